Background: an optimization exercise with open tools, aiming at small area and a short achievable clock period. Do not read the settings as production practice.
Where RTL was checked, it was by simulation tests only, not by an equivalence proof against the original.
Runs are listed by start time; runs that overlapped did not see each other's results, and the first one shown may already differ from the original design.
The series may have gaps, and a smaller design here may also do less where the tests do not look.
No functional check of the RTL was part of runs 2, 5 to 11, 13 and 19.
The clock port is modelled as an ideal driver; clocking choices that lean on that would not hold on a real chip.
Power figures rest on the tool's default switching activity, not on a simulated workload.

File: config.mk
export PLATFORM = sky130hd
export DESIGN_NAME = timing
export DESIGN_NICKNAME = timing
export VERILOG_FILES = /design/flow/design.v
export SDC_FILE = /design/flow/constraint.sdc
export NUM_CORES = 4
export LEC_CHECK = 0
export CAP_MARGIN = 20
export CORE_MARGIN = 2
export CORE_UTILIZATION = 40
export SLEW_MARGIN = 20
File: run.sh
#!/bin/bash
# synth_recipe.tcl (not shown) runs the flow's synth.tcl, then flattens the netlist and writes it again
# the make line also repeats each setting of config.mk as NAME=value (left out here)
make -C /OpenROAD-flow-scripts/flow DESIGN_CONFIG=/design/flow/config.mk WORK_HOME=/design/flow/orfs CLKGATE_MAP_FILE= SYNTH_SCRIPT=/design/flow/synth_recipe.tcl finish
File: design.v
module timing (
    input clk,
    input [7:0] a,
    input [7:0] b,
    output [31:0] c
  );
  reg [7:0] a_d, a_q, b_d, b_q;
  reg [31:0] c_d, c_q;
  reg [15:0] temp1_d, temp1_q;
  reg [15:0] temp2_d, temp2_q;
  assign c = c_q;
  always @(*) begin
    a_d = a;
    b_d = b;
    temp1_d = (a_q * a_q) * (a_q * a_q);
    temp2_d = (b_q * b_q) * (b_q * b_q);
    c_d =  temp1_q * temp2_q;
  end
  always @(posedge clk) begin
    a_q <= a_d;
    b_q <= b_d;
    c_q <= c_d;
    temp1_q <= temp1_d;
    temp2_q <= temp2_d;
  end
endmodule
File: constraint.sdc
create_clock -name core_clock -period 8.5 [get_ports {clk}]
set_input_delay 1.7000 -clock core_clock [delete_from_list [all_inputs] [get_ports {clk}]]
set_output_delay 1.7000 -clock core_clock [all_outputs]
set_load 0.01 [all_outputs]
==> reports/metrics.csv, run 1 <==
metric,value,unit
status,"complete, no violations",
num-fill-cells,4083,
netlist.area_leader.share,36.4,%
min_path_type,reg2reg,
worst-path-buf-inv,4,
grt_max_degree,18,
routed_wl,32700,microns
die_area,43700,sq um
drive_gt1_share,3.91,%
path_delay_family,adder cells,
drc,0,
cpPeakStageDelay,600,ps
first_pass_iters,5,
synth_area_leaders,"fa_1, ha_1, inv_1",
overflow,0,
path_max_fanout,10,
synthArstFlopShare,0,%
drt-initial-drc-count,391,
synth_cell_types,55,
chipHeight,209,microns
cts_setup_buffers,0,
seq_area_frac_synth,8.80,%
multiInputGateArea,13800,sq um
cp.arrival,8380,ps
drv_slew,0,
fin_area,18400,sq um
synth_area_per_cell,9.21,sq um
relSlewSlack,44.9,%
clock-sinks,74,
areaGrowthSynthToFinish,9.50,%
grt_usage,16.2,%
clk_pin_slew,70,ps
grt_pass1_vias,12408,
cts_buffers,9,
placedCellCount,2420,
fin_tns_setup,0,ps
via_per_inst,4.70,
antenna_found_initial,0,
ys_ff_latch,74,
stdcell_count,2434,
cp-end-kind,flop,
synth-edff-count,0,
hold_viol,0,
fin_nets,2476,
dpl_cell_area,18000,sq um
start_util,40.3,%
synth_warnings,1,
antenna_left,0,
critPathRequiredTime,8740,ps
port_buffers,46,
hold_ws,577,ps
seqCellArea,1510,sq um
insertion_delay,380,ps
grt_pass1_wl,57800,microns
ioPinCount,49,
core_area,41800,sq um
die_width,209,microns
drv_cap,0,
via_count,11442,
tritoncts,done,
wl_per_cell,13.4,microns
period_needed,8140,ps
hpwl,27800,microns
synthFlopType,dfxtp_1,
synth_area,16800,sq um
cp-start-kind,flop,
cts-root-buf,clkbuf_16,
cts_buffer_depth,2,
period_share,95.8,%
cts.hold.buffers_added,0,
finalSetupViolCount,0,
path_class,reg2reg,
row_count,75,
antenna_cells,0,
rrSetupSlack,360,ps
crit_top_cell,fa_1,
tightest_slew,820,ps
yosysTopAreaCell,fa_1,
gp_congestion,0.803,
max_freq,0.123,GHz
finClkSkew,18.5,ps
cts_max_level,3,
synth_cells,1826,
slowest_stage,or4b_2,
path summary, 6_finish.rpt:
path,startpoint,endpoint,cells after the start
setup / recovery,b_q[1]$_DFF_P_,temp2_q[14]$_DFF_P_,26
hold / removal,a_q[0]$_DFF_P_,temp1_q[0]$_DFF_P_,1
setup reg to reg,b_q[1]$_DFF_P_,temp2_q[14]$_DFF_P_,26
hold reg to reg,a_q[0]$_DFF_P_,temp1_q[0]$_DFF_P_,1
per-stage QoR:
stage / setup WS, ps / utilization (%)
3_5_place_dp: 44.2 / 43.1
3_3_place_gp: 162 / 43.1
6_report: 357 / 44.1
4_1_cts: 22.4 / 43.9
5_1_grt: -14.8 / 44.1
2_1_floorplan: 311 / -
synth_stat cells (4+ instances only):
master	n
o21ai_0	23
fa_1	306
nand2b_1	9
ha_1	261
dfxtp_1	74
a21o_1	19
clkbuf_1	38
a21oi_1	50
and3_1	6
and2_1	146
nor2_1	57
nand3_1	5
a31o_2	5
o21bai_1	7
nor2b_1	8
o21a_1	12
xor2_1	26
a31oi_1	4
inv_1	436
nand2_1	187
xnor2_1	75
nor3_1	9
a211oi_1	9
placed cells by master (no fill, tap or decap), types with 3 or more instances in the layout:
master           Yosys  layout
and2_1             146     144
a211oi_1             9       9
dfxtp_4              0       4
inv_1              436     436
ha_1               261     260
a31o_2               5       5
nor4_1               3       3
or3_1                3       3
nor2_2               0       3
xnor2_2              0       3
o21ai_1              0       6
xor2_2               0       3
conb_1               2      43
and3_1               6       6
a31oi_1              4       4
o21bai_1             7       7
o21ai_0             23      17
nand2_1            187     187
mux2i_1              3       3
o21a_1              12      12
fa_1               306     306
o211ai_1             3       3
mux2_2               3       3
a21oi_2              2       6
xnor2_1             75      72
clkbuf_16            0       9
buf_4                2       8
clkdlybuf4s50_1      0      46
dfxtp_1             74      62
nand3_1              5       5
nor2_1              57      54
a21o_1              19      19
dfxtp_2              0       8
nor3_1               9       9
nor2b_1              8       8
a21oi_1             50      46
xor2_1              26      23
nand2b_1             9       9
layer usage:
layer	track usage (%)	share of wire, %	vias up
met4	3.87	1.2	0
met1	21.3	47	5679
met2	28.3	49	135
met3	2.04	2.5	22
met5	0	0	-
li1	-	-	5606
registers in the layout (all words and copies together) (netlist names):
signal / cells
c_q: 30
temp1_q: 14
temp2_q: 14
a_q: 8
b_q: 8
area by class of cell:
class                   count  share of cell area, %
clock inverters             4                  0.292
inverters                 437                   8.90
clock buffers              10                   1.30
well taps                 539                   3.66
repair buffers             54                   2.83
flip-flops and latches     74                   8.18
multi-input cells        1316                   74.8
what timing repair did:
item                                   in CTS  in global routing
endpoints found under the hold margin       0                  0
gates resized for setup                     1                 40
setup endpoints to repair                   1                  7
pin swaps                                   0                  4
cell families after synthesis:
logic type                 synth area share [%]
xor gates and xnor gates                   5.26
and+or+nand+nor                            12.9
muxes                                     0.379
DFF                                        8.80
AOI/OAI and AO/OA                          6.13
buffers and inverters                      10.7
other                                    0.0446
adders and majority gates                  55.8
Power of run 1 is not shown: default switching activity piles up to over one toggle a cycle in this logic, so the estimate is an artifact.
==> inputs of run 2 (changes only) <==
==> design.v (replaced) <==
module timing (
    input clk,
    input [7:0] a,
    input [7:0] b,
    output [31:0] c
  );
  function [11:0] p4hi(input [7:0] v);
    case (v)
      8'd0: p4hi = 12'd0;
      8'd1: p4hi = 12'd0;
      8'd2: p4hi = 12'd1;
      8'd3: p4hi = 12'd5;
      8'd4: p4hi = 12'd16;
      8'd5: p4hi = 12'd39;
      8'd6: p4hi = 12'd81;
      8'd7: p4hi = 12'd150;
      8'd8: p4hi = 12'd256;
      8'd9: p4hi = 12'd410;
      8'd10: p4hi = 12'd625;
      8'd11: p4hi = 12'd915;
      8'd12: p4hi = 12'd1296;
      8'd13: p4hi = 12'd1785;
      8'd14: p4hi = 12'd2401;
      8'd15: p4hi = 12'd3164;
      8'd16: p4hi = 12'd0;
      8'd17: p4hi = 12'd1124;
      8'd18: p4hi = 12'd2465;
      8'd19: p4hi = 12'd4049;
      8'd20: p4hi = 12'd1808;
      8'd21: p4hi = 12'd3963;
      8'd22: p4hi = 12'd2353;
      8'd23: p4hi = 12'd1106;
      8'd24: p4hi = 12'd256;
      8'd25: p4hi = 12'd3934;
      8'd26: p4hi = 12'd3985;
      8'd27: p4hi = 12'd447;
      8'd28: p4hi = 12'd1552;
      8'd29: p4hi = 12'd3245;
      8'd30: p4hi = 12'd1473;
      8'd31: p4hi = 12'd376;
      8'd32: p4hi = 12'd0;
      8'd33: p4hi = 12'd392;
      8'd34: p4hi = 12'd1601;
      8'd35: p4hi = 12'd3677;
      8'd36: p4hi = 12'd2576;
      8'd37: p4hi = 12'd2447;
      8'd38: p4hi = 12'd3345;
      8'd39: p4hi = 12'd1230;
      8'd40: p4hi = 12'd256;
      8'd41: p4hi = 12'd482;
      8'd42: p4hi = 12'd1969;
      8'd43: p4hi = 12'd683;
      8'd44: p4hi = 12'd784;
      8'd45: p4hi = 12'd2337;
      8'd46: p4hi = 12'd1313;
      8'd47: p4hi = 12'd1876;
      8'd48: p4hi = 12'd0;
      8'd49: p4hi = 12'd3948;
      8'd50: p4hi = 12'd1505;
      8'd51: p4hi = 12'd937;
      8'd52: p4hi = 12'd2320;
      8'd53: p4hi = 12'd1635;
      8'd54: p4hi = 12'd3057;
      8'd55: p4hi = 12'd2570;
      8'd56: p4hi = 12'd256;
      8'd57: p4hi = 12'd294;
      8'd58: p4hi = 12'd2769;
      8'd59: p4hi = 12'd3671;
      8'd60: p4hi = 12'd3088;
      8'd61: p4hi = 12'd1109;
      8'd62: p4hi = 12'd1921;
      8'd63: p4hi = 12'd1520;
      8'd64: p4hi = 12'd0;
      8'd65: p4hi = 12'd1552;
      8'd66: p4hi = 12'd2177;
      8'd67: p4hi = 12'd1973;
      8'd68: p4hi = 12'd1040;
      8'd69: p4hi = 12'd3575;
      8'd70: p4hi = 12'd1489;
      8'd71: p4hi = 12'd3078;
      8'd72: p4hi = 12'd256;
      8'd73: p4hi = 12'd1322;
      8'd74: p4hi = 12'd2289;
      8'd75: p4hi = 12'd3267;
      8'd76: p4hi = 12'd272;
      8'd77: p4hi = 12'd1609;
      8'd78: p4hi = 12'd3297;
      8'd79: p4hi = 12'd1356;
      8'd80: p4hi = 12'd0;
      8'd81: p4hi = 12'd3444;
      8'd82: p4hi = 12'd3617;
      8'd83: p4hi = 12'd641;
      8'd84: p4hi = 12'd2832;
      8'd85: p4hi = 12'd2123;
      8'd86: p4hi = 12'd2737;
      8'd87: p4hi = 12'd706;
      8'd88: p4hi = 12'd256;
      8'd89: p4hi = 12'd1518;
      8'd90: p4hi = 12'd529;
      8'd91: p4hi = 12'd1519;
      8'd92: p4hi = 12'd528;
      8'd93: p4hi = 12'd1789;
      8'd94: p4hi = 12'd1345;
      8'd95: p4hi = 12'd3432;
      8'd96: p4hi = 12'd0;
      8'd97: p4hi = 12'd3480;
      8'd98: p4hi = 12'd1729;
      8'd99: p4hi = 12'd3085;
      8'd100: p4hi = 12'd3600;
      8'd101: p4hi = 12'd3423;
      8'd102: p4hi = 12'd2705;
      8'd103: p4hi = 12'd1598;
      8'd104: p4hi = 12'd256;
      8'd105: p4hi = 12'd2930;
      8'd106: p4hi = 12'd1585;
      8'd107: p4hi = 12'd475;
      8'd108: p4hi = 12'd3856;
      8'd109: p4hi = 12'd3697;
      8'd110: p4hi = 12'd161;
      8'd111: p4hi = 12'd1604;
      8'd112: p4hi = 12'd0;
      8'd113: p4hi = 12'd3708;
      8'd114: p4hi = 12'd609;
      8'd115: p4hi = 12'd3161;
      8'd116: p4hi = 12'd3344;
      8'd117: p4hi = 12'd1331;
      8'd118: p4hi = 12'd1393;
      8'd119: p4hi = 12'd3706;
      8'd120: p4hi = 12'd256;
      8'd121: p4hi = 12'd3510;
      8'd122: p4hi = 12'd1361;
      8'd123: p4hi = 12'd2183;
      8'd124: p4hi = 12'd2064;
      8'd125: p4hi = 12'd1189;
      8'd126: p4hi = 12'd3841;
      8'd127: p4hi = 12'd2016;
      8'd128: p4hi = 12'd0;
      8'd129: p4hi = 12'd2080;
      8'd130: p4hi = 12'd257;
      8'd131: p4hi = 12'd2917;
      8'd132: p4hi = 12'd2064;
      8'd133: p4hi = 12'd1991;
      8'd134: p4hi = 12'd2897;
      8'd135: p4hi = 12'd886;
      8'd136: p4hi = 12'd256;
      8'd137: p4hi = 12'd1210;
      8'd138: p4hi = 12'd3953;
      8'd139: p4hi = 12'd499;
      8'd140: p4hi = 12'd3344;
      8'd141: p4hi = 12'd409;
      8'd142: p4hi = 12'd97;
      8'd143: p4hi = 12'd2620;
      8'd144: p4hi = 12'd0;
      8'd145: p4hi = 12'd644;
      8'd146: p4hi = 12'd673;
      8'd147: p4hi = 12'd305;
      8'd148: p4hi = 12'd3856;
      8'd149: p4hi = 12'd3355;
      8'd150: p4hi = 12'd3121;
      8'd151: p4hi = 12'd3378;
      8'd152: p4hi = 12'd256;
      8'd153: p4hi = 12'd2174;
      8'd154: p4hi = 12'd1169;
      8'd155: p4hi = 12'd1567;
      8'd156: p4hi = 12'd3600;
      8'd157: p4hi = 12'd3405;
      8'd158: p4hi = 12'd1217;
      8'd159: p4hi = 12'd1368;
      8'd160: p4hi = 12'd0;
      8'd161: p4hi = 12'd1448;
      8'd162: p4hi = 12'd1857;
      8'd163: p4hi = 12'd1469;
      8'd164: p4hi = 12'd528;
      8'd165: p4hi = 12'd3375;
      8'd166: p4hi = 12'd2065;
      8'd167: p4hi = 12'd942;
      8'd168: p4hi = 12'd256;
      8'd169: p4hi = 12'd258;
      8'd170: p4hi = 12'd1201;
      8'd171: p4hi = 12'd3339;
      8'd172: p4hi = 12'd2832;
      8'd173: p4hi = 12'd4033;
      8'd174: p4hi = 12'd3105;
      8'd175: p4hi = 12'd308;
      8'd176: p4hi = 12'd0;
      8'd177: p4hi = 12'd2444;
      8'd178: p4hi = 12'd3809;
      8'd179: p4hi = 12'd265;
      8'd180: p4hi = 12'd272;
      8'd181: p4hi = 12'd3;
      8'd182: p4hi = 12'd3825;
      8'd183: p4hi = 12'd3818;
      8'd184: p4hi = 12'd256;
      8'd185: p4hi = 12'd1606;
      8'd186: p4hi = 12'd4049;
      8'd187: p4hi = 12'd3767;
      8'd188: p4hi = 12'd1040;
      8'd189: p4hi = 12'd245;
      8'd190: p4hi = 12'd1665;
      8'd191: p4hi = 12'd1488;
      8'd192: p4hi = 12'd0;
      8'd193: p4hi = 12'd1584;
      8'd194: p4hi = 12'd2433;
      8'd195: p4hi = 12'd2837;
      8'd196: p4hi = 12'd3088;
      8'd197: p4hi = 12'd3479;
      8'd198: p4hi = 12'd209;
      8'd199: p4hi = 12'd1766;
      8'd200: p4hi = 12'd256;
      8'd201: p4hi = 12'd74;
      8'd202: p4hi = 12'd1521;
      8'd203: p4hi = 12'd803;
      8'd204: p4hi = 12'd2320;
      8'd205: p4hi = 12'd2281;
      8'd206: p4hi = 12'd993;
      8'd207: p4hi = 12'd2860;
      8'd208: p4hi = 12'd0;
      8'd209: p4hi = 12'd916;
      8'd210: p4hi = 12'd1825;
      8'd211: p4hi = 12'd3041;
      8'd212: p4hi = 12'd784;
      8'd213: p4hi = 12'd3563;
      8'd214: p4hi = 12'd3505;
      8'd215: p4hi = 12'd930;
      8'd216: p4hi = 12'd256;
      8'd217: p4hi = 12'd1806;
      8'd218: p4hi = 12'd1809;
      8'd219: p4hi = 12'd591;
      8'd220: p4hi = 12'd2576;
      8'd221: p4hi = 12'd3997;
      8'd222: p4hi = 12'd1089;
      8'd223: p4hi = 12'd2376;
      8'd224: p4hi = 12'd0;
      8'd225: p4hi = 12'd2488;
      8'd226: p4hi = 12'd1985;
      8'd227: p4hi = 12'd2925;
      8'd228: p4hi = 12'd1552;
      8'd229: p4hi = 12'd2303;
      8'd230: p4hi = 12'd1425;
      8'd231: p4hi = 12'd3358;
      8'd232: p4hi = 12'd256;
      8'd233: p4hi = 12'd658;
      8'd234: p4hi = 12'd817;
      8'd235: p4hi = 12'd1083;
      8'd236: p4hi = 12'd1808;
      8'd237: p4hi = 12'd3345;
      8'd238: p4hi = 12'd1953;
      8'd239: p4hi = 12'd2084;
      8'd240: p4hi = 12'd0;
      8'd241: p4hi = 12'd156;
      8'd242: p4hi = 12'd2913;
      8'd243: p4hi = 12'd441;
      8'd244: p4hi = 12'd1296;
      8'd245: p4hi = 12'd1747;
      8'd246: p4hi = 12'd2161;
      8'd247: p4hi = 12'd2906;
      8'd248: p4hi = 12'd256;
      8'd249: p4hi = 12'd2774;
      8'd250: p4hi = 12'd2641;
      8'd251: p4hi = 12'd231;
      8'd252: p4hi = 12'd16;
      8'd253: p4hi = 12'd2373;
      8'd254: p4hi = 12'd3585;
      8'd255: p4hi = 12'd4032;
      default: p4hi = 12'd0;
    endcase
  endfunction
  reg [7:0] a_q, b_q;
  reg [11:0] x_q, y_q;
  reg a0_q, b0_q;
  reg [11:0] lo_q;
  reg cy_q;
  reg [19:0] hs_q, hc_q;
  wire s1, k2, s3, k4, s5, k6, s7, k8, s9, k10, s11, k12, s13, k14, s15, k16, s17, k18, s19, k20, s21, k22, s23, k24, s25, k26, s27, k28, s29, k30, s31, k32, s33, k34, s35, k36, s37, k38, s39, k40, s41, k42, s43, k44, s45, k46, s47, k48, s49, k50, s51, k52, s53, k54, s55, k56, s57, k58, s59, k60, s61, k62, s63, k64, s65, k66, s67, k68, s69, k70, s71, k72, s73, k74, s75, k76, s77, k78, s79, k80, s81, k82, s83, k84, s85, k86, s87, k88, s89, k90, s91, k92, s93, k94, s95, k96, s97, k98, s99, k100, s101, k102, s103, k104, s105, k106, s107, k108, s109, k110, s111, k112, s113, k114, s115, k116, s117, k118, s119, k120, s121, k122, s123, k124, s125, k126, s127, k128, s129, k130, s131, k132, s133, k134, s135, k136, s137, k138, s139, k140, s141, k142, s143, k144, s145, k146, s147, k148, s149, k150, s151, k152, s153, k154, s155, k156, s157, k158, s159, k160, s161, k162, s163, k164, s165, k166, s167, k168, s169, k170, s171, k172, s173, k174, s175, k176, s177, k178, s179, k180, s181, k182, s183, k184, s185, k186, s187, k188, s189, k190, s191, k192, s193, k194, s195, k196, s197, k198, s199, k200, s201, k202, s203, k204, s205, k206, s207, k208, s209, k210, s211, k212, s213, k214, s215, k216, s217, k218, s219, k220, s221, k222, s223, k224, s225, k226, s227, k228, s229, k230, s231, k232, s233, k234, s235, k236, s237, k238, s239, k240, s241, k242, s243, k244, s245, k246, s247, k248, s249, k250, s251, k252, p253, p254, p255, p256, p257, p258, p259, p260, p261, p262, p263;
  ha_cell us1 (.a(x_q[0] & y_q[7]), .b(x_q[1] & y_q[6]), .s(s1), .co(k2));
  ha_cell us3 (.a(x_q[0] & y_q[8]), .b(x_q[1] & y_q[7]), .s(s3), .co(k4));
  fa_cell us5 (.a(x_q[0] & y_q[9]), .b(x_q[1] & y_q[8]), .c(x_q[2] & y_q[7]), .s(s5), .co(k6));
  fa_cell us7 (.a(x_q[0] & y_q[10]), .b(x_q[1] & y_q[9]), .c(x_q[2] & y_q[8]), .s(s7), .co(k8));
  ha_cell us9 (.a(x_q[3] & y_q[7]), .b(x_q[4] & y_q[6]), .s(s9), .co(k10));
  fa_cell us11 (.a(x_q[0] & y_q[11]), .b(x_q[1] & y_q[10]), .c(x_q[2] & y_q[9]), .s(s11), .co(k12));
  fa_cell us13 (.a(x_q[3] & y_q[8]), .b(x_q[4] & y_q[7]), .c(x_q[5] & y_q[6]), .s(s13), .co(k14));
  ha_cell us15 (.a(x_q[6] & y_q[5]), .b(x_q[7] & y_q[4]), .s(s15), .co(k16));
  fa_cell us17 (.a(x_q[1] & y_q[11]), .b(x_q[2] & y_q[10]), .c(x_q[3] & y_q[9]), .s(s17), .co(k18));
  fa_cell us19 (.a(x_q[4] & y_q[8]), .b(x_q[5] & y_q[7]), .c(x_q[6] & y_q[6]), .s(s19), .co(k20));
  ha_cell us21 (.a(x_q[7] & y_q[5]), .b(x_q[8] & y_q[4]), .s(s21), .co(k22));
  fa_cell us23 (.a(x_q[2] & y_q[11]), .b(x_q[3] & y_q[10]), .c(x_q[4] & y_q[9]), .s(s23), .co(k24));
  fa_cell us25 (.a(x_q[5] & y_q[8]), .b(x_q[6] & y_q[7]), .c(x_q[7] & y_q[6]), .s(s25), .co(k26));
  fa_cell us27 (.a(x_q[3] & y_q[11]), .b(x_q[4] & y_q[10]), .c(x_q[5] & y_q[9]), .s(s27), .co(k28));
  ha_cell us29 (.a(x_q[0] & y_q[4]), .b(x_q[1] & y_q[3]), .s(s29), .co(k30));
  fa_cell us31 (.a(x_q[0] & y_q[5]), .b(x_q[1] & y_q[4]), .c(x_q[2] & y_q[3]), .s(s31), .co(k32));
  ha_cell us33 (.a(x_q[3] & y_q[2]), .b(x_q[4] & y_q[1]), .s(s33), .co(k34));
  fa_cell us35 (.a(x_q[0] & y_q[6]), .b(x_q[1] & y_q[5]), .c(x_q[2] & y_q[4]), .s(s35), .co(k36));
  fa_cell us37 (.a(x_q[3] & y_q[3]), .b(x_q[4] & y_q[2]), .c(x_q[5] & y_q[1]), .s(s37), .co(k38));
  ha_cell us39 (.a(x_q[6] & y_q[0]), .b(a0_q & y_q[10]), .s(s39), .co(k40));
  fa_cell us41 (.a(x_q[2] & y_q[5]), .b(x_q[3] & y_q[4]), .c(x_q[4] & y_q[3]), .s(s41), .co(k42));
  fa_cell us43 (.a(x_q[5] & y_q[2]), .b(x_q[6] & y_q[1]), .c(x_q[7] & y_q[0]), .s(s43), .co(k44));
  fa_cell us45 (.a(a0_q & y_q[11]), .b(b0_q & x_q[11]), .c(s1), .s(s45), .co(k46));
  fa_cell us47 (.a(x_q[2] & y_q[6]), .b(x_q[3] & y_q[5]), .c(x_q[4] & y_q[4]), .s(s47), .co(k48));
  fa_cell us49 (.a(x_q[5] & y_q[3]), .b(x_q[6] & y_q[2]), .c(x_q[7] & y_q[1]), .s(s49), .co(k50));
  fa_cell us51 (.a(x_q[8] & y_q[0]), .b(k2), .c(s3), .s(s51), .co(k52));
  fa_cell us53 (.a(x_q[3] & y_q[6]), .b(x_q[4] & y_q[5]), .c(x_q[5] & y_q[4]), .s(s53), .co(k54));
  fa_cell us55 (.a(x_q[6] & y_q[3]), .b(x_q[7] & y_q[2]), .c(x_q[8] & y_q[1]), .s(s55), .co(k56));
  fa_cell us57 (.a(x_q[9] & y_q[0]), .b(k4), .c(s5), .s(s57), .co(k58));
  fa_cell us59 (.a(x_q[5] & y_q[5]), .b(x_q[6] & y_q[4]), .c(x_q[7] & y_q[3]), .s(s59), .co(k60));
  fa_cell us61 (.a(x_q[8] & y_q[2]), .b(x_q[9] & y_q[1]), .c(x_q[10] & y_q[0]), .s(s61), .co(k62));
  fa_cell us63 (.a(s9), .b(k6), .c(s7), .s(s63), .co(k64));
  fa_cell us65 (.a(x_q[8] & y_q[3]), .b(x_q[9] & y_q[2]), .c(x_q[10] & y_q[1]), .s(s65), .co(k66));
  fa_cell us67 (.a(x_q[11] & y_q[0]), .b(k10), .c(s15), .s(s67), .co(k68));
  fa_cell us69 (.a(k8), .b(s11), .c(s13), .s(s69), .co(k70));
  fa_cell us71 (.a(x_q[9] & y_q[3]), .b(x_q[10] & y_q[2]), .c(x_q[11] & y_q[1]), .s(s71), .co(k72));
  fa_cell us73 (.a(k16), .b(s21), .c(k12), .s(s73), .co(k74));
  fa_cell us75 (.a(k14), .b(s17), .c(s19), .s(s75), .co(k76));
  fa_cell us77 (.a(x_q[8] & y_q[5]), .b(x_q[9] & y_q[4]), .c(x_q[10] & y_q[3]), .s(s77), .co(k78));
  fa_cell us79 (.a(x_q[11] & y_q[2]), .b(k22), .c(k18), .s(s79), .co(k80));
  fa_cell us81 (.a(k20), .b(s23), .c(s25), .s(s81), .co(k82));
  fa_cell us83 (.a(x_q[6] & y_q[8]), .b(x_q[7] & y_q[7]), .c(x_q[8] & y_q[6]), .s(s83), .co(k84));
  fa_cell us85 (.a(x_q[9] & y_q[5]), .b(x_q[10] & y_q[4]), .c(x_q[11] & y_q[3]), .s(s85), .co(k86));
  fa_cell us87 (.a(k24), .b(k26), .c(s27), .s(s87), .co(k88));
  fa_cell us89 (.a(x_q[4] & y_q[11]), .b(x_q[5] & y_q[10]), .c(x_q[6] & y_q[9]), .s(s89), .co(k90));
  fa_cell us91 (.a(x_q[7] & y_q[8]), .b(x_q[8] & y_q[7]), .c(x_q[9] & y_q[6]), .s(s91), .co(k92));
  fa_cell us93 (.a(x_q[10] & y_q[5]), .b(x_q[11] & y_q[4]), .c(k28), .s(s93), .co(k94));
  fa_cell us95 (.a(x_q[5] & y_q[11]), .b(x_q[6] & y_q[10]), .c(x_q[7] & y_q[9]), .s(s95), .co(k96));
  fa_cell us97 (.a(x_q[8] & y_q[8]), .b(x_q[9] & y_q[7]), .c(x_q[10] & y_q[6]), .s(s97), .co(k98));
  fa_cell us99 (.a(x_q[6] & y_q[11]), .b(x_q[7] & y_q[10]), .c(x_q[8] & y_q[9]), .s(s99), .co(k100));
  ha_cell us101 (.a(x_q[0] & y_q[2]), .b(x_q[1] & y_q[1]), .s(s101), .co(k102));
  fa_cell us103 (.a(x_q[0] & y_q[3]), .b(x_q[1] & y_q[2]), .c(x_q[2] & y_q[1]), .s(s103), .co(k104));
  ha_cell us105 (.a(x_q[3] & y_q[0]), .b(a0_q & y_q[7]), .s(s105), .co(k106));
  fa_cell us107 (.a(x_q[2] & y_q[2]), .b(x_q[3] & y_q[1]), .c(x_q[4] & y_q[0]), .s(s107), .co(k108));
  fa_cell us109 (.a(a0_q & y_q[8]), .b(b0_q & x_q[8]), .c(s29), .s(s109), .co(k110));
  fa_cell us111 (.a(x_q[5] & y_q[0]), .b(a0_q & y_q[9]), .c(b0_q & x_q[9]), .s(s111), .co(k112));
  fa_cell us113 (.a(k30), .b(s33), .c(s31), .s(s113), .co(k114));
  fa_cell us115 (.a(b0_q & x_q[10]), .b(k34), .c(s39), .s(s115), .co(k116));
  fa_cell us117 (.a(k32), .b(s35), .c(s37), .s(s117), .co(k118));
  fa_cell us119 (.a(k40), .b(k36), .c(k38), .s(s119), .co(k120));
  fa_cell us121 (.a(s41), .b(s43), .c(s45), .s(s121), .co(k122));
  fa_cell us123 (.a(k42), .b(k44), .c(s47), .s(s123), .co(k124));
  fa_cell us125 (.a(s49), .b(k46), .c(s51), .s(s125), .co(k126));
  fa_cell us127 (.a(k48), .b(k50), .c(s53), .s(s127), .co(k128));
  fa_cell us129 (.a(s55), .b(k52), .c(s57), .s(s129), .co(k130));
  fa_cell us131 (.a(k54), .b(k56), .c(s59), .s(s131), .co(k132));
  fa_cell us133 (.a(s61), .b(k58), .c(s63), .s(s133), .co(k134));
  fa_cell us135 (.a(k60), .b(k62), .c(s65), .s(s135), .co(k136));
  fa_cell us137 (.a(s67), .b(k64), .c(s69), .s(s137), .co(k138));
  fa_cell us139 (.a(k66), .b(s71), .c(k68), .s(s139), .co(k140));
  fa_cell us141 (.a(s73), .b(k70), .c(s75), .s(s141), .co(k142));
  fa_cell us143 (.a(k72), .b(s77), .c(k74), .s(s143), .co(k144));
  fa_cell us145 (.a(s79), .b(k76), .c(s81), .s(s145), .co(k146));
  fa_cell us147 (.a(k78), .b(s83), .c(s85), .s(s147), .co(k148));
  fa_cell us149 (.a(k80), .b(k82), .c(s87), .s(s149), .co(k150));
  fa_cell us151 (.a(k84), .b(k86), .c(s89), .s(s151), .co(k152));
  fa_cell us153 (.a(s91), .b(s93), .c(k88), .s(s153), .co(k154));
  fa_cell us155 (.a(x_q[11] & y_q[5]), .b(k90), .c(k92), .s(s155), .co(k156));
  fa_cell us157 (.a(s95), .b(s97), .c(k94), .s(s157), .co(k158));
  fa_cell us159 (.a(x_q[9] & y_q[8]), .b(x_q[10] & y_q[7]), .c(x_q[11] & y_q[6]), .s(s159), .co(k160));
  fa_cell us161 (.a(k96), .b(k98), .c(s99), .s(s161), .co(k162));
  fa_cell us163 (.a(x_q[7] & y_q[11]), .b(x_q[8] & y_q[10]), .c(x_q[9] & y_q[9]), .s(s163), .co(k164));
  fa_cell us165 (.a(x_q[10] & y_q[8]), .b(x_q[11] & y_q[7]), .c(k100), .s(s165), .co(k166));
  fa_cell us167 (.a(x_q[8] & y_q[11]), .b(x_q[9] & y_q[10]), .c(x_q[10] & y_q[9]), .s(s167), .co(k168));
  ha_cell us169 (.a(x_q[0] & y_q[1]), .b(x_q[1] & y_q[0]), .s(s169), .co(k170));
  fa_cell us171 (.a(x_q[2] & y_q[0]), .b(a0_q & y_q[6]), .c(b0_q & x_q[6]), .s(s171), .co(k172));
  fa_cell us173 (.a(b0_q & x_q[7]), .b(k102), .c(s105), .s(s173), .co(k174));
  fa_cell us175 (.a(k106), .b(k104), .c(s107), .s(s175), .co(k176));
  fa_cell us177 (.a(k108), .b(s111), .c(k110), .s(s177), .co(k178));
  fa_cell us179 (.a(k112), .b(s115), .c(k114), .s(s179), .co(k180));
  fa_cell us181 (.a(k116), .b(s119), .c(k118), .s(s181), .co(k182));
  fa_cell us183 (.a(k120), .b(s123), .c(k122), .s(s183), .co(k184));
  fa_cell us185 (.a(k124), .b(s127), .c(k126), .s(s185), .co(k186));
  fa_cell us187 (.a(k128), .b(s131), .c(k130), .s(s187), .co(k188));
  fa_cell us189 (.a(k132), .b(s135), .c(k134), .s(s189), .co(k190));
  fa_cell us191 (.a(k136), .b(s139), .c(k138), .s(s191), .co(k192));
  fa_cell us193 (.a(k140), .b(s143), .c(k142), .s(s193), .co(k194));
  fa_cell us195 (.a(s147), .b(k144), .c(k146), .s(s195), .co(k196));
  fa_cell us197 (.a(k148), .b(s151), .c(s153), .s(s197), .co(k198));
  fa_cell us199 (.a(s155), .b(k152), .c(s157), .s(s199), .co(k200));
  fa_cell us201 (.a(s159), .b(k156), .c(s161), .s(s201), .co(k202));
  fa_cell us203 (.a(k160), .b(s163), .c(s165), .s(s203), .co(k204));
  fa_cell us205 (.a(x_q[11] & y_q[8]), .b(k164), .c(s167), .s(s205), .co(k206));
  fa_cell us207 (.a(x_q[9] & y_q[11]), .b(x_q[10] & y_q[10]), .c(x_q[11] & y_q[9]), .s(s207), .co(k208));
  ha_cell us209 (.a(x_q[0] & y_q[0]), .b(a0_q & y_q[4]), .s(s209), .co(k210));
  fa_cell us211 (.a(a0_q & y_q[5]), .b(b0_q & x_q[5]), .c(s169), .s(s211), .co(k212));
  fa_cell us213 (.a(k170), .b(s101), .c(s171), .s(s213), .co(k214));
  fa_cell us215 (.a(k172), .b(s103), .c(s173), .s(s215), .co(k216));
  fa_cell us217 (.a(k174), .b(s109), .c(s175), .s(s217), .co(k218));
  fa_cell us219 (.a(k176), .b(s113), .c(s177), .s(s219), .co(k220));
  fa_cell us221 (.a(s117), .b(k178), .c(s179), .s(s221), .co(k222));
  fa_cell us223 (.a(s121), .b(k180), .c(s181), .s(s223), .co(k224));
  fa_cell us225 (.a(s125), .b(k182), .c(s183), .s(s225), .co(k226));
  fa_cell us227 (.a(s129), .b(k184), .c(s185), .s(s227), .co(k228));
  fa_cell us229 (.a(s133), .b(k186), .c(s187), .s(s229), .co(k230));
  fa_cell us231 (.a(s137), .b(k188), .c(s189), .s(s231), .co(k232));
  fa_cell us233 (.a(s141), .b(k190), .c(s191), .s(s233), .co(k234));
  fa_cell us235 (.a(s145), .b(k192), .c(s193), .s(s235), .co(k236));
  fa_cell us237 (.a(s149), .b(k194), .c(s195), .s(s237), .co(k238));
  fa_cell us239 (.a(k150), .b(k196), .c(s197), .s(s239), .co(k240));
  fa_cell us241 (.a(k154), .b(s199), .c(k198), .s(s241), .co(k242));
  fa_cell us243 (.a(k158), .b(s201), .c(k200), .s(s243), .co(k244));
  fa_cell us245 (.a(k162), .b(s203), .c(k202), .s(s245), .co(k246));
  fa_cell us247 (.a(k166), .b(s205), .c(k204), .s(s247), .co(k248));
  fa_cell us249 (.a(k168), .b(s207), .c(k206), .s(s249), .co(k250));
  fa_cell us251 (.a(x_q[10] & y_q[11]), .b(x_q[11] & y_q[10]), .c(k208), .s(s251), .co(k252));
  assign p253 = a0_q & b0_q;
  assign p254 = a0_q & y_q[0];
  assign p255 = b0_q & x_q[0];
  assign p256 = a0_q & y_q[1];
  assign p257 = b0_q & x_q[1];
  assign p258 = a0_q & y_q[2];
  assign p259 = b0_q & x_q[2];
  assign p260 = a0_q & y_q[3];
  assign p261 = b0_q & x_q[3];
  assign p262 = b0_q & x_q[4];
  assign p263 = x_q[11] & y_q[11];
  wire [11:0] s_lo = {s215, s213, s211, p262, p260, p258, p256, p254, 1'b0, 1'b0, 1'b0, p253};
  wire [11:0] c_lo = {k214, k212, k210, s209, p261, p259, p257, p255, 1'b0, 1'b0, 1'b0, 1'b0};
  wire [19:0] s_hi = {1'b0, p263, s251, s249, s247, s245, s243, s241, s239, s237, s235, s233, s231, s229, s227, s225, s223, s221, s219, s217};
  wire [19:0] c_hi = {1'b0, k252, k250, k248, k246, k244, k242, k240, k238, k236, k234, k232, k230, k228, k226, k224, k222, k220, k218, k216};
  wire [12:0] lo_sum = s_lo + c_lo;
  always @(posedge clk) begin
    a_q <= a;
    b_q <= b;
    x_q <= p4hi(a_q);
    y_q <= p4hi(b_q);
    a0_q <= a_q[0];
    b0_q <= b_q[0];
    lo_q <= lo_sum[11:0];
    cy_q <= lo_sum[12];
    hs_q <= s_hi;
    hc_q <= c_hi;
  end
  wire [19:0] hi_sum = hs_q + hc_q + cy_q;
  assign c = {hi_sum, lo_q};
endmodule
module fa_cell (input a, input b, input c, output s, output co);
  assign {co, s} = a + b + c;
endmodule
module ha_cell (input a, input b, output s, output co);
  assign {co, s} = a + b;
endmodule
--- a/config.mk
+++ b/config.mk
@@ -5,7 +5,9 @@
 export SDC_FILE = /design/flow/constraint.sdc
 export NUM_CORES = 4
 export LEC_CHECK = 0
+export ABC_AREA = 1
 export CAP_MARGIN = 20
 export CORE_MARGIN = 2
 export CORE_UTILIZATION = 40
 export SLEW_MARGIN = 20
+export SYNTH_HIERARCHICAL = 1
==> run 2 against run 1 <==
  * Via count grew 17%
  * Critical path type is now reg2out
  * Maximum frequency up 78%
  * Critical path depth shrank 16
  * Sequential share of layout area increased by 5.4 points
  * Synthesized area is 25% lower
  * Worst setup slack improved by 3600 ps
  * Synthesized cell count increased by 9.2%
  * Routed wire length grew 40%
  * Cell area decreased by 28%
  * First-iteration DRC count grew to 3.8 times the previous value
==> reports/metrics.csv, run 2 <==
metric,value,unit
relSlewSlack,28.7,%
ff2ff_path_depth,7,
cts_setup_buffers,0,
ir_worst_vdd,158,uV
antenna_left,0,
routed_wl,45800,microns
via_per_inst,5.69,
seq_area_frac_synth,14.3,%
areaGrowthSynthToFinish,6.08,%
critPathRequiredTime,6800,ps
fin_util,43.3,%
reg.largest.list,"hc_q: 19 flops, hs_q: 19 flops",
ys_top_cells_by_count,"nand2_1, nand3_1, inv_1",
grt_pass1_vias,13109,
antenna_found_initial,0,
timing.rr.start,x_q[5]$_DFF_P_,
synth-edff-count,0,
cp-start-kind,flop,
gp_congestion,0.990,
wl_per_cell,19.4,microns
hpwl,32400,microns
reg2reg_to,hs_q[11]$_DFF_P_,
period_share,53.7,%
antenna_cells,0,
min_path_type,reg2reg,
period_needed,4570,ps
layout_setup_ws,3930,ps
die_width,181,microns
placedCellCount,2342,
cp-end-kind,output pin,
grt_max_degree,60,
tritoncts,done,
synth_area_per_cell,6.30,sq um
cts_buffers,9,
place_ws,4290,ps
multiInputGateArea,9240,sq um
fin_nets,2161,
path_class,reg2out,
p_per_area,213,nW/um^2
dpl_cell_area,13000,sq um
drv_cap,0,
grt_pass1_wl,72600,microns
drt-initial-drc-count,1477,
rsz0062_at_grt,no,
netlist.area_leader.share,21.6,%
tightest_slew,1060,ps
p_leak,7.93,nW
seqCellArea,1800,sq um
yosysTopAreaCell,nand2_1,
final_common_cell,nand2_1,
cts.hold.buffers_added,0,
cts-root-buf,clkbuf_16,
drc,0,
grt_usage,28.2,%
post_cts_resized,0,
finalSetupViolCount,0,
synth_area,12600,sq um
synth_warnings,7,
finClkSkew,17.9,ps
chipHeight,181,microns
synthFlopType,dfxtp_1,
core_area,30700,sq um
cp.arrival,2870,ps
cts_buffer_depth,2,
first_pass_iters,5,
insertion_delay,370,ps
max_freq,0.219,GHz
path_max_fanout,3,
num-fill-cells,3266,
drv_slew,0,
overflow,0,
power,2.85,mW
port_buffers,45,
row_count,64,
die_area,32800,sq um
ys_ff_latch,90,
most-common-layout-cells,"nand2_1, nand3_1, inv_1",
clk_pin_slew,80,ps
critPathLaunch,cy_q$_DFF_P_,
rrSetupSlack,5130,ps
via_count,13407,
status,"complete, no violations",
start_util,40.9,%
hold_path_startpoint,a_q[7]$_DFF_P_,
ioPinCount,49,
fin_tns_setup,0,ps
endpoint,c[28],
hold_viol,0,
cts_max_level,3,
synth_cell_types,45,
drive_gt1_share,3.47,%
clock-sinks,90,
stdcell_count,2358,
synth_area_leaders,"nand2_1, fa_1, dfxtp_1",
synth_cells,1994,
hold_ws,607,ps
fin_area,13300,sq um
yosysMostFrequentCell,nand2_1,
synthArstFlopShare,0,%
==> run 2: kinds of logic (layout without fill, tap and decap cells) <==
| logic type | count (synthesis) | count (layout) | synth area share, % |
|---|---|---|---|
| adder cells (fa/ha/maj) | 187 | 187 | 25.6 |
| AO/OA/AOI/OAI | 143 | 143 | 6.21 |
| flip-flops | 90 | 90 | 14.3 |
| other | 1 | 3 | 0.0298 |
| XOR/XNOR | 21 | 21 | 1.46 |
| buffers and inverters | 364 | 330 | 12.1 |
| AND/OR/NAND/NOR | 1188 | 1188 | 40.2 |
==> run 2: per-layer routing <==
layer | vias to the layer above | track usage, % | wire length (microns)
met5 | - | 0 | 0
met4 | 0 | 13.5 | 2020
met3 | 159 | 4.98 | 4390
met2 | 816 | 44.0 | 20300
met1 | 6269 | 37.7 | 19200
li1 | 6163 | - | -
==> run 2: where the power goes <==
| group | internal (mW) | leakage [nW] | switching, mW |
|---|---|---|---|
| Clock | 0.208 | 0.136 | 0.193 |
| Combinational | 0.782 | 7.04 | 1.01 |
| Sequential | 0.545 | 0.755 | 0.111 |
| Total | 1.54 | 7.93 | 1.31 |
==> run 2: Yosys stat by module, one instance, submodules excluded <==
module / cells inside / area, sq um / times used / flops+latches
ha_cell: 1 / 12.5 / 12 / 0
timing: 1868 / 10100 / 1 / 90
fa_cell: 1 / 20.0 / 114 / 0
==> run 2: worst min-delay path by stage <==
stage	endpoint	slack (ps)	cells after the start
floorplan	a0_q$_DFF_P_	400	0
global placement	x_q[6]$_DFF_P_	570	2
detailed placement	x_q[5]$_DFF_P_	590	2
CTS	x_q[5]$_DFF_P_	600	2
global route	x_q[5]$_DFF_P_	640	2
finish	x_q[6]$_DFF_P_	610	2
==> run 2: critical path: stages, from the launching register on <==
cell	delay, ps
dfxtp_1	320
fa_1	490
fa_1	460
nand3_1	110
nand2_1	100
nand3_1	100
nand2_1	110
nand3_1	100
nand2_1	70
xor2_1	120
clkdlybuf4s50_1	540
==> run 2: final cells by class <==
type	count	area share (%)
Multi-Input combinational cell	1542	69.4
Sequential cell	90	13.5
Inverter	258	7.28
Timing Repair Buffer	56	4.00
Tap cell	396	3.72
Clock buffer	11	1.82
Clock inverter	5	0.291
==> inputs of run 3 (changes only) <==
==> design.v (replaced) <==
module timing (
    input clk,
    input [7:0] a,
    input [7:0] b,
    output [31:0] c
  );
  wire [11:0] x, y;
  p4tab ta (.v(a), .p(x));
  p4tab tb (.v(b), .p(y));
  reg [11:0] x_q, y_q;
  reg a0_q, b0_q;
  reg [11:0] lo_q, lo2_q;
  reg cy_q;
  reg [19:0] hs_q, hc_q, hi_q;
  wire p1, p2, p3, p4, p5, p6, p7, p8, p9, p10, p11, p12, p13, p14, p15, p16, p17, p18, p19, p20, p21, p22, p23, p24, p25, p26, p27, p28, p29, p30, p31, p32, p33, p34, p35, p36, p37, p38, p39, p40, p41, p42, p43, p44, p45, p46, p47, p48, p49, p50, p51, p52, p53, p54, p55, p56, p57, p58, p59, p60, p61, p62, p63, p64, p65, p66, p67, p68, p69, p70, p71, p72, p73, p74, p75, p76, p77, p78, p79, p80, p81, p82, p83, p84, p85, p86, p87, p88, p89, p90, p91, p92, p93, p94, p95, p96, p97, p98, p99, p100, p101, p102, p103, p104, p105, p106, p107, p108, p109, p110, p111, p112, p113, p114, p115, p116, p117, p118, p119, p120, p121, p122, p123, p124, p125, p126, p127, p128, p129, p130, p131, p132, p133, p134, p135, p136, p137, p138, p139, p140, p141, p142, p143, p144, p145, p146, p147, p148, p149, p150, p151, p152, p153, p154, p155, p156, p157, p158, p159, p160, p161, p162, p163, p164, p165, p166, p167, p168, p169, s170, k171, s172, k173, s174, k175, s176, k177, s178, k179, s180, k181, s182, k183, s184, k185, s186, k187, s188, k189, s190, k191, s192, k193, s194, k195, s196, k197, s198, k199, s200, k201, s202, k203, s204, k205, s206, k207, s208, k209, s210, k211, s212, k213, s214, k215, s216, k217, s218, k219, s220, k221, s222, k223, s224, k225, s226, k227, s228, k229, s230, k231, s232, k233, s234, k235, s236, k237, s238, k239, s240, k241, s242, k243, s244, k245, s246, k247, s248, k249, s250, k251, s252, k253, s254, k255, s256, k257, s258, k259, s260, k261, s262, k263, s264, k265, s266, k267, s268, k269, s270, k271, s272, k273, s274, k275, s276, k277, s278, k279, s280, k281, s282, k283, s284, k285, s286, k287, s288, k289, s290, k291, s292, k293, s294, k295, s296, k297, s298, k299, s300, k301, s302, k303, s304, k305, s306, k307, s308, k309, s310, k311, s312, k313, s314, k315, s316, k317, s318, k319, s320, k321, s322, k323, s324, k325, s326, k327, s328, k329, s330, k331, s332, k333, s334, k335, s336, k337, s338, k339, s340, k341, s342, k343, s344, k345, s346, k347, s348, k349, s350, k351, s352, k353, s354, k355, s356, k357, s358, k359, s360, k361, s362, k363, s364, k365, s366, k367, s368, k369, s370, k371, s372, k373, s374, k375, s376, k377, s378, k379, s380, k381, s382, k383, s384, k385, s386, k387, s388, k389, s390, k391, s392, k393, s394, k395, s396, k397, s398, k399, s400, k401, s402, k403, s404, k405, s406, k407, s408, k409, s410, k411, s412, k413, s414, k415, s416, k417, s418, k419, s420, k421;
  assign p1 = ~(x_q[0] & y_q[0]);
  assign p2 = ~(x_q[0] & y_q[1]);
  assign p3 = ~(x_q[0] & y_q[2]);
  assign p4 = ~(x_q[0] & y_q[3]);
  assign p5 = ~(x_q[0] & y_q[4]);
  assign p6 = ~(x_q[0] & y_q[5]);
  assign p7 = ~(x_q[0] & y_q[6]);
  assign p8 = ~(x_q[0] & y_q[7]);
  assign p9 = ~(x_q[0] & y_q[8]);
  assign p10 = ~(x_q[0] & y_q[9]);
  assign p11 = ~(x_q[0] & y_q[10]);
  assign p12 = ~(x_q[0] & y_q[11]);
  assign p13 = ~(x_q[1] & y_q[0]);
  assign p14 = ~(x_q[1] & y_q[1]);
  assign p15 = ~(x_q[1] & y_q[2]);
  assign p16 = ~(x_q[1] & y_q[3]);
  assign p17 = ~(x_q[1] & y_q[4]);
  assign p18 = ~(x_q[1] & y_q[5]);
  assign p19 = ~(x_q[1] & y_q[6]);
  assign p20 = ~(x_q[1] & y_q[7]);
  assign p21 = ~(x_q[1] & y_q[8]);
  assign p22 = ~(x_q[1] & y_q[9]);
  assign p23 = ~(x_q[1] & y_q[10]);
  assign p24 = ~(x_q[1] & y_q[11]);
  assign p25 = ~(x_q[2] & y_q[0]);
  assign p26 = ~(x_q[2] & y_q[1]);
  assign p27 = ~(x_q[2] & y_q[2]);
  assign p28 = ~(x_q[2] & y_q[3]);
  assign p29 = ~(x_q[2] & y_q[4]);
  assign p30 = ~(x_q[2] & y_q[5]);
  assign p31 = ~(x_q[2] & y_q[6]);
  assign p32 = ~(x_q[2] & y_q[7]);
  assign p33 = ~(x_q[2] & y_q[8]);
  assign p34 = ~(x_q[2] & y_q[9]);
  assign p35 = ~(x_q[2] & y_q[10]);
  assign p36 = ~(x_q[2] & y_q[11]);
  assign p37 = ~(x_q[3] & y_q[0]);
  assign p38 = ~(x_q[3] & y_q[1]);
  assign p39 = ~(x_q[3] & y_q[2]);
  assign p40 = ~(x_q[3] & y_q[3]);
  assign p41 = ~(x_q[3] & y_q[4]);
  assign p42 = ~(x_q[3] & y_q[5]);
  assign p43 = ~(x_q[3] & y_q[6]);
  assign p44 = ~(x_q[3] & y_q[7]);
  assign p45 = ~(x_q[3] & y_q[8]);
  assign p46 = ~(x_q[3] & y_q[9]);
  assign p47 = ~(x_q[3] & y_q[10]);
  assign p48 = ~(x_q[3] & y_q[11]);
  assign p49 = ~(x_q[4] & y_q[0]);
  assign p50 = ~(x_q[4] & y_q[1]);
  assign p51 = ~(x_q[4] & y_q[2]);
  assign p52 = ~(x_q[4] & y_q[3]);
  assign p53 = ~(x_q[4] & y_q[4]);
  assign p54 = ~(x_q[4] & y_q[5]);
  assign p55 = ~(x_q[4] & y_q[6]);
  assign p56 = ~(x_q[4] & y_q[7]);
  assign p57 = ~(x_q[4] & y_q[8]);
  assign p58 = ~(x_q[4] & y_q[9]);
  assign p59 = ~(x_q[4] & y_q[10]);
  assign p60 = ~(x_q[4] & y_q[11]);
  assign p61 = ~(x_q[5] & y_q[0]);
  assign p62 = ~(x_q[5] & y_q[1]);
  assign p63 = ~(x_q[5] & y_q[2]);
  assign p64 = ~(x_q[5] & y_q[3]);
  assign p65 = ~(x_q[5] & y_q[4]);
  assign p66 = ~(x_q[5] & y_q[5]);
  assign p67 = ~(x_q[5] & y_q[6]);
  assign p68 = ~(x_q[5] & y_q[7]);
  assign p69 = ~(x_q[5] & y_q[8]);
  assign p70 = ~(x_q[5] & y_q[9]);
  assign p71 = ~(x_q[5] & y_q[10]);
  assign p72 = ~(x_q[5] & y_q[11]);
  assign p73 = ~(x_q[6] & y_q[0]);
  assign p74 = ~(x_q[6] & y_q[1]);
  assign p75 = ~(x_q[6] & y_q[2]);
  assign p76 = ~(x_q[6] & y_q[3]);
  assign p77 = ~(x_q[6] & y_q[4]);
  assign p78 = ~(x_q[6] & y_q[5]);
  assign p79 = ~(x_q[6] & y_q[6]);
  assign p80 = ~(x_q[6] & y_q[7]);
  assign p81 = ~(x_q[6] & y_q[8]);
  assign p82 = ~(x_q[6] & y_q[9]);
  assign p83 = ~(x_q[6] & y_q[10]);
  assign p84 = ~(x_q[6] & y_q[11]);
  assign p85 = ~(x_q[7] & y_q[0]);
  assign p86 = ~(x_q[7] & y_q[1]);
  assign p87 = ~(x_q[7] & y_q[2]);
  assign p88 = ~(x_q[7] & y_q[3]);
  assign p89 = ~(x_q[7] & y_q[4]);
  assign p90 = ~(x_q[7] & y_q[5]);
  assign p91 = ~(x_q[7] & y_q[6]);
  assign p92 = ~(x_q[7] & y_q[7]);
  assign p93 = ~(x_q[7] & y_q[8]);
  assign p94 = ~(x_q[7] & y_q[9]);
  assign p95 = ~(x_q[7] & y_q[10]);
  assign p96 = ~(x_q[7] & y_q[11]);
  assign p97 = ~(x_q[8] & y_q[0]);
  assign p98 = ~(x_q[8] & y_q[1]);
  assign p99 = ~(x_q[8] & y_q[2]);
  assign p100 = ~(x_q[8] & y_q[3]);
  assign p101 = ~(x_q[8] & y_q[4]);
  assign p102 = ~(x_q[8] & y_q[5]);
  assign p103 = ~(x_q[8] & y_q[6]);
  assign p104 = ~(x_q[8] & y_q[7]);
  assign p105 = ~(x_q[8] & y_q[8]);
  assign p106 = ~(x_q[8] & y_q[9]);
  assign p107 = ~(x_q[8] & y_q[10]);
  assign p108 = ~(x_q[8] & y_q[11]);
  assign p109 = ~(x_q[9] & y_q[0]);
  assign p110 = ~(x_q[9] & y_q[1]);
  assign p111 = ~(x_q[9] & y_q[2]);
  assign p112 = ~(x_q[9] & y_q[3]);
  assign p113 = ~(x_q[9] & y_q[4]);
  assign p114 = ~(x_q[9] & y_q[5]);
  assign p115 = ~(x_q[9] & y_q[6]);
  assign p116 = ~(x_q[9] & y_q[7]);
  assign p117 = ~(x_q[9] & y_q[8]);
  assign p118 = ~(x_q[9] & y_q[9]);
  assign p119 = ~(x_q[9] & y_q[10]);
  assign p120 = ~(x_q[9] & y_q[11]);
  assign p121 = ~(x_q[10] & y_q[0]);
  assign p122 = ~(x_q[10] & y_q[1]);
  assign p123 = ~(x_q[10] & y_q[2]);
  assign p124 = ~(x_q[10] & y_q[3]);
  assign p125 = ~(x_q[10] & y_q[4]);
  assign p126 = ~(x_q[10] & y_q[5]);
  assign p127 = ~(x_q[10] & y_q[6]);
  assign p128 = ~(x_q[10] & y_q[7]);
  assign p129 = ~(x_q[10] & y_q[8]);
  assign p130 = ~(x_q[10] & y_q[9]);
  assign p131 = ~(x_q[10] & y_q[10]);
  assign p132 = ~(x_q[10] & y_q[11]);
  assign p133 = ~(x_q[11] & y_q[0]);
  assign p134 = ~(x_q[11] & y_q[1]);
  assign p135 = ~(x_q[11] & y_q[2]);
  assign p136 = ~(x_q[11] & y_q[3]);
  assign p137 = ~(x_q[11] & y_q[4]);
  assign p138 = ~(x_q[11] & y_q[5]);
  assign p139 = ~(x_q[11] & y_q[6]);
  assign p140 = ~(x_q[11] & y_q[7]);
  assign p141 = ~(x_q[11] & y_q[8]);
  assign p142 = ~(x_q[11] & y_q[9]);
  assign p143 = ~(x_q[11] & y_q[10]);
  assign p144 = ~(x_q[11] & y_q[11]);
  assign p145 = ~(a0_q & y_q[0]);
  assign p146 = ~(b0_q & x_q[0]);
  assign p147 = ~(a0_q & y_q[1]);
  assign p148 = ~(b0_q & x_q[1]);
  assign p149 = ~(a0_q & y_q[2]);
  assign p150 = ~(b0_q & x_q[2]);
  assign p151 = ~(a0_q & y_q[3]);
  assign p152 = ~(b0_q & x_q[3]);
  assign p153 = ~(a0_q & y_q[4]);
  assign p154 = ~(b0_q & x_q[4]);
  assign p155 = ~(a0_q & y_q[5]);
  assign p156 = ~(b0_q & x_q[5]);
  assign p157 = ~(a0_q & y_q[6]);
  assign p158 = ~(b0_q & x_q[6]);
  assign p159 = ~(a0_q & y_q[7]);
  assign p160 = ~(b0_q & x_q[7]);
  assign p161 = ~(a0_q & y_q[8]);
  assign p162 = ~(b0_q & x_q[8]);
  assign p163 = ~(a0_q & y_q[9]);
  assign p164 = ~(b0_q & x_q[9]);
  assign p165 = ~(a0_q & y_q[10]);
  assign p166 = ~(b0_q & x_q[10]);
  assign p167 = ~(a0_q & y_q[11]);
  assign p168 = ~(b0_q & x_q[11]);
  assign p169 = ~(a0_q & b0_q);
  han_cell us170 (.a(p8), .b(p19), .s(s170), .co(k171));
  han_cell us172 (.a(p9), .b(p20), .s(s172), .co(k173));
  fa_cell us174 (.a(p10), .b(p21), .c(p32), .s(s174), .co(k175));
  fa_cell us176 (.a(p11), .b(p22), .c(p33), .s(s176), .co(k177));
  han_cell us178 (.a(p44), .b(p55), .s(s178), .co(k179));
  fa_cell us180 (.a(p12), .b(p23), .c(p34), .s(s180), .co(k181));
  fa_cell us182 (.a(p45), .b(p56), .c(p67), .s(s182), .co(k183));
  han_cell us184 (.a(p78), .b(p89), .s(s184), .co(k185));
  fa_cell us186 (.a(p24), .b(p35), .c(p46), .s(s186), .co(k187));
  fa_cell us188 (.a(p57), .b(p68), .c(p79), .s(s188), .co(k189));
  han_cell us190 (.a(p90), .b(p101), .s(s190), .co(k191));
  fa_cell us192 (.a(p36), .b(p47), .c(p58), .s(s192), .co(k193));
  fa_cell us194 (.a(p69), .b(p80), .c(p91), .s(s194), .co(k195));
  fa_cell us196 (.a(p48), .b(p59), .c(p70), .s(s196), .co(k197));
  han_cell us198 (.a(p5), .b(p16), .s(s198), .co(k199));
  fa_cell us200 (.a(p6), .b(p17), .c(p28), .s(s200), .co(k201));
  han_cell us202 (.a(p39), .b(p50), .s(s202), .co(k203));
  fa_cell us204 (.a(p7), .b(p18), .c(p29), .s(s204), .co(k205));
  fa_cell us206 (.a(p40), .b(p51), .c(p62), .s(s206), .co(k207));
  han_cell us208 (.a(p73), .b(p165), .s(s208), .co(k209));
  fa_cell us210 (.a(p30), .b(p41), .c(p52), .s(s210), .co(k211));
  fa_cell us212 (.a(p63), .b(p74), .c(p85), .s(s212), .co(k213));
  fa_cell us214 (.a(p167), .b(p168), .c(s170), .s(s214), .co(k215));
  fa_cell us216 (.a(p31), .b(p42), .c(p53), .s(s216), .co(k217));
  fa_cell us218 (.a(p64), .b(p75), .c(p86), .s(s218), .co(k219));
  fa_cell us220 (.a(p97), .b(k171), .c(s172), .s(s220), .co(k221));
  fa_cell us222 (.a(p43), .b(p54), .c(p65), .s(s222), .co(k223));
  fa_cell us224 (.a(p76), .b(p87), .c(p98), .s(s224), .co(k225));
  fa_cell us226 (.a(p109), .b(k173), .c(s174), .s(s226), .co(k227));
  fa_cell us228 (.a(p66), .b(p77), .c(p88), .s(s228), .co(k229));
  fa_cell us230 (.a(p99), .b(p110), .c(p121), .s(s230), .co(k231));
  fa_cell us232 (.a(s178), .b(k175), .c(s176), .s(s232), .co(k233));
  fa_cell us234 (.a(p100), .b(p111), .c(p122), .s(s234), .co(k235));
  fa_cell us236 (.a(p133), .b(k179), .c(s184), .s(s236), .co(k237));
  fa_cell us238 (.a(k177), .b(s180), .c(s182), .s(s238), .co(k239));
  fa_cell us240 (.a(p112), .b(p123), .c(p134), .s(s240), .co(k241));
  fa_cell us242 (.a(k185), .b(s190), .c(k181), .s(s242), .co(k243));
  fa_cell us244 (.a(k183), .b(s186), .c(s188), .s(s244), .co(k245));
  fa_cell us246 (.a(p102), .b(p113), .c(p124), .s(s246), .co(k247));
  fa_cell us248 (.a(p135), .b(k191), .c(k187), .s(s248), .co(k249));
  fa_cell us250 (.a(k189), .b(s192), .c(s194), .s(s250), .co(k251));
  fa_cell us252 (.a(p81), .b(p92), .c(p103), .s(s252), .co(k253));
  fa_cell us254 (.a(p114), .b(p125), .c(p136), .s(s254), .co(k255));
  fa_cell us256 (.a(k193), .b(k195), .c(s196), .s(s256), .co(k257));
  fa_cell us258 (.a(p60), .b(p71), .c(p82), .s(s258), .co(k259));
  fa_cell us260 (.a(p93), .b(p104), .c(p115), .s(s260), .co(k261));
  fa_cell us262 (.a(p126), .b(p137), .c(k197), .s(s262), .co(k263));
  fa_cell us264 (.a(p72), .b(p83), .c(p94), .s(s264), .co(k265));
  fa_cell us266 (.a(p105), .b(p116), .c(p127), .s(s266), .co(k267));
  fa_cell us268 (.a(p84), .b(p95), .c(p106), .s(s268), .co(k269));
  han_cell us270 (.a(p3), .b(p14), .s(s270), .co(k271));
  fa_cell us272 (.a(p4), .b(p15), .c(p26), .s(s272), .co(k273));
  han_cell us274 (.a(p37), .b(p159), .s(s274), .co(k275));
  fa_cell us276 (.a(p27), .b(p38), .c(p49), .s(s276), .co(k277));
  fa_cell us278 (.a(p161), .b(p162), .c(s198), .s(s278), .co(k279));
  fa_cell us280 (.a(p61), .b(p163), .c(p164), .s(s280), .co(k281));
  fa_cell us282 (.a(k199), .b(s202), .c(s200), .s(s282), .co(k283));
  fa_cell us284 (.a(p166), .b(k203), .c(s208), .s(s284), .co(k285));
  fa_cell us286 (.a(k201), .b(s204), .c(s206), .s(s286), .co(k287));
  fa_cell us288 (.a(k209), .b(k205), .c(k207), .s(s288), .co(k289));
  fa_cell us290 (.a(s210), .b(s212), .c(s214), .s(s290), .co(k291));
  fa_cell us292 (.a(k211), .b(k213), .c(s216), .s(s292), .co(k293));
  fa_cell us294 (.a(s218), .b(k215), .c(s220), .s(s294), .co(k295));
  fa_cell us296 (.a(k217), .b(k219), .c(s222), .s(s296), .co(k297));
  fa_cell us298 (.a(s224), .b(k221), .c(s226), .s(s298), .co(k299));
  fa_cell us300 (.a(k223), .b(k225), .c(s228), .s(s300), .co(k301));
  fa_cell us302 (.a(s230), .b(k227), .c(s232), .s(s302), .co(k303));
  fa_cell us304 (.a(k229), .b(k231), .c(s234), .s(s304), .co(k305));
  fa_cell us306 (.a(s236), .b(k233), .c(s238), .s(s306), .co(k307));
  fa_cell us308 (.a(k235), .b(s240), .c(k237), .s(s308), .co(k309));
  fa_cell us310 (.a(s242), .b(k239), .c(s244), .s(s310), .co(k311));
  fa_cell us312 (.a(k241), .b(s246), .c(k243), .s(s312), .co(k313));
  fa_cell us314 (.a(s248), .b(k245), .c(s250), .s(s314), .co(k315));
  fa_cell us316 (.a(k247), .b(s252), .c(s254), .s(s316), .co(k317));
  fa_cell us318 (.a(k249), .b(k251), .c(s256), .s(s318), .co(k319));
  fa_cell us320 (.a(k253), .b(k255), .c(s258), .s(s320), .co(k321));
  fa_cell us322 (.a(s260), .b(s262), .c(k257), .s(s322), .co(k323));
  fa_cell us324 (.a(p138), .b(k259), .c(k261), .s(s324), .co(k325));
  fa_cell us326 (.a(s264), .b(s266), .c(k263), .s(s326), .co(k327));
  fa_cell us328 (.a(p117), .b(p128), .c(p139), .s(s328), .co(k329));
  fa_cell us330 (.a(k265), .b(k267), .c(s268), .s(s330), .co(k331));
  fa_cell us332 (.a(p96), .b(p107), .c(p118), .s(s332), .co(k333));
  fa_cell us334 (.a(p129), .b(p140), .c(k269), .s(s334), .co(k335));
  fa_cell us336 (.a(p108), .b(p119), .c(p130), .s(s336), .co(k337));
  han_cell us338 (.a(p2), .b(p13), .s(s338), .co(k339));
  fa_cell us340 (.a(p25), .b(p157), .c(p158), .s(s340), .co(k341));
  fa_cell us342 (.a(p160), .b(k271), .c(s274), .s(s342), .co(k343));
  fa_cell us344 (.a(k275), .b(k273), .c(s276), .s(s344), .co(k345));
  fa_cell us346 (.a(k277), .b(s280), .c(k279), .s(s346), .co(k347));
  fa_cell us348 (.a(k281), .b(s284), .c(k283), .s(s348), .co(k349));
  fa_cell us350 (.a(k285), .b(s288), .c(k287), .s(s350), .co(k351));
  fa_cell us352 (.a(k289), .b(s292), .c(k291), .s(s352), .co(k353));
  fa_cell us354 (.a(k293), .b(s296), .c(k295), .s(s354), .co(k355));
  fa_cell us356 (.a(k297), .b(s300), .c(k299), .s(s356), .co(k357));
  fa_cell us358 (.a(k301), .b(s304), .c(k303), .s(s358), .co(k359));
  fa_cell us360 (.a(k305), .b(s308), .c(k307), .s(s360), .co(k361));
  fa_cell us362 (.a(k309), .b(s312), .c(k311), .s(s362), .co(k363));
  fa_cell us364 (.a(s316), .b(k313), .c(k315), .s(s364), .co(k365));
  fa_cell us366 (.a(k317), .b(s320), .c(s322), .s(s366), .co(k367));
  fa_cell us368 (.a(s324), .b(k321), .c(s326), .s(s368), .co(k369));
  fa_cell us370 (.a(s328), .b(k325), .c(s330), .s(s370), .co(k371));
  fa_cell us372 (.a(k329), .b(s332), .c(s334), .s(s372), .co(k373));
  fa_cell us374 (.a(p141), .b(k333), .c(s336), .s(s374), .co(k375));
  fa_cell us376 (.a(p120), .b(p131), .c(p142), .s(s376), .co(k377));
  han_cell us378 (.a(p1), .b(p153), .s(s378), .co(k379));
  fa_cell us380 (.a(p155), .b(p156), .c(s338), .s(s380), .co(k381));
  fa_cell us382 (.a(k339), .b(s270), .c(s340), .s(s382), .co(k383));
  fa_cell us384 (.a(k341), .b(s272), .c(s342), .s(s384), .co(k385));
  fa_cell us386 (.a(k343), .b(s278), .c(s344), .s(s386), .co(k387));
  fa_cell us388 (.a(k345), .b(s282), .c(s346), .s(s388), .co(k389));
  fa_cell us390 (.a(s286), .b(k347), .c(s348), .s(s390), .co(k391));
  fa_cell us392 (.a(s290), .b(k349), .c(s350), .s(s392), .co(k393));
  fa_cell us394 (.a(s294), .b(k351), .c(s352), .s(s394), .co(k395));
  fa_cell us396 (.a(s298), .b(k353), .c(s354), .s(s396), .co(k397));
  fa_cell us398 (.a(s302), .b(k355), .c(s356), .s(s398), .co(k399));
  fa_cell us400 (.a(s306), .b(k357), .c(s358), .s(s400), .co(k401));
  fa_cell us402 (.a(s310), .b(k359), .c(s360), .s(s402), .co(k403));
  fa_cell us404 (.a(s314), .b(k361), .c(s362), .s(s404), .co(k405));
  fa_cell us406 (.a(s318), .b(k363), .c(s364), .s(s406), .co(k407));
  fa_cell us408 (.a(k319), .b(k365), .c(s366), .s(s408), .co(k409));
  fa_cell us410 (.a(k323), .b(s368), .c(k367), .s(s410), .co(k411));
  fa_cell us412 (.a(k327), .b(s370), .c(k369), .s(s412), .co(k413));
  fa_cell us414 (.a(k331), .b(s372), .c(k371), .s(s414), .co(k415));
  fa_cell us416 (.a(k335), .b(s374), .c(k373), .s(s416), .co(k417));
  fa_cell us418 (.a(k337), .b(s376), .c(k375), .s(s418), .co(k419));
  fa_cell us420 (.a(p132), .b(p143), .c(k377), .s(s420), .co(k421));
  wire [11:0] s_lo = {s384, s382, s380, p154, p151, p149, p147, p145, 1'b0, 1'b0, 1'b0, p169};
  wire [11:0] c_lo = {k383, k381, k379, s378, p152, p150, p148, p146, 1'b0, 1'b0, 1'b0, 1'b0};
  wire [19:0] s_hi = {1'b0, p144, s420, s418, s416, s414, s412, s410, s408, s406, s404, s402, s400, s398, s396, s394, s392, s390, s388, s386};
  wire [19:0] c_hi = {1'b0, k421, k419, k417, k415, k413, k411, k409, k407, k405, k403, k401, k399, k397, k395, k393, k391, k389, k387, k385};
  wire [12:0] lo_sum = (s_lo ^ 12'hff1) + (c_lo ^ 12'hff0);
  wire [19:0] hi_sum = (hs_q ^ 20'h7ffff) + (hc_q ^ 20'h7ffff) + cy_q;
  assign c = {hi_q, lo2_q};
  always @(posedge clk) begin
    x_q <= x;
    y_q <= y;
    a0_q <= a[0];
    b0_q <= b[0];
    lo_q <= lo_sum[11:0];
    cy_q <= lo_sum[12];
    hs_q <= s_hi;
    hc_q <= c_hi;
    lo2_q <= lo_q;
    hi_q <= hi_sum;
  end
endmodule
module fa_cell (input a, input b, input c, output s, output co);
  assign {co, s} = a + b + c;
endmodule
module ha_cell (input a, input b, output s, output co);
  assign {co, s} = a + b;
endmodule
module han_cell (input a, input b, output s, output co);
  assign s = ~(a ^ b);
  assign co = a | b;
endmodule
module p4tab (input [7:0] v, output reg [11:0] p);
  always @* case (v)
    8'd0: p = 12'd0;
    8'd1: p = 12'd0;
    8'd2: p = 12'd1;
    8'd3: p = 12'd5;
    8'd4: p = 12'd16;
    8'd5: p = 12'd39;
    8'd6: p = 12'd81;
    8'd7: p = 12'd150;
    8'd8: p = 12'd256;
    8'd9: p = 12'd410;
    8'd10: p = 12'd625;
    8'd11: p = 12'd915;
    8'd12: p = 12'd1296;
    8'd13: p = 12'd1785;
    8'd14: p = 12'd2401;
    8'd15: p = 12'd3164;
    8'd16: p = 12'd0;
    8'd17: p = 12'd1124;
    8'd18: p = 12'd2465;
    8'd19: p = 12'd4049;
    8'd20: p = 12'd1808;
    8'd21: p = 12'd3963;
    8'd22: p = 12'd2353;
    8'd23: p = 12'd1106;
    8'd24: p = 12'd256;
    8'd25: p = 12'd3934;
    8'd26: p = 12'd3985;
    8'd27: p = 12'd447;
    8'd28: p = 12'd1552;
    8'd29: p = 12'd3245;
    8'd30: p = 12'd1473;
    8'd31: p = 12'd376;
    8'd32: p = 12'd0;
    8'd33: p = 12'd392;
    8'd34: p = 12'd1601;
    8'd35: p = 12'd3677;
    8'd36: p = 12'd2576;
    8'd37: p = 12'd2447;
    8'd38: p = 12'd3345;
    8'd39: p = 12'd1230;
    8'd40: p = 12'd256;
    8'd41: p = 12'd482;
    8'd42: p = 12'd1969;
    8'd43: p = 12'd683;
    8'd44: p = 12'd784;
    8'd45: p = 12'd2337;
    8'd46: p = 12'd1313;
    8'd47: p = 12'd1876;
    8'd48: p = 12'd0;
    8'd49: p = 12'd3948;
    8'd50: p = 12'd1505;
    8'd51: p = 12'd937;
    8'd52: p = 12'd2320;
    8'd53: p = 12'd1635;
    8'd54: p = 12'd3057;
    8'd55: p = 12'd2570;
    8'd56: p = 12'd256;
    8'd57: p = 12'd294;
    8'd58: p = 12'd2769;
    8'd59: p = 12'd3671;
    8'd60: p = 12'd3088;
    8'd61: p = 12'd1109;
    8'd62: p = 12'd1921;
    8'd63: p = 12'd1520;
    8'd64: p = 12'd0;
    8'd65: p = 12'd1552;
    8'd66: p = 12'd2177;
    8'd67: p = 12'd1973;
    8'd68: p = 12'd1040;
    8'd69: p = 12'd3575;
    8'd70: p = 12'd1489;
    8'd71: p = 12'd3078;
    8'd72: p = 12'd256;
    8'd73: p = 12'd1322;
    8'd74: p = 12'd2289;
    8'd75: p = 12'd3267;
    8'd76: p = 12'd272;
    8'd77: p = 12'd1609;
    8'd78: p = 12'd3297;
    8'd79: p = 12'd1356;
    8'd80: p = 12'd0;
    8'd81: p = 12'd3444;
    8'd82: p = 12'd3617;
    8'd83: p = 12'd641;
    8'd84: p = 12'd2832;
    8'd85: p = 12'd2123;
    8'd86: p = 12'd2737;
    8'd87: p = 12'd706;
    8'd88: p = 12'd256;
    8'd89: p = 12'd1518;
    8'd90: p = 12'd529;
    8'd91: p = 12'd1519;
    8'd92: p = 12'd528;
    8'd93: p = 12'd1789;
    8'd94: p = 12'd1345;
    8'd95: p = 12'd3432;
    8'd96: p = 12'd0;
    8'd97: p = 12'd3480;
    8'd98: p = 12'd1729;
    8'd99: p = 12'd3085;
    8'd100: p = 12'd3600;
    8'd101: p = 12'd3423;
    8'd102: p = 12'd2705;
    8'd103: p = 12'd1598;
    8'd104: p = 12'd256;
    8'd105: p = 12'd2930;
    8'd106: p = 12'd1585;
    8'd107: p = 12'd475;
    8'd108: p = 12'd3856;
    8'd109: p = 12'd3697;
    8'd110: p = 12'd161;
    8'd111: p = 12'd1604;
    8'd112: p = 12'd0;
    8'd113: p = 12'd3708;
    8'd114: p = 12'd609;
    8'd115: p = 12'd3161;
    8'd116: p = 12'd3344;
    8'd117: p = 12'd1331;
    8'd118: p = 12'd1393;
    8'd119: p = 12'd3706;
    8'd120: p = 12'd256;
    8'd121: p = 12'd3510;
    8'd122: p = 12'd1361;
    8'd123: p = 12'd2183;
    8'd124: p = 12'd2064;
    8'd125: p = 12'd1189;
    8'd126: p = 12'd3841;
    8'd127: p = 12'd2016;
    8'd128: p = 12'd0;
    8'd129: p = 12'd2080;
    8'd130: p = 12'd257;
    8'd131: p = 12'd2917;
    8'd132: p = 12'd2064;
    8'd133: p = 12'd1991;
    8'd134: p = 12'd2897;
    8'd135: p = 12'd886;
    8'd136: p = 12'd256;
    8'd137: p = 12'd1210;
    8'd138: p = 12'd3953;
    8'd139: p = 12'd499;
    8'd140: p = 12'd3344;
    8'd141: p = 12'd409;
    8'd142: p = 12'd97;
    8'd143: p = 12'd2620;
    8'd144: p = 12'd0;
    8'd145: p = 12'd644;
    8'd146: p = 12'd673;
    8'd147: p = 12'd305;
    8'd148: p = 12'd3856;
    8'd149: p = 12'd3355;
    8'd150: p = 12'd3121;
    8'd151: p = 12'd3378;
    8'd152: p = 12'd256;
    8'd153: p = 12'd2174;
    8'd154: p = 12'd1169;
    8'd155: p = 12'd1567;
    8'd156: p = 12'd3600;
    8'd157: p = 12'd3405;
    8'd158: p = 12'd1217;
    8'd159: p = 12'd1368;
    8'd160: p = 12'd0;
    8'd161: p = 12'd1448;
    8'd162: p = 12'd1857;
    8'd163: p = 12'd1469;
    8'd164: p = 12'd528;
    8'd165: p = 12'd3375;
    8'd166: p = 12'd2065;
    8'd167: p = 12'd942;
    8'd168: p = 12'd256;
    8'd169: p = 12'd258;
    8'd170: p = 12'd1201;
    8'd171: p = 12'd3339;
    8'd172: p = 12'd2832;
    8'd173: p = 12'd4033;
    8'd174: p = 12'd3105;
    8'd175: p = 12'd308;
    8'd176: p = 12'd0;
    8'd177: p = 12'd2444;
    8'd178: p = 12'd3809;
    8'd179: p = 12'd265;
    8'd180: p = 12'd272;
    8'd181: p = 12'd3;
    8'd182: p = 12'd3825;
    8'd183: p = 12'd3818;
    8'd184: p = 12'd256;
    8'd185: p = 12'd1606;
    8'd186: p = 12'd4049;
    8'd187: p = 12'd3767;
    8'd188: p = 12'd1040;
    8'd189: p = 12'd245;
    8'd190: p = 12'd1665;
    8'd191: p = 12'd1488;
    8'd192: p = 12'd0;
    8'd193: p = 12'd1584;
    8'd194: p = 12'd2433;
    8'd195: p = 12'd2837;
    8'd196: p = 12'd3088;
    8'd197: p = 12'd3479;
    8'd198: p = 12'd209;
    8'd199: p = 12'd1766;
    8'd200: p = 12'd256;
    8'd201: p = 12'd74;
    8'd202: p = 12'd1521;
    8'd203: p = 12'd803;
    8'd204: p = 12'd2320;
    8'd205: p = 12'd2281;
    8'd206: p = 12'd993;
    8'd207: p = 12'd2860;
    8'd208: p = 12'd0;
    8'd209: p = 12'd916;
    8'd210: p = 12'd1825;
    8'd211: p = 12'd3041;
    8'd212: p = 12'd784;
    8'd213: p = 12'd3563;
    8'd214: p = 12'd3505;
    8'd215: p = 12'd930;
    8'd216: p = 12'd256;
    8'd217: p = 12'd1806;
    8'd218: p = 12'd1809;
    8'd219: p = 12'd591;
    8'd220: p = 12'd2576;
    8'd221: p = 12'd3997;
    8'd222: p = 12'd1089;
    8'd223: p = 12'd2376;
    8'd224: p = 12'd0;
    8'd225: p = 12'd2488;
    8'd226: p = 12'd1985;
    8'd227: p = 12'd2925;
    8'd228: p = 12'd1552;
    8'd229: p = 12'd2303;
    8'd230: p = 12'd1425;
    8'd231: p = 12'd3358;
    8'd232: p = 12'd256;
    8'd233: p = 12'd658;
    8'd234: p = 12'd817;
    8'd235: p = 12'd1083;
    8'd236: p = 12'd1808;
    8'd237: p = 12'd3345;
    8'd238: p = 12'd1953;
    8'd239: p = 12'd2084;
    8'd240: p = 12'd0;
    8'd241: p = 12'd156;
    8'd242: p = 12'd2913;
    8'd243: p = 12'd441;
    8'd244: p = 12'd1296;
    8'd245: p = 12'd1747;
    8'd246: p = 12'd2161;
    8'd247: p = 12'd2906;
    8'd248: p = 12'd256;
    8'd249: p = 12'd2774;
    8'd250: p = 12'd2641;
    8'd251: p = 12'd231;
    8'd252: p = 12'd16;
    8'd253: p = 12'd2373;
    8'd254: p = 12'd3585;
    8'd255: p = 12'd4032;
    default: p = 12'd0;
  endcase
endmodule
==> run 3 against run 2 <==
  * Still clean on timing, DRC and antenna
  * Utilization decreased by 0.41 points
  * Clock skew fell by 3.4 ps
  * Synthesized cell count fell by 0.25%
  * Register-to-register slack got worse by 130 ps
  * Synthesized area up 0.56%
  * Global-route usage down 0.39 points
  * Sequential share of layout area is 1.8 points higher
  * Combinational power decreased by 8%
  * Count of clock-buffer cells in the layout is 1 lower
  * Critical endpoint is now y_q[11]$_DFF_P_
  * Largest power group unchanged
  * Highest routed layer unchanged
==> reports/metrics.csv, run 3 <==
metric,value,unit
cts_setup_buffers,0,
most-common-layout-cells,"nand2_1, nand3_1, inv_1",
p_leak,6.82,nW
synth_compound_area_share,6.33,%
first_pass_iters,6,
finClkSkew,14.5,ps
wl_met1,18700,microns
cp-start-kind,input port,
intPower,1.57,mW
cts_buffers,9,
cts_buffer_depth,2,
ioPinCount,49,
final_common_cell,nand2_1,
relSlewSlack,37.7,%
min_path_type,reg2reg,
power_switching_share,45.1,%
synth_xor_area_share,1.04,%
via_per_inst,5.66,
clock-sinks,103,
cpPeakStageDelay,850,ps
grt_pass1_vias,13162,
synth_cell_types,35,
status,"complete, no violations",
yosysMostFrequentCell,nand2_1,
drc,0,
met3_length,4640,microns
die_area,33000,sq um
period_share,52.0,%
grt_usage,27.8,%
synth_area,12600,sq um
hpwl,32900,microns
row_count,65,
synthMuxAreaShare,0,%
synth_cells,1989,
wl_per_cell,19.3,microns
rsz0062_at_grt,no,
finalSetupViolCount,0,
cts-root-buf,clkbuf_16,
wl_met2,19900,microns
top_register,hi_q,
num-fill-cells,3400,
cp_cell_sequence,clkdlybuf4s50_1 > buf_4 > nand2_1 > inv_1 > nand3_1 > nand2_1 > inv_1 > nand2_1 > nand3_1 > nand2_1 > nand2_1 > nand2_1,
place_ws,3910,ps
drive_gt1_share,3.57,%
slowest_stage,clkdlybuf4s50_1,
period_needed,4420,ps
critPathLaunch,b[3],
largest_register_ffs,20,
power.switching,1.29,mW
timing.rr.start,y_q[8]$_DFF_P_,
hold_viol,0,
power,2.87,mW
tritoncts,done,
port_buffers,45,
p_per_area,213,nW/um^2
routed_wl,45700,microns
core_area,31300,sq um
overflow,0,
synth-edff-count,0,
clk_pin_slew,80,ps
comb_power_share,57.1,%
ys_top_cells_by_count,"nand2_1, nand3_1, inv_1",
antenna_found_initial,0,
layout_setup_ws,4080,ps
grt_max_degree,50,
netlist.area_leader.share,23.2,%
crit_top_cell,nand2_1,
tightest_slew,935,ps
fin_nets,2160,
areaGrowthSynthToFinish,6.41,%
synth_fa_ha_area_share,25.5,%
cts.hold.buffers_added,0,
seq_area_frac_synth,16.3,%
antenna_cells,0,
ys_ff_latch,103,
reg.largest.list,"hi_q: 20 flops, hc_q: 19 flops, hs_q: 19 flops",
fin_util,42.9,%
synth_warnings,8,
synth_area_per_cell,6.35,sq um
ir_worst_vdd,106,uV
path_class,in2reg,
critPathRequiredTime,8800,ps
gp_congestion,1.08,
grt_pass1_wl,72300,microns
cts_max_level,3,
synth-simple-area-share,40.3,%
antenna_left,0,
yosysTopAreaCell,nand2_1,
path_max_fanout,39,
drt-initial-drc-count,1465,
insertion_delay,360,ps
synthFlopType,dfxtp_1,
chipHeight,182,microns
drv_cap,0,
top_layer_used,met4,
synth_top_family_by_area,simple AND/OR/NAND/NOR gates,
drv_slew,0,
synthArstFlopShare,0,%
hold_path_startpoint,lo_q[11]$_DFF_P_,
p_seq_share,27.3,%
cp.arrival,4720,ps
post_cts_resized,0,
fin_tns_setup,0,ps
die_width,182,microns
clock_power_share,15.6,%
via_count,13385,
start_util,40.4,%
max_freq,0.226,GHz
synth_area_leaders,"nand2_1, fa_1, dfxtp_1",
cp-end-kind,flop,
==> run 3: path summary, 6_finish.rpt <==
check,end,slack [ps],cells after the start
max,y_q[11]$_DFF_P_,4080,12
min,lo2_q[11]$_DFF_P_,330,0
max reg2reg,hs_q[8]$_DFF_P_,5000,6
min reg2reg,lo2_q[11]$_DFF_P_,330,0
==> run 3: layer usage <==
metal  up-vias  GRT usage (%)
met4         0           15.4
met1      6212           36.5
li1       6170              -
met2       831           43.6
met3       172           4.57
met5         -              0
==> run 3: logic make-up after synthesis <==
family	after synthesis
adders and majority gates	187
AOI/OAI and AO/OA	153
xor gates and xnor gates	15
other	1
and+or+nand+nor	1222
buffers and inverters	308
DFF	103
==> run 3: final cells by class <==
type                            instances  area, sq um  share of cell area [%]
Multi-Input combinational cell       1580         9250                    68.8
Sequential cell                       103         2060                    15.3
Inverter                              203          762                    5.67
Timing Repair Buffer                   59          556                    4.13
Tap cell                              402          503                    3.74
Clock buffer                           10          239                    1.78
Clock inverter                          6         75.1                   0.558
==> run 3: through the flow <==
step / area (sq um) / hold slack [ps] / std cells
finish: 13400 / 329 / 2363
global route: 13400 / 341 / 2363
CTS: 13400 / 332 / 2363
detailed placement: 13100 / 313 / 2347
global placement: 13100 / 314 / 2347
floorplan: 12600 / 310 / 1991
==> run 3: modules after synthesis, one instance, submodules excluded <==
| module | cell area, sq um | flip-flops and latches | times used |
|---|---|---|---|
| timing | 4390 | 103 | 1 |
| p4tab | 2810 | 0 | 2 |
| han_cell | 27.5 | 0 | 12 |
| fa_cell | 20.0 | 0 | 114 |
==> run 3: power groups by stage <==
stage	combinational (mW)	sequential, mW	clock [mW]
after floorplan	1.17	0.759	0
after global placement	1.61	0.794	0
after CTS	1.64	0.784	0.459
after global routing	1.88	0.802	0.477
after detailed placement	1.63	0.795	0
final	1.64	0.783	0.448
==> run 3: worst max-delay path, delay by kind of cell <==
kind,cells,cell delay (ps)
and+or+nand+nor,8,1040
buffers and inverters,4,1960
==> inputs of run 4 (changes only) <==
--- a/config.mk
+++ b/config.mk
@@ -9,5 +9,6 @@
 export CAP_MARGIN = 20
 export CORE_MARGIN = 2
 export CORE_UTILIZATION = 40
+export SETUP_SLACK_MARGIN = 5
 export SLEW_MARGIN = 20
 export SYNTH_HIERARCHICAL = 1
==> run 4 against run 3 <==
  * Sequential share of layout area shrank 0.54 points
  * Clock power is essentially flat
  * Die area is the same
  * First-iteration DRC count shrank 1.6%
  * Hold slack is essentially flat
  * Register-to-register slack gained 120 ps
  * Global-route usage grew 0.53 points
  * Sequential cell count is the same
  * Critical endpoint is now y_q[9]$_DFF_P_
==> reports/metrics.csv, run 4 <==
metric,value,unit
status,"complete, no violations",
grt_max_degree,50,
critPathRequiredTime,8800,ps
synth-edff-count,0,
yosysTopAreaCell,nand2_1,
routed_wl,47200,microns
hold_viol,0,
die_width,182,microns
min_path_type,reg2reg,
netlist.area_leader.share,23.2,%
seqCellArea,2070,sq um
worst-path-buf-inv,4,
grt_pass1_wl,73600,microns
cp_cell_sequence,clkdlybuf4s15_2 > inv_2 > buf_6 > nand2_1 > inv_2 > nand2_2 > nand3_1 > nor2_1 > nor2_1 > nand2_1 > nand2_1 > nand2_1 > nand2_1,
antenna_cells,0,
grt_pass1_vias,13433,
ir_worst_vdd,106,uV
tightest_slew,703,ps
path_delay_family,buffers and inverters,
cts_max_level,3,
antenna_found_initial,0,
cp.depth,13,
power,2.90,mW
hpwl,32900,microns
slowest_stage,buf_6,
finClkSkew,13.7,ps
dpl_cell_area,13100,sq um
seq_area_frac_synth,16.3,%
fin_tns_setup,0,ps
cts_buffers,9,
tritoncts,done,
synth_area,12600,sq um
largest_register_ffs,20,
chipHeight,182,microns
period_share,41.0,%
cts-root-buf,clkbuf_16,
drive_gt1_share,6.44,%
clk_pin_slew,80,ps
cpPeakStageDelay,360,ps
cp-end-kind,flop,
fin_nets,2187,
final_common_cell,nand2_1,
port_buffers,45,
most-common-layout-cells,"nand2_1, nand3_1, inv_1",
crit_top_cell,nand2_1,
num-fill-cells,3355,
synth_cells,1989,
gp_congestion,1.08,
insertion_delay,360,ps
ff2ff_path_depth,6,
via_per_inst,5.69,
cp.arrival,3780,ps
p_leak,7.04,nW
reg.largest.list,"hi_q: 20 flops, hc_q: 19 flops, hs_q: 19 flops",
first_pass_iters,7,
cts_buffer_depth,2,
endpoint,y_q[9]$_DFF_P_,
synth_cell_types,35,
drv_slew,0,
yosysMostFrequentCell,nand2_1,
synthFlopType,dfxtp_1,
areaGrowthSynthToFinish,10.5,%
max_freq,0.287,GHz
multiInputGateArea,9290,sq um
wl_per_cell,19.7,microns
overflow,0,
synth_area_per_cell,6.35,sq um
row_count,65,
p_per_area,208,nW/um^2
rsz0062_at_grt,yes,
drc,0,
grt_usage,28.3,%
via_count,13605,
start_util,40.4,%
die_area,33000,sq um
ioPinCount,49,
drv_cap,0,
ys_ff_latch,103,
ys_top_cells_by_count,"nand2_1, nand3_1, inv_1",
timing.rr.start,y_q[11]$_DFF_P_,
core_area,31300,sq um
clock-sinks,103,
path_max_fanout,48,
drt-initial-drc-count,1441,
reg2reg_to,hs_q[8]$_DFF_P_,
hold_path_startpoint,lo_q[11]$_DFF_P_,
top_register,hi_q,
synthArstFlopShare,0,%
period_needed,3480,ps
synth_area_leaders,"nand2_1, fa_1, dfxtp_1",
fin_area,14000,sq um
cp-start-kind,input port,
cts.hold.buffers_added,0,
path_class,in2reg,
relSlewSlack,53.0,%
antenna_left,0,
critPathLaunch,b[3],
synth_warnings,8,
rrSetupSlack,5120,ps
finalSetupViolCount,0,
[run 4: per-layer routing]
layer / share of wire, % / track usage, % / vias to the layer above / wire length [microns]
met5: 0 / 0 / - / 0
met4: 5.3 / 16.2 / 0 / 2500
met3: 11 / 4.73 / 193 / 4980
met2: 43 / 44.2 / 872 / 20500
met1: 41 / 37.1 / 6301 / 19200
li1: - / - / 6239 / -
[run 4: per-stage QoR]
stage / setup slack [ps] / hold slack (ps) / utilization (%) / std cells
finish: 5020 / 329 / 44.6 / 2390
global route: 4980 / 341 / 44.6 / 2390
CTS: 4990 / 332 / 44.3 / 2387
detailed placement: 3910 / 313 / 41.9 / 2347
global placement: 3790 / 314 / 41.9 / 2347
floorplan: 5240 / 310 / - / 1991
[run 4: worst min-delay path by stage]
stage	cells past startpoint	slack, ps	to
floorplan	0	310	lo2_q[0]$_DFF_P_
detailed placement	0	310	lo2_q[11]$_DFF_P_
CTS	0	330	lo2_q[11]$_DFF_P_
global placement	0	310	lo2_q[7]$_DFF_P_
finish	0	330	lo2_q[11]$_DFF_P_
global route	0	340	lo2_q[7]$_DFF_P_
[run 4: cells by family (layout without fill, tap and decap cells)]
kind of cell,after synthesis,after routing,share of synthesized area (%)
and+or+nand+nor,1222,1222,40.3
buffers and inverters,308,305,10.5
adders and majority gates,187,187,25.5
AOI/OAI and AO/OA,153,153,6.33
DFF,103,103,16.3
xor gates and xnor gates,15,15,1.04
other,1,3,0.0297
[run 4: final cells by class]
type	count	share of cell area, %
clock inverter	6	0.538
tap	402	3.60
inverter	203	5.85
clock buffer	10	1.71
timing repair buffer	84	6.85
multi-input combinational	1580	66.5
timing repair inverter	2	0.108
sequential	103	14.8
[run 4: timing repair]
action                                  CTS  global route
endpoints found under the setup margin   23            24
endpoints found under the hold margin     0             0
cloned                                    5             2
gates resized for setup                  64            26
setup buffers                            19             1
[run 4: power breakdown]
part | switching (mW) | internal [mW] | leakage (nW)
Combinational | 0.989 | 0.682 | 6.02
Sequential | 0.112 | 0.672 | 0.864
Clock | 0.207 | 0.242 | 0.152
Total | 1.31 | 1.60 | 7.04
[run 4: Yosys stat by module, one instance, submodules excluded]
| module | cell area, sq um | flops+latches | copies in the design |
|---|---|---|---|
| p4tab | 2810 | 0 | 2 |
| timing | 4390 | 103 | 1 |
| han_cell | 27.5 | 0 | 12 |
| fa_cell | 20.0 | 0 | 114 |
--- run 5: outline of the changes from run 4 ---
design.v: 601 -> 1722 lines; modules unchanged: 3
  timing: edited, 330 -> 1640 lines, shown in part
  g_a211o: new, 3 lines
  g_a21o: new, 3 lines
  g_a22o: new, 3 lines
  g_a311o: new, 3 lines
  g_a311oi: new, 3 lines
  g_a31oi: new, 3 lines
  g_a32oi: new, 3 lines
  g_and2: new, 3 lines
  g_clkinv: new, 3 lines
  g_nand2: new, 3 lines
  g_nand2b: new, 3 lines
  g_nand3: new, 3 lines
  g_nand4: new, 3 lines
  g_nor2: new, 3 lines
  g_o21a: new, 3 lines
  g_o21ai: new, 3 lines
  g_o21bai: new, 3 lines
  g_o221a: new, 3 lines
  g_o22ai: new, 3 lines
  g_o311a: new, 3 lines
  g_o311ai: new, 3 lines
  g_o41a: new, 3 lines
  g_or3: new, 3 lines
  g_xor2: new, 3 lines
  removed: p4tab
==> module timing, changes in run 5, first 104 of 1386 lines <==
@@ -5,8 +5,1318 @@
     output [31:0] c
   );
   wire [11:0] x, y;
-  p4tab ta (.v(a), .p(x));
-  p4tab tb (.v(b), .p(y));
+  wire ta_000_;
+  wire ta_001_;
+  wire ta_002_;
+  wire ta_003_;
+  wire ta_004_;
+  wire ta_005_;
+  wire ta_006_;
+  wire ta_007_;
+  wire ta_008_;
+  wire ta_009_;
+  wire ta_010_;
+  wire ta_011_;
+  wire ta_012_;
+  wire ta_013_;
+  wire ta_014_;
+  wire ta_015_;
+  wire ta_016_;
+  wire ta_017_;
+  wire ta_018_;
+  wire ta_019_;
+  wire ta_020_;
+  wire ta_021_;
+  wire ta_022_;
+  wire ta_023_;
+  wire ta_024_;
+  wire ta_025_;
+  wire ta_026_;
+  wire ta_027_;
+  wire ta_028_;
+  wire ta_029_;
+  wire ta_030_;
+  wire ta_031_;
+  wire ta_032_;
+  wire ta_033_;
+  wire ta_034_;
+  wire ta_035_;
+  wire ta_036_;
+  wire ta_037_;
+  wire ta_038_;
+  wire ta_039_;
+  wire ta_040_;
+  wire ta_041_;
+  wire ta_042_;
+  wire ta_043_;
+  wire ta_044_;
+  wire ta_045_;
+  wire ta_046_;
+  wire ta_047_;
+  wire ta_048_;
+  wire ta_049_;
+  wire ta_050_;
+  wire ta_051_;
+  wire ta_052_;
+  wire ta_053_;
+  wire ta_054_;
+  wire ta_055_;
+  wire ta_056_;
+  wire ta_057_;
+  wire ta_058_;
+  wire ta_059_;
+  wire ta_060_;
+  wire ta_061_;
+  wire ta_062_;
+  wire ta_063_;
+  wire ta_064_;
+  wire ta_065_;
+  wire ta_066_;
+  wire ta_067_;
+  wire ta_068_;
+  wire ta_069_;
+  wire ta_070_;
+  wire ta_071_;
+  wire ta_072_;
+  wire ta_073_;
+  wire ta_074_;
+  wire ta_075_;
+  wire ta_076_;
+  wire ta_077_;
+  wire ta_078_;
+  wire ta_079_;
+  wire ta_080_;
+  wire ta_081_;
+  wire ta_082_;
+  wire ta_083_;
+  wire ta_084_;
+  wire ta_085_;
+  wire ta_086_;
+  wire ta_087_;
+  wire ta_088_;
+  wire ta_089_;
+  wire ta_090_;
+  wire ta_091_;
+  wire ta_092_;
+  wire ta_093_;
+  wire ta_094_;
+  wire ta_095_;
+  wire ta_096_;
+  wire ta_097_;
==> module g_a211o as of run 5 <==
module g_a211o (input A1, input A2, input B1, input C1, output X);
  assign X = (A1&A2) | (B1) | (C1);
endmodule
==> module g_a21o as of run 5 <==
module g_a21o (input A1, input A2, input B1, output X);
  assign X = (A1&A2) | (B1);
endmodule
==> module g_a22o as of run 5 <==
module g_a22o (input A1, input A2, input B1, input B2, output X);
  assign X = (B1&B2) | (A1&A2);
endmodule
==> module g_a311o as of run 5 <==
module g_a311o (input A1, input A2, input A3, input B1, input C1, output X);
  assign X = (A1&A2&A3) | (B1) | (C1);
endmodule
==> module g_a311oi as of run 5 <==
module g_a311oi (input A1, input A2, input A3, input B1, input C1, output Y);
  assign Y = (~A1&~B1&~C1) | (~A2&~B1&~C1) | (~A3&~B1&~C1);
endmodule
==> module g_a31oi as of run 5 <==
module g_a31oi (input A1, input A2, input A3, input B1, output Y);
  assign Y = (~A1&~B1) | (~A2&~B1) | (~A3&~B1);
endmodule
==> module g_a32oi as of run 5 <==
module g_a32oi (input A1, input A2, input A3, input B1, input B2, output Y);
  assign Y = (~A1&~B1) | (~A1&~B2) | (~A2&~B1) | (~A3&~B1) | (~A2&~B2) | (~A3&~B2);
endmodule
==> module g_and2 as of run 5 <==
module g_and2 (input A, input B, output X);
  assign X = (A&B);
endmodule
==> module g_clkinv as of run 5 <==
module g_clkinv (input A, output Y);
  assign Y = (~A);
endmodule
==> module g_nand2 as of run 5 <==
module g_nand2 (input A, input B, output Y);
  assign Y = (~A) | (~B);
endmodule
==> module g_nand2b as of run 5 <==
module g_nand2b (input A_N, input B, output Y);
  assign Y = (A_N) | (~B);
endmodule
==> module g_nand3 as of run 5 <==
module g_nand3 (input A, input B, input C, output Y);
  assign Y = (~A) | (~B) | (~C);
endmodule
==> module g_nand4 as of run 5 <==
module g_nand4 (input A, input B, input C, input D, output Y);
  assign Y = (~A) | (~B) | (~C) | (~D);
endmodule
==> module g_nor2 as of run 5 <==
module g_nor2 (input A, input B, output Y);
  assign Y = (~A&~B);
endmodule
==> module g_o21a as of run 5 <==
module g_o21a (input A1, input A2, input B1, output X);
  assign X = (A1&B1) | (A2&B1);
endmodule
==> module g_o21ai as of run 5 <==
module g_o21ai (input A1, input A2, input B1, output Y);
  assign Y = (~A1&~A2) | (~B1);
endmodule
==> module g_o21bai as of run 5 <==
module g_o21bai (input A1, input A2, input B1_N, output Y);
  assign Y = (~A1&~A2) | (B1_N);
endmodule
==> module g_o221a as of run 5 <==
module g_o221a (input A1, input A2, input B1, input B2, input C1, output X);
  assign X = (A1&B1&C1) | (A2&B1&C1) | (A1&B2&C1) | (A2&B2&C1);
endmodule
==> module g_o22ai as of run 5 <==
module g_o22ai (input A1, input A2, input B1, input B2, output Y);
  assign Y = (~B1&~B2) | (~A1&~A2);
endmodule
==> module g_o311a as of run 5 <==
module g_o311a (input A1, input A2, input A3, input B1, input C1, output X);
  assign X = (A1&B1&C1) | (A2&B1&C1) | (A3&B1&C1);
endmodule
==> module g_o311ai as of run 5 <==
module g_o311ai (input A1, input A2, input A3, input B1, input C1, output Y);
  assign Y = (~A1&~A2&~A3) | (~B1) | (~C1);
endmodule
==> module g_o41a as of run 5 <==
module g_o41a (input A1, input A2, input A3, input A4, input B1, output X);
  assign X = (A1&B1) | (A2&B1) | (A3&B1) | (A4&B1);
endmodule
==> module g_or3 as of run 5 <==
module g_or3 (input A, input B, input C, output X);
  assign X = (A) | (B) | (C);
endmodule
==> module g_xor2 as of run 5 <==
module g_xor2 (input A, input B, output X);
  assign X = (A&~B) | (~A&B);
endmodule
--- a/config.mk
+++ b/config.mk
@@ -5,7 +5,6 @@
 export SDC_FILE = /design/flow/constraint.sdc
 export NUM_CORES = 4
 export LEC_CHECK = 0
-export ABC_AREA = 1
 export CAP_MARGIN = 20
 export CORE_MARGIN = 2
 export CORE_UTILIZATION = 40
==> run 5 against run 4 <==
  * Clock skew decreased by 5.1 ps
  * Register-to-register slack lost 60 ps
  * Synthesized area is 21% lower
  * Utilization rose by 11 points
  * Cell area fell by 2.7%
  * Synthesized cell count shrank 35%
  * Power grew 2.9%
  * Count of clock-buffer cells in the layout is the same
  * Global-route usage grew 2.9 points
  * Die area down 21%
  * Worst setup slack worse by 140 ps
  * Final cell count down 22%
  * Highest routed layer unchanged
==> reports/metrics.csv, run 5 <==
metric,value,unit
endpoint,x_q[7]$_DFF_P_,
synth_warnings,7,
seq_area_frac_synth,20.8,%
overflow,0,
cp-end-kind,flop,
slowest_stage,a311oi_1,
ff2ff_path_depth,6,
cts-root-buf,clkbuf_16,
die_width,162,microns
core_area,24300,sq um
via_count,11335,
synth-edff-count,0,
wl_per_cell,22.4,microns
ir_worst_vdd,175,uV
yosysTopAreaCell,fa_1,
fin_nets,1696,
multiInputGateArea,7970,sq um
fin_area,13600,sq um
ys_top_cells_by_count,"nand2_1, nor2_1, inv_1",
power.switching,1.30,mW
insertion_delay,350,ps
reg2reg_to,hs_q[8]$_DFF_P_,
hold_ws,327,ps
synth_area,9940,sq um
tritoncts,done,
drv_cap,0,
path_class,in2reg,
yosysMostFrequentCell,nand2_1,
grt_usage,31.2,%
antenna_left,0,
period_needed,3630,ps
max_freq,0.276,GHz
grt_max_degree,19,
hpwl,28100,microns
fin_util,55.9,%
clock-sinks,103,
p_leak,5.50,nW
min_path_type,reg2reg,
finalSetupViolCount,0,
crit_top_cell,buf_4,
finClkSkew,8.58,ps
ioPinCount,49,
drt-initial-drc-count,1555,
cts_buffers,9,
clock_power_share,13.3,%
gp_congestion,1.05,
power_switching_share,43.5,%
reg.largest.list,"hi_q: 20 flops, hc_q: 19 flops, hs_q: 19 flops",
grt_pass1_vias,11177,
clk_pin_slew,70,ps
power,2.99,mW
cp_cell_sequence,buf_2 > buf_12 > clkinvlp_4 > buf_6 > nor2_4 > inv_2 > nor2_2 > inv_1 > buf_4 > buf_4 > buf_4 > buf_4 > buf_4 > buf_4 > nand2_1 > a311oi_1 > a31oi_1,
cts_max_level,3,
synth_area_per_cell,7.70,sq um
num-fill-cells,2212,
critPathLaunch,a[5],
port_buffers,45,
fin_tns_setup,0,ps
rrSetupSlack,5060,ps
rsz0062_at_grt,yes,
areaGrowthSynthToFinish,36.7,%
ys_ff_latch,103,
antenna_cells,0,
synthArstFlopShare,0,%
synthFlopType,dfxtp_1,
largest_register_ffs,20,
antenna_found_initial,0,
drive_gt1_share,26.4,%
synth_area_leaders,"fa_1, dfxtp_1, nand2_1",
critPathRequiredTime,8700,ps
netlist.area_leader.share,26.0,%
timing.rr.start,y_q[4]$_DFF_P_,
chipHeight,162,microns
intPower,1.69,mW
drv_slew,0,
grt_pass1_wl,62900,microns
first_pass_iters,7,
cp-start-kind,input port,
cp.arrival,3830,ps
start_util,40.9,%
cpPeakStageDelay,570,ps
die_area,26100,sq um
via_per_inst,6.12,
p_seq_share,26.7,%
seqCellArea,2070,sq um
top_register,hi_q,
drc,0,
final_common_cell,nand2_1,
relSlewSlack,49.0,%
cts_buffer_depth,2,
most-common-layout-cells,"nand2_1, buf_4, fa_1",
dpl_cell_area,10800,sq um
status,"complete, no violations",
synth_cell_types,51,
cts.hold.buffers_added,0,
tightest_slew,765,ps
path_max_fanout,8,
comb_power_share,60.0,%
row_count,57,
period_share,42.7,%
hold_depth,0,
hold_viol,0,
p_per_area,220,nW/um^2
routed_wl,41500,microns
synth_cells,1290,
-- run 5: power by group through the flow --
stage	sequential, mW	combinational [mW]	clock [mW]
floorplan	0.769	1.15	0
global placement	0.807	1.60	0
detailed placement	0.810	1.64	0
CTS	0.798	1.75	0.407
global route	0.817	2.02	0.429
finish	0.799	1.79	0.397
-- run 5: logic make-up (layout without fill, tap and decap cells) --
logic type,count (synthesis),after routing,synth area share [%]
compound gates,251,251,16.6
xor+xnor,22,22,1.94
fa+ha+maj,155,155,29.3
buf+inv,172,398,6.62
flops,103,103,20.8
mux,1,1,0.101
other cells,2,15,0.0756
simple gates,584,584,24.6
-- run 5: worst min path at each step --
stage | startpoint | to
finish | lo_q[5]$_DFF_P_ | lo2_q[5]$_DFF_P_
detailed placement | lo_q[9]$_DFF_P_ | lo2_q[9]$_DFF_P_
global route | lo_q[6]$_DFF_P_ | lo2_q[6]$_DFF_P_
CTS | lo_q[9]$_DFF_P_ | lo2_q[9]$_DFF_P_
floorplan | lo_q[0]$_DFF_P_ | lo2_q[0]$_DFF_P_
global placement | lo_q[8]$_DFF_P_ | lo2_q[8]$_DFF_P_
-- run 5: final cells by class --
cell class	count	share of cell area [%]
flip-flops and latches	103	15.2
multi-input cells	1028	58.7
well taps	324	2.98
clock inverters	6	0.396
clock buffers	10	1.69
inverters	141	4.46
repair buffers	241	16.6
-- run 5: modules after synthesis (local to each module, per instance), a selection --
module / area, sq um / flip-flops and latches / cells
g_nand3: 5.00 / 0 / 1
g_a22o: 8.76 / 0 / 1
g_clkinv: 3.75 / 0 / 1
g_and2: 6.26 / 0 / 1
g_a21o: 7.51 / 0 / 1
g_nand4: 6.26 / 0 / 1
g_o21bai: 7.51 / 0 / 1
g_a31oi: 6.26 / 0 / 1
-- run 5: critical path: cells and delay by family --
family	cells	cell delay, ps
buffers and inverters	12	1250
AND/OR/NAND/NOR	3	130
AO/OA/AOI/OAI	2	750
-- run 5: metal layers --
metal  GRT usage, %  vias up  routed length [microns]
li1               -     4780                        -
met1           38.8     5381                    15900
met2           49.9      876                    17900
met3           8.35      298                     4690
met4           16.0        0                     3050
met5              0        -                        0
-- run 5: per-stage QoR --
stage | std cells | setup slack, ps
2_1_floorplan | 1303 | 4980
3_3_place_gp | 1651 | 2640
3_5_place_dp | 1651 | 2890
4_1_cts | 1821 | 4910
5_1_grt | 1853 | 4890
6_report | 1853 | 4870
-- run 5: timing repair --
action                                  4_1_cts  5_1_grt
endpoints found under the setup margin       21       18
pin swaps                                    51       44
setup buffers                               154       32
gates resized for setup                     274       79
==> inputs of run 6 (changes only) <==
--- a/config.mk
+++ b/config.mk
@@ -8,6 +8,7 @@
 export CAP_MARGIN = 20
 export CORE_MARGIN = 2
 export CORE_UTILIZATION = 40
+export CTS_BUF_LIST = sky130_fd_sc_hd__clkbuf_4 sky130_fd_sc_hd__clkbuf_8
 export SETUP_SLACK_MARGIN = 5
 export SLEW_MARGIN = 20
 export SYNTH_HIERARCHICAL = 1
==> run 6 against run 5 <==
  * Synthesized area did not move
  * Register-to-register slack improved by 60 ps
  * Die area unchanged
  * Global-route usage decreased by 0.38 points
  * Combinational power barely moved
  * Power decreased by 3.7%
  * Sequential share of layout area rose by 0.17 points
  * Critical path type unchanged
  * Largest cell class unchanged
==> reports/metrics.csv, run 6 <==
metric,value,unit
clock-sinks,103,
hold_viol,0,
drc,0,
grt_max_degree,19,
ff2ff_path_depth,6,
top_register,hi_q,
synth-edff-count,0,
relSlewSlack,52.3,%
cts.hold.buffers_added,0,
fin_tns_setup,0,ps
seq_area_frac_synth,20.8,%
finClkSkew,13.3,ps
rsz0062_at_grt,yes,
multiInputGateArea,7980,sq um
cts-root-buf,clkbuf_8,
cp-end-kind,flop,
insertion_delay,380,ps
drv_slew,0,
hold_ws,330,ps
synth_cells,1290,
wl_per_cell,22.2,microns
most-common-layout-cells,"nand2_1, buf_4, fa_1",
tightest_slew,716,ps
fin_area,13500,sq um
yosysMostFrequentCell,nand2_1,
cp.depth,12,
p_leak,5.46,nW
clk_pin_slew,110,ps
yosysTopAreaCell,fa_1,
dpl_cell_area,10800,sq um
cp.arrival,3880,ps
p_per_area,214,nW/um^2
areaGrowthSynthToFinish,35.5,%
final_common_cell,nand2_1,
first_pass_iters,8,
grt_pass1_wl,62100,microns
netlist.area_leader.share,26.0,%
grt_usage,30.8,%
synthArstFlopShare,0,%
drive_gt1_share,26.4,%
hold_depth,0,
cts_max_level,3,
ioPinCount,49,
start_util,40.9,%
via_count,11260,
synthFlopType,dfxtp_1,
core_area,24300,sq um
status,"complete, no violations",
period_needed,3610,ps
seqCellArea,2070,sq um
antenna_cells,0,
synth_area_per_cell,7.70,sq um
hpwl,28100,microns
place_ws,2890,ps
cts_buffer_depth,2,
synth_area,9940,sq um
die_area,26100,sq um
min_path_type,reg2reg,
ir_worst_vdd,160,uV
ys_ff_latch,103,
slowest_stage,clkdlybuf4s50_1,
finalSetupViolCount,0,
path_delay_family,buffers and inverters,
cp-start-kind,input port,
antenna_found_initial,0,
hold_path_startpoint,lo_q[6]$_DFF_P_,
cts_buffers,9,
path_class,in2reg,
period_share,42.5,%
fin_nets,1691,
grt_pass1_vias,10966,
cp_cell_sequence,clkdlybuf4s50_1 > buf_12 > clkinvlp_4 > buf_12 > nor2_4 > o21ai_4 > inv_1 > o311ai_1 > o22ai_1 > o311ai_1 > nand3_2 > o21ai_2,
antenna_left,0,
synth_area_leaders,"fa_1, dfxtp_1, nand2_1",
synth_cell_types,51,
worst-path-buf-inv,5,
port_buffers,45,
drt-initial-drc-count,1509,
ys_top_cells_by_count,"nand2_1, nor2_1, inv_1",
largest_register_ffs,20,
path_max_fanout,5,
timing.rr.start,x_q[4]$_DFF_P_,
drv_cap,0,
gp_congestion,1.05,
critPathLaunch,b[6],
row_count,57,
synth_warnings,7,
reg.largest.list,"hi_q: 20 flops, hc_q: 19 flops, hs_q: 19 flops",
routed_wl,41100,microns
chipHeight,162,microns
layout_setup_ws,4890,ps
max_freq,0.277,GHz
num-fill-cells,2259,
die_width,162,microns
critPathRequiredTime,8760,ps
via_per_inst,6.09,
cpPeakStageDelay,510,ps
tritoncts,done,
overflow,0,
run 6: final timing paths:
check	slack, ps	end
max	4890	y_q[9]$_DFF_P_
min	330	lo2_q[6]$_DFF_P_
max reg2reg	5120	hs_q[8]$_DFF_P_
min reg2reg	330	lo2_q[6]$_DFF_P_
run 6: repair_timing:
action                                  4_1_cts  5_1_grt
pin swaps                                    44       48
setup buffers                               134       45
resized for setup                           267       84
endpoints found under the setup margin       21       17
cloned                                        1        1
run 6: final cells by class:
cell class                 count  share of cell area, %
multi-input combinational   1028                   59.2
tap                          324                   3.01
inverter                     141                   4.44
sequential                   103                   15.4
clock buffer                  10                  0.975
clock inverter                 6                  0.399
timing repair buffer         236                   16.6
run 6: cells by family (layout without fill, tap and decap cells):
| family | Yosys count | in the layout | synth area share (%) |
|---|---|---|---|
| mux | 1 | 1 | 0.101 |
| buf+inv | 172 | 393 | 6.62 |
| simple gates | 584 | 584 | 24.6 |
| xor+xnor | 22 | 22 | 1.94 |
| flops | 103 | 103 | 20.8 |
| fa+ha+maj | 155 | 155 | 29.3 |
| other cells | 2 | 15 | 0.0756 |
| compound gates | 251 | 251 | 16.6 |
run 6: stage by stage:
step	util [%]	total power, mW	cells
3_3_place_gp	44.5	2.41	1651
5_1_grt	55.4	3.16	1848
4_1_cts	52.5	2.84	1802
6_report	55.4	2.88	1848
3_5_place_dp	44.5	2.45	1651
2_1_floorplan	-	1.92	1303
run 6: Yosys stat by module (local to each module, per instance), a selection:
module	cells	copies in the design	area, sq um
fa_cell	1	126	20.0
g_o21ai	1	82	5.00
g_a22o	1	2	8.76
g_o311ai	1	16	8.76
g_a211o	1	2	8.76
g_nand2	1	116	3.75
g_a311o	1	4	10.0
g_a21o	1	4	7.51
g_o221a	1	2	11.3
g_nand2b	1	4	6.26
g_nand3	1	52	5.00
g_o22ai	1	18	6.26
run 6: power by group:
part	internal, mW	switching, mW
combinational	0.800	0.986
sequential	0.683	0.116
clock	0.114	0.179
total	1.60	1.28
run 6: per-layer routing:
metal | part of all wire, % | track usage [%] | routed length (microns)
met1 | 38 | 39.1 | 15700
met2 | 44 | 49.7 | 18100
met3 | 11 | 6.99 | 4450
met4 | 7.1 | 14.9 | 2900
met5 | 0 | 0 | 0
==> inputs of run 7 (changes only) <==
--- a/config.mk
+++ b/config.mk
@@ -8,7 +8,7 @@
 export CAP_MARGIN = 20
 export CORE_MARGIN = 2
 export CORE_UTILIZATION = 40
-export CTS_BUF_LIST = sky130_fd_sc_hd__clkbuf_4 sky130_fd_sc_hd__clkbuf_8
-export SETUP_SLACK_MARGIN = 5
+export SETUP_SLACK_MARGIN = 4.5
 export SLEW_MARGIN = 20
 export SYNTH_HIERARCHICAL = 1
+export TNS_END_PERCENT = 0
==> run 7 against run 6 <==
  * Power fell by 0.35%
  * Cell area fell by 11%
  * Critical path type unchanged
  * Synthesized area did not move
==> reports/metrics.csv, run 7 <==
metric,value,unit
p_per_area,240,nW/um^2
period_needed,4080,ps
synth_warnings,7,
seq_area_frac_synth,20.8,%
min_path_type,reg2reg,
start_util,40.9,%
dpl_cell_area,10800,sq um
slowest_stage,clkdlybuf4s50_1,
antenna_found_initial,0,
fin_tns_setup,0,ps
first_pass_iters,5,
path_max_fanout,16,
fin_nets,1575,
comb_power_share,58.2,%
ir_worst_vdd,142,uV
ioPinCount,49,
reg2reg_to,hs_q[8]$_DFF_P_,
max_freq,0.245,GHz
rrSetupSlack,4970,ps
clock-sinks,103,
insertion_delay,360,ps
path_delay_family,buffers and inverters,
path_class,in2reg,
overflow,0,
clk_pin_slew,70,ps
hold_viol,0,
drv_cap,0,
via_count,10543,
critPathRequiredTime,8770,ps
clock_power_share,13.9,%
relSlewSlack,50.7,%
fin_area,12000,sq um
status,"complete, no violations",
synthFlopType,dfxtp_1,
drt-initial-drc-count,1432,
grt_pass1_wl,59300,microns
worst-path-buf-inv,5,
ff2ff_path_depth,6,
reg.largest.list,"hi_q: 20 flops, hc_q: 19 flops, hs_q: 19 flops",
hold_path_startpoint,lo_q[5]$_DFF_P_,
p_seq_share,27.8,%
p_leak,4.78,nW
num-fill-cells,2388,
drive_gt1_share,12.7,%
largest_register_ffs,20,
antenna_left,0,
yosysTopAreaCell,fa_1,
grt_max_degree,19,
yosysMostFrequentCell,nand2_1,
synth_cell_types,51,
grt_usage,29.4,%
power_switching_share,43.6,%
synth_cells,1290,
tightest_slew,739,ps
wl_per_cell,22.1,microns
antenna_cells,0,
ys_ff_latch,103,
ys_top_cells_by_count,"nand2_1, nor2_1, inv_1",
synthArstFlopShare,0,%
period_share,48.0,%
cp-end-kind,flop,
intPower,1.62,mW
core_area,24300,sq um
synth_area_per_cell,7.70,sq um
hold_depth,0,
synth_area_leaders,"fa_1, dfxtp_1, nand2_1",
netlist.area_leader.share,26.0,%
drv_slew,0,
port_buffers,45,
final_common_cell,nand2_1,
rsz0062_at_grt,yes,
cp.arrival,4340,ps
finClkSkew,12.9,ps
power.switching,1.25,mW
drc,0,
cpPeakStageDelay,530,ps
timing.rr.start,y_q[5]$_DFF_P_,
die_width,162,microns
top_register,hi_q,
cts_max_level,3,
cts_buffer_depth,2,
areaGrowthSynthToFinish,20.3,%
chipHeight,162,microns
die_area,26100,sq um
finalSetupViolCount,0,
synth-edff-count,0,
hold_end,lo2_q[5]$_DFF_P_,
most-common-layout-cells,"nand2_1, nor2_1, fa_1",
tritoncts,done,
synth_area,9940,sq um
grt_pass1_vias,10611,
gp_congestion,1.04,
cts.hold.buffers_added,0,
cp-start-kind,input port,
cts-root-buf,clkbuf_16,
row_count,57,
cts_buffers,9,
hpwl,27700,microns
cp_cell_sequence,clkdlybuf4s50_1 > buf_12 > clkinvlp_4 > buf_4 > nor2_2 > inv_1 > nor2_1 > nor2_1 > o221a_1 > nand2_1 > a32oi_1 > o22ai_1 > nand2_1 > a31oi_1,
via_per_inst,6.09,
routed_wl,38300,microns
## run 7: cell counts after synthesis
Identical to the previous run, type by type.
## run 7: timing repair
action,CTS,global route
buffers inserted,56,11
pin swaps,8,11
endpoints found under the hold margin,0,0
gates cloned,0,1
resized for setup,105,52
endpoints found under the setup margin,16,13
## run 7: power groups by stage
stage / clock network, mW / registers [mW] / logic (mW)
2_1_floorplan: 0 / 0.769 / 1.15
3_3_place_gp: 0 / 0.807 / 1.60
3_5_place_dp: 0 / 0.811 / 1.61
4_1_cts: 0.413 / 0.799 / 1.66
5_1_grt: 0.434 / 0.817 / 1.89
6_report: 0.400 / 0.798 / 1.67
## run 7: cell families (layout without fill, tap and decap cells)
kind of cell,Yosys count,count (layout),share of synthesized area [%]
AND/OR/NAND/NOR,584,584,24.6
AO/OA/AOI/OAI,251,251,16.6
buffers and inverters,172,276,6.62
adder cells (fa/ha/maj),155,155,29.3
flip-flops,103,103,20.8
XOR/XNOR,22,22,1.94
other,2,15,0.0756
multiplexers,1,1,0.101
## run 7: per-stage QoR
stage	util (%)	power [mW]	hold slack, ps	setup WS [ps]	std cells
after floorplan	-	1.92	310	4700	1303
after global placement	44.3	2.41	310	2910	1648
after detailed placement	44.3	2.42	312	3070	1648
after CTS	48.3	2.87	330	4500	1719
after global routing	49.2	3.14	342	4400	1731
final	49.2	2.87	330	4420	1731
## run 7: worst max-delay path by stage
| stage | start | to | slack, ps | cells after the start |
|---|---|---|---|---|
| 3_5_place_dp | a[4] | x_q[7]$_DFF_P_ | 3070 | 14 |
| 5_1_grt | b[0] | y_q[7]$_DFF_P_ | 4400 | 14 |
| 4_1_cts | a[3] | x_q[9]$_DFF_P_ | 4500 | 17 |
| 6_report | b[0] | y_q[7]$_DFF_P_ | 4420 | 14 |
| 2_1_floorplan | a[4] | x_q[7]$_DFF_P_ | 4700 | 13 |
| 3_3_place_gp | a[4] | x_q[7]$_DFF_P_ | 2910 | 14 |
## run 7: layout make-up
type | instances | area (sq um) | share of cell area (%)
inverters | 141 | 577 | 4.82
multi-input cells | 1028 | 7510 | 62.8
well taps | 324 | 405 | 3.39
clock buffers | 9 | 225 | 1.88
flip-flops and latches | 103 | 2060 | 17.2
repair buffers | 120 | 1120 | 9.41
clock inverters | 6 | 53.8 | 0.450
## run 7: per-layer routing
metal  vias up  global-route usage, %  share of wire [%]
met1      5027                   37.0                 39
met4         0                   15.4                6.4
met3       210                   6.06                 10
met5         -                      0                  0
met2       769                   47.6                 45
li1       4537                      -                  -
## run 7: modules after synthesis, one instance, submodules excluded, a selection
module / flops+latches / times used
g_o221a: 0 / 2
g_nand3: 0 / 52
g_o21bai: 0 / 2
g_o41a: 0 / 2
g_o21a: 0 / 6
g_a32oi: 0 / 8
g_or3: 0 / 2
g_nor2: 0 / 154
g_clkinv: 0 / 88
timing: 103 / 1
==> inputs of run 8 (changes only) <==
--- a/config.mk
+++ b/config.mk
@@ -8,7 +8,7 @@
 export CAP_MARGIN = 20
 export CORE_MARGIN = 2
 export CORE_UTILIZATION = 40
-export SETUP_SLACK_MARGIN = 4.5
+export SETUP_SLACK_MARGIN = 5
 export SLEW_MARGIN = 20
 export SYNTH_HIERARCHICAL = 1
 export TNS_END_PERCENT = 0
==> run 8 against run 7 <==
  * First-iteration DRC count fell by 0.42%
  * Routed wire length rose by 5.6%
  * Highest routed layer unchanged
  * Sequential cell count did not move
  * Still clean
  * Sequential power barely moved
  * Maximum frequency rose by 15%
  * Sequential share of layout area fell by 1.8 points
==> reports/metrics.csv, run 8 <==
metric,value,unit
status,"complete, no violations",
power,2.96,mW
yosysMostFrequentCell,nand2_1,
row_count,57,
ir_worst_vdd,158,uV
min_path_type,reg2reg,
tritoncts,done,
drv_cap,0,
cp-start-kind,input port,
gp_congestion,1.02,
hold_depth,0,
final_common_cell,nand2_1,
max_freq,0.282,GHz
antenna_found_initial,0,
hpwl,27800,microns
p_leak,5.40,nW
cts_buffers,9,
synth-edff-count,0,
ys_ff_latch,103,
port_buffers,45,
grt_pass1_vias,11105,
period_needed,3540,ps
yosysTopAreaCell,fa_1,
synth_cell_types,51,
tightest_slew,772,ps
drive_gt1_share,25.0,%
fin_util,54.9,%
relSlewSlack,48.5,%
die_area,26100,sq um
core_area,24300,sq um
routed_wl,40500,microns
cp_cell_sequence,buf_2 > buf_12 > clkinvlp_4 > buf_6 > buf_4 > o21ai_1 > nand2_2 > nand2_1 > nand4_1 > a311oi_2 > o22ai_1 > nand4_1 > o21ai_1 > a31oi_1,
cts-root-buf,clkbuf_16,
finalSetupViolCount,0,
grt_max_degree,19,
areaGrowthSynthToFinish,34.2,%
ioPinCount,49,
netlist.area_leader.share,26.0,%
fin_nets,1676,
synth_area_per_cell,7.70,sq um
most-common-layout-cells,"nand2_1, buf_4, fa_1",
grt_pass1_wl,61600,microns
insertion_delay,360,ps
seq_area_frac_synth,20.8,%
p_per_area,222,nW/um^2
synthArstFlopShare,0,%
grt_usage,30.5,%
synth_area,9940,sq um
fin_tns_setup,0,ps
wl_per_cell,22.1,microns
synth_warnings,7,
cp-end-kind,flop,
top_register,hi_q,
largest_register_ffs,20,
path_max_fanout,4,
finClkSkew,12.3,ps
start_util,40.9,%
via_count,11082,
slowest_stage,a311oi_2,
overflow,0,
reg.largest.list,"hi_q: 20 flops, hc_q: 19 flops, hs_q: 19 flops",
via_per_inst,6.05,
synth_area_leaders,"fa_1, dfxtp_1, nand2_1",
layout_setup_ws,4960,ps
synth_cells,1290,
die_width,162,microns
antenna_cells,0,
hold_ws,325,ps
antenna_left,0,
cpPeakStageDelay,410,ps
ff2ff_path_depth,6,
clock-sinks,103,
num-fill-cells,2197,
ys_top_cells_by_count,"nand2_1, nor2_1, inv_1",
drc,0,
cts_buffer_depth,2,
period_share,41.7,%
cp.arrival,3820,ps
first_pass_iters,7,
path_class,in2reg,
synthFlopType,dfxtp_1,
clk_pin_slew,80,ps
chipHeight,162,microns
drv_slew,0,
drt-initial-drc-count,1426,
cts_max_level,3,
place_ws,3190,ps
critPathRequiredTime,8780,ps
rsz0062_at_grt,yes,
hold_viol,0,
## run 8: cell count changes in the layout (fill, tap and decap cells not counted), sizes merged
cell / change
buf: +110
clkbuf: -3
clkdlybuf4s50: -3
dlymetal6s2s: -3
dlygate4sd2: +2
clkdlybuf4s15: -1
clkinv: +1
inv: -1
## run 8: worst max-delay path, delay by kind of cell
kind                   cells  cell delay [ps]
AND/OR/NAND/NOR            4              450
buffers and inverters      5              660
AO/OA/AOI/OAI              5              990
## run 8: cells by family (layout without fill, tap and decap cells)
logic type / Yosys count / in the layout / synth area share, %
AOI/OAI and AO/OA: 251 / 251 / 16.6
xor gates and xnor gates: 22 / 22 / 1.94
adders and majority gates: 155 / 155 / 29.3
buffers and inverters: 172 / 378 / 6.62
DFF: 103 / 103 / 20.8
muxes: 1 / 1 / 0.101
other: 2 / 15 / 0.0756
and+or+nand+nor: 584 / 584 / 24.6
## run 8: path summary, 6_finish.rpt
check,from,slack (ps),endpoint
worst min-delay path,lo_q[5]$_DFF_P_,320,lo2_q[5]$_DFF_P_
worst max register to register,x_q[5]$_DFF_P_,5080,hs_q[10]$_DFF_P_
worst min register to register,lo_q[5]$_DFF_P_,320,lo2_q[5]$_DFF_P_
worst max-delay path,a[3],4960,x_q[6]$_DFF_P_
## run 8: repair_timing
action	in CTS	in global routing
setup endpoints to repair	21	21
pin swaps	44	49
resized for setup	255	95
buffers inserted	122	43
hold buffers	0	0
endpoints found under the hold margin	0	0
## run 8: per-module statistics from Yosys (local to each module, per instance), a selection
module,cells,flip-flops and latches,times used
g_o311ai,1,0,16
g_and2,1,0,6
g_o41a,1,0,2
g_clkinv,1,0,88
g_or3,1,0,2
g_a21o,1,0,4
timing,520,103,1
g_o21a,1,0,6
g_xor2,1,0,2
g_a311o,1,0,4
g_o21bai,1,0,2
g_o221a,1,0,2
g_a31oi,1,0,30
g_nand2b,1,0,4
## run 8: layout make-up
| cell class | instances | area, sq um | area share (%) |
|---|---|---|---|
| Multi-Input combinational cell | 1028 | 7970 | 59.8 |
| Sequential cell | 103 | 2070 | 15.5 |
| Timing Repair Buffer | 221 | 2020 | 15.1 |
| Inverter | 141 | 598 | 4.48 |
| Tap cell | 324 | 405 | 3.04 |
| Clock buffer | 10 | 229 | 1.72 |
| Clock inverter | 6 | 51.3 | 0.385 |
## run 8: through the flow
step | cells | instance area [sq um]
floorplan | 1303 | 10000
global placement | 1652 | 10800
detailed placement | 1652 | 10800
CTS | 1790 | 12700
global route | 1833 | 13300
finish | 1833 | 13300
## run 8: power by group
group	switching [mW]	internal, mW	leakage, nW
logic	0.973	0.789	4.40
registers	0.114	0.682	0.865
clock network	0.195	0.203	0.133
total	1.28	1.67	5.40
## run 8: layer usage
metal / track usage [%] / share of wire (%) / up-vias / wire length, microns
met5: 0 / 0 / - / 0
met1: 38.2 / 38 / 5244 / 15300
met2: 48.7 / 44 / 817 / 18000
met3: 7.52 / 11 / 275 / 4350
li1: - / - / 4746 / -
met4: 16.7 / 7.1 / 0 / 2860
==> inputs of run 9 (changes only) <==
--- a/design.v
+++ b/design.v
@@ -1319,9 +1319,9 @@
   assign tb_n_ys__n251 = y[7];
   reg [11:0] x_q, y_q;
   reg a0_q, b0_q;
-  reg [11:0] lo_q, lo2_q;
+  reg [15:0] lo_q, lo2_q;
   reg cy_q;
-  reg [19:0] hs_q, hc_q, hi_q;
+  reg [15:0] hs_q, hc_q, hi_q;
   wire p1, p2, p3, p4, p5, p6, p7, p8, p9, p10, p11, p12, p13, p14, p15, p16, p17, p18, p19, p20, p21, p22, p23, p24, p25, p26, p27, p28, p29, p30, p31, p32, p33, p34, p35, p36, p37, p38, p39, p40, p41, p42, p43, p44, p45, p46, p47, p48, p49, p50, p51, p52, p53, p54, p55, p56, p57, p58, p59, p60, p61, p62, p63, p64, p65, p66, p67, p68, p69, p70, p71, p72, p73, p74, p75, p76, p77, p78, p79, p80, p81, p82, p83, p84, p85, p86, p87, p88, p89, p90, p91, p92, p93, p94, p95, p96, p97, p98, p99, p100, p101, p102, p103, p104, p105, p106, p107, p108, p109, p110, p111, p112, p113, p114, p115, p116, p117, p118, p119, p120, p121, p122, p123, p124, p125, p126, p127, p128, p129, p130, p131, p132, p133, p134, p135, p136, p137, p138, p139, p140, p141, p142, p143, p144, p145, p146, p147, p148, p149, p150, p151, p152, p153, p154, p155, p156, p157, p158, p159, p160, p161, p162, p163, p164, p165, p166, p167, p168, p169, s170, k171, s172, k173, s174, k175, s176, k177, s178, k179, s180, k181, s182, k183, s184, k185, s186, k187, s188, k189, s190, k191, s192, k193, s194, k195, s196, k197, s198, k199, s200, k201, s202, k203, s204, k205, s206, k207, s208, k209, s210, k211, s212, k213, s214, k215, s216, k217, s218, k219, s220, k221, s222, k223, s224, k225, s226, k227, s228, k229, s230, k231, s232, k233, s234, k235, s236, k237, s238, k239, s240, k241, s242, k243, s244, k245, s246, k247, s248, k249, s250, k251, s252, k253, s254, k255, s256, k257, s258, k259, s260, k261, s262, k263, s264, k265, s266, k267, s268, k269, s270, k271, s272, k273, s274, k275, s276, k277, s278, k279, s280, k281, s282, k283, s284, k285, s286, k287, s288, k289, s290, k291, s292, k293, s294, k295, s296, k297, s298, k299, s300, k301, s302, k303, s304, k305, s306, k307, s308, k309, s310, k311, s312, k313, s314, k315, s316, k317, s318, k319, s320, k321, s322, k323, s324, k325, s326, k327, s328, k329, s330, k331, s332, k333, s334, k335, s336, k337, s338, k339, s340, k341, s342, k343, s344, k345, s346, k347, s348, k349, s350, k351, s352, k353, s354, k355, s356, k357, s358, k359, s360, k361, s362, k363, s364, k365, s366, k367, s368, k369, s370, k371, s372, k373, s374, k375, s376, k377, s378, k379, s380, k381, s382, k383, s384, k385, s386, k387, s388, k389, s390, k391, s392, k393, s394, k395, s396, k397, s398, k399, s400, k401, s402, k403, s404, k405, s406, k407, s408, k409, s410, k411, s412, k413, s414, k415, s416, k417, s418, k419, s420, k421;
   assign p1 = ~(x_q[0] & y_q[0]);
   assign p2 = ~(x_q[0] & y_q[1]);
@@ -1618,20 +1618,20 @@
   fa_cell us416 (.a(k335), .b(s374), .c(k373), .s(s416), .co(k417));
   fa_cell us418 (.a(k337), .b(s376), .c(k375), .s(s418), .co(k419));
   fa_cell us420 (.a(p132), .b(p143), .c(k377), .s(s420), .co(k421));
-  wire [11:0] s_lo = {s384, s382, s380, p154, p151, p149, p147, p145, 1'b0, 1'b0, 1'b0, p169};
-  wire [11:0] c_lo = {k383, k381, k379, s378, p152, p150, p148, p146, 1'b0, 1'b0, 1'b0, 1'b0};
-  wire [19:0] s_hi = {1'b0, p144, s420, s418, s416, s414, s412, s410, s408, s406, s404, s402, s400, s398, s396, s394, s392, s390, s388, s386};
-  wire [19:0] c_hi = {1'b0, k421, k419, k417, k415, k413, k411, k409, k407, k405, k403, k401, k399, k397, k395, k393, k391, k389, k387, k385};
-  wire [12:0] lo_sum = (s_lo ^ 12'hff1) + (c_lo ^ 12'hff0);
-  wire [19:0] hi_sum = (hs_q ^ 20'h7ffff) + (hc_q ^ 20'h7ffff) + cy_q;
+  wire [15:0] s_lo = {s392, s390, s388, s386, s384, s382, s380, p154, p151, p149, p147, p145, 1'b0, 1'b0, 1'b0, p169};
+  wire [15:0] c_lo = {k391, k389, k387, k385, k383, k381, k379, s378, p152, p150, p148, p146, 1'b0, 1'b0, 1'b0, 1'b0};
+  wire [15:0] s_hi = {1'b0, p144, s420, s418, s416, s414, s412, s410, s408, s406, s404, s402, s400, s398, s396, s394};
+  wire [15:0] c_hi = {1'b0, k421, k419, k417, k415, k413, k411, k409, k407, k405, k403, k401, k399, k397, k395, k393};
+  wire [16:0] lo_sum = (s_lo ^ 16'hfff1) + (c_lo ^ 16'hfff0);
+  wire [15:0] hi_sum = (hs_q ^ 16'h7fff) + (hc_q ^ 16'h7fff) + cy_q;
   assign c = {hi_q, lo2_q};
   always @(posedge clk) begin
     x_q <= x;
     y_q <= y;
     a0_q <= a[0];
     b0_q <= b[0];
-    lo_q <= lo_sum[11:0];
-    cy_q <= lo_sum[12];
+    lo_q <= lo_sum[15:0];
+    cy_q <= lo_sum[16];
     hs_q <= s_hi;
     hc_q <= c_hi;
     lo2_q <= lo_q;
==> run 9 against run 8 <==
  * Still clean on timing, DRC and antenna
  * Utilization decreased by 0.93 points
  * Critical path depth increased by 1
  * Count of clock-buffer cells in the layout unchanged
  * Register-to-register slack got worse by 100 ps
  * Worst setup slack got worse by 120 ps
  * Global-route usage increased by 0.36 points
  * Cell area decreased by 1.7%
  * Clock skew decreased by 1.7 ps
  * Combinational power increased by 9%
  * Sequential share of layout area increased by 0.075 points
  * Final cell count decreased by 0.65%
  * Critical path type unchanged
==> reports/metrics.csv, run 9 <==
metric,value,unit
critPathLaunch,b[3],
grt_usage,30.9,%
via_per_inst,6.10,
cp-end-kind,flop,
synth_warnings,7,
hpwl,27100,microns
clock_power_share,13.3,%
ys_ff_latch,99,
drt-initial-drc-count,1609,
largest_register_ffs,16,
areaGrowthSynthToFinish,32.1,%
cp_cell_sequence,buf_2 > buf_12 > clkinvlp_4 > buf_8 > nor2_4 > inv_2 > o311ai_1 > or3_4 > nand2_2 > o21a_1 > and2_1 > a21o_1 > nand3_2 > nand3_1 > o21ai_1,
rrSetupSlack,4980,ps
routed_wl,40200,microns
intPower,1.76,mW
synth-edff-count,0,
seq_area_frac_synth,20.0,%
timing.rr.start,x_q[7]$_DFF_P_,
row_count,57,
power.switching,1.32,mW
drive_gt1_share,24.0,%
grt_max_degree,19,
insertion_delay,360,ps
via_count,11109,
cpPeakStageDelay,280,ps
antenna_left,0,
relSlewSlack,46.2,%
synthFlopType,dfxtp_1,
clock-sinks,99,
final_common_cell,nand2_1,
ys_top_cells_by_count,"nand2_1, nor2_1, inv_1",
chipHeight,162,microns
port_buffers,45,
fin_nets,1664,
cts_max_level,3,
period_share,43.1,%
netlist.area_leader.share,26.0,%
power,3.08,mW
cts.hold.buffers_added,0,
first_pass_iters,8,
ioPinCount,49,
fin_tns_setup,0,ps
cp-start-kind,input port,
critPathRequiredTime,8770,ps
synthArstFlopShare,0,%
p_per_area,235,nW/um^2
path_max_fanout,6,
grt_pass1_vias,11052,
top_register,hi_q,
slowest_stage,o311ai_1,
max_freq,0.273,GHz
grt_pass1_wl,61900,microns
clk_pin_slew,60,ps
core_area,24300,sq um
yosysTopAreaCell,fa_1,
antenna_cells,0,
cts_buffer_depth,2,
min_path_type,reg2reg,
die_width,162,microns
most-common-layout-cells,"nand2_1, buf_4, fa_1",
period_needed,3660,ps
die_area,26100,sq um
endpoint,y_q[9]$_DFF_P_,
wl_per_cell,22.1,microns
reg2reg_to,hs_q[5]$_DFF_P_,
cts-root-buf,clkbuf_16,
num-fill-cells,2277,
finalSetupViolCount,0,
path_class,in2reg,
synth_area_per_cell,7.68,sq um
drv_slew,0,
hold_viol,0,
reg.largest.list,"hi_q: 16 flops, hc_q: 15 flops, hs_q: 15 flops",
drc,0,
cts_buffers,9,
status,"complete, no violations",
start_util,40.8,%
synth_area_leaders,"fa_1, dfxtp_1, nand2_1",
cp.arrival,3940,ps
yosysMostFrequentCell,nand2_1,
antenna_found_initial,0,
power_switching_share,42.8,%
synth_area,9930,sq um
overflow,0,
comb_power_share,62.3,%
rsz0062_at_grt,yes,
synth_cell_types,56,
drv_cap,0,
tritoncts,done,
finClkSkew,10.6,ps
tightest_slew,807,ps
ff2ff_path_depth,6,
p_leak,5.28,nW
ir_worst_vdd,181,uV
hold_path_startpoint,lo_q[14]$_DFF_P_,
p_seq_share,24.4,%
gp_congestion,1.11,
synth_cells,1292,
run 9: changes by cell type after synthesis, moves of 4 or more:
cell	delta
nor3_1	+4
nand2_1	-9
xor2_1	-5
dfxtp_1	-4
a21o_1	+4
run 9: worst min-delay path by stage:
stage,endpoint,slack [ps],cells after the start
final,lo2_q[14]$_DFF_P_,330,0
after global routing,lo2_q[6]$_DFF_P_,330,0
after CTS,lo2_q[6]$_DFF_P_,330,0
after detailed placement,lo2_q[6]$_DFF_P_,310,0
after global placement,lo2_q[7]$_DFF_P_,310,0
after floorplan,lo2_q[0]$_DFF_P_,310,0
run 9: cells by family after synthesis:
| family | count (synthesis) | share of synthesized area [%] |
|---|---|---|
| xor gates and xnor gates | 20 | 1.76 |
| buffers and inverters | 172 | 6.62 |
| AOI/OAI and AO/OA | 256 | 17.1 |
| DFF | 99 | 20.0 |
| and+or+nand+nor | 588 | 25.2 |
| other | 2 | 0.0757 |
| adders and majority gates | 155 | 29.3 |
run 9: critical path, delay by kind of cell:
kind                   cells  cell delay (ps)
AND/OR/NAND/NOR            6              760
buffers and inverters      5              670
AO/OA/AOI/OAI              4              790
run 9: cell type report:
cell class	count	area [sq um]	share of cell area, %
Multi-Input combinational cell	1034	7890	60.2
Clock inverter	6	65.1	0.496
Inverter	140	587	4.47
Tap cell	324	405	3.09
Sequential cell	99	2040	15.6
Clock buffer	10	229	1.75
Timing Repair Buffer	208	1900	14.5
run 9: layer usage:
metal  GRT usage (%)  routed length, microns  vias to the layer above  part of all wire (%)
li1                -                       -                     4743                     -
met1            38.5                   15400                     5252                    38
met2            48.5                   17700                      845                    44
met3            7.86                    4270                      269                    11
met4            18.0                    2880                        0                   7.1
met5               0                       0                        -                     0
run 9: power by group through the flow:
stage,Sequential [mW],Clock [mW],Combinational [mW]
after global placement,0.774,0,1.74
final,0.751,0.410,1.92
after global routing,0.769,0.446,2.16
after floorplan,0.740,0,1.25
after detailed placement,0.780,0,1.75
after CTS,0.753,0.423,1.89
run 9: repair_timing:
item	in CTS	in global routing
cloned	2	0
buffers inserted	136	15
pin swaps	43	17
endpoints found under the hold margin	0	0
resized for setup	263	60
endpoints found under the setup margin	27	23
run 9: Yosys stat by module, one instance, submodules excluded, excerpt:
module / flip-flops and latches / cell area, sq um
g_nand2: 0 / 3.75
g_and2: 0 / 6.26
g_a311o: 0 / 10.0
g_nand2b: 0 / 6.26
g_nand4: 0 / 6.26
g_o311ai: 0 / 8.76
g_o21ai: 0 / 5.00
timing: 99 / 4290
g_or3: 0 / 6.26
run 9: stage by stage:
stage	instance area, sq um	setup WS, ps	utilization (%)	hold slack [ps]	instances
floorplan	10000	4980	-	310	1305
global placement	10800	2870	44.4	311	1652
detailed placement	10800	3060	44.4	312	1652
CTS	12800	4990	52.5	326	1806
global route	13100	4790	53.9	325	1821
finish	13100	4840	53.9	326	1821
==> inputs of run 10 (changes only) <==
==> design.v: back to that of run 5 <==
==> flow/run.sh (new file) <==
#!/bin/bash
# The standard layout (standard.sh, unchanged), with the port buffers that
# ORFS's buffer_ports inserts made plain buf_2 cells instead of its default pick.
export BUFFER_PORTS_ARGS="-buffer_cell sky130_fd_sc_hd__buf_2"
cp standard.sh standard_copy.sh.txt
bash standard.sh > standard.log 2>&1
==> standard.sh (new file) <==
#!/bin/bash
# synth_recipe.tcl (not shown) runs the flow's synth.tcl, then flattens the netlist and writes it again
# the make line also repeats each setting of config.mk as NAME=value (left out here)
make -C /OpenROAD-flow-scripts/flow DESIGN_CONFIG=/design/flow/config.mk WORK_HOME=/design/flow/orfs CLKGATE_MAP_FILE= SYNTH_SCRIPT=/design/flow/synth_recipe.tcl "${@:-finish}"
removed: run.sh
==> run 10 against run 9 <==
  * Critical endpoint is now x_q[7]$_DFF_P_
  * Cell area decreased by 4.8%
  * Die area rose by 0.11%
  * Maximum frequency increased by 1.3%
  * Sequential share of layout area rose by 0.99 points
  * Critical path type unchanged
  * Hold slack improved by 4.2 ps
  * Register-to-register slack improved by 30 ps
  * Global-route usage fell by 1.5 points
  * Largest cell class unchanged
  * Routed wire length shrank 2.6%
  * Combinational power shrank 12%
  * Utilization is 2.6 points lower
==> reports/metrics.csv, run 10 <==
metric,value,unit
drv_slew,0,
routed_wl,39200,microns
overflow,0,
hold_path_startpoint,lo_q[11]$_DFF_P_,
cts_buffer_depth,2,
synthFlopType,dfxtp_1,
start_util,40.9,%
synth_top_family_by_area,adder cells,
synth_area,9940,sq um
critPathRequiredTime,8770,ps
antenna_cells,0,
final_common_cell,nand2_1,
relSlewSlack,44.4,%
tightest_slew,830,ps
fin_nets,1611,
tritoncts,done,
drc,0,
p_per_area,230,nW/um^2
ys_top_cells_by_count,"nand2_1, nor2_1, inv_1",
synth_xor_area_share,1.94,%
min_path_type,reg2reg,
via_count,10773,
core_area,24300,sq um
synth_compound_area_share,16.6,%
fin_area,12500,sq um
drive_gt1_share,21.7,%
synth_fa_ha_area_share,29.3,%
synthArstFlopShare,0,%
cp-end-kind,flop,
synth_cells,1290,
synth-edff-count,0,
yosysMostFrequentCell,nand2_1,
gp_congestion,1.06,
yosysTopAreaCell,fa_1,
fin_tns_setup,0,ps
synth-simple-area-share,24.6,%
layout_setup_ws,4880,ps
ys_ff_latch,103,
netlist.area_leader.share,26.0,%
insertion_delay,350,ps
synthMuxAreaShare,0.101,%
most-common-layout-cells,"nand2_1, fa_1, nor2_1",
areaGrowthSynthToFinish,25.6,%
largest_register_ffs,20,
p_leak,5.03,nW
synth_cell_types,51,
num-fill-cells,2319,
synth_area_per_cell,7.70,sq um
synth_warnings,7,
cts_max_level,3,
dpl_cell_area,10500,sq um
first_pass_iters,6,
chipHeight,162,microns
cts.hold.buffers_added,0,
rsz0062_at_grt,yes,
antenna_left,0,
cts-root-buf,clkbuf_16,
die_area,26100,sq um
status,"complete, no violations",
reg.largest.list,"hi_q: 20 flops, hc_q: 19 flops, hs_q: 19 flops",
via_per_inst,6.09,
drt-initial-drc-count,1343,
grt_usage,29.4,%
port_buffers,45,
stdcell_count,1768,
grt_pass1_wl,59600,microns
drv_cap,0,
cp.arrival,3890,ps
hpwl,28300,microns
top_register,hi_q,
clk_pin_slew,70,ps
period_needed,3620,ps
die_width,162,microns
power,2.87,mW
hold_viol,0,
max_freq,0.276,GHz
timing.rr.start,x_q[6]$_DFF_P_,
ir_worst_vdd,157,uV
critPathLaunch,a[1],
wl_per_cell,22.1,microns
row_count,57,
synth_area_leaders,"fa_1, dfxtp_1, nand2_1",
path_class,in2reg,
grt_pass1_vias,10792,
antenna_found_initial,0,
path_max_fanout,15,
finalSetupViolCount,0,
clock-sinks,103,
ioPinCount,49,
grt_max_degree,19,
placedCellCount,1642,
cts_buffers,9,
finClkSkew,8.41,ps
period_share,42.6,%
cp-start-kind,input port,
place_ws,3840,ps
seq_area_frac_synth,20.8,%
==> run 10: cell count changes after synthesis, moves of 4 or more <==
cell | before | now
xor2_1 | 6 | 11
nand2_1 | 282 | 291
dfxtp_1 | 99 | 103
nor3_1 | 7 | 3
a21o_1 | 15 | 11
==> run 10: metrics by stage <==
step	util (%)	hold slack (ps)
2_1_floorplan	-	310
3_3_place_gp	43.3	311
3_5_place_dp	43.3	315
4_1_cts	48.5	333
5_1_grt	51.3	339
6_report	51.3	330
==> run 10: cell families after synthesis <==
group	Yosys count
simple gates	584
flops	103
compound gates	251
other cells	2
xor+xnor	22
buf+inv	172
fa+ha+maj	155
mux	1
==> run 10: report_power, final <==
part | internal, mW | switching (mW)
registers | 0.682 | 0.111
clock network | 0.211 | 0.192
logic | 0.711 | 0.965
==> run 10: worst paths after layout <==
check | to | slack (ps) | depth (start not counted)
max reg2reg | hs_q[8]$_DFF_P_ | 5010 | 6
min | lo2_q[11]$_DFF_P_ | 330 | 0
min reg2reg | lo2_q[11]$_DFF_P_ | 330 | 0
max | x_q[7]$_DFF_P_ | 4880 | 12
==> run 10: routing by layer <==
layer | vias to the layer above | track usage (%) | share of wire [%]
met5 | - | 0 | 0
li1 | 4612 | - | -
met2 | 804 | 46.9 | 44
met4 | 0 | 17.2 | 7.0
met1 | 5121 | 37.7 | 39
met3 | 236 | 5.01 | 9.9
==> run 10: area by class of cell <==
cell class                      count  area (sq um)  share of cell area [%]
Clock buffer                       10           239                    1.91
Clock inverter                      6          52.6                   0.421
Inverter                          141           591                    4.73
Multi-Input combinational cell   1028          7760                    62.2
Sequential cell                   103          2070                    16.6
Tap cell                          324           405                    3.25
Timing Repair Buffer              156          1360                    10.9
==> run 10: worst max-delay path, cell delays in order <==
cell      delay, ps
buf_12          130
nor2_2          210
inv_1           220
nand3_2         120
o21ai_2          70
a211o_1         340
a311oi_2        350
o311a_1         240
a32oi_1          80
o22ai_2         210
nand2_1          70
a31oi_1         160
==> run 10: repair_timing <==
item / CTS / global route
setup buffers: 69 / 40
pin swaps: 21 / 39
resized for setup: 132 / 95
endpoints found under the setup margin: 14 / 18
cloned: 0 / 1
==> run 10: modules after synthesis, one instance, submodules excluded, excerpt <==
module / times used / area (sq um) / flip-flops and latches / cells
g_nand4: 32 / 6.26 / 0 / 1
fa_cell: 126 / 20.0 / 0 / 1
g_o21ai: 82 / 5.00 / 0 / 1
g_a311oi: 8 / 8.76 / 0 / 1
g_a21o: 4 / 7.51 / 0 / 1
g_o21a: 6 / 7.51 / 0 / 1
g_nor2: 154 / 3.75 / 0 / 1
g_o311a: 2 / 10.0 / 0 / 1
g_nand2b: 4 / 6.26 / 0 / 1
g_a22o: 2 / 8.76 / 0 / 1
g_a211o: 2 / 8.76 / 0 / 1
g_and2: 6 / 6.26 / 0 / 1
==> run 11: too many edits to list; what changed since run 10 <==
design.v: 1722 -> 1767 lines; modules unchanged: 25
  timing: edited, 1640 -> 1676 lines, shown in part
  g_a221o: new, 3 lines
  g_a32o: new, 3 lines
  g_and3: new, 3 lines
  g_nand3b: new, 3 lines
  g_o22a: new, 3 lines
  removed: g_o221a, g_xor2
==> module timing, changes in run 11, first 44 of 1376 lines <==
@@ -315,6 +315,15 @@
   wire ta_307_;
   wire ta_308_;
   wire ta_309_;
+  wire ta_310_;
+  wire ta_311_;
+  wire ta_312_;
+  wire ta_313_;
+  wire ta_314_;
+  wire ta_315_;
+  wire ta_316_;
+  wire ta_317_;
+  wire ta_318_;
   wire ta_n_ys__n145;
   wire ta_n_ys__n208;
   wire ta_n_ys__n251;
@@ -327,332 +336,342 @@
   wire ta_n_ys__n411;
   wire ta_n_ys__n448;
   wire ta_n_ys__n82;
-  g_clkinv ta_i_310_ (.A(a[1]), .Y(ta_107_));
-  g_nor2 ta_i_311_ (.A(a[2]), .B(ta_107_), .Y(ta_118_));
-  g_clkinv ta_i_312_ (.A(ta_118_), .Y(ta_129_));
-  g_clkinv ta_i_313_ (.A(a[0]), .Y(ta_140_));
-  g_clkinv ta_i_314_ (.A(a[3]), .Y(ta_151_));
-  g_nor2 ta_i_315_ (.A(ta_140_), .B(ta_151_), .Y(ta_159_));
-  g_nand2 ta_i_316_ (.A(ta_159_), .B(a[4]), .Y(ta_170_));
-  g_clkinv ta_i_317_ (.A(a[4]), .Y(ta_180_));
-  g_nor2 ta_i_318_ (.A(ta_140_), .B(ta_180_), .Y(ta_190_));
-  g_nand3 ta_i_319_ (.A(ta_190_), .B(a[5]), .C(ta_107_), .Y(ta_201_));
-  g_nor2 ta_i_320_ (.A(a[2]), .B(a[3]), .Y(ta_211_));
-  g_nor2 ta_i_321_ (.A(a[6]), .B(ta_211_), .Y(ta_221_));
-  g_clkinv ta_i_322_ (.A(ta_221_), .Y(ta_231_));
-  g_clkinv ta_i_323_ (.A(a[2]), .Y(ta_242_));
-  g_nor2 ta_i_324_ (.A(a[4]), .B(ta_242_), .Y(ta_245_));
-  g_nand2 ta_i_325_ (.A(ta_245_), .B(a[5]), .Y(ta_246_));
-  g_o21ai ta_i_326_ (.A1(ta_140_), .A2(ta_246_), .B1(ta_201_), .Y(ta_247_));
-  g_nor2 ta_i_327_ (.A(a[5]), .B(ta_107_), .Y(ta_248_));
-  g_clkinv ta_i_328_ (.A(ta_159_), .Y(ta_249_));
-  g_nor2 ta_i_329_ (.A(a[3]), .B(ta_242_), .Y(ta_250_));
-  g_nand2 ta_i_330_ (.A(ta_250_), .B(a[1]), .Y(ta_251_));
-  g_o311ai ta_i_331_ (.A1(a[4]), .A2(ta_248_), .A3(ta_249_), .B1(a[6]), .C1(ta_251_), .Y(ta_252_));
-  g_nor2 ta_i_332_ (.A(a[3]), .B(ta_107_), .Y(ta_253_));
-  g_clkinv ta_i_333_ (.A(ta_253_), .Y(ta_254_));
==> module g_a221o as of run 11 <==
module g_a221o (input A1, input A2, input B1, input B2, input C1, output X);
  assign X = (B1&B2) | (A1&A2) | (C1);
endmodule
==> module g_a32o as of run 11 <==
module g_a32o (input A1, input A2, input A3, input B1, input B2, output X);
  assign X = (A1&A2&A3) | (B1&B2);
endmodule
==> module g_and3 as of run 11 <==
module g_and3 (input A, input B, input C, output X);
  assign X = (A&B&C);
endmodule
==> module g_nand3b as of run 11 <==
module g_nand3b (input A_N, input B, input C, output Y);
  assign Y = (A_N) | (~B) | (~C);
endmodule
==> module g_o22a as of run 11 <==
module g_o22a (input A1, input A2, input B1, input B2, output X);
  assign X = (A1&B1) | (A2&B1) | (A1&B2) | (A2&B2);
endmodule
==> flow/run.sh (replaced) <==
#!/bin/bash
# The standard layout (standard.sh, unchanged), with the port buffers that
# ORFS's buffer_ports inserts made plain buf_2 cells instead of its default pick.
export BUFFER_PORTS_ARGS="-buffer_cell sky130_fd_sc_hd__buf_2"

bash standard.sh > standard.log 2>&1
==> run 11 against run 10 <==
  * Synthesized area rose by 0.48%
  * Register-to-register slack improved by 60 ps
  * Sequential power barely moved
  * Critical endpoint is now y_q[9]$_DFF_P_
  * Hold slack barely moved
  * Clock skew barely moved
  * Worst setup slack improved by 74 ps
  * Via count fell by 2.4%
  * Non-clock buffer count fell by 47
  * Synthesized cell count rose by 1.0%
==> reports/metrics.csv, run 11 <==
metric,value,unit
status,"complete, no violations",
gp_congestion,1.03,
yosysMostFrequentCell,nand2_1,
top_register,hi_q,
synth_xor_area_share,1.58,%
via_count,10512,
ys_ff_latch,103,
p_leak,4.92,nW
drv_cap,0,
cp-start-kind,input port,
synth_area_leaders,"fa_1, dfxtp_1, nand2_1",
synth_cells,1303,
drive_gt1_share,16.1,%
areaGrowthSynthToFinish,19.5,%
ff2ff_path_depth,6,
rrSetupSlack,5070,ps
finalSetupViolCount,0,
start_util,40.9,%
hpwl,28000,microns
via_per_inst,6.05,
reg2reg_to,hs_q[7]$_DFF_P_,
drv_slew,0,
synth-simple-area-share,26.2,%
path_class,in2reg,
synth_cell_types,54,
synth_compound_area_share,16.3,%
netlist.area_leader.share,25.9,%
grt_usage,28.9,%
p_per_area,234,nW/um^2
clock_power_share,14.9,%
power.switching,1.23,mW
dpl_cell_area,10600,sq um
antenna_left,0,
rsz0062_at_grt,yes,
grt_pass1_vias,10232,
clock-sinks,103,
synth_area_per_cell,7.66,sq um
wl_per_cell,22.0,microns
cts.hold.buffers_added,0,
row_count,57,
relSlewSlack,57.4,%
period_share,41.7,%
synthMuxAreaShare,0.113,%
stdcell_count,1737,
cp-end-kind,flop,
period_needed,3540,ps
seq_area_frac_synth,20.7,%
finClkSkew,8.27,ps
multiInputGateArea,7790,sq um
ir_worst_vdd,176,uV
critPathRequiredTime,8740,ps
port_buffers,45,
ioPinCount,49,
synth_area,9980,sq um
hold_end,lo2_q[8]$_DFF_P_,
placedCellCount,1657,
core_area,24400,sq um
min_path_type,reg2reg,
synthFlopType,dfxtp_1,
cts_buffer_depth,2,
ys_top_cells_by_count,"nand2_1, nor2_1, fa_1",
most-common-layout-cells,"nand2_1, fa_1, nor2_1",
power_switching_share,43.9,%
hold_viol,0,
cts-root-buf,clkbuf_16,
grt_pass1_wl,58300,microns
antenna_found_initial,2,
path_max_fanout,18,
synth_warnings,7,
comb_power_share,56.7,%
antenna_cells,0,
cts_buffers,9,
clk_pin_slew,80,ps
timing.rr.start,y_q[7]$_DFF_P_,
fin_nets,1580,
synth_fa_ha_area_share,29.1,%
p_seq_share,28.3,%
fin_tns_setup,0,ps
seqCellArea,2070,sq um
drt-initial-drc-count,1371,
final_common_cell,nand2_1,
routed_wl,38100,microns
synth_top_family_by_area,adder cells,
overflow,0,
cp.arrival,3780,ps
largest_register_ffs,20,
yosysTopAreaCell,fa_1,
grt_max_degree,21,
hold_depth,0,
fin_util,48.9,%
die_width,162,microns
chipHeight,162,microns
reg.largest.list,"hi_q: 20 flops, hc_q: 19 flops, hs_q: 19 flops",
max_freq,0.282,GHz
tritoncts,done,
num-fill-cells,2445,
drc,0,
first_pass_iters,8,
insertion_delay,360,ps
cts_max_level,3,
synthArstFlopShare,0,%
intPower,1.57,mW
die_area,26200,sq um
fin_area,11900,sq um
synth-edff-count,0,
hold_path_startpoint,lo_q[8]$_DFF_P_,
tightest_slew,637,ps
[run 11: cell count changes after synthesis, moves of 4 or more]
cell and change:
nand3_1 -5, o311ai_1 -8, a21o_1 -6, nor2_1 -14
o21ai_1 -34, o22ai_1 +7, nand3b_1 +6, nand2_1 +50
a31oi_1 +19, and3_1 +8, and2_1 -4, o21ai_0 +11
inv_1 -15
[run 11: layer usage]
layer / global-route usage [%] / part of all wire, %
met5: 0 / 0.018
met4: 14.9 / 5.7
met3: 6.66 / 10
met2: 45.2 / 44
met1: 37.6 / 40
[run 11: worst max path at each step]
stage	cells after the start	to	slack (ps)	from
finish	12	y_q[9]$_DFF_P_	4960	b[4]
CTS	12	x_q[9]$_DFF_P_	4880	a[1]
global placement	11	x_q[9]$_DFF_P_	3510	a[1]
detailed placement	11	x_q[9]$_DFF_P_	3610	a[1]
global route	12	x_q[9]$_DFF_P_	4940	a[2]
floorplan	10	x_q[9]$_DFF_P_	5010	a[4]
[run 11: power groups by stage]
stage	Sequential, mW	Combinational [mW]	Clock, mW
after floorplan	0.768	1.13	0
after detailed placement	0.803	1.52	0
after global placement	0.801	1.49	0
after global routing	0.814	1.81	0.451
after CTS	0.793	1.55	0.429
final	0.793	1.59	0.417
[run 11: per-stage QoR]
step,setup slack (ps),total power [mW],hold slack [ps]
5_1_grt,4940,3.07,337
4_1_cts,4880,2.78,334
6_report,4960,2.80,330
2_1_floorplan,5010,1.90,310
3_3_place_gp,3510,2.30,311
3_5_place_dp,3610,2.32,315
[run 11: layout make-up]
class / instances / share of cell area, %
multi-input cells: 1057 / 65.3
flip-flops and latches: 103 / 17.3
repair buffers: 109 / 6.99
inverters: 126 / 4.37
well taps: 324 / 3.40
clock buffers: 10 / 2.00
clock inverters: 6 / 0.482
repair inverters: 2 / 0.105
[run 11: logic make-up (layout without fill, tap and decap cells)]
family / count (synthesis) / after routing
multiplexers: 1 / 1
AND/OR/NAND/NOR: 623 / 623
buffers and inverters: 156 / 253
adder cells (fa/ha/maj): 155 / 155
AO/OA/AOI/OAI: 245 / 245
other: 2 / 15
flip-flops: 103 / 103
XOR/XNOR: 18 / 18
[run 11: per-module statistics from Yosys, one instance, submodules excluded, excerpt]
| module | flops+latches | times used | cell area [sq um] |
|---|---|---|---|
| fa_cell | 0 | 126 | 20.0 |
| g_a21o | 0 | 2 | 7.51 |
| g_a221o | 0 | 2 | 10.0 |
| g_a31oi | 0 | 48 | 6.26 |
| g_a32oi | 0 | 8 | 8.76 |
| g_nand2 | 0 | 164 | 3.75 |
| g_nand3 | 0 | 48 | 5.00 |
| g_o311a | 0 | 2 | 10.0 |
| g_o41a | 0 | 2 | 11.3 |
| g_or3 | 0 | 2 | 6.26 |
| timing | 103 | 1 | 4250 |
[run 11: worst max-delay path, cell delays in order]
cell and delay, ps:
buf_6 180, clkinvlp_4 210, buf_4 250, nand2_1 160, inv_1 140, a22o_1 220
nand2_1 70, nand4_1 240, o21a_1 280, nand2_1 80, and3_1 150, o22ai_1 80
[run 11: repair_timing]
item / in CTS / in global routing
gates cloned: 1 / 1
buffers inserted: 35 / 27
gates resized for setup: 63 / 84
endpoints found under the setup margin: 16 / 20
pin swaps: 4 / 13
hold endpoints to repair: 0 / 0
--- run 12: outline of the changes from run 11 ---
design.v: 1767 -> 1990 lines; modules unchanged: 29
  timing: edited, 1676 -> 1896 lines, shown in part
  g_buf: new, 3 lines
  g_inv: new, 3 lines
  removed: g_clkinv
==> module timing, changes in run 12, first 77 of 1602 lines <==
@@ -324,6 +324,61 @@
   wire ta_316_;
   wire ta_317_;
   wire ta_318_;
+  wire ta_319_;
+  wire ta_320_;
+  wire ta_321_;
+  wire ta_322_;
+  wire ta_323_;
+  wire ta_324_;
+  wire ta_325_;
+  wire ta_326_;
+  wire ta_327_;
+  wire ta_328_;
+  wire ta_329_;
+  wire ta_330_;
+  wire ta_331_;
+  wire ta_332_;
+  wire ta_333_;
+  wire ta_334_;
+  wire ta_335_;
+  wire ta_336_;
+  wire ta_337_;
+  wire ta_338_;
+  wire ta_339_;
+  wire ta_340_;
+  wire ta_341_;
+  wire ta_342_;
+  wire ta_343_;
+  wire ta_344_;
+  wire ta_345_;
+  wire ta_346_;
+  wire ta_347_;
+  wire ta_348_;
+  wire ta_349_;
+  wire ta_350_;
+  wire ta_351_;
+  wire ta_352_;
+  wire ta_353_;
+  wire ta_354_;
+  wire ta_355_;
+  wire ta_356_;
+  wire ta_357_;
+  wire ta_358_;
+  wire ta_359_;
+  wire ta_360_;
+  wire ta_361_;
+  wire ta_362_;
+  wire ta_363_;
+  wire ta_364_;
+  wire ta_365_;
+  wire ta_366_;
+  wire ta_367_;
+  wire ta_368_;
+  wire ta_369_;
+  wire ta_370_;
+  wire ta_371_;
+  wire ta_372_;
+  wire ta_373_;
   wire ta_n_ys__n145;
   wire ta_n_ys__n208;
   wire ta_n_ys__n251;
@@ -336,349 +391,404 @@
   wire ta_n_ys__n411;
   wire ta_n_ys__n448;
   wire ta_n_ys__n82;
-  g_nor2 ta_i_319_ (.A(a[2]), .B(a[0]), .Y(ta_107_));
-  g_nand2 ta_i_320_ (.A(ta_107_), .B(a[4]), .Y(ta_118_));
-  g_clkinv ta_i_321_ (.A(a[1]), .Y(ta_129_));
-  g_nor2 ta_i_322_ (.A(a[3]), .B(ta_129_), .Y(ta_140_));
-  g_clkinv ta_i_323_ (.A(ta_140_), .Y(ta_151_));
-  g_clkinv ta_i_324_ (.A(a[5]), .Y(ta_160_));
-  g_clkinv ta_i_325_ (.A(a[4]), .Y(ta_170_));
-  g_nor2 ta_i_326_ (.A(ta_160_), .B(ta_170_), .Y(ta_181_));
-  g_nor2 ta_i_327_ (.A(a[0]), .B(ta_129_), .Y(ta_191_));
-  g_nand2 ta_i_328_ (.A(ta_181_), .B(ta_191_), .Y(ta_201_));
-  g_o21ai ta_i_329_ (.A1(ta_118_), .A2(ta_151_), .B1(ta_201_), .Y(ta_212_));
==> module g_buf as of run 12 <==
module g_buf (input A, output X);
  assign X = (A);
endmodule
==> module g_inv as of run 12 <==
module g_inv (input A, output Y);
  assign Y = (~A);
endmodule
==> run 12 against run 11 <==
  * Sequential cell count is the same
  * Clock skew up 1.7 ps
  * Critical path depth down 1
  * Utilization down 4.1 points
  * Global-route usage down 3.9 points
==> reports/metrics.csv, run 12 <==
metric,value,unit
status,"complete, no violations",
antenna_found_initial,1,
cp-end-kind,flop,
stdcell_count,1761,
tightest_slew,653,ps
cts_max_level,3,
drive_gt1_share,16.0,%
path_class,in2reg,
hold_end,lo2_q[7]$_DFF_P_,
areaGrowthSynthToFinish,10.8,%
p_per_area,234,nW/um^2
die_area,28400,sq um
seq_area_frac_synth,19.1,%
die_width,168,microns
reg.largest.list,"hi_q: 20 flops, hc_q: 19 flops, hs_q: 19 flops",
via_per_inst,5.90,
hold_path_startpoint,lo_q[7]$_DFF_P_,
hpwl,26100,microns
relSlewSlack,56.4,%
ys_ff_latch,103,
routed_wl,35900,microns
gp_congestion,1.04,
overflow,0,
dpl_cell_area,10600,sq um
max_freq,0.282,GHz
synth_cells,1413,
ff2ff_path_depth,6,
rrSetupSlack,5080,ps
p_leak,4.94,nW
cts_buffer_depth,2,
cp-start-kind,input port,
synth_area_per_cell,7.65,sq um
period_share,41.8,%
wl_per_cell,20.4,microns
ioPinCount,49,
cts_buffers,9,
synthFlopType,dfxtp_1,
clock-sinks,103,
rsz0062_at_grt,yes,
min_path_type,reg2reg,
most-common-layout-cells,"nand2_1, fa_1, nor2_1",
ys_top_cells_by_count,"nand2_1, nor2_1, fa_1",
critPathRequiredTime,8770,ps
clk_pin_slew,70,ps
period_needed,3550,ps
port_buffers,45,
hold_viol,0,
grt_max_degree,21,
yosysMostFrequentCell,nand2_1,
synth_area,10800,sq um
ir_worst_vdd,91.5,uV
chipHeight,168,microns
synth_area_leaders,"fa_1, dfxtp_1, nand2_1",
grt_usage,25.0,%
hold_ws,329,ps
synth-edff-count,0,
fin_nets,1586,
row_count,60,
drv_slew,0,
first_pass_iters,8,
start_util,40.4,%
largest_register_ffs,20,
hold_depth,0,
fin_util,44.8,%
drc,0,
netlist.area_leader.share,23.9,%
drt-initial-drc-count,1428,
synth_cell_types,54,
timing.rr.start,y_q[7]$_DFF_P_,
cp.arrival,3820,ps
finClkSkew,9.95,ps
synth_warnings,7,
grt_pass1_wl,55600,microns
reg2reg_to,hs_q[8]$_DFF_P_,
drv_cap,0,
yosysTopAreaCell,fa_1,
tritoncts,done,
antenna_left,0,
synthArstFlopShare,0,%
grt_pass1_vias,10095,
finalSetupViolCount,0,
fin_area,12000,sq um
cts-root-buf,clkbuf_16,
via_count,10393,
core_area,26700,sq um
placedCellCount,1674,
top_register,hi_q,
final_common_cell,nand2_1,
insertion_delay,350,ps
fin_tns_setup,0,ps
path_max_fanout,16,
==> run 12: changes by cell type in the layout (fill, tap and decap cells not counted), sizes merged <==
| cell | previous run | this run |
|---|---|---|
| diode | 0 | 1 |
| inv | 117 | 115 |
| clkinv | 2 | 3 |
| bufinv | 0 | 1 |
| clkbuf | 12 | 11 |
| buf | 107 | 114 |
==> run 12: Yosys stat by module, one instance, submodules excluded, a selection <==
module,cells inside,flops+latches,cell area [sq um]
g_inv,1,0,3.75
g_nor2,1,0,3.75
g_a31oi,1,0,6.26
g_nand4,1,0,6.26
g_o311ai,1,0,8.76
g_o41a,1,0,11.3
g_o22ai,1,0,6.26
g_or3,1,0,6.26
g_a22o,1,0,8.76
g_o311a,1,0,10.0
fa_cell,1,0,20.0
g_nand2,1,0,3.75
g_o21a,1,0,7.51
g_a311oi,1,0,8.76
==> run 12: critical path, stage by stage <==
cell and delay [ps]:
buf_6 180, clkinvlp_4 190, nand2_2 250, nand4_1 260, a31oi_4 310, o22ai_4 130
o21ai_2 250, nand3b_1 140, nand2_1 70, and3_1 160, o22ai_1 160
==> run 12: final cells by class <==
type	count	area, sq um
Fill cell	2672	14800
Multi-Input combinational cell	1057	7770
Sequential cell	103	2070
Timing Repair Buffer	115	855
Inverter	126	522
Tap cell	341	427
Clock buffer	10	239
Clock inverter	6	76.3
Timing Repair inverter	2	10.0
Antenna cell	1	2.50
==> run 12: worst max path at each step <==
stage	start	to	slack, ps	cells past startpoint
floorplan	a[1]	x_q[9]$_DFF_P_	5270	11
global placement	a[4]	x_q[9]$_DFF_P_	3710	11
detailed placement	a[4]	x_q[9]$_DFF_P_	3840	11
CTS	a[4]	x_q[6]$_DFF_P_	4930	12
global route	a[6]	x_q[7]$_DFF_P_	4910	12
finish	a[5]	x_q[9]$_DFF_P_	4950	11
==> run 12: repair_timing <==
item,in CTS,in global routing
hold buffers,0,0
endpoints found under the hold margin,0,0
pin swaps,0,14
setup endpoints to repair,18,19
gates cloned,1,1
buffers inserted,32,36
resized for setup,65,78
==> run 12: through the flow <==
stage               setup slack, ps  total power [mW]
floorplan                      5270              1.94
global placement               3710              2.29
detailed placement             3840              2.31
CTS                            4930              2.78
global route                   4910              3.08
finish                         4950              2.80
==> run 12: layer usage <==
| metal | share of wire (%) | routed length (microns) | GRT usage (%) |
|---|---|---|---|
| met2 | 43 | 15500 | 39.3 |
| met3 | 10 | 3650 | 4.89 |
| met4 | 7.4 | 2670 | 14.9 |
| met1 | 39 | 14100 | 32.0 |
| met5 | 0 | 0 | 0 |
==> run 12: logic make-up (layout without fill, tap and decap cells) <==
logic type	count (synthesis)	count (layout)	synth area share, %
buffers and inverters	266	259	13.2
flip-flops	103	103	19.1
multiplexers	1	1	0.104
other	2	16	0.0695
AND/OR/NAND/NOR	623	623	24.2
adder cells (fa/ha/maj)	155	155	26.9
AO/OA/AOI/OAI	245	245	15.0
XOR/XNOR	18	18	1.46
==> run 12: where the power goes <==
part	internal, mW	switching (mW)
Clock	0.241	0.191
Combinational	0.677	0.899
Sequential	0.681	0.108
## Run 13: large edit since run 12, in outline
design.v: 1990 -> 2179 lines; modules unchanged: 31
  timing: edited, 1896 -> 2085 lines, shown in part
==> module timing, changes in run 13, first 72 of 1878 lines <==
@@ -379,6 +379,54 @@
   wire ta_371_;
   wire ta_372_;
   wire ta_373_;
+  wire ta_374_;
+  wire ta_375_;
+  wire ta_376_;
+  wire ta_377_;
+  wire ta_378_;
+  wire ta_379_;
+  wire ta_380_;
+  wire ta_381_;
+  wire ta_382_;
+  wire ta_383_;
+  wire ta_384_;
+  wire ta_385_;
+  wire ta_386_;
+  wire ta_387_;
+  wire ta_388_;
+  wire ta_389_;
+  wire ta_390_;
+  wire ta_391_;
+  wire ta_392_;
+  wire ta_393_;
+  wire ta_394_;
+  wire ta_395_;
+  wire ta_396_;
+  wire ta_397_;
+  wire ta_398_;
+  wire ta_399_;
+  wire ta_400_;
+  wire ta_401_;
+  wire ta_402_;
+  wire ta_403_;
+  wire ta_404_;
+  wire ta_405_;
+  wire ta_406_;
+  wire ta_407_;
+  wire ta_408_;
+  wire ta_409_;
+  wire ta_410_;
+  wire ta_411_;
+  wire ta_412_;
+  wire ta_413_;
+  wire ta_414_;
+  wire ta_415_;
+  wire ta_416_;
+  wire ta_417_;
+  wire ta_418_;
+  wire ta_419_;
+  wire ta_420_;
+  wire ta_421_;
   wire ta_n_ys__n145;
   wire ta_n_ys__n208;
   wire ta_n_ys__n251;
@@ -391,404 +439,452 @@
   wire ta_n_ys__n411;
   wire ta_n_ys__n448;
   wire ta_n_ys__n82;
-  g_nor2 ta_i_374_ (.A(a[2]), .B(a[0]), .Y(ta_109_));
-  g_nand2 ta_i_375_ (.A(ta_109_), .B(a[4]), .Y(ta_120_));
-  g_inv ta_i_376_ (.A(a[1]), .Y(ta_131_));
-  g_nor2 ta_i_377_ (.A(a[3]), .B(ta_131_), .Y(ta_142_));
-  g_inv ta_i_378_ (.A(ta_142_), .Y(ta_151_));
-  g_inv ta_i_379_ (.A(a[5]), .Y(ta_162_));
-  g_inv ta_i_380_ (.A(a[4]), .Y(ta_173_));
-  g_nor2 ta_i_381_ (.A(ta_162_), .B(ta_173_), .Y(ta_184_));
-  g_buf ta_i_382_ (.A(ta_131_), .X(ta_195_));
-  g_nor2 ta_i_383_ (.A(a[0]), .B(ta_195_), .Y(ta_206_));
-  g_nand2 ta_i_384_ (.A(ta_184_), .B(ta_206_), .Y(ta_217_));
-  g_o21ai ta_i_385_ (.A1(ta_120_), .A2(ta_151_), .B1(ta_217_), .Y(ta_225_));
-  g_buf ta_i_386_ (.A(ta_131_), .X(ta_236_));
--- a/config.mk
+++ b/config.mk
@@ -8,6 +8,7 @@
 export CAP_MARGIN = 20
 export CORE_MARGIN = 2
 export CORE_UTILIZATION = 40
+export CTS_BUF_LIST = sky130_fd_sc_hd__clkbuf_4 sky130_fd_sc_hd__clkbuf_8
 export SETUP_SLACK_MARGIN = 5
 export SLEW_MARGIN = 20
 export SYNTH_HIERARCHICAL = 1
==> run 13 against run 12 <==
  * Still clean on timing, DRC and antenna
  * Via count up 1.7%
  * Worst setup slack better by 34 ps
  * Non-clock buffer count decreased by 12
  * Sequential cell count up 25
  * Count of clock-buffer cells in the layout rose by 9
  * Power up 27%
  * Clock skew grew 2.1 ps
  * Routed wire length grew 9.1%
  * Clock power grew 18%
  * First-iteration DRC count fell by 39%
  * Combinational power rose by 31%
  * Largest power group unchanged
==> reports/metrics.csv, run 13 <==
metric,value,unit
p_leak,5.16,nW
drv_cap,0,
yosysTopAreaCell,dfxtp_1,
status,"complete, no violations",
routed_wl,39100,microns
die_area,31600,sq um
reg.largest.list,"hb_q: 67 flops, hi_q: 24 flops",
synth_area_per_cell,7.83,sq um
min_path_type,reg2reg,
critPathLaunch,b[2],
grt_usage,25.2,%
rsz0062_at_grt,yes,
drc,0,
hold_ws,324,ps
via_per_inst,5.74,
die_width,178,microns
insertion_delay,430,ps
synth_cells,1544,
synth_area,12100,sq um
tritoncts,done,
synthFlopType,dfxtp_1,
period_needed,3520,ps
first_pass_iters,6,
largest_register_ffs,67,
clock-sinks,128,
drv_slew,0,
ir_worst_vdd,148,uV
critPathRequiredTime,8800,ps
hpwl,29200,microns
synth_cell_types,52,
max_freq,0.284,GHz
antenna_found_initial,0,
relSlewSlack,55.1,%
wl_per_cell,21.2,microns
hold_viol,0,
fin_tns_setup,0,ps
cp-start-kind,input port,
tightest_slew,673,ps
gp_congestion,1.02,
cts.hold.buffers_added,0,
endpoint,y_q[9]$_DFF_P_,
finClkSkew,12.1,ps
synth_area_leaders,"dfxtp_1, fa_1, buf_4",
cts_buffers,17,
netlist.area_leader.share,21.2,%
ioPinCount,49,
top_register,hb_q,
most-common-layout-cells,"nand2_1, nor2_1, fa_1, dfxtp_1, inv_1",
ys_ff_latch,128,
cp-end-kind,flop,
reg2reg_to,hi_q[22]$_DFF_P_,
path_max_fanout,19,
port_buffers,45,
p_per_area,284,nW/um^2
via_count,10572,
drt-initial-drc-count,868,
path_class,in2reg,
row_count,63,
start_util,40.7,%
cts-root-buf,clkbuf_8,
synthArstFlopShare,0,%
ys_top_cells_by_count,"nand2_1, buf_4, nor2_1",
grt_pass1_vias,10530,
synth-edff-count,0,
cts_buffer_depth,2,
yosysMostFrequentCell,nand2_1,
drive_gt1_share,15.3,%
antenna_cells,0,
finalSetupViolCount,0,
grt_pass1_wl,61000,microns
final_common_cell,nand2_1,
timing.rr.start,hb_q[0]$_DFF_P_,
core_area,29700,sq um
grt_max_degree,21,
seq_area_frac_synth,21.2,%
cts_max_level,4,
antenna_left,0,
overflow,0,
fin_nets,1611,
clk_pin_slew,80,ps
ff2ff_path_depth,10,
rrSetupSlack,5430,ps
num-fill-cells,3051,
cp.arrival,3820,ps
areaGrowthSynthToFinish,3.39,%
chipHeight,178,microns
synth_warnings,7,
period_share,41.4,%
## run 13: cell types whose count changed in the layout (fill, tap and decap cells not counted), sizes merged, moves of 4 or more
cell | previous run | this run
dfxtp | 103 | 128
xnor2 | 10 | 15
a21o | 5 | 11
nand4 | 33 | 37
buf | 114 | 103
o21ai | 73 | 63
o21bai | 5 | 9
clkbuf | 11 | 19
and2 | 16 | 11
inv | 115 | 119
clkinvlp | 15 | 20
## run 13: metal layers
layer,track usage (%),share of wire (%)
met5,0,0
met1,33.5,42
met4,12.0,4.9
met2,40.1,45
met3,3.92,8.5
## run 13: stage by stage
step                      cell area [sq um]  power [mW]  util (%)  std cells  setup slack (ps)
final                                 12500        3.55      42.0       1842              4980
after global routing                  12500        3.91      42.0       1842              4980
after CTS                             12200        3.54      40.9       1827              4990
after detailed placement              11200        2.99      37.6       1752              3700
after global placement                11200        2.98      37.6       1752              3680
after floorplan                       12100        2.55         -       1556              5280
## run 13: area by class of cell
| type | count | area [sq um] | area share [%] |
|---|---|---|---|
| well taps | 390 | 488 | 3.91 |
| inverters | 129 | 537 | 4.30 |
| multi-input cells | 1058 | 7780 | 62.2 |
| flip-flops and latches | 128 | 2560 | 20.5 |
| clock inverters | 13 | 129 | 1.03 |
| repair inverters | 2 | 12.5 | 0.100 |
| clock buffers | 19 | 262 | 2.09 |
| repair buffers | 103 | 728 | 5.83 |
## run 13: kinds of logic after synthesis
family / share of synthesized area (%)
other cells: 0.0621
fa+ha+maj: 24.0
compound gates: 13.7
simple gates: 21.4
flops: 21.2
buf+inv: 18.0
xor+xnor: 1.67
## run 13: power by group
group          total, mW  leakage [nW]  switching [mW]  internal [mW]
sequential         0.964          1.07           0.144          0.821
combinational       2.07          3.90            1.21          0.858
clock              0.509         0.187           0.257          0.252
## run 13: worst min-delay path by stage
stage | start | end | slack [ps] | cells past startpoint
after global placement | lo_q[0]$_DFF_P_ | lo2_q[0]$_DFF_P_ | 310 | 0
after global routing | lo_q[7]$_DFF_P_ | lo2_q[7]$_DFF_P_ | 340 | 0
after CTS | lo_q[6]$_DFF_P_ | lo2_q[6]$_DFF_P_ | 330 | 0
after floorplan | lo_q[0]$_DFF_P_ | lo2_q[0]$_DFF_P_ | 310 | 0
after detailed placement | lo_q[0]$_DFF_P_ | lo2_q[0]$_DFF_P_ | 310 | 0
final | lo_q[6]$_DFF_P_ | lo2_q[6]$_DFF_P_ | 320 | 0
## run 13: worst max-delay path, stage by stage
cell and delay (ps):
buf_6 220, clkinvlp_4 200, buf_4 180, nor2_2 270
nor2_1 160, a31oi_1 180, nand4_1 280, o21a_1 290
nand2_1 80, and3_1 160, o22ai_1 90
## run 13: repair_timing
action | in CTS | in global routing
endpoints found under the setup margin | 16 | 10
gates resized for setup | 74 | 51
gates cloned | 2 | 0
pin swaps | 5 | 8
buffers inserted | 41 | 15
## run 13: Yosys stat by module (local to each module, per instance), a selection
module | area (sq um) | copies in the design
g_a311oi | 8.76 | 10
g_a22o | 8.76 | 4
g_nand3b | 7.51 | 6
g_o21a | 7.51 | 4
g_o22ai | 6.26 | 24
g_a31oi | 6.26 | 48
g_nand4 | 6.26 | 32
g_nand2b | 6.26 | 4
==> inputs of run 14 (changes only) <==
==> design.v: back to that of run 12 <==
--- a/config.mk
+++ b/config.mk
@@ -7,7 +7,7 @@
 export LEC_CHECK = 0
 export CAP_MARGIN = 20
 export CORE_MARGIN = 2
-export CORE_UTILIZATION = 40
+export CORE_UTILIZATION = 55
 export CTS_BUF_LIST = sky130_fd_sc_hd__clkbuf_4 sky130_fd_sc_hd__clkbuf_8
 export SETUP_SLACK_MARGIN = 5
 export SLEW_MARGIN = 20
==> run 14 against run 13 <==
  * Hold slack gained 16 ps
  * Die area shrank 34%
  * Register-to-register slack lost 370 ps
  * Sequential share of layout area shrank 2.7 points
  * Clock power shrank 39%
  * Largest power group unchanged
==> reports/metrics.csv, run 14 <==
metric,value,unit
yosysTopAreaCell,fa_1,
path_delay_family,compound AO/OA/AOI/OAI gates,
cts_max_level,3,
gp_congestion,1.06,
max_freq,0.281,GHz
synth-edff-count,0,
via_count,10727,
core_area,19400,sq um
status,"complete, no violations",
drv_slew,0,
die_area,20800,sq um
seq_area_frac_synth,19.1,%
synthArstFlopShare,0,%
tightest_slew,652,ps
ys_top_cells_by_count,"nand2_1, nor2_1, fa_1",
synth_warnings,7,
num-fill-cells,1674,
p_per_area,232,nW/um^2
crit_top_cell,buf_4,
cp.arrival,3850,ps
grt_pass1_vias,10321,
synth_area_leaders,"fa_1, dfxtp_1, nand2_1",
grt_max_degree,21,
row_count,51,
synthFlopType,dfxtp_1,
period_needed,3550,ps
most-common-layout-cells,"nand2_1, fa_1, nor2_1",
largest_register_ffs,20,
tritoncts,done,
slowest_stage,a311oi_2,
cts_buffers,9,
first_pass_iters,8,
synth_cell_types,54,
fin_tns_setup,0,ps
antenna_cells,0,
netlist.area_leader.share,23.9,%
ys_ff_latch,103,
antenna_found_initial,0,
fin_nets,1570,
critPathRequiredTime,8800,ps
port_buffers,45,
ioPinCount,49,
die_width,144,microns
synth_cells,1413,
synth_area_per_cell,7.65,sq um
top_register,hi_q,
hold_viol,0,
clock-sinks,103,
drt-initial-drc-count,2035,
min_path_type,reg2reg,
period_share,41.8,%
overflow,0,
cpPeakStageDelay,370,ps
grt_usage,35.1,%
areaGrowthSynthToFinish,7.33,%
yosysMostFrequentCell,nand2_1,
routed_wl,36600,microns
drv_cap,0,
fin_util,59.8,%
p_leak,4.80,nW
cp-start-kind,input port,
via_per_inst,6.43,
worst-path-buf-inv,4,
chipHeight,144,microns
place_ws,3870,ps
wl_per_cell,21.9,microns
reg.largest.list,"hi_q: 20 flops, hc_q: 19 flops, hs_q: 19 flops",
cts-root-buf,clkbuf_8,
drc,0,
hpwl,26400,microns
cp_cell_sequence,buf_4 > clkinvlp_4 > buf_4 > buf_4 > nor2_1 > nand2_1 > a32o_1 > a311oi_2 > o22ai_1 > nand3_1 > o22ai_1 > a31oi_1,
start_util,55.7,%
rsz0062_at_grt,yes,
ir_worst_vdd,135,uV
finalSetupViolCount,0,
cp-end-kind,flop,
antenna_left,0,
synth_area,10800,sq um
finClkSkew,11.3,ps
path_max_fanout,20,
final_common_cell,nand2_1,
grt_pass1_wl,55700,microns
rrSetupSlack,5060,ps
insertion_delay,370,ps
cts_buffer_depth,2,
path_class,in2reg,
clk_pin_slew,110,ps
layout_setup_ws,4950,ps
relSlewSlack,56.5,%
drive_gt1_share,14.7,%
## run 14: changes by cell type after synthesis, sizes merged, moves of 4 or more
cell | before | now
buf | 209 | 114
dfxtp | 128 | 103
o21ai | 63 | 73
a21o | 11 | 5
clkbuf | 32 | 26
and2 | 11 | 16
xnor2 | 15 | 10
nand4 | 37 | 33
o21bai | 9 | 5
## run 14: kinds of logic (layout without fill, tap and decap cells)
family          after synthesis  in the layout  synth area share [%]
compound gates              245            245                  15.0
xor+xnor                     18             18                  1.46
fa+ha+maj                   155            155                  26.9
buf+inv                     266            243                  13.2
flops                       103            103                  19.1
mux                           1              1                 0.104
other cells                   2             15                0.0695
simple gates                623            623                  24.2
## run 14: metal layers
layer	track usage, %	part of all wire [%]	vias up
li1	-	-	4558
met1	44.3	37	4955
met2	55.8	44	970
met3	9.64	13	244
met4	17.5	6.2	0
met5	0	0	-
## run 14: final timing paths
check                                      start                end  cells after the start
worst min-delay path            lo_q[11]$_DFF_P_  lo2_q[11]$_DFF_P_                      0
worst max-delay path                        b[0]     y_q[6]$_DFF_P_                     12
worst min register to register  lo_q[11]$_DFF_P_  lo2_q[11]$_DFF_P_                      0
worst max register to register    y_q[8]$_DFF_P_    hs_q[8]$_DFF_P_                      6
## run 14: per-module statistics from Yosys (local to each module, per instance), a selection
module	area, sq um	copies in the design	flops+latches
g_o311a	10.0	2	0
g_nand3b	7.51	6	0
g_a311oi	8.76	10	0
g_or3	6.26	2	0
g_o21a	7.51	4	0
g_o41a	11.3	2	0
g_a32o	10.0	2	0
## run 14: power breakdown
part | switching [mW] | total (mW) | internal [mW] | leakage (nW)
registers | 0.115 | 0.795 | 0.681 | 0.865
logic | 0.920 | 1.59 | 0.673 | 3.83
clock network | 0.185 | 0.308 | 0.123 | 0.103
## run 14: area by class of cell
| class | count | area [sq um] | area share (%) |
|---|---|---|---|
| repair buffers | 100 | 721 | 6.21 |
| well taps | 265 | 332 | 2.86 |
| multi-input cells | 1057 | 7760 | 66.9 |
| flip-flops and latches | 103 | 2070 | 17.8 |
| clock buffers | 10 | 138 | 1.19 |
| clock inverters | 6 | 60.1 | 0.518 |
| inverters | 126 | 522 | 4.50 |
| repair inverters | 1 | 5.00 | 0.0431 |
## run 14: through the flow
stage	std cells	instance area [sq um]	hold slack, ps	total power [mW]
CTS	1649	11200	341	2.66
global placement	1599	10500	310	2.24
finish	1668	11600	340	2.70
detailed placement	1599	10500	313	2.32
global route	1668	11600	344	2.94
floorplan	1426	10900	310	1.94
## run 14: timing repair
action | in CTS | in global routing
gates resized for setup | 66 | 68
setup buffers | 33 | 19
pin swaps | 2 | 14
endpoints found under the hold margin | 0 | 0
setup endpoints to repair | 16 | 17
hold buffers | 0 | 0
gates cloned | 1 | 0
==> inputs of run 15 (changes only) <==
--- a/config.mk
+++ b/config.mk
@@ -9,6 +9,7 @@
 export CORE_MARGIN = 2
 export CORE_UTILIZATION = 55
 export CTS_BUF_LIST = sky130_fd_sc_hd__clkbuf_4 sky130_fd_sc_hd__clkbuf_8
+export GPL_ROUTABILITY_DRIVEN = 0
 export SETUP_SLACK_MARGIN = 5
 export SLEW_MARGIN = 20
 export SYNTH_HIERARCHICAL = 1
==> run 15 against run 14 <==
  * Routed wire length decreased by 6.7%
  * Sequential cell count unchanged
  * Synthesized cell count unchanged
  * Final cell count increased by 0.12%
  * Largest power group unchanged
  * Clock skew about the same
  * Power decreased by 1.3%
==> reports/metrics.csv, run 15 <==
metric,value,unit
routed_wl,34100,microns
synthFlopType,dfxtp_1,
ys_top_cells_by_count,"nand2_1, nor2_1, fa_1",
relSlewSlack,54.0,%
synth_area,10800,sq um
largest_register_ffs,20,
tightest_slew,690,ps
drc,0,
power_switching_share,44.8,%
grt_usage,32.3,%
p_per_area,230,nW/um^2
insertion_delay,380,ps
synth_xor_area_share,1.46,%
ir_worst_vdd,112,uV
max_freq,0.273,GHz
dpl_cell_area,10500,sq um
period_needed,3660,ps
layout_setup_ws,4840,ps
synth_top_family_by_area,adder cells,
areaGrowthSynthToFinish,6.85,%
cts-root-buf,clkbuf_8,
cts_max_level,3,
via_count,10694,
min_path_type,reg2reg,
die_width,144,microns
clk_pin_slew,100,ps
slowest_stage,a31oi_2,
antenna_found_initial,0,
chipHeight,144,microns
synth_warnings,7,
cts_buffer_depth,2,
finalSetupViolCount,0,
synth_cell_types,54,
synth_cells,1413,
synth_area_per_cell,7.65,sq um
antenna_left,0,
fin_nets,1572,
power,2.66,mW
comb_power_share,59.2,%
synthArstFlopShare,0,%
cts.hold.buffers_added,0,
path_max_fanout,17,
grt_max_degree,21,
finClkSkew,10.9,ps
place_ws,4010,ps
ys_ff_latch,103,
start_util,55.7,%
fin_area,11600,sq um
rsz0062_at_grt,yes,
cp.arrival,3970,ps
port_buffers,45,
row_count,51,
cpPeakStageDelay,310,ps
synth_fa_ha_area_share,26.9,%
first_pass_iters,28,
p_leak,4.75,nW
synthMuxAreaShare,0.104,%
final_common_cell,nand2_1,
drv_slew,0,
die_area,20800,sq um
clock-sinks,103,
drv_cap,0,
crit_top_cell,nand2_1,
reg.largest.list,"hi_q: 20 flops, hc_q: 19 flops, hs_q: 19 flops",
cp_cell_sequence,buf_4 > nand2b_1 > nand2_1 > nand4_1 > a31oi_2 > o22ai_4 > o21ai_2 > nand3b_1 > nand2_1 > and3_1 > o22ai_1,
via_per_inst,6.40,
yosysTopAreaCell,fa_1,
stdcell_count,1670,
cts_buffers,9,
overflow,0,
intPower,1.47,mW
seq_area_frac_synth,19.1,%
power.switching,1.19,mW
period_share,43.0,%
drive_gt1_share,14.3,%
cp-end-kind,flop,
synth-simple-area-share,24.2,%
hpwl,23300,microns
path_class,in2reg,
hold_viol,0,
synth_compound_area_share,15.0,%
antenna_cells,0,
fin_util,59.5,%
p_seq_share,29.7,%
synth-edff-count,0,
grt_pass1_vias,9739,
ioPinCount,49,
status,"complete, no violations",
hold_ws,331,ps
yosysMostFrequentCell,nand2_1,
drt-initial-drc-count,1993,
cp-start-kind,input port,
clock_power_share,11.0,%
synth_area_leaders,"fa_1, dfxtp_1, nand2_1",
netlist.area_leader.share,23.9,%
tritoncts,done,
wl_per_cell,20.4,microns
grt_pass1_wl,52400,microns
critPathRequiredTime,8810,ps
placedCellCount,1596,
core_area,19400,sq um
most-common-layout-cells,"nand2_1, fa_1, nor2_1",
fin_tns_setup,0,ps
top_register,hi_q,
-- run 15: cell counts after synthesis --
No cell type changed its count.
-- run 15: worst max-delay path: cells and delay by family --
family / cells / cell delay (ps)
AOI/OAI and AO/OA: 4 / 830
buffers and inverters: 1 / 200
and+or+nand+nor: 6 / 1240
-- run 15: cells by family after synthesis --
| kind of cell | Yosys count |
|---|---|
| compound gates | 245 |
| xor+xnor | 18 |
| fa+ha+maj | 155 |
| buf+inv | 266 |
| flops | 103 |
| mux | 1 |
| other cells | 2 |
| simple gates | 623 |
-- run 15: path summary, 6_finish.rpt --
kind,start,to,slack [ps],cells after the start
setup reg to reg,y_q[11]$_DFF_P_,hs_q[8]$_DFF_P_,5060,6
hold / removal,lo_q[7]$_DFF_P_,lo2_q[7]$_DFF_P_,330,0
hold reg to reg,lo_q[7]$_DFF_P_,lo2_q[7]$_DFF_P_,330,0
setup / recovery,a[3],x_q[9]$_DFF_P_,4840,11
-- run 15: area by class of cell --
class / instances / area (sq um)
Timing Repair Buffer: 98 / 699
Sequential cell: 103 / 2070
Inverter: 126 / 526
Multi-Input combinational cell: 1057 / 7710
Clock inverter: 6 / 55.1
Clock buffer: 10 / 131
Tap cell: 265 / 332
Timing Repair inverter: 5 / 27.5
Fill cell: 1777 / 7850
-- run 15: power groups by stage --
stage	Combinational [mW]	Clock, mW	Sequential (mW)
after floorplan	1.17	0	0.768
after global placement	1.49	0	0.802
after detailed placement	1.51	0	0.803
after CTS	1.53	0.308	0.791
after global routing	1.78	0.327	0.815
final	1.58	0.293	0.791
-- run 15: timing repair --
item,4_1_cts,5_1_grt
endpoints found under the hold margin,0,0
setup buffers,27,26
endpoints found under the setup margin,14,19
cloned,2,3
resized for setup,47,69
pin swaps,0,11
-- run 15: per-layer routing --
metal / share of wire (%) / up-vias / global-route usage [%]
met4: 8.3 / 0 / 14.5
met1: 37 / 4813 / 43.2
met3: 12 / 347 / 7.62
met2: 42 / 973 / 50.1
li1: - / 4561 / -
met5: 0 / - / 0
-- run 15: modules after synthesis (local to each module, per instance), excerpt --
module,times used,cell area (sq um)
g_a211o,2,8.76
g_a21o,2,7.51
g_a221o,2,10.0
g_a311o,2,10.0
g_a32oi,8,8.76
g_inv,78,3.75
g_nand2,164,3.75
g_nand2b,4,6.26
g_nand3b,6,7.51
g_o21a,4,7.51
g_o21bai,4,7.51
g_o22a,2,8.76
g_o311ai,8,8.76
g_or3,2,6.26
timing,1,4250
==> inputs of run 16 (changes only) <==
--- a/config.mk
+++ b/config.mk
@@ -9,7 +9,7 @@
 export CORE_MARGIN = 2
 export CORE_UTILIZATION = 55
 export CTS_BUF_LIST = sky130_fd_sc_hd__clkbuf_4 sky130_fd_sc_hd__clkbuf_8
-export GPL_ROUTABILITY_DRIVEN = 0
+export PLACE_DENSITY = 0.7
 export SETUP_SLACK_MARGIN = 5
 export SLEW_MARGIN = 20
 export SYNTH_HIERARCHICAL = 1
==> run 16 against run 15 <==
  * Critical path type unchanged
  * Utilization grew 1.1 points
  * Clock power up 9.6%
  * Sequential share of layout area fell by 0.31 points
  * Sequential power about the same
  * Final cell count about the same
  * Register-to-register slack gained 20 ps
  * Critical path depth did not move
  * Synthesized cell count unchanged
  * Hold slack lost 8.8 ps
==> reports/metrics.csv, run 16 <==
metric,value,unit
status,"complete, no violations",
comb_power_share,59.2,%
tightest_slew,645,ps
wl_per_cell,21.6,microns
path_max_fanout,16,
ys_ff_latch,103,
drv_cap,0,
drive_gt1_share,15.9,%
areaGrowthSynthToFinish,8.80,%
slowest_stage,nor2_1,
clock-sinks,103,
p_seq_share,29.0,%
cp_cell_sequence,buf_4 > nor2_1 > nor2_1 > o21a_1 > a31oi_4 > o22ai_4 > o21ai_2 > nand3b_1 > nand2_1 > and3_1 > o22ai_1,
intPower,1.51,mW
power.switching,1.22,mW
critPathRequiredTime,8790,ps
relSlewSlack,57.0,%
grt_pass1_wl,55000,microns
grt_usage,34.5,%
crit_top_cell,nor2_1,
hold_end,lo2_q[8]$_DFF_P_,
chipHeight,144,microns
top_register,hi_q,
cts_max_level,3,
period_needed,3530,ps
hpwl,26300,microns
ioPinCount,49,
synth_area_leaders,"fa_1, dfxtp_1, nand2_1",
via_count,10714,
reg.largest.list,"hi_q: 20 flops, hc_q: 19 flops, hs_q: 19 flops",
fin_tns_setup,0,ps
synth_area,10800,sq um
clk_pin_slew,110,ps
path_class,in2reg,
drv_slew,0,
overflow,0,
synth_area_per_cell,7.65,sq um
gp_congestion,1.10,
drc,0,
hold_path_startpoint,lo_q[8]$_DFF_P_,
port_buffers,45,
timing.rr.start,x_q[6]$_DFF_P_,
hold_depth,0,
finClkSkew,20.3,ps
place_ws,3830,ps
ff2ff_path_depth,6,
ys_top_cells_by_count,"nand2_1, nor2_1, fa_1",
synth_cell_types,54,
synth_warnings,7,
grt_pass1_vias,10396,
tritoncts,done,
netlist.area_leader.share,23.9,%
routed_wl,36000,microns
synth_cells,1413,
rsz0062_at_grt,yes,
power,2.73,mW
most-common-layout-cells,"nand2_1, fa_1, nor2_1",
period_share,41.5,%
row_count,51,
antenna_cells,0,
power_switching_share,44.6,%
largest_register_ffs,20,
yosysTopAreaCell,fa_1,
ir_worst_vdd,111,uV
grt_max_degree,21,
die_area,20800,sq um
synthArstFlopShare,0,%
die_width,144,microns
drt-initial-drc-count,2014,
seq_area_frac_synth,19.1,%
via_per_inst,6.41,
hold_viol,0,
antenna_left,0,
max_freq,0.283,GHz
p_per_area,232,nW/um^2
finalSetupViolCount,0,
cts_buffer_depth,2,
min_path_type,reg2reg,
yosysMostFrequentCell,nand2_1,
fin_nets,1573,
antenna_found_initial,0,
cp-start-kind,input port,
p_leak,4.84,nW
clock_power_share,11.8,%
cpPeakStageDelay,450,ps
synth-edff-count,0,
cts_buffers,9,
rrSetupSlack,5080,ps
final_common_cell,nand2_1,
layout_setup_ws,4970,ps
core_area,19400,sq um
first_pass_iters,10,
insertion_delay,380,ps
num-fill-cells,1708,
cp.arrival,3820,ps
cp-end-kind,flop,
reg2reg_to,hs_q[8]$_DFF_P_,
synthFlopType,dfxtp_1,
cts-root-buf,clkbuf_8,
start_util,55.7,%
-- run 16: cell counts after synthesis --
No cell type changed its count.
-- run 16: power by group through the flow --
stage / sequential [mW] / combinational (mW) / clock [mW]
after floorplan: 0.768 / 1.17 / 0
after global placement: 0.795 / 1.45 / 0
after detailed placement: 0.801 / 1.54 / 0
after CTS: 0.790 / 1.57 / 0.329
after global routing: 0.812 / 1.81 / 0.343
final: 0.791 / 1.61 / 0.321
-- run 16: through the flow --
stage | hold slack [ps] | utilization, % | instance area (sq um) | cells
2_1_floorplan | 310 | - | 10900 | 1426
3_3_place_gp | 310 | 54.0 | 10500 | 1597
3_5_place_dp | 314 | 54.0 | 10500 | 1597
4_1_cts | 329 | 57.9 | 11200 | 1648
5_1_grt | 331 | 60.6 | 11800 | 1671
6_report | 322 | 60.6 | 11800 | 1671
-- run 16: layout make-up --
type                            count  area [sq um]  area share (%)
Clock buffer                       10           131            1.12
Clock inverter                      6          76.3           0.649
Inverter                          126           526            4.47
Multi-Input combinational cell   1058          7820            66.5
Sequential cell                   103          2070            17.6
Tap cell                          265           332            2.82
Timing Repair Buffer              102           803            6.83
Timing Repair inverter              1          5.00          0.0426
-- run 16: worst max-delay path by stage --
stage	startpoint	end	slack, ps	cells after the start
after global routing	a[6]	x_q[7]$_DFF_P_	4930	12
after detailed placement	b[1]	y_q[9]$_DFF_P_	3830	11
after CTS	a[1]	x_q[7]$_DFF_P_	4970	14
after floorplan	a[1]	x_q[9]$_DFF_P_	5270	11
after global placement	b[1]	y_q[9]$_DFF_P_	3690	11
final	b[5]	y_q[9]$_DFF_P_	4970	11
-- run 16: critical path, delay by kind of cell --
| kind | cells | cell delay (ps) |
|---|---|---|
| buffers and inverters | 1 | 190 |
| AND/OR/NAND/NOR | 5 | 990 |
| AO/OA/AOI/OAI | 5 | 930 |
-- run 16: metal layers --
metal  part of all wire [%]  GRT usage [%]  routed length [microns]  up-vias
li1                       -              -                        -     4571
met1                     38           43.8                    13800     5055
met2                     45           55.4                    16100      861
met3                     12           8.01                     4150      227
met4                    5.7           17.3                     2070        0
met5                      0              0                        0        -
-- run 16: kinds of logic (layout without fill, tap and decap cells) --
| logic type | after synthesis | count (layout) | synth area share (%) |
|---|---|---|---|
| AOI/OAI and AO/OA | 245 | 245 | 15.0 |
| xor gates and xnor gates | 18 | 18 | 1.46 |
| adders and majority gates | 155 | 155 | 26.9 |
| buffers and inverters | 266 | 245 | 13.2 |
| DFF | 103 | 103 | 19.1 |
| muxes | 1 | 1 | 0.104 |
| other | 2 | 15 | 0.0695 |
| and+or+nand+nor | 623 | 624 | 24.2 |
-- run 16: per-module statistics from Yosys, one instance, submodules excluded, excerpt --
module / cells inside / cell area, sq um / flops+latches
g_o21a: 1 / 7.51 / 0
timing: 515 / 4250 / 103
g_nand2b: 1 / 6.26 / 0
g_o311ai: 1 / 8.76 / 0
g_or3: 1 / 6.26 / 0
g_a22o: 1 / 8.76 / 0
g_o21bai: 1 / 7.51 / 0
g_a311o: 1 / 10.0 / 0
g_a32oi: 1 / 8.76 / 0
-- run 16: what timing repair did --
action,4_1_cts,5_1_grt
endpoints found under the setup margin,16,16
hold buffers,0,0
buffers inserted,34,22
gates cloned,1,1
gates resized for setup,74,88
pin swaps,4,24
==> inputs of run 17 (changes only) <==
==> flow/run.sh (replaced) <==
#!/bin/bash
# The standard layout (standard.sh, unchanged) with two additions:
#  - the port buffers that ORFS's buffer_ports inserts are plain buf_2 cells;
#  - after clock-tree synthesis, a second setup repair pass (flow/post_cts.tcl).
export BUFFER_PORTS_ARGS="-buffer_cell sky130_fd_sc_hd__buf_2"
export POST_CTS_TCL="$PWD/flow/post_cts.tcl"
bash standard.sh > standard.log 2>&1
==> flow/post_cts.tcl (new file) <==
# Second setup-repair pass after CTS (same margin as the first), then re-legalize.
estimate_parasitics -placement
repair_timing -setup -setup_margin $::env(SETUP_SLACK_MARGIN) -repair_tns 0 -max_passes 200 -verbose
detailed_placement
check_placement -verbose
--- a/config.mk
+++ b/config.mk
@@ -9,7 +9,6 @@
 export CORE_MARGIN = 2
 export CORE_UTILIZATION = 55
 export CTS_BUF_LIST = sky130_fd_sc_hd__clkbuf_4 sky130_fd_sc_hd__clkbuf_8
-export PLACE_DENSITY = 0.7
 export SETUP_SLACK_MARGIN = 5
 export SLEW_MARGIN = 20
 export SYNTH_HIERARCHICAL = 1
==> run 17 against run 16 <==
  * Final cell count grew 0.66%
  * Still clean on timing, DRC and antenna
  * Power down 1.1%
  * Utilization decreased by 0.27 points
==> reports/metrics.csv, run 17 <==
metric,value,unit
status,"complete, no violations",
synth_cells,1413,
path_class,in2reg,
relSlewSlack,57.5,%
rsz0062_at_grt,yes,
row_count,51,
areaGrowthSynthToFinish,8.31,%
drive_gt1_share,15.2,%
grt_max_degree,21,
tightest_slew,633,ps
synthFlopType,dfxtp_1,
ff2ff_path_depth,6,
p_per_area,230,nW/um^2
die_area,20800,sq um
chipHeight,144,microns
cp-start-kind,input port,
start_util,55.7,%
yosysMostFrequentCell,nand2_1,
fin_tns_setup,0,ps
grt_pass1_wl,55800,microns
synth_area,10800,sq um
path_max_fanout,8,
routed_wl,36700,microns
die_width,144,microns
hold_viol,0,
top_register,hi_q,
drc,0,
core_area,19400,sq um
cp-end-kind,flop,
via_per_inst,6.42,
ys_ff_latch,103,
clock-sinks,103,
antenna_left,0,
via_count,10803,
synth_area_leaders,"fa_1, dfxtp_1, nand2_1",
ioPinCount,49,
antenna_found_initial,0,
synth_warnings,7,
grt_usage,35.2,%
endpoint,x_q[7]$_DFF_P_,
synthArstFlopShare,0,%
antenna_cells,0,
seq_area_frac_synth,19.1,%
seqCellArea,2070,sq um
drt-initial-drc-count,1920,
yosysTopAreaCell,fa_1,
port_buffers,45,
tritoncts,done,
hpwl,26400,microns
reg2reg_to,hs_q[8]$_DFF_P_,
ys_top_cells_by_count,"nand2_1, nor2_1, fa_1",
reg.largest.list,"hi_q: 20 flops, hc_q: 19 flops, hs_q: 19 flops",
num-fill-cells,1664,
insertion_delay,370,ps
overflow,0,
final_common_cell,nand2_1,
drv_slew,0,
max_freq,0.283,GHz
clk_pin_slew,110,ps
most-common-layout-cells,"nand2_1, fa_1, nor2_1",
rrSetupSlack,5110,ps
critPathLaunch,a[1],
synth_area_per_cell,7.65,sq um
ir_worst_vdd,134,uV
gp_congestion,1.06,
cp.arrival,3770,ps
period_needed,3530,ps
synth_cell_types,54,
min_path_type,reg2reg,
period_share,41.6,%
synth-edff-count,0,
hold_ws,339,ps
finClkSkew,10.6,ps
timing.rr.start,y_q[7]$_DFF_P_,
wl_per_cell,21.8,microns
fin_nets,1584,
netlist.area_leader.share,23.9,%
grt_pass1_vias,10325,
p_leak,4.87,nW
first_pass_iters,9,
multiInputGateArea,7730,sq um
critPathRequiredTime,8730,ps
drv_cap,0,
finalSetupViolCount,0,
largest_register_ffs,20,
run 17: power breakdown:
part	internal (mW)	switching [mW]	leakage (nW)	total, mW
logic	0.677	0.918	3.91	1.59
clock network	0.123	0.185	0.103	0.308
registers	0.681	0.115	0.865	0.796
run 17: per-module statistics from Yosys, one instance, submodules excluded, excerpt:
module    cells inside  times used
g_or3                1           2
g_and2               1           4
g_o22a               1           2
g_o21ai              1          54
g_o311a              1           2
g_a22o               1           4
g_o21bai             1           4
timing             515           1
g_inv                1          78
g_a311o              1           2
run 17: layer usage:
| metal | part of all wire, % | global-route usage, % | up-vias |
|---|---|---|---|
| li1 | - | - | 4590 |
| met1 | 37 | 44.3 | 5006 |
| met2 | 44 | 55.9 | 945 |
| met3 | 13 | 9.74 | 262 |
| met4 | 6.4 | 17.2 | 0 |
| met5 | 0 | 0 | - |
run 17: layout make-up:
type	count	share of cell area [%]
clock buffer	10	1.18
clock inverter	6	0.513
inverter	126	4.49
multi-input combinational	1057	66.0
sequential	103	17.7
tap	265	2.83
timing repair buffer	114	7.29
timing repair inverter	1	0.0427
run 17: cells by family after synthesis:
group / after synthesis / synth area share, %
flops: 103 / 19.1
mux: 1 / 0.104
simple gates: 623 / 24.2
buf+inv: 266 / 13.2
fa+ha+maj: 155 / 26.9
compound gates: 245 / 15.0
other cells: 2 / 0.0695
xor+xnor: 18 / 1.46
run 17: worst max-delay path, cell delays in order:
cell	delay, ps
buf_12	80
clkinvlp_4	260
buf_6	240
nor2_4	180
clkinvlp_4	210
o311ai_4	410
a311oi_2	190
a32oi_1	220
o22ai_1	120
nand2_1	80
a31oi_1	80
run 17: metrics by stage:
| stage | setup WS, ps | instance area, sq um | power (mW) | util, % | std cells |
|---|---|---|---|---|---|
| after floorplan | 5270 | 10900 | 1.94 | - | 1426 |
| after global placement | 3830 | 10500 | 2.24 | 54.1 | 1599 |
| after detailed placement | 3870 | 10500 | 2.32 | 54.1 | 1599 |
| after global routing | 4930 | 11700 | 2.95 | 60.4 | 1682 |
| final | 4970 | 11700 | 2.70 | 60.4 | 1682 |
run 17: worst min path at each step:
stage	from	endpoint	slack, ps	cells after the start
floorplan	lo_q[0]$_DFF_P_	lo2_q[0]$_DFF_P_	310	0
global placement	lo_q[10]$_DFF_P_	lo2_q[10]$_DFF_P_	310	0
detailed placement	lo_q[8]$_DFF_P_	lo2_q[8]$_DFF_P_	310	0
global route	lo_q[7]$_DFF_P_	lo2_q[7]$_DFF_P_	340	0
finish	lo_q[9]$_DFF_P_	lo2_q[9]$_DFF_P_	340	0
==> inputs of run 18 (changes only) <==
==> flow/run.sh (replaced) <==
#!/bin/bash
# The standard layout (standard.sh, unchanged), with the port buffers that
# ORFS's buffer_ports inserts made plain buf_2 cells instead of its default pick.
export BUFFER_PORTS_ARGS="-buffer_cell sky130_fd_sc_hd__buf_2"

bash standard.sh > standard.log 2>&1
--- a/config.mk
+++ b/config.mk
@@ -9,6 +9,7 @@
 export CORE_MARGIN = 2
 export CORE_UTILIZATION = 55
 export CTS_BUF_LIST = sky130_fd_sc_hd__clkbuf_4 sky130_fd_sc_hd__clkbuf_8
+export GPL_TIMING_DRIVEN = 0
 export SETUP_SLACK_MARGIN = 5
 export SLEW_MARGIN = 20
 export SYNTH_HIERARCHICAL = 1
removed: flow/post_cts.tcl
==> run 18 against run 17 <==
  * Critical path type is now reg2reg
  * Non-clock buffer count rose by 76
  * Critical endpoint is now hs_q[5]$_DFF_P_
  * Clock power is 4% lower
  * Hold slack about the same
  * Sequential share of layout area is 0.40 points lower
  * Routed wire length is 12% higher
  * Final cell count is 4.5% higher
  * Largest power group unchanged
  * Via count rose by 4.3%
  * Still clean on timing, DRC and antenna
==> reports/metrics.csv, run 18 <==
metric,value,unit
synth_area_leaders,"fa_1, dfxtp_1, nand2_1",
tritoncts,done,
reg.largest.list,"hi_q: 20 flops, hc_q: 19 flops, hs_q: 19 flops",
grt_max_degree,21,
start_util,55.7,%
die_area,20800,sq um
cts_max_level,3,
max_freq,0.282,GHz
intPower,1.52,mW
drv_cap,0,
fin_area,11900,sq um
hpwl,31900,microns
synthArstFlopShare,0,%
yosysTopAreaCell,fa_1,
ir_worst_vdd,118,uV
synth_cell_types,54,
rsz0062_at_grt,yes,
period_share,41.7,%
antenna_found_initial,1,
most-common-layout-cells,"nand2_1, nor2_1, fa_1",
via_count,11265,
status,"complete, no violations",
power.switching,1.35,mW
num-fill-cells,1632,
synth_cells,1413,
port_buffers,45,
path_class,reg2reg,
row_count,51,
drv_slew,0,
fin_nets,1659,
synthFlopType,dfxtp_1,
top_register,hi_q,
clock-sinks,103,
synth-edff-count,0,
clock_power_share,10.3,%
seq_area_frac_synth,19.1,%
yosysMostFrequentCell,nand2_1,
p_leak,5.21,nW
cts_buffer_depth,2,
ioPinCount,49,
min_path_type,reg2reg,
path_max_fanout,10,
clk_pin_slew,110,ps
routed_wl,41100,microns
period_needed,3550,ps
comb_power_share,63.4,%
finalSetupViolCount,0,
dpl_cell_area,11400,sq um
cts.hold.buffers_added,0,
antenna_left,0,
chipHeight,144,microns
netlist.area_leader.share,23.9,%
gp_congestion,1.07,
drc,0,
insertion_delay,380,ps
fin_tns_setup,0,ps
drt-initial-drc-count,1734,
die_width,144,microns
p_seq_share,26.3,%
grt_usage,39.3,%
cp-start-kind,flop,
final_common_cell,nand2_1,
ys_top_cells_by_count,"nand2_1, nor2_1, fa_1",
synth_area_per_cell,7.65,sq um
areaGrowthSynthToFinish,10.4,%
synth_warnings,7,
synth_area,10800,sq um
largest_register_ffs,20,
core_area,19400,sq um
p_per_area,240,nW/um^2
power_switching_share,47.1,%
overflow,0,
relSlewSlack,50.6,%
drive_gt1_share,16.3,%
cts_buffers,9,
cts-root-buf,clkbuf_8,
grt_pass1_vias,11046,
hold_viol,0,
cp-end-kind,flop,
wl_per_cell,23.4,microns
via_per_inst,6.41,
ys_ff_latch,103,
first_pass_iters,6,
tightest_slew,733,ps
cp.arrival,3800,ps
critPathRequiredTime,8750,ps
grt_pass1_wl,61400,microns
finClkSkew,12.7,ps
==> run 18: cell counts after synthesis <==
Identical to the previous run, type by type.
==> run 18: worst paths after layout <==
| path | start | end | slack [ps] | depth (start not counted) |
|---|---|---|---|---|
| setup / recovery | x_q[1]$_DFF_P_ | hs_q[5]$_DFF_P_ | 4950 | 7 |
| hold / removal | lo_q[5]$_DFF_P_ | lo2_q[5]$_DFF_P_ | 340 | 0 |
| hold reg to reg | lo_q[5]$_DFF_P_ | lo2_q[5]$_DFF_P_ | 340 | 0 |
| setup reg to reg | x_q[1]$_DFF_P_ | hs_q[5]$_DFF_P_ | 4950 | 7 |
==> run 18: cells by family after synthesis <==
| family | after synthesis | share of synthesized area (%) |
|---|---|---|
| simple gates | 623 | 24.2 |
| mux | 1 | 0.104 |
| xor+xnor | 18 | 1.46 |
| flops | 103 | 19.1 |
| other cells | 2 | 0.0695 |
| fa+ha+maj | 155 | 26.9 |
| compound gates | 245 | 15.0 |
| buf+inv | 266 | 13.2 |
==> run 18: modules after synthesis (local to each module, per instance), excerpt <==
module    copies in the design  cells inside  cell area [sq um]
fa_cell                    126             1               20.0
g_a21o                       2             1               7.51
g_a221o                      2             1               10.0
g_a311o                      2             1               10.0
g_a311oi                    10             1               8.76
g_a31oi                     48             1               6.26
g_a32o                       2             1               10.0
g_nand2                    164             1               3.75
g_nand2b                     4             1               6.26
g_o21ai                     54             1               5.00
g_o22a                       2             1               8.76
g_or3                        2             1               6.26
==> run 18: timing repair <==
action / 4_1_cts / 5_1_grt
pin swaps: 4 / 12
endpoints found under the setup margin: 23 / 28
buffers inserted: 4 / 1
resized for setup: 25 / 68
==> run 18: power groups by stage <==
| stage | sequential (mW) | combinational [mW] | clock [mW] |
|---|---|---|---|
| 2_1_floorplan | 0.768 | 1.17 | 0 |
| 3_3_place_gp | 0.749 | 1.54 | 0 |
| 3_5_place_dp | 0.762 | 1.72 | 0 |
| 4_1_cts | 0.752 | 1.74 | 0.298 |
| 5_1_grt | 0.773 | 1.96 | 0.316 |
| 6_report | 0.756 | 1.82 | 0.295 |
==> run 18: per-layer routing <==
layer / GRT usage [%] / part of all wire (%) / up-vias
met1: 48.9 / 36 / 5156
met3: 10.3 / 13 / 295
met2: 62.0 / 43 / 1064
li1: - / - / 4750
met5: 0 / 0 / -
met4: 22.7 / 7.3 / 0
==> run 18: area by class of cell <==
class	instances	area, sq um	area share (%)
timing repair buffer	50	319	2.67
multi-input combinational	1057	7580	63.5
sequential	103	2060	17.3
buffer	140	975	8.17
clock buffer	9	124	1.04
clock inverter	7	66.3	0.556
tap	265	332	2.78
inverter	126	473	3.96
antenna	1	2.50	0.0210
==> run 18: critical path: stages, from the launching register on <==
cell,delay (ps)
dfxtp_1,510
buf_2,330
nand2_1,150
fa_1,540
fa_1,440
fa_1,430
fa_1,570
fa_1,450
==> run 18: through the flow <==
stage / util [%] / hold WS (ps) / worst slack, ps / instances / power (mW)
floorplan: - / 310 / 5270 / 1426 / 1.94
global placement: 58.8 / 310 / 3810 / 1736 / 2.29
detailed placement: 58.8 / 315 / 4030 / 1736 / 2.48
CTS: 60.4 / 340 / 4880 / 1756 / 2.79
global route: 61.5 / 344 / 4900 / 1757 / 3.05
finish: 61.5 / 339 / 4950 / 1758 / 2.87
## Run 19: large edit since run 18, in outline
design.v: 1990 -> 2195 lines; modules unchanged: 27
  timing: edited, 1896 -> 2101 lines, shown in part
  g_a31o: new, 3 lines
  g_and4: new, 3 lines
  g_o211a: new, 3 lines
  g_or2: new, 3 lines
  removed: g_a311o, g_a32o, g_nand3b, g_o41a
==> module timing, changes in run 19, first 33 of 1762 lines <==
@@ -391,392 +391,392 @@
   wire ta_n_ys__n411;
   wire ta_n_ys__n448;
   wire ta_n_ys__n82;
-  g_nor2 ta_i_374_ (.A(a[2]), .B(a[0]), .Y(ta_109_));
-  g_nand2 ta_i_375_ (.A(ta_109_), .B(a[4]), .Y(ta_120_));
-  g_inv ta_i_376_ (.A(a[1]), .Y(ta_131_));
-  g_nor2 ta_i_377_ (.A(a[3]), .B(ta_131_), .Y(ta_142_));
-  g_inv ta_i_378_ (.A(ta_142_), .Y(ta_151_));
+  g_nor2 ta_i_374_ (.A(a[2]), .B(a[0]), .Y(ta_108_));
+  g_nand2 ta_i_375_ (.A(ta_108_), .B(a[4]), .Y(ta_119_));
+  g_inv ta_i_376_ (.A(a[1]), .Y(ta_130_));
+  g_nor2 ta_i_377_ (.A(a[3]), .B(ta_130_), .Y(ta_141_));
+  g_inv ta_i_378_ (.A(ta_141_), .Y(ta_151_));
   g_inv ta_i_379_ (.A(a[5]), .Y(ta_162_));
   g_inv ta_i_380_ (.A(a[4]), .Y(ta_173_));
   g_nor2 ta_i_381_ (.A(ta_162_), .B(ta_173_), .Y(ta_184_));
-  g_buf ta_i_382_ (.A(ta_131_), .X(ta_195_));
-  g_nor2 ta_i_383_ (.A(a[0]), .B(ta_195_), .Y(ta_206_));
-  g_nand2 ta_i_384_ (.A(ta_184_), .B(ta_206_), .Y(ta_217_));
-  g_o21ai ta_i_385_ (.A1(ta_120_), .A2(ta_151_), .B1(ta_217_), .Y(ta_225_));
-  g_buf ta_i_386_ (.A(ta_131_), .X(ta_236_));
-  g_nand2 ta_i_387_ (.A(a[2]), .B(a[0]), .Y(ta_246_));
-  g_nand2 ta_i_388_ (.A(ta_173_), .B(a[5]), .Y(ta_256_));
-  g_nor2 ta_i_389_ (.A(ta_246_), .B(ta_256_), .Y(ta_267_));
-  g_a31oi ta_i_390_ (.A1(a[0]), .A2(ta_236_), .A3(ta_184_), .B1(ta_267_), .Y(ta_278_));
+  g_nor2 ta_i_382_ (.A(a[0]), .B(ta_130_), .Y(ta_195_));
+  g_nand2 ta_i_383_ (.A(ta_184_), .B(ta_195_), .Y(ta_206_));
+  g_o21ai ta_i_384_ (.A1(ta_119_), .A2(ta_151_), .B1(ta_206_), .Y(ta_217_));
+  g_buf ta_i_385_ (.A(ta_130_), .X(ta_225_));
+  g_nand2 ta_i_386_ (.A(a[2]), .B(a[0]), .Y(ta_236_));
+  g_nand2 ta_i_387_ (.A(ta_173_), .B(a[5]), .Y(ta_246_));
+  g_nor2 ta_i_388_ (.A(ta_236_), .B(ta_246_), .Y(ta_256_));
==> module g_a31o as of run 19 <==
module g_a31o (input A1, input A2, input A3, input B1, output X);
  assign X = (A1&A2&A3) | (B1);
endmodule
==> module g_and4 as of run 19 <==
module g_and4 (input A, input B, input C, input D, output X);
  assign X = (A&B&C&D);
endmodule
==> module g_o211a as of run 19 <==
module g_o211a (input A1, input A2, input B1, input C1, output X);
  assign X = (A1&B1&C1) | (A2&B1&C1);
endmodule
==> module g_or2 as of run 19 <==
module g_or2 (input A, input B, output X);
  assign X = (A) | (B);
endmodule
--- a/config.mk
+++ b/config.mk
@@ -9,7 +9,6 @@
 export CORE_MARGIN = 2
 export CORE_UTILIZATION = 55
 export CTS_BUF_LIST = sky130_fd_sc_hd__clkbuf_4 sky130_fd_sc_hd__clkbuf_8
-export GPL_TIMING_DRIVEN = 0
 export SETUP_SLACK_MARGIN = 5
 export SLEW_MARGIN = 20
 export SYNTH_HIERARCHICAL = 1
==> run 19 against run 18 <==
  * Sequential cell count unchanged
  * Non-clock buffer count down 77
  * Clock power up 13%
  * Sequential power up 6.9%
  * Maximum frequency down 0.14%
  * Critical path depth up 6
  * Final cell count down 9.2%
  * Global-route usage down 3.2 points
  * Clock skew up 4.5 ps
  * Highest routed layer unchanged
==> reports/metrics.csv, run 19 <==
metric,value,unit
period_share,41.8,%
areaGrowthSynthToFinish,8.08,%
largest_register_ffs,20,
fin_util,60.6,%
hpwl,26900,microns
port_buffers,45,
synth_cell_types,48,
comb_power_share,56.4,%
synth_cells,1344,
hold_viol,0,
critPathLaunch,b[4],
fin_tns_setup,0,ps
gp_congestion,1.09,
netlist.area_leader.share,26.9,%
row_count,50,
cp-start-kind,input port,
first_pass_iters,9,
finClkSkew,17.2,ps
intPower,1.46,mW
ys_ff_latch,103,
most-common-layout-cells,"nand2_1, fa_1, inv_1",
clock_power_share,12.7,%
drv_cap,0,
drv_slew,0,
clock-sinks,103,
reg.largest.list,"hi_q: 20 flops, hc_q: 19 flops, hs_q: 19 flops",
synth_area_leaders,"fa_1, dfxtp_1, nand2_1",
cp.arrival,3810,ps
cp-end-kind,flop,
antenna_found_initial,0,
yosysMostFrequentCell,nand2_1,
p_per_area,231,nW/um^2
hold_ws,337,ps
wl_per_cell,23.0,microns
via_count,10473,
clk_pin_slew,100,ps
synth_area,10500,sq um
hold_path_startpoint,lo_q[5]$_DFF_P_,
finalSetupViolCount,0,
tritoncts,done,
insertion_delay,380,ps
path_class,in2reg,
power_switching_share,44.4,%
power.switching,1.16,mW
path_delay_family,compound AO/OA/AOI/OAI gates,
synth_warnings,7,
relSlewSlack,55.9,%
synth_area_per_cell,7.80,sq um
placedCellCount,1513,
cts-root-buf,clkbuf_8,
ys_top_cells_by_count,"nand2_1, fa_1, inv_1",
die_width,142,microns
max_freq,0.281,GHz
drt-initial-drc-count,2142,
top_register,hi_q,
start_util,56.0,%
timing.rr.start,y_q[4]$_DFF_P_,
min_path_type,reg2reg,
cts_buffers,9,
period_needed,3550,ps
antenna_cells,0,
drive_gt1_share,15.1,%
cts_buffer_depth,2,
p_leak,4.84,nW
worst-path-buf-inv,4,
power,2.62,mW
rsz0062_at_grt,yes,
yosysTopAreaCell,fa_1,
cpPeakStageDelay,220,ps
core_area,18700,sq um
grt_pass1_wl,56400,microns
overflow,0,
synthArstFlopShare,0,%
p_seq_share,30.9,%
grt_usage,36.2,%
antenna_left,0,
routed_wl,36700,microns
cp_cell_sequence,buf_6 > clkinvlp_4 > nand2_4 > clkinvlp_4 > buf_4 > nor2_2 > or3_1 > o311a_1 > nand2_1 > o22ai_1 > o311ai_1 > o21ai_1 > o22ai_1,
drc,0,
fin_nets,1539,
seq_area_frac_synth,19.7,%
critPathRequiredTime,8760,ps
num-fill-cells,1677,
chipHeight,142,microns
grt_max_degree,21,
die_area,20200,sq um
final_common_cell,nand2_1,
ir_worst_vdd,149,uV
status,"complete, no violations",
path_max_fanout,18,
stdcell_count,1597,
ioPinCount,49,
synthFlopType,dfxtp_1,
tightest_slew,660,ps
slowest_stage,nor2_2,
grt_pass1_vias,10562,
via_per_inst,6.56,
cts_max_level,3,
synth-edff-count,0,
-- run 19: cell count changes in the layout (fill, tap and decap cells not counted), sizes merged, moves of 7 or more --
cell | previous run | this run
clkinvlp | 1 | 20
clkbuf | 36 | 12
o21ai | 73 | 58
a311oi | 12 | 4
a21oi | 21 | 7
fa | 129 | 141
buf | 163 | 110
and2 | 16 | 9
nor2 | 152 | 130
-- run 19: Yosys stat by module, one instance, submodules excluded, a selection --
module	cells	area (sq um)
g_a22o	1	8.76
g_a311oi	1	8.76
g_a31oi	1	6.26
g_a32oi	1	8.76
g_nand3	1	5.00
g_nand4	1	6.26
g_nor2	1	3.75
g_o211a	1	10.0
g_o21a	1	7.51
g_o22a	1	8.76
g_o311a	1	10.0
g_or2	1	6.26
g_or3	1	6.26
timing	446	4000
-- run 19: power by group through the flow --
stage	Combinational, mW	Clock, mW	Sequential (mW)
floorplan	1.01	0	0.777
global placement	1.28	0	0.804
detailed placement	1.41	0	0.814
CTS	1.45	0.339	0.803
global route	1.66	0.358	0.824
finish	1.48	0.333	0.808
-- run 19: per-stage QoR --
step	area, sq um	setup slack (ps)
2_1_floorplan	10500	5280
3_3_place_gp	10200	3820
3_5_place_dp	10200	3950
4_1_cts	10900	4970
5_1_grt	11300	4910
6_report	11300	4950
-- run 19: cell type report --
cell class	instances	area [sq um]	area share (%)
Inverter	142	591	5.21
Timing Repair Buffer	113	817	7.21
Multi-Input combinational cell	985	7320	64.6
Clock buffer	9	124	1.09
Clock inverter	7	100	0.883
Sequential cell	103	2070	18.3
Timing Repair inverter	4	22.5	0.199
Tap cell	234	293	2.58
-- run 19: kinds of logic after synthesis --
kind of cell | after synthesis | synth area share [%]
AND/OR/NAND/NOR | 591 | 23.4
buffers and inverters | 269 | 13.3
AO/OA/AOI/OAI | 204 | 13.0
adder cells (fa/ha/maj) | 164 | 29.7
flip-flops | 103 | 19.7
XOR/XNOR | 11 | 0.919
other | 2 | 0.0716
-- run 19: metal layers --
layer | part of all wire [%] | up-vias | GRT usage (%)
met5 | 0 | - | 0
met4 | 6.1 | 0 | 17.8
met3 | 15 | 253 | 10.5
met2 | 44 | 967 | 57.1
met1 | 36 | 4913 | 45.6
li1 | - | 4340 | -
-- run 19: repair_timing --
action                     4_1_cts  5_1_grt
setup buffers                   33       31
pin swaps                        4       10
setup endpoints to repair       16       22
hold buffers                     0        0
gates cloned                     4        0
gates resized for setup         42       61
-- run 19: worst paths after layout --
check	endpoint	slack, ps	cells past startpoint
min reg2reg	lo2_q[5]$_DFF_P_	340	0
max reg2reg	hs_q[8]$_DFF_P_	5000	6
max	y_q[9]$_DFF_P_	4950	13
min	lo2_q[5]$_DFF_P_	340	0
--- run 20: outline of the changes from run 19 ---
design.v: 2195 -> 2195 lines; modules unchanged: 27
  timing: edited, 2101 -> 2101 lines, shown in part
  g_a311o: new, 3 lines
  g_a32o: new, 3 lines
  g_nand3b: new, 3 lines
  g_o41a: new, 3 lines
  removed: g_a31o, g_and4, g_o211a, g_or2
==> module timing, changes in run 20, first 34 of 1546 lines <==
@@ -391,392 +391,392 @@
   wire ta_n_ys__n411;
   wire ta_n_ys__n448;
   wire ta_n_ys__n82;
-  g_nor2 ta_i_374_ (.A(a[2]), .B(a[0]), .Y(ta_108_));
-  g_nand2 ta_i_375_ (.A(ta_108_), .B(a[4]), .Y(ta_119_));
-  g_inv ta_i_376_ (.A(a[1]), .Y(ta_130_));
-  g_nor2 ta_i_377_ (.A(a[3]), .B(ta_130_), .Y(ta_141_));
-  g_inv ta_i_378_ (.A(ta_141_), .Y(ta_151_));
+  g_nor2 ta_i_374_ (.A(a[2]), .B(a[0]), .Y(ta_109_));
+  g_nand2 ta_i_375_ (.A(ta_109_), .B(a[4]), .Y(ta_120_));
+  g_inv ta_i_376_ (.A(a[1]), .Y(ta_131_));
+  g_nor2 ta_i_377_ (.A(a[3]), .B(ta_131_), .Y(ta_142_));
+  g_inv ta_i_378_ (.A(ta_142_), .Y(ta_151_));
   g_inv ta_i_379_ (.A(a[5]), .Y(ta_162_));
   g_inv ta_i_380_ (.A(a[4]), .Y(ta_173_));
   g_nor2 ta_i_381_ (.A(ta_162_), .B(ta_173_), .Y(ta_184_));
-  g_nor2 ta_i_382_ (.A(a[0]), .B(ta_130_), .Y(ta_195_));
-  g_nand2 ta_i_383_ (.A(ta_184_), .B(ta_195_), .Y(ta_206_));
-  g_o21ai ta_i_384_ (.A1(ta_119_), .A2(ta_151_), .B1(ta_206_), .Y(ta_217_));
-  g_buf ta_i_385_ (.A(ta_130_), .X(ta_225_));
-  g_nand2 ta_i_386_ (.A(a[2]), .B(a[0]), .Y(ta_236_));
-  g_nand2 ta_i_387_ (.A(ta_173_), .B(a[5]), .Y(ta_246_));
-  g_nor2 ta_i_388_ (.A(ta_236_), .B(ta_246_), .Y(ta_256_));
-  g_a31oi ta_i_389_ (.A1(a[0]), .A2(ta_225_), .A3(ta_184_), .B1(ta_256_), .Y(ta_267_));
-  g_inv ta_i_390_ (.A(a[0]), .Y(ta_277_));
+  g_buf ta_i_382_ (.A(ta_131_), .X(ta_195_));
+  g_nor2 ta_i_383_ (.A(a[0]), .B(ta_195_), .Y(ta_206_));
+  g_nand2 ta_i_384_ (.A(ta_184_), .B(ta_206_), .Y(ta_217_));
+  g_o21ai ta_i_385_ (.A1(ta_120_), .A2(ta_151_), .B1(ta_217_), .Y(ta_225_));
+  g_buf ta_i_386_ (.A(ta_131_), .X(ta_236_));
+  g_nand2 ta_i_387_ (.A(a[2]), .B(a[0]), .Y(ta_246_));
+  g_nand2 ta_i_388_ (.A(ta_173_), .B(a[5]), .Y(ta_256_));
+  g_nor2 ta_i_389_ (.A(ta_246_), .B(ta_256_), .Y(ta_267_));
==> module g_a311o as of run 20 <==
module g_a311o (input A1, input A2, input A3, input B1, input C1, output X);
  assign X = (A1&A2&A3) | (B1) | (C1);
endmodule
==> module g_a32o as of run 20 <==
module g_a32o (input A1, input A2, input A3, input B1, input B2, output X);
  assign X = (A1&A2&A3) | (B1&B2);
endmodule
==> module g_nand3b as of run 20 <==
module g_nand3b (input A_N, input B, input C, output Y);
  assign Y = (A_N) | (~B) | (~C);
endmodule
==> module g_o41a as of run 20 <==
module g_o41a (input A1, input A2, input A3, input A4, input B1, output X);
  assign X = (A1&B1) | (A2&B1) | (A3&B1) | (A4&B1);
endmodule
==> run 20 against run 19 <==
  * Still clean on timing, DRC and antenna
  * Worst setup slack gained 28 ps
  * Synthesized area is 0.72% higher
  * First-iteration DRC count decreased by 7.3%
  * Register-to-register slack improved by 70 ps
  * Critical path depth unchanged
  * Cell area is 0.86% higher
  * Critical path type unchanged
==> reports/metrics.csv, run 20 <==
metric,value,unit
status,"complete, no violations",
drive_gt1_share,16.0,%
hold_end,lo2_q[9]$_DFF_P_,
synthFlopType,dfxtp_1,
reg.largest.list,"hi_q: 20 flops, hc_q: 19 flops, hs_q: 19 flops",
overflow,0,
antenna_left,0,
num-fill-cells,1663,
tritoncts,done,
slowest_stage,a311oi_2,
synthArstFlopShare,0,%
port_buffers,45,
cp.depth,13,
tightest_slew,637,ps
antenna_cells,0,
worst-path-buf-inv,4,
first_pass_iters,10,
cp-start-kind,input port,
intPower,1.42,mW
comb_power_share,55.3,%
final_common_cell,nand2_1,
cts-root-buf,clkbuf_8,
period_share,41.5,%
grt_max_degree,21,
reg2reg_to,hs_q[9]$_DFF_P_,
layout_setup_ws,4970,ps
ioPinCount,49,
relSlewSlack,57.3,%
gp_congestion,1.08,
grt_pass1_vias,9752,
path_delay_family,compound AO/OA/AOI/OAI gates,
largest_register_ffs,20,
synth_area,10600,sq um
yosysMostFrequentCell,nand2_1,
drv_slew,0,
clk_pin_slew,100,ps
synth-edff-count,0,
fin_tns_setup,0,ps
place_ws,3880,ps
synth_cells,1345,
wl_per_cell,21.1,microns
hold_path_startpoint,lo_q[9]$_DFF_P_,
start_util,56.3,%
die_area,20300,sq um
routed_wl,33400,microns
insertion_delay,380,ps
cts_buffers,9,
grt_usage,32.6,%
seq_area_frac_synth,19.5,%
critPathRequiredTime,8790,ps
areaGrowthSynthToFinish,8.24,%
drc,0,
drv_cap,0,
fin_area,11400,sq um
row_count,50,
via_count,10105,
synth_area_leaders,"fa_1, dfxtp_1, nand2_1",
finClkSkew,10.9,ps
die_width,143,microns
antenna_found_initial,0,
max_freq,0.284,GHz
cp.arrival,3820,ps
synth_warnings,7,
path_max_fanout,17,
cts.hold.buffers_added,0,
ff2ff_path_depth,6,
fin_util,60.9,%
power_switching_share,42.7,%
path_class,in2reg,
clock-sinks,103,
p_seq_share,32.2,%
power.switching,1.05,mW
hold_viol,0,
cp-end-kind,flop,
drt-initial-drc-count,1985,
cp_cell_sequence,buf_6 > clkinvlp_4 > buf_4 > buf_4 > nor2_1 > nor2_1 > o21ai_2 > nand4_1 > a311oi_2 > o22ai_1 > nand3_1 > o22ai_1 > a31oi_1,
synth_cell_types,51,
ir_worst_vdd,114,uV
top_register,hi_q,
timing.rr.start,y_q[4]$_DFF_P_,
grt_pass1_wl,51300,microns
dpl_cell_area,10200,sq um
synth_area_per_cell,7.85,sq um
p_leak,4.81,nW
chipHeight,143,microns
core_area,18800,sq um
hold_depth,0,
hpwl,23800,microns
cts_buffer_depth,2,
finalSetupViolCount,0,
most-common-layout-cells,"nand2_1, fa_1, inv_1",
min_path_type,reg2reg,
netlist.area_leader.share,26.7,%
rrSetupSlack,5070,ps
yosysTopAreaCell,fa_1,
ys_top_cells_by_count,"nand2_1, fa_1, nor2_1",
clock_power_share,12.5,%
via_per_inst,6.38,
fin_nets,1526,
ys_ff_latch,103,
period_needed,3530,ps
cpPeakStageDelay,340,ps
p_per_area,216,nW/um^2
rsz0062_at_grt,yes,
cts_max_level,3,
## run 20: cell count changes after synthesis, sizes merged, moves of 3 or more
cell and delta:
nand3 -6, a311oi +6, buf +12, nand3b +6, inv -6, o21a +3
nand2 -14, nand4 -5, and3 +4, nor2 +8
## run 20: area by class of cell
type / instances / area [sq um] / area share (%)
Inverter: 135 / 559 / 4.89
Clock buffer: 9 / 124 / 1.08
Tap cell: 234 / 293 / 2.56
Timing Repair inverter: 3 / 17.5 / 0.153
Sequential cell: 103 / 2060 / 18.1
Timing Repair Buffer: 112 / 813 / 7.12
Multi-Input combinational cell: 981 / 7480 / 65.4
Clock inverter: 7 / 80.1 / 0.701
## run 20: worst reg2reg max path: cells and delay by family (launching register included)
family	cells	cell delay, ps
fa+ha+maj	5	2420
flops	1	730
simple gates	1	160
## run 20: through the flow
| stage | cells | total power, mW | hold slack (ps) |
|---|---|---|---|
| after floorplan | 1358 | 1.77 | 310 |
| after global placement | 1499 | 2.07 | 310 |
| after detailed placement | 1499 | 2.12 | 315 |
| after CTS | 1554 | 2.46 | 334 |
| after global routing | 1584 | 2.73 | 341 |
| final | 1584 | 2.47 | 327 |
## run 20: how the worst max path moves through the flow
| stage | startpoint | slack, ps | to |
|---|---|---|---|
| after floorplan | a[1] | 5270 | x_q[9]$_DFF_P_ |
| after detailed placement | a[1] | 3880 | x_q[9]$_DFF_P_ |
| after global placement | a[1] | 3800 | x_q[9]$_DFF_P_ |
| after CTS | a[5] | 4970 | x_q[9]$_DFF_P_ |
| after global routing | a[3] | 4960 | x_q[7]$_DFF_P_ |
| final | a[3] | 4970 | x_q[6]$_DFF_P_ |
## run 20: logic make-up after synthesis
logic type | share of synthesized area, %
AND/OR/NAND/NOR | 23.0
buffers and inverters | 13.8
adder cells (fa/ha/maj) | 29.5
AO/OA/AOI/OAI | 13.2
XOR/XNOR | 0.912
other | 0.0711
flip-flops | 19.5
## run 20: repair_timing
item                       in CTS  in global routing
cloned                          3                  0
setup buffers                  36                 30
gates resized for setup        62                 71
setup endpoints to repair      16                 16
pin swaps                       1                 13
## run 20: layer usage
layer / GRT usage, % / share of wire, % / vias to the layer above
li1: - / - / 4316
met1: 42.4 / 38 / 4707
met4: 16.5 / 6.4 / 0
met5: 0 / 0 / -
met2: 49.4 / 42 / 839
met3: 10.1 / 13 / 243
## run 20: power by group through the flow
stage	Clock [mW]	Combinational (mW)	Sequential [mW]
after global placement	0	1.27	0.804
after detailed placement	0	1.32	0.807
final	0.309	1.37	0.797
after global routing	0.338	1.57	0.817
after CTS	0.320	1.35	0.796
after floorplan	0	0.990	0.776
## run 20: modules after synthesis (local to each module, per instance), excerpt
module | copies in the design | area (sq um) | cells inside
g_nand2 | 164 | 3.75 | 1
g_o22a | 2 | 8.76 | 1
g_a311oi | 10 | 8.76 | 1
g_a311o | 2 | 10.0 | 1
g_buf | 110 | 7.51 | 1
g_o21a | 4 | 7.51 | 1
g_o311ai | 8 | 8.76 | 1
fa_cell | 126 | 20.0 | 1
g_nor2 | 138 | 3.75 | 1
g_a32oi | 8 | 8.76 | 1
timing | 1 | 4000 | 447
g_nand4 | 32 | 6.26 | 1
g_a221o | 2 | 10.0 | 1
g_inv | 78 | 3.75 | 1
## Run 21: large edit since run 20, in outline
design.v: 2195 -> 2133 lines; modules unchanged: 27
  timing: edited, 2101 -> 2033 lines, shown in part
  h_xnor2: new, 3 lines
  h_or2: new, 3 lines
  g_a31o: new, 3 lines
  g_and4: new, 3 lines
  g_o211a: new, 3 lines
  g_or2: new, 3 lines
  removed: g_a311o, g_a32o, g_nand3b, g_o41a
==> module timing as of run 21, first 112 of 2033 lines <==
module timing (
    input clk,
    input [7:0] a,
    input [7:0] b,
    output [31:0] c
  );
  wire [11:0] x, y;
  wire ta_000_;
  wire ta_001_;
  wire ta_002_;
  wire ta_003_;
  wire ta_004_;
  wire ta_005_;
  wire ta_006_;
  wire ta_007_;
  wire ta_008_;
  wire ta_009_;
  wire ta_010_;
  wire ta_011_;
  wire ta_012_;
  wire ta_013_;
  wire ta_014_;
  wire ta_015_;
  wire ta_016_;
  wire ta_017_;
  wire ta_018_;
  wire ta_019_;
  wire ta_020_;
  wire ta_021_;
  wire ta_022_;
  wire ta_023_;
  wire ta_024_;
  wire ta_025_;
  wire ta_026_;
  wire ta_027_;
  wire ta_028_;
  wire ta_029_;
  wire ta_030_;
  wire ta_031_;
  wire ta_032_;
  wire ta_033_;
  wire ta_034_;
  wire ta_035_;
  wire ta_036_;
  wire ta_037_;
  wire ta_038_;
  wire ta_039_;
  wire ta_040_;
  wire ta_041_;
  wire ta_042_;
  wire ta_043_;
  wire ta_044_;
  wire ta_045_;
  wire ta_046_;
  wire ta_047_;
  wire ta_048_;
  wire ta_049_;
  wire ta_050_;
  wire ta_051_;
  wire ta_052_;
  wire ta_053_;
  wire ta_054_;
  wire ta_055_;
  wire ta_056_;
  wire ta_057_;
  wire ta_058_;
  wire ta_059_;
  wire ta_060_;
  wire ta_061_;
  wire ta_062_;
  wire ta_063_;
  wire ta_064_;
  wire ta_065_;
  wire ta_066_;
  wire ta_067_;
  wire ta_068_;
  wire ta_069_;
  wire ta_070_;
  wire ta_071_;
  wire ta_072_;
  wire ta_073_;
  wire ta_074_;
  wire ta_075_;
  wire ta_076_;
  wire ta_077_;
  wire ta_078_;
  wire ta_079_;
  wire ta_080_;
  wire ta_081_;
  wire ta_082_;
  wire ta_083_;
  wire ta_084_;
  wire ta_085_;
  wire ta_086_;
  wire ta_087_;
  wire ta_088_;
  wire ta_089_;
  wire ta_090_;
  wire ta_091_;
  wire ta_092_;
  wire ta_093_;
  wire ta_094_;
  wire ta_095_;
  wire ta_096_;
  wire ta_097_;
  wire ta_098_;
  wire ta_099_;
  wire ta_100_;
  wire ta_101_;
  wire ta_102_;
  wire ta_103_;
  wire ta_104_;
==> module h_xnor2 as of run 21 <==
module h_xnor2 (input A, input B, output Y);
  assign Y = ~(A ^ B);
endmodule
==> module h_or2 as of run 21 <==
module h_or2 (input A, input B, output X);
  assign X = A | B;
endmodule
==> module g_a31o as of run 21 <==
module g_a31o (input A1, input A2, input A3, input B1, output X);
  assign X = (A1&A2&A3) | (B1);
endmodule
==> module g_and4 as of run 21 <==
module g_and4 (input A, input B, input C, input D, output X);
  assign X = (A&B&C&D);
endmodule
==> module g_o211a as of run 21 <==
module g_o211a (input A1, input A2, input B1, input C1, output X);
  assign X = (A1&B1&C1) | (A2&B1&C1);
endmodule
==> module g_or2 as of run 21 <==
module g_or2 (input A, input B, output X);
  assign X = (A) | (B);
endmodule
==> run 21 against run 20 <==
  * Critical path depth fell by 1
  * Sequential cell count unchanged
  * Highest routed layer is now met5
  * Sequential share of layout area grew 0.35 points
  * Clock power grew 4%
  * Maximum frequency is essentially flat
  * Clock skew hardly changed
  * Hold slack improved by 10 ps
  * Utilization rose by 1.2 points
  * Sequential power fell by 1%
  * Largest power group unchanged
==> reports/metrics.csv, run 21 <==
metric,value,unit
areaGrowthSynthToFinish,10.6,%
fin_nets,1518,
clk_pin_slew,100,ps
fin_tns_setup,0,ps
hpwl,24900,microns
start_util,56.2,%
grt_usage,34.9,%
drv_slew,0,
drc,0,
synth_warnings,7,
clock-sinks,103,
ir_worst_vdd,262,uV
path_class,in2reg,
power,2.42,mW
finClkSkew,11.2,ps
synth_cell_types,48,
period_needed,3530,ps
period_share,41.5,%
first_pass_iters,9,
critPathRequiredTime,8760,ps
cts_max_level,3,
drive_gt1_share,14.7,%
seq_area_frac_synth,20.4,%
via_count,10419,
core_area,18000,sq um
drv_cap,0,
reg.largest.list,"hi_q: 20 flops, hc_q: 19 flops, hs_q: 19 flops",
synthArstFlopShare,0,%
ioPinCount,49,
final_common_cell,nand2_1,
top_register,hi_q,
largest_register_ffs,20,
grt_max_degree,21,
antenna_cells,0,
yosysTopAreaCell,fa_1,
max_freq,0.283,GHz
synthFlopType,dfxtp_1,
tightest_slew,669,ps
synth_area_leaders,"fa_1, dfxtp_1, nand2_1",
ys_ff_latch,103,
overflow,0,
p_leak,4.71,nW
drt-initial-drc-count,1895,
cts-root-buf,clkbuf_8,
synth-edff-count,0,
row_count,49,
grt_pass1_wl,53800,microns
cts_buffer_depth,2,
status,"complete, no violations",
wl_per_cell,21.9,microns
synth_area_per_cell,7.69,sq um
antenna_found_initial,1,
path_max_fanout,17,
gp_congestion,1.14,
via_per_inst,6.58,
chipHeight,140,microns
cp.arrival,3790,ps
ys_top_cells_by_count,"nand2_1, inv_1, nor2_1",
grt_pass1_vias,10209,
die_area,19500,sq um
die_width,140,microns
hold_ws,337,ps
antenna_left,0,
netlist.area_leader.share,25.5,%
cts_buffers,9,
synth_area,10100,sq um
port_buffers,45,
p_per_area,216,nW/um^2
tritoncts,done,
min_path_type,reg2reg,
yosysMostFrequentCell,nand2_1,
hold_viol,0,
finalSetupViolCount,0,
most-common-layout-cells,"nand2_1, fa_1, inv_1",
insertion_delay,380,ps
cp-end-kind,flop,
cp-start-kind,input port,
cts.hold.buffers_added,0,
rsz0062_at_grt,yes,
synth_cells,1316,
num-fill-cells,1559,
relSlewSlack,55.3,%
routed_wl,34600,microns
==> run 21: cell count changes after synthesis, moves of 8 or more <==
cell	change
buf_4	-52
xnor2_1	+12
fa_1	-12
nor2_1	-8
nand2_1	+14
or2_1	+14
==> run 21: worst paths after layout <==
kind | start | end | slack (ps) | cells past startpoint
min reg2reg | lo_q[9]$_DFF_P_ | lo2_q[9]$_DFF_P_ | 340 | 0
max reg2reg | y_q[9]$_DFF_P_ | hs_q[6]$_DFF_P_ | 5100 | 6
min | lo_q[9]$_DFF_P_ | lo2_q[9]$_DFF_P_ | 340 | 0
max | b[5] | y_q[9]$_DFF_P_ | 4970 | 12
==> run 21: logic make-up (layout without fill, tap and decap cells) <==
group / Yosys count / after routing / share of synthesized area [%]
flops: 103 / 103 / 20.4
fa+ha+maj: 152 / 152 / 28.4
buf+inv: 228 / 264 / 10.7
simple gates: 605 / 605 / 25.2
xor+xnor: 23 / 23 / 1.99
other cells: 1 / 3 / 0.0370
compound gates: 204 / 204 / 13.4
==> run 21: final cells by class <==
class	instances	area, sq um	share of cell area (%)
clock buffers	9	124	1.11
clock inverters	7	86.3	0.771
inverters	141	586	5.23
multi-input cells	987	7280	65.0
flip-flops and latches	103	2060	18.4
well taps	229	287	2.56
repair buffers	104	763	6.81
repair inverters	3	15.0	0.134
==> run 21: what timing repair did <==
item	CTS	global route
gates resized for setup	38	73
gates cloned	2	1
endpoints found under the setup margin	12	13
buffers inserted	32	25
pin swaps	3	14
==> run 21: worst max-delay path: stages <==
cell	delay, ps
buf_6	180
clkinvlp_4	300
nand2_4	210
inv_1	110
nor2_2	200
or3_1	140
o311a_1	210
nand2_1	130
o22ai_1	250
o311ai_1	130
o21ai_1	110
o22ai_1	100
==> run 21: Yosys stat by module, one instance, submodules excluded, a selection <==
module / area, sq um / times used / cells
g_o311ai: 8.76 / 8 / 1
g_and4: 8.76 / 2 / 1
h_xnor2: 8.76 / 12 / 1
g_a311oi: 8.76 / 4 / 1
g_nor2: 3.75 / 130 / 1
g_and2: 6.26 / 2 / 1
g_nand2: 3.75 / 178 / 1
g_o22a: 8.76 / 4 / 1
g_a22o: 8.76 / 2 / 1
g_o211a: 10.0 / 2 / 1
g_a221o: 10.0 / 4 / 1
==> run 21: report_power, final <==
group	total (mW)	switching [mW]	internal, mW
logic	1.31	0.746	0.562
registers	0.788	0.117	0.671
clock network	0.320	0.178	0.142
==> run 21: layer usage <==
layer  vias up  global-route usage, %  part of all wire, %
li1       4345                      -                    -
met1      4850                   44.9                   36
met2       960                   53.8                   43
met3       262                   10.3                   14
met4         2                   17.7                  7.0
met5         -                      0                0.032
==> run 21: per-stage QoR <==
stage	area (sq um)	instances	utilization, %	worst slack (ps)
finish	11200	1583	62.1	4970
global route	11200	1583	62.1	4950
CTS	10700	1557	59.4	4970
detailed placement	10100	1507	56.0	4030
global placement	10100	1507	56.0	3840
floorplan	10100	1318	-	5360

## what the ideal ports hide
The flow's constraints put no driver on any port. The routed layouts listed below were extracted and timed again, unchanged, in two steps.
Step 1 sets driving cells, clkbuf_16 on the clock port and buf_2 on the other inputs (assumed; they add their load-dependent delay and slew).
Step 2 also shifts input and output timing later by t, the mid clock arrival at the registers, as if the neighbouring blocks saw the same clock.
Slacks: ideal / step 1 / step 2; pairs: ideal / step 1.
run | shift t [ns] | setup slack, ns | worst setup path after step 2 | clock arrival spread, ns
run 1 | 0.417 | 0.357 / 0.357 / 0.357 | register to register | 0.018 / 0.018
run 2 | 0.413 | 3.934 / 3.883 / 4.296 | register to output | 0.019 / 0.019
run 3 | 0.401 | 4.077 / 4.097 / 3.696 | input to register | 0.014 / 0.014
run 4 | 0.400 | 5.018 / 5.041 / 4.641 | input to register | 0.014 / 0.014
run 5 | 0.388 | 4.874 / 4.888 / 4.500 | input to register | 0.010 / 0.010
run 6 | 0.416 | 4.887 / 4.899 / 4.483 | input to register | 0.014 / 0.014
run 7 | 0.393 | 4.423 / 4.413 / 4.021 | input to register | 0.013 / 0.013
run 8 | 0.398 | 4.956 / 4.954 / 4.557 | input to register | 0.013 / 0.013
run 9 | 0.399 | 4.837 / 4.864 / 4.465 | input to register | 0.012 / 0.011
run 10 | 0.390 | 4.883 / 4.867 / 4.477 | input to register | 0.008 / 0.008
run 11 | 0.401 | 4.957 / 4.957 / 4.557 | input to register | 0.009 / 0.009
run 12 | 0.388 | 4.949 / 4.947 / 4.559 | input to register | 0.010 / 0.010
run 13 | 0.460 | 4.983 / 4.972 / 4.512 | input to register | 0.012 / 0.012
run 14 | 0.404 | 4.946 / 4.956 / 4.552 | input to register | 0.012 / 0.012
run 15 | 0.405 | 4.842 / 4.846 / 4.441 | input to register | 0.012 / 0.012
run 16 | 0.415 | 4.970 / 4.979 / 4.564 | input to register | 0.020 / 0.021
run 17 | 0.404 | 4.967 / 4.941 / 4.537 | input to register | 0.012 / 0.012
run 18 | 0.413 | 4.952 / 4.952 / 4.569 | input to register | 0.014 / 0.014
run 19 | 0.409 | 4.947 / 4.940 / 4.531 | input to register | 0.017 / 0.017
run 20 | 0.411 | 4.975 / 4.976 / 4.564 | input to register | 0.011 / 0.011
run 21 | 0.410 | 4.973 / 4.969 / 4.558 | input to register | 0.012 / 0.013
After both steps setup and hold are still met in every run listed. For run 13, which loses most, drivers alone change the setup slack by -0.011 ns; drivers and shift together by -0.471 ns.
